This design comes from an exercise in tuning for small area and a short achievable clock period on the open sky130 flow, not from production work.
RTL that was checked went through simulation tests only; none was proved equivalent to the original.
Order is by start time. A run may have started before the one above it ended, and the first run may already hold edits.
Not every run is shown, and edits may drop behaviour that the tests do not exercise.
For runs 2, 3, 12 and 21, only the layout was checked, not whether the RTL still works.
Power is estimated from default activity; no workload was simulated.

===== design/flow/config.mk =====
export PLATFORM = sky130hd
export DESIGN_NAME = muitiplier
export DESIGN_NICKNAME = muitiplier
export VERILOG_FILES = /design/flow/design.v
export SDC_FILE = /design/flow/constraint.sdc
export NUM_CORES = 4
export LEC_CHECK = 0
export CAP_MARGIN = 20
export CORE_MARGIN = 2
export CORE_UTILIZATION = 40
export SLEW_MARGIN = 20

===== design/flow/constraint.sdc =====
create_clock -name core_clock -period 12.0 [get_ports {clk}]
set_input_delay 2.4000 -clock core_clock [delete_from_list [all_inputs] [get_ports {clk}]]
set_output_delay 2.4000 -clock core_clock [all_outputs]
set_load 0.01 [all_outputs]

===== design/flow/design.v =====
module muitiplier(
    input clk,rstn,
    input pipeline_muitiplier_flush,
    input pipeline_muitiplier_stall,
    input [4:0] pipeline_muitiplier_subtype,
    input [31:0] pipeline_muitiplier_din1,
    input [31:0] pipeline_muitiplier_din2,
    output [31:0] muitiplier_pipeline_dout
);
    localparam MULW=0,MULHW=1,MULHWU=2;
    wire stall,flush;wire [4:0] mode;reg [4:0] mode_reg;wire [31:0] din1,din2;reg [31:0] dout;
    reg [63:0]result;reg [31:0] ac,ad,bc,bd,a_b,c_d,abs,cds;
    assign stall=pipeline_muitiplier_stall,flush=pipeline_muitiplier_flush;
    assign mode=pipeline_muitiplier_subtype,din1=pipeline_muitiplier_din1;
    assign din2=pipeline_muitiplier_din2,muitiplier_pipeline_dout=dout;
    always@(posedge(clk))
    begin
    if(!rstn || (flush&&!stall))
        begin
        ac<=0;ad<=0;bc<=0;bd<=0;a_b<=0;c_d<=0;mode_reg<=0;
        end
    else if(!stall)
        begin
        ac<=din1[31:16]*din2[31:16];
        bd<=din1[15:0]*din2[15:0];
        ad<=din1[31:16]*din2[15:0];
        bc<=din1[15:0]*din2[31:16];
        a_b<=din1;
        c_d<=din2;
        mode_reg<=mode;
        end
    end
    always@(*)
    begin
    dout=0;
    result={ac,bd}+{15'b0,{1'b0,ad}+{1'b0,bc},16'b0};
    if(c_d[31]&&mode_reg==MULHW)
        abs=a_b;
    else
        abs=0;
    if(a_b[31]&&mode_reg==MULHW)
        cds=c_d;
    else
        cds=0;
    if(mode_reg==MULW)
        dout=result[31:0];
    else
        dout=result[63:32]-abs-cds;
    end
endmodule

===== design/flow/run.sh =====
#!/bin/bash
# synth_recipe.tcl (not shown) runs the flow's synth.tcl, then flattens the netlist and writes it again
# the make line also repeats each setting of config.mk as NAME=value (left out here)
make -C /OpenROAD-flow-scripts/flow DESIGN_CONFIG=/design/flow/config.mk WORK_HOME=/design/flow/orfs CLKGATE_MAP_FILE= SYNTH_SCRIPT=/design/flow/synth_recipe.tcl finish

==> summary.md, run 1 <==
| Metric | Value |
|---|---|
| Hold Violations, Final | `0` |
| Synth area leaders | `fa_1, ha_1, dfxtp_1` |
| Drt pass-1 iters | `5` |
| CP max FO | `6` |
| RSZ-0062 raised after global routing | `false` |
| Asr flop ratio synth | `0` |
| Clk Latency, worst-skew pair | `0.49 ns` |
| Mean post-synth cell area | `8.452 um^2` |
| #FFs+latches synth | `197` |
| CP max stage delay | `0.56 ns` |
| Overall routing resource usage | `0.2386` |
| I/O Buffers | `104` |
| H-tree levels | `4` |
| Syn-to-layout area delta | `7.084%` |
| Root buffer cell | `clkbuf_16` |
| WL final | `136900 um` |
| Compound-Gate Fraction of Synth Area | `0.08745` |
| Worst Skew | `0 ns` |
| Mux share of post-synthesis cell area | `0.02095` |
| Total congestion overflow | `0` |
| Commonest non-fill, non-tap cell in the layout | `nand2_1` |
| Die area | `117400 um^2` |
| Adder-cell share of the synthesized area | `0.4935` |
| Max-Cap Viols | `0` |
| Total CTS buffers | `17` |
| Largest net degree at the start of global routing | `193` |
| Startpoint types | `register` |
| Worst setup margin | `0.6400 ns` |
| Clock Sinks | `197` |
| Pre-CTS WS | `1.147 ns` |
| Setup TNS | `0 ns` |
| Area leader, netlist | `fa_1` |
| Fin. max-slew vios | `0` |
| Final Wtd Congestion | `0.9217` |
| Fmax | `88.03 MHz` |
| Arrival @ worst endpoint | `8.96 ns` |
| Residual antenna-violating net count after detailed routing | `0` |
| Synthesized cell area | `45870 um^2` |
| Via density | `5.264` |
| Fin crit period | `11.36 ns` |
| Die height | `342.6 um` |
| Finish-stage setup viols | `0` |
| Core Rows | `124` |
| Post-synth cell types | `65` |
| Core ar. | `114000 um^2` |
| Final period utilization | `0.9467` |
| CP max stage cell | `clkdlybuf4s50_1` |
| Critical path type | `reg -> out` |
| Global-route wire length before repair | `215700 um` |
| Main flop type after synthesis | `dfxtp_1` |
| Filler instances | `11.39k` |
| Status | `timing/DRC/antenna clean` |
| Clock-pin slew on the worst setup and hold paths | `0.09 ns` |
| Layout cells sized above 1 | `0.03042` |
| CTS Buffer Depth | `2` |
| Avg WL per Cell | `19.81 um` |
| IO Count | `105` |
| Register area share after synthesis | `0.08598` |
| Post-Synthesis Cells | `5427` |
| Final net count | `6776` |
| Vias in the first global route | `36.80k` |
| Initial antenna violation count | `8` |
| Number of synthesized flops with an enable pin | `0` |
| Initial Utilization | `0.4022` |
| Combinational family with the most area after synthesis | `adder cells` |
| Most frequent cells in the layout | `nand2_1, inv_1, fa_1` |
| Drc violations | `0` |
| CP required | `9.60 ns` |
| Vias | `36.37k` |
| Worst setup EP type | `primary output` |
| Xor and xnor area share after synthesis | `0.03781` |
| Die width | `342.6 um` |
| CTS tree | `done` |
| DRT iter0 DRCs | `2536` |
| Worst-Margin Slew | `1.055 ns` |
| Dpl hpwl | `108200 um` |
| Hold WC Path Type | `reg -> reg` |
| Synthesis Warnings | `1` |
| Worst rel slew slack | `0.2944` |
| Top cell type's share of synthesized area | `0.3531` |
| Post-synthesis simple-gate area fraction | `0.1758` |
| Number of hold buffers added after CTS | `0` |
==> Yosys cell counts, types with 12 or more instances <==
library cell / n
nand2_1: 935
inv_1: 934
fa_1: 809
ha_1: 515
and2_1: 362
a21oi_1: 256
clkbuf_1: 256
nor2_1: 235
dfxtp_1: 197
xnor2_1: 139
o21ai_0: 119
a21o_1: 98
mux2i_1: 96
xor2_1: 59
nand3_1: 37
nor2b_1: 36
nand2b_1: 29
nor3_1: 27
and3_1: 26
o21bai_1: 25
o21a_1: 21
a31oi_1: 20
nand4_1: 19
a211oi_1: 17
or3_1: 16
buf_1: 12
o211ai_1: 12
==> cell families after synthesis <==
group,count (synthesis)
AND/OR/NAND/NOR,1761
AO/OA/AOI/OAI,648
buffers and inverters,1203
adder cells (fa/ha/maj),1324
multiplexers,96
XOR/XNOR,198
flip-flops,197
==> routing by layer <==
metal | vias to the layer above | wire, um | GRT usage
li1 | 16710 | - | -
met1 | 18410 | 61600 | 0.3377
met2 | 1091 | 63410 | 0.3878
met3 | 147 | 8607 | 0.02975
met4 | 8 | 3210 | 0.05729
met5 | - | 50 | 0
==> what timing repair did <==
action | CTS | global route
endpoints found under the setup margin | 0 | 5
gates resized for setup | 0 | 3
setup buffers | 0 | 1
==> path summary, 6_finish.rpt <==
path	start	end	slack, ns	cells past startpoint
setup / recovery	bc[0]	muitiplier_pipeline_dout[31]	0.64	37
hold reg to reg	ad[30]	ad[30]	0.47	2
setup reg to reg	ad[31]	ad[31]	10.75	5
hold / removal	ad[30]	ad[30]	0.47	2
==> cell type report <==
| cell class | instances | area [um^2] | share of cell area |
|---|---|---|---|
| antenna | 5 | 12.51 | 0.0002547 |
| multi-input combinational | 4027 | 37440 | 0.7621 |
| sequential | 197 | 3944 | 0.08029 |
| tap | 1512 | 1892 | 0.03851 |
| clock buffer | 17 | 425.4 | 0.008661 |
| clock inverter | 15 | 183.9 | 0.003744 |
| inverter | 935 | 3510 | 0.07145 |
| timing repair buffer | 201 | 1717 | 0.03495 |
==> stage by stage <==
| stage | util | cells | hold slack, ns | cell area [um^2] |
|---|---|---|---|---|
| after detailed placement | 0.4252 | 6871 | 0.4489 | 48480 |
| final | 0.4307 | 6909 | 0.4714 | 49120 |
| after global routing | 0.4306 | 6904 | 0.4911 | 49110 |
| after floorplan | - | 5427 | 0.4291 | 45870 |
| after global placement | 0.4252 | 6871 | 0.4457 | 48480 |
| after CTS | 0.4305 | 6903 | 0.4691 | 49090 |
==> worst max-delay path, delay by kind of cell (launching register included) <==
kind                     cells  cell delay, ns
AO/OA/AOI/OAI               17            3.48
multiplexers                 1            0.15
buffers and inverters        2            0.62
AND/OR/NAND/NOR              9            1.65
adder cells (fa/ha/maj)      5            1.72
flip-flops                   1            0.35
XOR/XNOR                     3            0.50
Power of run 1 is not shown: the default activity estimate is doubtful for this run.
==> run 2: too many edits to list; what changed since run 1 <==
design/flow/design.v: 50 -> 2245 lines; modules unchanged: 0
  muitiplier: edited, 50 -> 2237 lines, shown in part
  mul_fa: new, 4 lines
  mul_ha: new, 4 lines
==> module muitiplier, changes in run 2, first 43 of 2269 lines <==
@@ -7,44 +7,2231 @@
     input [31:0] pipeline_muitiplier_din2,
     output [31:0] muitiplier_pipeline_dout
 );
-    localparam MULW=0,MULHW=1,MULHWU=2;
-    wire stall,flush;wire [4:0] mode;reg [4:0] mode_reg;wire [31:0] din1,din2;reg [31:0] dout;
-    reg [63:0]result;reg [31:0] ac,ad,bc,bd,a_b,c_d,abs,cds;
-    assign stall=pipeline_muitiplier_stall,flush=pipeline_muitiplier_flush;
-    assign mode=pipeline_muitiplier_subtype,din1=pipeline_muitiplier_din1;
-    assign din2=pipeline_muitiplier_din2,muitiplier_pipeline_dout=dout;
-    always@(posedge(clk))
-    begin
-    if(!rstn || (flush&&!stall))
-        begin
-        ac<=0;ad<=0;bc<=0;bd<=0;a_b<=0;c_d<=0;mode_reg<=0;
-        end
-    else if(!stall)
-        begin
-        ac<=din1[31:16]*din2[31:16];
-        bd<=din1[15:0]*din2[15:0];
-        ad<=din1[31:16]*din2[15:0];
-        bc<=din1[15:0]*din2[31:16];
-        a_b<=din1;
-        c_d<=din2;
-        mode_reg<=mode;
+    wire stall = pipeline_muitiplier_stall;
+    wire flush = pipeline_muitiplier_flush;
+    wire [4:0] mode = pipeline_muitiplier_subtype;
+    wire [31:0] a = pipeline_muitiplier_din1;
+    wire [31:0] b = pipeline_muitiplier_din2;
+    wire sgn = (mode == 5'd1);
+    wire a32 = sgn & a[31];
+    wire b32 = sgn & b[31];
+    wire one0 = b[0] ^ 1'b0;
+    wire two0 = (b[1] & ~b[0] & ~1'b0) | (~b[1] & b[0] & 1'b0);
+    wire neg0 = b[1];
+    wire [33:0] pp0;
+    assign pp0[0] = ((one0 & a[0]) | (two0 & 1'b0)) ^ neg0;
+    assign pp0[1] = ((one0 & a[1]) | (two0 & a[0])) ^ neg0;
+    assign pp0[2] = ((one0 & a[2]) | (two0 & a[1])) ^ neg0;
+    assign pp0[3] = ((one0 & a[3]) | (two0 & a[2])) ^ neg0;
+    assign pp0[4] = ((one0 & a[4]) | (two0 & a[3])) ^ neg0;
+    assign pp0[5] = ((one0 & a[5]) | (two0 & a[4])) ^ neg0;
==> module mul_fa as of run 2 <==
module mul_fa(input a, input b, input c, output s, output co);
    assign s = a ^ b ^ c;
    assign co = (a & b) | (a & c) | (b & c);
endmodule
==> module mul_ha as of run 2 <==
module mul_ha(input a, input b, output s, output co);
    assign s = a ^ b;
    assign co = a & b;
endmodule
--- a/design/flow/config.mk
+++ b/design/flow/config.mk
@@ -5,7 +5,10 @@
 export SDC_FILE = /design/flow/constraint.sdc
 export NUM_CORES = 4
 export LEC_CHECK = 0
+export ABC_AREA = 1
 export CAP_MARGIN = 20
 export CORE_MARGIN = 2
-export CORE_UTILIZATION = 40
+export CORE_UTILIZATION = 60
+export SETUP_SLACK_MARGIN = 4
 export SLEW_MARGIN = 20
+export SYNTH_HIERARCHICAL = 1
==> run 2 against run 1 <==
Net effect:
- still clean on timing, DRC and antenna
- area after synthesis fell by 41%
- sequential share of layout area grew 5.3 points
- clock-buffer cell count is 2 higher
- fmax increased by 45%
- non-clock buffer count decreased by 15
- final area down 41%
- cell count is 54% lower
- critical path depth shrank 21
- flip-flop and latch count fell by 68
- global-route usage grew 19 points
- largest cell class unchanged
==> summary.md, run 2 <==
| Metric | Value |
|---|---|
| Status | `timing/DRC/antenna clean` |
| Startpoint types | `input pin` |
| Number of synthesized flops with an enable pin | `127 (+127)` |
| Leakage | `11.73 nW` |
| Vias | `23.05k (-37%)` |
| Synthesis Warnings | `7 (+6)` |
| Max reg flops | `64` |
| Filler instances | `3559 (-69%)` |
| CP required | `12.20 ns (+2.60 ns)` |
| Top cell type's share of synthesized area | `0.3569 (+0.003802)` |
| Main flop type after synthesis | `edfxtp_1` |
| DP Area | `28330 um^2 (-42%)` |
| Final net count | `3301 (-51%)` |
| Avg WL per Cell | `31.13 um (+57%)` |
| Top reg by flops | `r0` |
| Fin crit period | `7.818 ns (-3.542 ns)` |
| Synth top cells by count | `xor2_1, o22ai_1, fa_1` |
| CTS tree | `done` |
| Finish-stage setup viols | `0 (unchanged)` |
| Dpl hpwl | `65910 um (-39%)` |
| Die area | `46680 um^2 (-60%)` |
| Postcts setup bufs | `0 (unchanged)` |
| Total CTS buffers | `17 (unchanged)` |
| Most frequent cells in the layout | `xor2_1, o22ai_1, fa_1` |
| Commonest non-fill, non-tap cell in the layout | `xor2_1` |
| Asr flop ratio synth | `0 (unchanged)` |
| Post-Synthesis Cells | `2658 (-51%)` |
| Mean post-synth cell area | `10.15 um^2 (+20%)` |
| Area leader, netlist | `fa_1` |
| CP max FO | `34 (+28)` |
| Footprint of the multi-input gates | `21760 um^2 (-42%)` |
| H-tree levels | `4 (unchanged)` |
| RSZ-0062 raised after global routing | `false` |
| Root buffer cell | `clkbuf_16` |
| Fin. max-slew vios | `0 (unchanged)` |
| IO Count | `105 (unchanged)` |
| Final period utilization | `0.6515 (-0.2952)` |
| Die height | `216.1 um (-37%)` |
| Final Wtd Congestion | `0.9575 (+3.9%)` |
| Initial Utilization | `0.6088 (+0.2066)` |
| Number of hold buffers added after CTS | `0 (unchanged)` |
| Worst rel slew slack | `0.2603 (-0.03405)` |
| Hold Violations, Final | `0 (unchanged)` |
| Syn-to-layout area delta | `7.197%` |
| Critical path type | `in -> reg` |
| Synth area leaders | `fa_1, xor2_1, edfxtp_1` |
| Drc violations | `0 (unchanged)` |
| Worst setup EP type | `register` |
| Setup TNS | `0 ns (unchanged)` |
| Hold WC Path Type | `reg -> reg` |
| Fmax | `127.9 MHz (+45%)` |
| Pwr dens | `321.0 nW/um^2` |
| Largest registers | `r0: 64 flops, r1: 63 flops` |
| VDD IR-drop max | `0.3600 mV` |
| Drt pass-1 iters | `9 (+4)` |
| DRT iter0 DRCs | `3475 (+37%)` |
| Via density | `7.180 (+36%)` |
| Clock Sinks | `129 (-35%)` |
| Layout cells sized above 1 | `0.07260 (+0.04219)` |
| Count leader, synth | `xor2_1` |
| Residual antenna-violating net count after detailed routing | `0 (unchanged)` |
| Die width | `216.1 um (-37%)` |
| Core Rows | `77 (-38%)` |
| Global-route wire length before repair | `148600 um (-31%)` |
| Total congestion overflow | `0 (unchanged)` |
| Seq. cell area | `3854 um^2 (-2.3%)` |
| Worst Skew | `0 ns (unchanged)` |
| Post-route cell area | `28920 um^2 (-41%)` |
| Clk Latency, worst-skew pair | `0.46 ns (-0.03 ns)` |
| Register area share after synthesis | `0.1428 (+0.05685)` |
| Clock-pin slew on the worst setup and hold paths | `0.06 ns (-0.03 ns)` |
| Vias in the first global route | `23.77k (-35%)` |
| Arrival @ worst endpoint | `8.02 ns (-0.94 ns)` |
| I/O Buffers | `104 (unchanged)` |
| #FFs+latches synth | `129 (-35%)` |
| Core ar. | `44320 um^2 (-61%)` |
| Post-cts sizing count | `0 (unchanged)` |
| Worst-Margin Slew | `1.109 ns (+0.05423 ns)` |
| Overall routing resource usage | `0.4325 (+0.1939)` |
| CTS Buffer Depth | `2 (unchanged)` |
| Initial antenna violation count | `5 (-3)` |
| Post-synth cell types | `40 (-38%)` |
| Max-Cap Viols | `0 (unchanged)` |
| WL final | `99950 um (-27%)` |
| Synthesized cell area | `26980 um^2 (-41%)` |
| Largest net degree at the start of global routing | `67 (-65%)` |
## run 2: routing by layer
metal / GRT usage / routed length (um)
met5: 0 / 46
met4: 0.1947 / 4890
met3: 0.1780 / 15940
met2: 0.6167 / 42010
met1: 0.5792 / 37060
## run 2: power by group
part	switching (mW)	leakage (nW)	internal, mW
clock network	0.216	0.282	0.326
logic	4.18	10.2	3.14
registers	0.114	1.26	1.31
total	4.51	11.7	4.77
## run 2: through the flow
stage	setup WS, ns	power (mW)	std cells	utilization	hold slack [ns]
floorplan	5.279	6.097	2673	-	0.5738
global placement	3.912	8.168	3178	0.6392	0.8884
detailed placement	3.800	8.514	3178	0.6392	0.8931
CTS	4.287	9.089	3209	0.6525	0.9053
global route	4.047	10.07	3209	0.6525	1.065
finish	4.182	9.285	3211	0.6527	0.9439
## run 2: worst paths after layout
check	from	to	slack, ns	cells after the start
setup reg to reg	zero	zero	10.52	2
setup / recovery	pipeline_muitiplier_subtype[4]	r0[35]	4.18	16
hold reg to reg	hi	hi	0.94	2
hold / removal	hi	hi	0.94	2
## run 2: cells by family after synthesis
| family | Yosys count | synth area share |
|---|---|---|
| compound gates | 708 | 0.1629 |
| xor+xnor | 512 | 0.1662 |
| fa+ha+maj | 623 | 0.4227 |
| buf+inv | 377 | 0.05574 |
| flops | 129 | 0.1428 |
| other cells | 2 | 0.0002783 |
| simple gates | 307 | 0.04929 |
## run 2: cell type report
type,instances,share of cell area
clock inverter,12,0.005451
timing repair buffer,186,0.05468
tap,592,0.02561
clock buffer,19,0.01497
sequential,129,0.1332
antenna,2,0.0001730
multi-input combinational,2167,0.7523
inverter,104,0.01358
## run 2: per-module statistics from Yosys (local to each module, per instance)
module / times used / flops+latches
mul_fa: 481 / 0
muitiplier: 1 / 129
mul_ha: 110 / 0
## run 2: worst max-delay path, cell delays in order
cell and delay [ns]:
clkdlybuf4s50_1 0.41, nor2_1 0.11, nand2_1 0.09, nor2_1 0.14, inv_2 0.05, buf_4 0.28
nor2_4 0.45, inv_2 0.39, a21oi_1 0.25, xor2_1 0.40, fa_1 0.49, fa_1 0.50
fa_1 0.58, fa_1 0.44, fa_1 0.59, fa_1 0.43
==> inputs of run 3 (changes only) <==
--- a/design/flow/config.mk
+++ b/design/flow/config.mk
@@ -8,7 +8,6 @@
 export ABC_AREA = 1
 export CAP_MARGIN = 20
 export CORE_MARGIN = 2
-export CORE_UTILIZATION = 60
-export SETUP_SLACK_MARGIN = 4
+export CORE_UTILIZATION = 40
 export SLEW_MARGIN = 20
 export SYNTH_HIERARCHICAL = 1
==> run 3 against run 2 <==
Net effect:
- hold slack better by 0.038 ns
- still clean on timing, DRC and antenna
- largest cell class unchanged
- global-route usage down 14 points
- flip-flop and latch count unchanged
- utilization down 22 points
- largest power group unchanged
- register-to-register slack better by 0.06 ns
- critical path type unchanged
- worst setup slack better by 0.26 ns
==> summary.md, run 3 <==
| Metric | Value |
|---|---|
| Synthesis Warnings | `7 (unchanged)` |
| Drt pass-1 iters | `6 (-3)` |
| Hold WS | `0.9820 ns (+0.03807 ns)` |
| Core Rows | `95 (+23%)` |
| Top cell type's share of synthesized area | `0.3569 (unchanged)` |
| Arrival @ worst endpoint | `7.75 ns (-0.27 ns)` |
| I/O Buffers | `104 (unchanged)` |
| Residual antenna-violating net count after detailed routing | `0 (unchanged)` |
| Root buffer cell | `clkbuf_16` |
| Core ar. | `66920 um^2 (+51%)` |
| Synth top cells by count | `xor2_1, o22ai_1, fa_1` |
| Mean post-synth cell area | `10.15 um^2 (unchanged)` |
| Area leader, netlist | `fa_1` |
| Dpl hpwl | `67170 um (+1.9%)` |
| Register area share after synthesis | `0.1428 (unchanged)` |
| Syn-to-layout area delta | `8.365%` |
| Count leader, synth | `xor2_1` |
| Setup TNS | `0 ns (unchanged)` |
| Critical path type | `in -> reg` |
| Largest registers | `r0: 64 flops, r1: 63 flops` |
| Post-cts sizing count | `0 (unchanged)` |
| Leakage | `11.70 nW (-0.24%)` |
| Fmax | `132.3 MHz (+3.5%)` |
| Max-Cap Viols | `0 (unchanged)` |
| Postcts setup bufs | `0 (unchanged)` |
| Final period utilization | `0.6297 (-0.02179)` |
| Vias in the first global route | `23.96k (+0.81%)` |
| CP required | `12.19 ns (about the same)` |
| Synthesized cell area | `26980 um^2 (unchanged)` |
| CP max stage cell | `inv_2` |
| Avg WL per Cell | `29.22 um (-6.1%)` |
| Synth area leaders | `fa_1, xor2_1, edfxtp_1` |
| Placed Cells | `3458 (+8.8%)` |
| Final Wtd Congestion | `0.9670 (+0.99%)` |
| H-tree levels | `4 (unchanged)` |
| Cell family with most CP delay | `adder cells` |
| Most used cell, CP | `fa_1` |
| Worst rel slew slack | `0.3087 (+0.04840)` |
| Hold WC Path Type | `reg -> reg` |
| Total CTS buffers | `17 (unchanged)` |
| RSZ-0062 raised after global routing | `false` |
| Fin. max-slew vios | `0 (unchanged)` |
| Drc violations | `0 (unchanged)` |
| Clk Latency, worst-skew pair | `0.45 ns (about the same)` |
| Worst-Margin Slew | `1.033 ns (-0.07612 ns)` |
| Die area | `69550 um^2 (+49%)` |
| Crit. Startpoint | `pipeline_muitiplier_subtype[4]` |
| VDD IR-drop max | `0.2572 mV (-29%)` |
| WL final | `102100 um (+2.1%)` |
| CP max stage delay | `0.60 ns (about the same)` |
| Hold_sp | `hi` |
| Commonest non-fill, non-tap cell in the layout | `xor2_1` |
| Global-route wire length before repair | `152200 um (+2.4%)` |
| Initial antenna violation count | `5 (unchanged)` |
| Status | `timing/DRC/antenna clean` |
| Hold Violations, Final | `0 (unchanged)` |
| Number of hold buffers added after CTS | `0 (unchanged)` |
| Top reg by flops | `r0` |
| Post-synth cell types | `40 (unchanged)` |
| Largest net degree at the start of global routing | `72 (+7.5%)` |
| #FFs+latches synth | `129 (unchanged)` |
| Final net count | `3300 (-0.030%)` |
| Number of synthesized flops with an enable pin | `127 (unchanged)` |
| Asr flop ratio synth | `0 (unchanged)` |
| Worst Skew | `0 ns (unchanged)` |
| R2r startpoint | `zero` |
| Post-Synthesis Cells | `2658 (unchanged)` |
| DRT iter0 DRCs | `2971 (-15%)` |
| CP bufs+invs | `4 (unchanged)` |
| Overall routing resource usage | `0.2912 (-0.1413)` |
| Die height | `263.7 um (+22%)` |
| Clock-pin slew on the worst setup and hold paths | `0.07 ns (about the same)` |
| CP max FO | `34 (unchanged)` |
| Via density | `6.531 (-9.0%)` |
| Die width | `263.7 um (+22%)` |
| Crit-path cells | `clkdlybuf4s50_1 -> nor2_1 -> nand2_1 -> nor2_1 -> inv_2 -> nor2_4 -> inv_2 -> buf_4 -> o22ai_1 -> xor2_1 -> fa_1 -> fa_1 -> fa_1 -> fa_1 -> fa_1 -> fa_1` |
| Max reg flops | `64 (unchanged)` |
| Finish-stage setup viols | `0 (unchanged)` |
| Startpoint types | `input pin` |
| Initial Utilization | `0.4032 (-0.2056)` |
| CTS Buffer Depth | `2 (unchanged)` |
| Total congestion overflow | `0 (unchanged)` |
| Worst setup EP type | `register` |
| Layout Cells excl Fill | `3493 (+8.8%)` |
| Vias | `22.81k (-1.0%)` |
| Layout cells sized above 1 | `0.07337 (+0.0007642)` |
| Clock Sinks | `129 (unchanged)` |
| Main flop type after synthesis | `edfxtp_1` |
| Most frequent cells in the layout | `xor2_1, o22ai_1, fa_1` |
| Fin crit period | `7.556 ns (-0.2615 ns)` |
| CTS tree | `done` |
| IO Count | `105 (unchanged)` |
| Pwr dens | `318.3 nW/um^2 (-0.86%)` |
==> run 3: stage by stage <==
| step | worst slack (ns) | area (um^2) | util | total power, mW |
|---|---|---|---|---|
| after detailed placement | 4.042 | 28670 | 0.4284 | 8.650 |
| after CTS | 4.505 | 29230 | 0.4368 | 9.167 |
| after global placement | 4.047 | 28670 | 0.4284 | 8.360 |
| after floorplan | 5.279 | 27040 | - | 6.097 |
| after global routing | 4.209 | 29230 | 0.4368 | 10.22 |
| final | 4.444 | 29240 | 0.4369 | 9.306 |
==> run 3: final cells by class <==
| class | instances | area, um^2 |
|---|---|---|
| Fill cell | 6225 | 37680 |
| Timing Repair Buffer | 185 | 1574 |
| Antenna cell | 3 | 7.507 |
| Multi-Input combinational cell | 2167 | 21760 |
| Inverter | 104 | 392.9 |
| Tap cell | 873 | 1092 |
| Sequential cell | 129 | 3854 |
| Clock buffer | 17 | 425.4 |
| Clock inverter | 15 | 136.4 |
==> run 3: routing by layer <==
| layer | track usage | part of all wire | vias up |
|---|---|---|---|
| met4 | 0.1612 | 0.060 | 4 |
| met5 | 0 | 0.00046 | - |
| met1 | 0.3739 | 0.38 | 11410 |
| met2 | 0.4471 | 0.44 | 1831 |
| li1 | - | - | 9129 |
| met3 | 0.07793 | 0.12 | 438 |
==> run 3: final timing paths <==
check / endpoint / slack [ns] / cells past startpoint
worst max-delay path: r0[34] / 4.44 / 16
worst min-delay path: hi / 0.98 / 2
worst max register to register: zero / 10.58 / 2
worst min register to register: hi / 0.98 / 2
==> run 3: kinds of logic after synthesis <==
logic type / Yosys count / synth area share
AOI/OAI and AO/OA: 708 / 0.1629
xor gates and xnor gates: 512 / 0.1662
adders and majority gates: 623 / 0.4227
buffers and inverters: 377 / 0.05574
DFF: 129 / 0.1428
other: 2 / 0.0002783
and+or+nand+nor: 307 / 0.04929
==> run 3: power by group <==
part	switching, mW	internal (mW)
combinational	4.22	3.17
clock	0.232	0.273
sequential	0.107	1.31
total	4.56	4.75
==> run 3: tightest hold or removal path, cell delays in order (launching register included) <==
cell	delay, ns
dfxtp_1	0.58
o21ai_0	0.30
nor2_1	0.05
==> run 3: per-module statistics from Yosys, one instance, submodules excluded <==
module | flops+latches | times used | cell area, um^2
muitiplier | 129 | 1 | 15980
mul_fa | 0 | 481 | 20.02
mul_ha | 0 | 110 | 12.51
## Run 4: large edit since run 3, in outline
design/flow/design.v: 2245 -> 2206 lines; modules unchanged: 2
  muitiplier: edited, 2237 -> 2198 lines, shown in part
==> module muitiplier as of run 4, first 38 of 2198 lines <==
module muitiplier(
    input clk,rstn,
    input pipeline_muitiplier_flush,
    input pipeline_muitiplier_stall,
    input [4:0] pipeline_muitiplier_subtype,
    input [31:0] pipeline_muitiplier_din1,
    input [31:0] pipeline_muitiplier_din2,
    output [31:0] muitiplier_pipeline_dout
);
    wire stall = pipeline_muitiplier_stall;
    wire flush = pipeline_muitiplier_flush;
    wire [4:0] mode = pipeline_muitiplier_subtype;
    wire [31:0] a = pipeline_muitiplier_din1;
    wire [31:0] b = pipeline_muitiplier_din2;
    wire sgn = (mode == 5'd1);
    wire a32 = sgn & a[31];
    wire b32 = sgn & b[31];
    wire one0 = b[0] ^ 1'b0;
    wire two0 = (b[1] & ~b[0] & ~1'b0) | (~b[1] & b[0] & 1'b0);
    wire neg0 = b[1];
    wire [33:0] pp0;
    assign pp0[0] = ((one0 & a[0]) | (two0 & 1'b0)) ^ neg0;
    assign pp0[1] = ((one0 & a[1]) | (two0 & a[0])) ^ neg0;
    assign pp0[2] = ((one0 & a[2]) | (two0 & a[1])) ^ neg0;
    assign pp0[3] = ((one0 & a[3]) | (two0 & a[2])) ^ neg0;
    assign pp0[4] = ((one0 & a[4]) | (two0 & a[3])) ^ neg0;
    assign pp0[5] = ((one0 & a[5]) | (two0 & a[4])) ^ neg0;
    assign pp0[6] = ((one0 & a[6]) | (two0 & a[5])) ^ neg0;
    assign pp0[7] = ((one0 & a[7]) | (two0 & a[6])) ^ neg0;
    assign pp0[8] = ((one0 & a[8]) | (two0 & a[7])) ^ neg0;
    assign pp0[9] = ((one0 & a[9]) | (two0 & a[8])) ^ neg0;
    assign pp0[10] = ((one0 & a[10]) | (two0 & a[9])) ^ neg0;
    assign pp0[11] = ((one0 & a[11]) | (two0 & a[10])) ^ neg0;
    assign pp0[12] = ((one0 & a[12]) | (two0 & a[11])) ^ neg0;
    assign pp0[13] = ((one0 & a[13]) | (two0 & a[12])) ^ neg0;
    assign pp0[14] = ((one0 & a[14]) | (two0 & a[13])) ^ neg0;
    assign pp0[15] = ((one0 & a[15]) | (two0 & a[14])) ^ neg0;
    assign pp0[16] = ((one0 & a[16]) | (two0 & a[15])) ^ neg0;
--- a/design/flow/config.mk
+++ b/design/flow/config.mk
@@ -9,5 +9,6 @@
 export CAP_MARGIN = 20
 export CORE_MARGIN = 2
 export CORE_UTILIZATION = 40
+export SETUP_SLACK_MARGIN = 5
 export SLEW_MARGIN = 20
 export SYNTH_HIERARCHICAL = 1
==> run 4 against run 3 <==
Net effect:
- flip-flop and latch count unchanged
- area after synthesis decreased by 0.13%
- utilization increased by 0.64 points
- largest cell class unchanged
- largest power group unchanged
==> summary.md, run 4 <==
| Metric | Value |
|---|---|
| Seq. cell area | `3854 um^2 (unchanged)` |
| Clock-pin slew on the worst setup and hold paths | `0.07 ns (about the same)` |
| Psw | `4.300 mW (-5.6%)` |
| Pwr dens | `308.4 nW/um^2 (-3.1%)` |
| CP required | `12.25 ns (+0.06 ns)` |
| Status | `timing/DRC/antenna clean` |
| Finish-stage setup viols | `0 (unchanged)` |
| Root buffer cell | `clkbuf_16` |
| Asr flop ratio synth | `0 (unchanged)` |
| Clock Power Share | `0.066 (+0.012)` |
| IO Count | `105 (unchanged)` |
| Clock Sinks | `129 (unchanged)` |
| Dpl hpwl | `66750 um (-0.63%)` |
| Commonest non-fill, non-tap cell in the layout | `xor2_1` |
| Hold Violations, Final | `0 (unchanged)` |
| Number of hold buffers added after CTS | `0 (unchanged)` |
| GR Layer Usage met1 | `0.3655 (-0.008315)` |
| Drc violations | `0 (unchanged)` |
| Hold depth | `3 (+1)` |
| Layout cells sized above 1 | `0.08655 (+0.01318)` |
| Combinational share of power | `0.781 (-0.013)` |
| WL final | `99250 um (-2.7%)` |
| Worst-Margin Slew | `0.9884 ns (-0.04489 ns)` |
| Synthesized cell area | `26950 um^2 (-0.13%)` |
| Global-route wire length before repair | `149000 um (-2.1%)` |
| Die area | `69460 um^2 (-0.13%)` |
| Worst setup EP type | `register` |
| Largest registers | `r0: 64 flops, r1: 63 flops` |
| Int Pwr | `4.848 mW (+2.1%)` |
| Top cell type's share of synthesized area | `0.3484 (-0.008451)` |
| Mean post-synth cell area | `10.06 um^2 (-0.91%)` |
| Worst Skew | `0 ns (unchanged)` |
| RSZ-0062 raised after global routing | `true` |
| DRT iter0 DRCs | `2807 (-5.5%)` |
| Startpoint types | `input pin` |
| Residual antenna-violating net count after detailed routing | `0 (unchanged)` |
| Clk Latency, worst-skew pair | `0.49 ns (+0.04 ns)` |
| Synthesis Warnings | `7 (unchanged)` |
| Fmax | `143.7 MHz (+8.6%)` |
| Overall routing resource usage | `0.2866 (-0.004592)` |
| ANT cells | `0 (-3)` |
| H-tree levels | `4 (unchanged)` |
| Syn-to-layout area delta | `10.08%` |
| I/O Buffers | `104 (unchanged)` |
| Max reg flops | `64 (unchanged)` |
| GR peak layer | `met2` |
| Most frequent cells in the layout | `xor2_1, o22ai_1, fa_1` |
| Grt met3 use | `0.07820 (+0.0002697)` |
| Vias | `22.60k (-0.95%)` |
| Leakage | `12.01 nW (+2.6%)` |
| Register-to-Register Path Depth | `3 (+1)` |
| Largest net degree at the start of global routing | `69 (-4.2%)` |
| Arrival @ worst endpoint | `7.20 ns (-0.55 ns)` |
| CP max FO | `34 (unchanged)` |
| Post-synth cell types | `41 (+2.5%)` |
| Fin. max-slew vios | `0 (unchanged)` |
| Area leader, netlist | `fa_1` |
| Filler instances | `6348 (+2.0%)` |
| Final net count | `3323 (+0.70%)` |
| Initial antenna violation count | `0 (-5)` |
| R2r startpoint | `zero` |
| CTS tree | `done` |
| Hold WS | `0.8547 ns (-0.1272 ns)` |
| Max-Cap Viols | `0 (unchanged)` |
| #FFs+latches synth | `129 (unchanged)` |
| Worst rel slew slack | `0.3404 (+0.03164)` |
| Sequential Power Share | `0.153 (about the same)` |
| Number of synthesized flops with an enable pin | `127 (unchanged)` |
| Register area share after synthesis | `0.1430 (+0.0001857)` |
| Synth area leaders | `fa_1, xor2_1, edfxtp_1` |
| Footprint of the multi-input gates | `21650 um^2 (-0.51%)` |
| Synth top cells by count | `xor2_1, o22ai_1, fa_1` |
| Main flop type after synthesis | `edfxtp_1` |
| Drt pass-1 iters | `6 (unchanged)` |
| Met2 usage in global routing | `0.4389 (-0.008201)` |
| Core ar. | `66920 um^2 (unchanged)` |
| Total CTS buffers | `17 (unchanged)` |
| Die height | `263.6 um (about the same)` |
| Sw Ratio | `0.4700 (-0.01964)` |
| Fin crit period | `6.958 ns (-0.5979 ns)` |
| Crit. Startpoint | `pipeline_muitiplier_din2[7]` |
| VDD IR-drop max | `0.1500 mV (-42%)` |
| Post-Synthesis Cells | `2679 (+0.79%)` |
| Pwr Total | `9.148 mW (-1.7%)` |
| Hold_sp | `hi` |
| Final period utilization | `0.5799 (-0.04982)` |
| Top reg by flops | `r0` |
| Die width | `263.6 um (about the same)` |
| CTS Buffer Depth | `2 (unchanged)` |
| Initial Utilization | `0.4027 (-0.0005235)` |
| Final Wtd Congestion | `0.9133 (-5.6%)` |
| Vias in the first global route | `24.27k (+1.3%)` |
| Critical path type | `in -> reg` |
| Via density | `6.421 (-1.7%)` |
| Setup TNS | `0 ns (unchanged)` |
| Total congestion overflow | `0 (unchanged)` |
| Core Rows | `95 (unchanged)` |
| Hold WC Path Type | `reg -> reg` |
| Avg WL per Cell | `28.20 um (-3.5%)` |
| Count leader, synth | `xor2_1` |
run 4: cell types whose count changed after synthesis, moves of 23 or more:
cell      previous run  this run
a21oi_1            106        55
buf_1               29        77
buf_2               71        48
clkbuf_1           173       147
inv_1               99       131
o221ai_1            26         0
o22ai_1            486       512
xor2_1             512       545
run 4: power by group through the flow:
stage / Sequential, mW / Combinational [mW] / Clock, mW
after global routing: 1.42 / 8.11 / 0.627
final: 1.40 / 7.15 / 0.600
after global placement: 1.41 / 6.84 / 0
after CTS: 1.40 / 7.14 / 0.612
after floorplan: 1.38 / 4.87 / 0
after detailed placement: 1.41 / 7.04 / 0
run 4: worst paths after layout:
check	end	slack (ns)
max	r0[29]	5.04
min reg2reg	hi	0.85
min	hi	0.85
max reg2reg	zero	10.31
run 4: layer usage:
metal | vias up | share of wire
met5 | - | 0
met4 | 0 | 0.057
met3 | 391 | 0.11
met2 | 1688 | 0.45
met1 | 11380 | 0.38
li1 | 9138 | -
run 4: stage by stage:
stage               setup WS [ns]  utilization  cells  cell area, um^2
global route                4.964       0.4433   3519            29660
CTS                         5.006       0.4396   3507            29420
floorplan                   5.282            -   2679            26950
finish                      5.042       0.4433   3519            29660
detailed placement          4.144       0.4280   3472            28640
global placement            4.171       0.4280   3472            28640
run 4: critical path, stage by stage:
cell	delay (ns)
buf_2	0.08
clkbuf_8	0.41
inv_2	0.21
o21ai_2	0.19
buf_6	0.32
o22ai_1	0.16
xor2_1	0.21
fa_1	0.52
fa_1	0.60
fa_1	0.47
fa_1	0.57
fa_1	0.48
fa_1	0.50
run 4: repair_timing:
action	CTS	global route
gates resized for setup	27	40
cloned	1	0
endpoints found under the setup margin	43	46
pin swaps	0	4
buffers inserted	2	12
run 4: cell families after synthesis:
group,synth area share
buffers and inverters,0.06004
other,0.0001392
DFF,0.1430
xor gates and xnor gates,0.1775
AOI/OAI and AO/OA,0.1531
adders and majority gates,0.4171
and+or+nand+nor,0.04912
run 4: modules after synthesis, one instance, submodules excluded:
module / cells / times used / flops+latches / cell area, um^2
muitiplier: 2105 / 1 / 129 / 16240
mul_fa: 1 / 469 / 0 / 20.02
mul_ha: 1 / 105 / 0 / 12.51
run 4: layout make-up:
cell class / instances / area share
Timing Repair Buffer: 206 / 0.06306
Multi-Input combinational cell: 2135 / 0.7297
Inverter: 143 / 0.01864
Timing Repair inverter: 1 / 0.0001687
Clock inverter: 13 / 0.007128
Sequential cell: 129 / 0.1299
Tap cell: 873 / 0.03682
Clock buffer: 19 / 0.01459
==> inputs of run 5 (changes only) <==
--- a/design/flow/config.mk
+++ b/design/flow/config.mk
@@ -8,7 +8,7 @@
 export ABC_AREA = 1
 export CAP_MARGIN = 20
 export CORE_MARGIN = 2
-export CORE_UTILIZATION = 40
+export CORE_UTILIZATION = 55
 export SETUP_SLACK_MARGIN = 5
 export SLEW_MARGIN = 20
 export SYNTH_HIERARCHICAL = 1
==> run 5 against run 4 <==
Net effect:
- still clean
- utilization increased by 16 points
- hold slack improved by 0.0076 ns
- fmax about the same
==> summary.md, run 5 <==
| Metric | Value |
|---|---|
| Status | `timing/DRC/antenna clean` |
| #FFs+latches synth | `129 (unchanged)` |
| Worst setup EP type | `register` |
| Arrival @ worst endpoint | `7.18 ns (-0.02 ns)` |
| CP max stage cell | `fa_1` |
| Register-to-Register Path Depth | `3 (unchanged)` |
| Max reg flops | `64 (unchanged)` |
| Finish-stage setup viols | `0 (unchanged)` |
| Mux share of post-synthesis cell area | `0 (unchanged)` |
| DRT iter0 DRCs | `2683 (-4.4%)` |
| Layout cells sized above 1 | `0.08957 (+0.003023)` |
| Synthesized cell area | `26950 um^2 (unchanged)` |
| Core ar. | `48650 um^2 (-27%)` |
| Post-synthesis simple-gate area fraction | `0.04912 (unchanged)` |
| Largest net degree at the start of global routing | `69 (unchanged)` |
| CP max stage delay | `0.58 ns (-0.02 ns)` |
| Fmax | `143.8 MHz (about the same)` |
| Syn-to-layout area delta | `8.827%` |
| Initial Utilization | `0.5539 (+0.1513)` |
| Synthesis Warnings | `7 (unchanged)` |
| Xor and xnor area share after synthesis | `0.1775 (unchanged)` |
| Drt pass-1 iters | `6 (unchanged)` |
| Clock-pin slew on the worst setup and hold paths | `0.06 ns (about the same)` |
| Avg WL per Cell | `29.68 um (+5.2%)` |
| R2r endpoint | `zero` |
| CP required | `12.23 ns (-0.02 ns)` |
| H-tree levels | `4 (unchanged)` |
| Synth area leaders | `fa_1, xor2_1, edfxtp_1` |
| Footprint of the multi-input gates | `21660 um^2 (about the same)` |
| Initial antenna violation count | `0 (unchanged)` |
| Vias in the first global route | `23.54k (-3.0%)` |
| Most used cell, CP | `fa_1` |
| Vias | `22.22k (-1.7%)` |
| Mean post-synth cell area | `10.06 um^2 (unchanged)` |
| Via density | `6.800 (+5.9%)` |
| Hold Crit Endpoint | `hi` |
| Core Rows | `81 (-15%)` |
| Dpl hpwl | `65050 um (-2.6%)` |
| Overall routing resource usage | `0.3942 (+0.1076)` |
| Top reg by flops | `r0` |
| CTS Buffer Depth | `2 (unchanged)` |
| Global-route wire length before repair | `145200 um (-2.6%)` |
| WL final | `97010 um (-2.3%)` |
| CTS tree | `done` |
| Total congestion overflow | `0 (unchanged)` |
| Max-Cap Viols | `0 (unchanged)` |
| Count leader, synth | `xor2_1` |
| Drc violations | `0 (unchanged)` |
| Post-Synthesis Cells | `2679 (unchanged)` |
| I/O Buffers | `104 (unchanged)` |
| Top cell type's share of synthesized area | `0.3484 (unchanged)` |
| Crit-path cells | `buf_4 -> buf_4 -> inv_2 -> o21ai_2 -> buf_8 -> o22ai_1 -> xor2_1 -> fa_1 -> fa_1 -> fa_1 -> fa_1 -> fa_1 -> fa_1` |
| Register area share after synthesis | `0.1430 (unchanged)` |
| ANT cells | `0 (unchanged)` |
| Compound-Gate Fraction of Synth Area | `0.1531 (unchanged)` |
| Die height | `225.3 um (-14%)` |
| Area leader, netlist | `fa_1` |
| Setup TNS | `0 ns (unchanged)` |
| Clock Sinks | `129 (unchanged)` |
| Post-synth cell types | `41 (unchanged)` |
| Commonest non-fill, non-tap cell in the layout | `xor2_1` |
| Startpoint types | `input pin` |
| CP max FO | `33 (-2.9%)` |
| Synth top cells by count | `xor2_1, o22ai_1, fa_1` |
| Largest registers | `r0: 64 flops, r1: 63 flops` |
| Hold WC Path Type | `reg -> reg` |
| Clk Latency, worst-skew pair | `0.49 ns (about the same)` |
| Hold depth | `3 (unchanged)` |
| Final Wtd Congestion | `0.9474 (+3.7%)` |
| Fin crit period | `6.954 ns (-0.004290 ns)` |
| IO Count | `105 (unchanged)` |
| Worst rel slew slack | `0.2717 (-0.06867)` |
| Pwr dens | `310.5 nW/um^2 (+0.69%)` |
| Hold WS | `0.8623 ns (+0.007593 ns)` |
| Final net count | `3323 (unchanged)` |
| Total CTS buffers | `17 (unchanged)` |
| Most frequent cells in the layout | `xor2_1, o22ai_1, fa_1` |
| Worst Skew | `0 ns (unchanged)` |
| Hold Violations, Final | `0 (unchanged)` |
| Root buffer cell | `clkbuf_16` |
| Final period utilization | `0.5795 (about the same)` |
| Worst-Margin Slew | `1.091 ns (+0.1029 ns)` |
| Asr flop ratio synth | `0 (unchanged)` |
| Leakage | `11.99 nW (-0.14%)` |
| Hold_sp | `hi` |
| VDD IR-drop max | `0.2040 mV (+36%)` |
| Residual antenna-violating net count after detailed routing | `0 (unchanged)` |
| Die width | `225.3 um (-14%)` |
| Main flop type after synthesis | `edfxtp_1` |
| R2r startpoint | `zero` |
| Filler instances | `4122 (-35%)` |
| Number of synthesized flops with an enable pin | `127 (unchanged)` |
| RSZ-0062 raised after global routing | `true` |
| Combinational family with the most area after synthesis | `adder cells` |
| Fin. max-slew vios | `0 (unchanged)` |
| Critical path type | `in -> reg` |
| Die area | `50780 um^2 (-27%)` |
| Seq. cell area | `3854 um^2 (unchanged)` |
| Adder-cell share of the synthesized area | `0.4171 (unchanged)` |
| R2r setup slk | `10.24 ns (-0.07 ns)` |
run 5: layout make-up:
cell class                 count  area share
tap                          622     0.02654
inverter                     143     0.01903
clock buffer                  17     0.01451
sequential                   129      0.1314
clock inverter                15    0.005461
timing repair buffer         207     0.06460
multi-input combinational   2135      0.7385
run 5: critical path: cells and delay by family:
kind	cells	cell delay, ns
XOR/XNOR	1	0.32
AO/OA/AOI/OAI	2	0.33
adder cells (fa/ha/maj)	6	3.02
buffers and inverters	4	1.09
run 5: worst max-delay path by stage:
| stage | depth (start not counted) | end | startpoint | slack [ns] |
|---|---|---|---|---|
| 3_3_place_gp | 16 | r0[35] | pipeline_muitiplier_subtype[2] | 4.23 |
| 4_1_cts | 16 | r0[35] | pipeline_muitiplier_subtype[2] | 4.94 |
| 5_1_grt | 13 | r0[35] | pipeline_muitiplier_din2[20] | 4.95 |
| 2_1_floorplan | 12 | r0[34] | pipeline_muitiplier_din2[19] | 5.28 |
| 3_5_place_dp | 16 | r0[35] | pipeline_muitiplier_subtype[2] | 4.13 |
| 6_report | 13 | r0[36] | pipeline_muitiplier_din2[11] | 5.05 |
run 5: metal layers:
metal / track usage / part of all wire
met1: 0.4829 / 0.37
met2: 0.6154 / 0.46
met3: 0.1069 / 0.11
met4: 0.2574 / 0.068
met5: 0 / 0.00080
run 5: report_power, final:
group          leakage (nW)  internal (mW)  switching, mW
clock network         0.284          0.306          0.243
logic                  10.4           3.17           3.98
registers              1.26           1.32         0.0837
total                  12.0           4.80           4.31
run 5: cells by family (layout without fill, tap and decap cells):
kind of cell               Yosys count  in the layout
buffers and inverters              415            382
AOI/OAI and AO/OA                  668            668
and+or+nand+nor                    303            303
adders and majority gates          617            617
DFF                                129            129
other                                1              1
xor gates and xnor gates           546            546
run 5: metrics by stage:
stage	instances	power [mW]	instance area (um^2)	util	setup slack (ns)
after CTS	3258	9.109	29050	0.5971	4.944
final	3268	9.106	29330	0.6028	5.046
after floorplan	2679	6.241	26950	-	5.282
after detailed placement	3225	8.468	28360	0.5830	4.131
after global routing	3268	10.10	29330	0.6028	4.950
after global placement	3225	8.216	28360	0.5830	4.234
run 5: per-module statistics from Yosys, one instance, submodules excluded:
module      area [um^2]  cells  times used
mul_fa            20.02      1         469
muitiplier        16240   2105           1
mul_ha            12.51      1         105
run 5: what timing repair did:
item                       4_1_cts  5_1_grt
resized for setup               23       52
hold buffers                     0        0
setup buffers                    1       10
setup endpoints to repair       43       41
cloned                           0        0
pin swaps                        0        5
==> run 6: too many edits to list; what changed since run 5 <==
design/flow/design.v: 2206 -> 2232 lines; modules unchanged: 2
  muitiplier: edited, 2198 -> 2224 lines, shown in part
==> module muitiplier, changes in run 6, first 37 of 2522 lines <==
@@ -625,23 +625,23 @@
     assign pp15[33] = ((one15 & a32) | (two15 & a32)) ^ neg15;
     wire u31 = b[31] & ~sgn;
     wire s1, c2;
-    mul_ha us1 (.a(pp0[24]), .b(pp1[22]), .s(s1), .co(c2));
+    mul_ha us1 (.a(neg12), .b(pp0[24]), .s(s1), .co(c2));
     wire s3, c4;
     mul_ha us3 (.a(pp0[25]), .b(pp1[23]), .s(s3), .co(c4));
     wire s5, c6;
-    mul_fa us5 (.a(pp0[26]), .b(pp1[24]), .c(pp2[22]), .s(s5), .co(c6));
+    mul_fa us5 (.a(neg13), .b(pp0[26]), .c(pp1[24]), .s(s5), .co(c6));
     wire s7, c8;
-    mul_ha us7 (.a(pp3[20]), .b(pp4[18]), .s(s7), .co(c8));
+    mul_ha us7 (.a(pp2[22]), .b(pp3[20]), .s(s7), .co(c8));
     wire s9, c10;
     mul_fa us9 (.a(pp0[27]), .b(pp1[25]), .c(pp2[23]), .s(s9), .co(c10));
     wire s11, c12;
     mul_ha us11 (.a(pp3[21]), .b(pp4[19]), .s(s11), .co(c12));
     wire s13, c14;
-    mul_fa us13 (.a(pp0[28]), .b(pp1[26]), .c(pp2[24]), .s(s13), .co(c14));
+    mul_fa us13 (.a(neg14), .b(pp0[28]), .c(pp1[26]), .s(s13), .co(c14));
     wire s15, c16;
-    mul_fa us15 (.a(pp3[22]), .b(pp4[20]), .c(pp5[18]), .s(s15), .co(c16));
+    mul_fa us15 (.a(pp2[24]), .b(pp3[22]), .c(pp4[20]), .s(s15), .co(c16));
     wire s17, c18;
-    mul_ha us17 (.a(pp6[16]), .b(pp7[14]), .s(s17), .co(c18));
+    mul_ha us17 (.a(pp5[18]), .b(pp6[16]), .s(s17), .co(c18));
     wire s19, c20;
     mul_fa us19 (.a(pp0[29]), .b(pp1[27]), .c(pp2[25]), .s(s19), .co(c20));
     wire s21, c22;
@@ -649,13 +649,13 @@
     wire s23, c24;
     mul_ha us23 (.a(pp6[17]), .b(pp7[15]), .s(s23), .co(c24));
     wire s25, c26;
-    mul_fa us25 (.a(pp0[30]), .b(pp1[28]), .c(pp2[26]), .s(s25), .co(c26));
+    mul_fa us25 (.a(neg15), .b(pp0[30]), .c(pp1[28]), .s(s25), .co(c26));
     wire s27, c28;
==> run 6 against run 5 <==
Net effect:
- still clean
- first-iteration DRC count increased by 13%
- cell count decreased by 1.0%
- clock power increased by 3%
- clock skew unchanged
- via count increased by 1.6%
- sequential share of layout area decreased by 0.88 points
- worst setup slack got worse by 0.0011 ns
- utilization about the same
- non-clock buffer count decreased by 6
- sequential power decreased by 9%
- flip-flop and latch count decreased by 11
- critical path type unchanged
- largest cell class unchanged
- largest power group unchanged
==> summary.md, run 6 <==
| Metric | Value |
|---|---|
| Count leader, synth | `xor2_1` |
| Pwr dens | `293.2 nW/um^2 (-5.6%)` |
| Core ar. | `47650 um^2 (-2.1%)` |
| Largest net degree at the start of global routing | `67 (-2.9%)` |
| DRT iter0 DRCs | `3026 (+13%)` |
| Worst setup EP type | `register` |
| Synth top cells by count | `xor2_1, o22ai_1, fa_1` |
| H-tree levels | `4 (unchanged)` |
| DP Area | `27840 um^2 (-1.8%)` |
| Worst rel slew slack | `0.3270 (+0.05528)` |
| Post-route cell area | `28730 um^2 (-2.0%)` |
| Clock-pin slew on the worst setup and hold paths | `0.07 ns (about the same)` |
| Worst setup margin | `5.045 ns (-0.001130 ns)` |
| Finish-stage setup viols | `0 (unchanged)` |
| Leakage | `11.81 nW (-1.5%)` |
| Avg WL per Cell | `30.92 um (+4.2%)` |
| Pwr Total | `8.425 mW (-7.5%)` |
| Initial antenna violation count | `2 (+2)` |
| CTS tree | `done` |
| Synth area leaders | `fa_1, xor2_1, edfxtp_1` |
| Clock Sinks | `118 (-8.5%)` |
| Startpoint types | `input pin` |
| CTS Buffer Depth | `2 (unchanged)` |
| Synthesis Warnings | `7 (unchanged)` |
| Via density | `6.980 (+2.6%)` |
| Clk Latency, worst-skew pair | `0.49 ns (about the same)` |
| Max-Cap Viols | `0 (unchanged)` |
| Drt pass-1 iters | `8 (+2)` |
| Largest registers | `r0: 51 flops, r1: 51 flops, rl: 14 flops` |
| Mean post-synth cell area | `9.969 um^2 (-0.89%)` |
| Final net count | `3298 (-0.75%)` |
| Asr flop ratio synth | `0 (unchanged)` |
| Final period utilization | `0.5796 (about the same)` |
| Root buffer cell | `clkbuf_16` |
| IO Count | `105 (unchanged)` |
| Fin crit period | `6.955 ns (+0.001130 ns)` |
| Total congestion overflow | `0 (unchanged)` |
| Setup TNS | `0 ns (unchanged)` |
| Residual antenna-violating net count after detailed routing | `0 (unchanged)` |
| Main flop type after synthesis | `edfxtp_1` |
| Total CTS buffers | `17 (unchanged)` |
| Dpl hpwl | `67080 um (+3.1%)` |
| Seq. cell area | `3523 um^2 (-8.6%)` |
| Vias | `22.58k (+1.6%)` |
| Register area share after synthesis | `0.1330 (-0.01004)` |
| Area leader, netlist | `fa_1` |
| Die area | `49950 um^2 (-1.6%)` |
| Overall routing resource usage | `0.4075 (+0.01330)` |
| Status | `timing/DRC/antenna clean` |
| Number of synthesized flops with an enable pin | `116 (-8.7%)` |
| Share of the core filled with cells | `0.6030 (about the same)` |
| Fmax | `143.8 MHz (about the same)` |
| Arrival @ worst endpoint | `7.20 ns (+0.02 ns)` |
| Drc violations | `0 (unchanged)` |
| Die height | `223.5 um (-0.82%)` |
| Post-Synthesis Cells | `2658 (-0.78%)` |
| Post-synth cell types | `42 (+2.4%)` |
| Worst Skew | `0 ns (unchanged)` |
| Syn-to-layout area delta | `8.429%` |
| RSZ-0062 raised after global routing | `true` |
| Top cell type's share of synthesized area | `0.3543 (+0.005906)` |
| Global-route wire length before repair | `148100 um (+2.0%)` |
| Hold Violations, Final | `0 (unchanged)` |
| Die width | `223.5 um (-0.82%)` |
| #FFs+latches synth | `118 (-8.5%)` |
| Most frequent cells in the layout | `xor2_1, o22ai_1, fa_1` |
| Fin. max-slew vios | `0 (unchanged)` |
| Layout cells sized above 1 | `0.08130 (-0.008271)` |
| Filler instances | `4046 (-1.8%)` |
| CP max FO | `22 (-33%)` |
| Final Wtd Congestion | `0.9160 (-3.3%)` |
| Worst-Margin Slew | `1.008 ns (-0.08283 ns)` |
| CP required | `12.25 ns (+0.02 ns)` |
| Commonest non-fill, non-tap cell in the layout | `xor2_1` |
| Pre-CTS WS | `4.279 ns (+0.1478 ns)` |
| ANT cells | `0 (unchanged)` |
| WL final | `100000 um (+3.1%)` |
| Critical path type | `in -> reg` |
| Core Rows | `80 (-1.2%)` |
| Synthesized cell area | `26500 um^2 (-1.7%)` |
| Hold WC Path Type | `reg -> reg` |
| I/O Buffers | `104 (unchanged)` |
| Initial Utilization | `0.5561 (+0.002210)` |
| Vias in the first global route | `23.23k (-1.3%)` |
| Footprint of the multi-input gates | `21530 um^2 (-0.58%)` |
| VDD IR-drop max | `0.2762 mV (+35%)` |
-- run 6: cells by family (layout without fill, tap and decap cells) --
| family | after synthesis | after routing | share of synthesized area |
|---|---|---|---|
| adder cells (fa/ha/maj) | 618 | 618 | 0.4247 |
| flip-flops | 118 | 118 | 0.1330 |
| other | 1 | 1 | 0.0001415 |
| AO/OA/AOI/OAI | 653 | 653 | 0.1517 |
| buffers and inverters | 409 | 371 | 0.06134 |
| XOR/XNOR | 548 | 548 | 0.1811 |
| AND/OR/NAND/NOR | 311 | 311 | 0.04802 |
-- run 6: metal layers --
layer,global-route usage,up-vias,wire [um]
met5,0.01857,-,160
met2,0.6036,1858,43580
met3,0.1193,435,12760
met4,0.2234,6,5993
met1,0.5379,11260,37520
li1,-,9022,-
-- run 6: worst paths after layout --
path              slack (ns)                          from  cells after the start  endpoint
setup reg to reg        9.97                          zero                      2      zero
setup / recovery        5.04  pipeline_muitiplier_din1[14]                     11    r0[34]
hold reg to reg         0.85                            hi                      3        hi
hold / removal          0.85                            hi                      3        hi
-- run 6: report_power, final --
group / internal, mW / switching [mW] / total (mW)
Combinational: 2.86 / 3.72 / 6.57
Clock: 0.327 / 0.236 / 0.563
Sequential: 1.21 / 0.0736 / 1.29
-- run 6: critical path, stage by stage --
cell             delay (ns)
clkdlybuf4s50_1        0.67
inv_1                  0.47
buf_4                  0.44
o22ai_1                0.17
xor2_1                 0.19
fa_1                   0.50
fa_1                   0.58
fa_1                   0.44
fa_1                   0.39
fa_1                   0.50
fa_1                   0.42
-- run 6: what timing repair did --
item / in CTS / in global routing
setup buffers: 1 / 8
resized for setup: 15 / 38
hold buffers: 0 / 0
endpoints found under the setup margin: 21 / 37
pin swaps: 0 / 2
hold endpoints to repair: 0 / 0
-- run 6: cell type report --
type,count,share of cell area
Clock inverter,14,0.006097
Multi-Input combinational cell,2131,0.7494
Sequential cell,118,0.1226
Clock buffer,18,0.01494
Inverter,138,0.01899
Timing Repair Buffer,201,0.06119
Tap cell,615,0.02678
-- run 6: metrics by stage --
stage          instances  hold slack (ns)
4_1_cts             3227           0.8529
6_report            3235           0.8501
3_3_place_gp        3194           0.8294
2_1_floorplan       2658           0.7109
5_1_grt             3235           0.8758
3_5_place_dp        3194           0.8443
-- run 6: modules after synthesis, one instance, submodules excluded --
module | cells | flip-flops and latches | cell area [um^2]
muitiplier | 2084 | 118 | 15800
mul_fa | 1 | 0 | 20.02
mul_ha | 1 | 0 | 12.51
==> inputs of run 7 (changes only) <==
--- a/design/flow/config.mk
+++ b/design/flow/config.mk
@@ -12,3 +12,4 @@
 export SETUP_SLACK_MARGIN = 5
 export SLEW_MARGIN = 20
 export SYNTH_HIERARCHICAL = 1
+export TNS_END_PERCENT = 5
==> run 7 against run 6 <==
Net effect:
- critical path depth is the same
- largest power group unchanged
- largest cell class unchanged
- sequential power is essentially flat
- worst setup slack got worse by 0.22 ns
- critical path type unchanged
- sequential share of layout area about the same
==> summary.md, run 7 <==
| Metric | Value |
|---|---|
| CP max stage cell | `o22ai_1` |
| Met2 usage in global routing | `0.6015 (-0.002010)` |
| Synthesis Warnings | `7 (unchanged)` |
| Leakage | `11.77 nW (-0.40%)` |
| Max-Cap Viols | `0 (unchanged)` |
| Psw | `4.006 mW (-0.56%)` |
| Arrival @ worst endpoint | `7.40 ns (+0.20 ns)` |
| Status | `timing/DRC/antenna clean` |
| Sequential Power Share | `0.154 (about the same)` |
| I/O Buffers | `104 (unchanged)` |
| Total CTS buffers | `17 (unchanged)` |
| Largest registers | `r0: 51 flops, r1: 51 flops, rl: 14 flops` |
| #FFs+latches synth | `118 (unchanged)` |
| Worst Skew | `0 ns (unchanged)` |
| Clock-pin slew on the worst setup and hold paths | `0.06 ns (about the same)` |
| Hold Violations, Final | `0 (unchanged)` |
| H-tree levels | `4 (unchanged)` |
| VDD IR-drop max | `0.2751 mV (-0.37%)` |
| Final period utilization | `0.5978 (+0.01824)` |
| Overall routing resource usage | `0.4069 (-0.0005314)` |
| Fmax | `139.4 MHz (-3.1%)` |
| Hold WC Path Type | `reg -> reg` |
| Die area | `49950 um^2 (unchanged)` |
| Final Wtd Congestion | `0.9160 (unchanged)` |
| Worst setup EP type | `register` |
| Number of synthesized flops with an enable pin | `116 (unchanged)` |
| IO Count | `105 (unchanged)` |
| Avg WL per Cell | `30.85 um (-0.21%)` |
| RSZ-0062 raised after global routing | `true` |
| Number of hold buffers added after CTS | `0 (unchanged)` |
| Dpl hpwl | `67080 um (unchanged)` |
| Asr flop ratio synth | `0 (unchanged)` |
| Global-route wire length before repair | `148100 um (about the same)` |
| Die height | `223.5 um (unchanged)` |
| Vias in the first global route | `23.26k (+0.12%)` |
| Fin. max-slew vios | `0 (unchanged)` |
| Via density | `6.945 (-0.51%)` |
| Largest net degree at the start of global routing | `67 (unchanged)` |
| Setup TNS | `0 ns (unchanged)` |
| Root buffer cell | `clkbuf_16` |
| Finish-stage setup viols | `0 (unchanged)` |
| Worst-Margin Slew | `1.025 ns (+0.01640 ns)` |
| Drt pass-1 iters | `6 (-2)` |
| Clock Sinks | `118 (unchanged)` |
| Clk Latency, worst-skew pair | `0.49 ns (about the same)` |
| Crit-path cells | `buf_2 -> buf_4 -> nand2_1 -> buf_4 -> o22ai_1 -> fa_1 -> fa_1 -> fa_1 -> fa_1 -> fa_1 -> fa_1` |
| Most used cell, CP | `fa_1` |
| CTS tree | `done` |
| Main flop type after synthesis | `edfxtp_1` |
| Residual antenna-violating net count after detailed routing | `0 (unchanged)` |
| Worst rel slew slack | `0.3160 (-0.01095)` |
| CP max stage delay | `0.61 ns (-0.06 ns)` |
| Commonest non-fill, non-tap cell in the layout | `xor2_1` |
| DRT iter0 DRCs | `2968 (-1.9%)` |
| Layout cells sized above 1 | `0.07639 (-0.004904)` |
| Int Pwr | `4.365 mW (-0.72%)` |
| Startpoint types | `input pin` |
| GR peak layer | `met2` |
| Clock Power Share | `0.067 (about the same)` |
| Synthesized cell area | `26500 um^2 (unchanged)` |
| Pre-CTS WS | `4.279 ns (unchanged)` |
| Fin crit period | `7.174 ns (+0.2189 ns)` |
| Grt met3 use | `0.1197 (+0.0003951)` |
| Mean post-synth cell area | `9.969 um^2 (unchanged)` |
| Count leader, synth | `xor2_1` |
| CTS Buffer Depth | `2 (unchanged)` |
| Initial antenna violation count | `2 (unchanged)` |
| Area leader, netlist | `fa_1` |
| Post-synth cell types | `42 (unchanged)` |
| Synth area leaders | `fa_1, xor2_1, edfxtp_1` |
| Core ar. | `47650 um^2 (unchanged)` |
| Vias | `22.45k (-0.57%)` |
| Die width | `223.5 um (unchanged)` |
| Core Rows | `80 (unchanged)` |
| Register area share after synthesis | `0.1330 (unchanged)` |
| Pwr dens | `292.5 nW/um^2 (-0.25%)` |
| Total congestion overflow | `0 (unchanged)` |
| Sw Ratio | `0.4785 (about the same)` |
| Most frequent cells in the layout | `xor2_1, o22ai_1, fa_1` |
| WL final | `99740 um (-0.27%)` |
| Synth top cells by count | `xor2_1, o22ai_1, fa_1` |
| Post-Synthesis Cells | `2658 (unchanged)` |
| Worst setup margin | `4.826 ns (-0.2189 ns)` |
| Syn-to-layout area delta | `7.999%` |
| Final net count | `3296 (-0.061%)` |
| Combinational share of power | `0.779 (about the same)` |
| Initial Utilization | `0.5561 (unchanged)` |
| Drc violations | `0 (unchanged)` |
| ANT cells | `0 (unchanged)` |
| Critical path type | `in -> reg` |
| CP required | `12.23 ns (-0.02 ns)` |
| Top cell type's share of synthesized area | `0.3543 (unchanged)` |
| CP max FO | `32 (+45%)` |
| GR Layer Usage met1 | `0.5365 (-0.001360)` |
run 7: cell counts after synthesis:
No cell type changed its count.
run 7: kinds of logic after synthesis:
| family | count (synthesis) | share of synthesized area |
|---|---|---|
| other | 1 | 0.0001415 |
| AND/OR/NAND/NOR | 311 | 0.04802 |
| buffers and inverters | 409 | 0.06134 |
| flip-flops | 118 | 0.1330 |
| adder cells (fa/ha/maj) | 618 | 0.4247 |
| XOR/XNOR | 548 | 0.1811 |
| AO/OA/AOI/OAI | 653 | 0.1517 |
run 7: repair_timing:
| action | CTS | global route |
|---|---|---|
| pin swaps | 0 | 0 |
| resized for setup | 7 | 23 |
| cloned | 0 | 0 |
| setup buffers | 0 | 7 |
| hold endpoints to repair | 0 | 0 |
| endpoints found under the setup margin | 21 | 42 |
run 7: worst paths after layout:
kind | endpoint | cells after the start | startpoint | slack (ns)
hold reg to reg | hi | 3 | hi | 0.85
hold / removal | hi | 3 | hi | 0.85
setup / recovery | r0[31] | 11 | pipeline_muitiplier_din2[1] | 4.83
setup reg to reg | zero | 2 | zero | 9.98
run 7: stage by stage:
step | instances | instance area [um^2] | power (mW) | util | hold WS, ns
2_1_floorplan | 2658 | 26500 | 5.605 | - | 0.7109
3_3_place_gp | 3194 | 27840 | 7.475 | 0.5844 | 0.8294
3_5_place_dp | 3194 | 27840 | 7.698 | 0.5844 | 0.8443
4_1_cts | 3226 | 28490 | 8.308 | 0.5979 | 0.8529
5_1_grt | 3233 | 28620 | 9.167 | 0.6006 | 0.8731
6_report | 3233 | 28620 | 8.370 | 0.6006 | 0.8516
run 7: worst max-delay path, delay by kind of cell:
kind / cells / cell delay (ns)
AOI/OAI and AO/OA: 1 / 0.61
adders and majority gates: 6 / 2.92
buffers and inverters: 3 / 1.34
and+or+nand+nor: 1 / 0.10
run 7: per-module statistics from Yosys, one instance, submodules excluded:
module / flip-flops and latches / times used / cell area, um^2 / cells inside
muitiplier: 118 / 1 / 15800 / 2084
mul_ha: 0 / 105 / 12.51 / 1
mul_fa: 0 / 469 / 20.02 / 1
run 7: power groups by stage:
stage / clock [mW] / combinational, mW / sequential (mW)
6_report: 0.562 / 6.52 / 1.29
5_1_grt: 0.583 / 7.28 / 1.30
4_1_cts: 0.572 / 6.45 / 1.29
3_5_place_dp: 0 / 6.40 / 1.30
3_3_place_gp: 0 / 6.18 / 1.29
2_1_floorplan: 0 / 4.34 / 1.26
run 7: area by class of cell:
| class | count | area [um^2] |
|---|---|---|
| clock buffers | 18 | 429.2 |
| clock inverters | 14 | 175.2 |
| fillers | 4063 | 19030 |
| inverters | 138 | 534.3 |
| multi-input cells | 2131 | 21460 |
| flip-flops and latches | 118 | 3523 |
| well taps | 615 | 769.5 |
| repair buffers | 199 | 1728 |
run 7: metal layers:
| metal | wire, um | share of wire |
|---|---|---|
| met5 | 159 | 0.0016 |
| met2 | 43110 | 0.43 |
| met3 | 12630 | 0.13 |
| met4 | 6231 | 0.062 |
| met1 | 37610 | 0.38 |
==> inputs of run 8 (changes only) <==
==> design/flow/flow/run.sh (new file) <==
#!/bin/bash
# The standard ORFS layout (standard.sh) with three changes:
#  - every port still gets a buffer, but a buf_2 instead of the slow
#    clkdlybuf4s50_1 that buffer_ports picks by default;
#  - clock tree synthesis without dummy loads;
#  - timing repair aims for the setup slack in SETUP_SLACK_MARGIN below.
set -euo pipefail
export BUFFER_PORTS_ARGS="-buffer_cell sky130_fd_sc_hd__buf_2"
export CTS_ARGS="-sink_clustering_enable -repair_clock_nets -dont_use_dummy_load"
export SETUP_SLACK_MARGIN=5
bash standard.sh > standard_flow.log 2>&1
==> design/flow/standard.sh (new file) <==
#!/bin/bash
# synth_recipe.tcl (not shown) runs the flow's synth.tcl, then flattens the netlist and writes it again
# the make line also repeats each setting of config.mk as NAME=value (left out here)
make -C /OpenROAD-flow-scripts/flow DESIGN_CONFIG=/design/flow/config.mk WORK_HOME=/design/flow/orfs CLKGATE_MAP_FILE= SYNTH_SCRIPT=/design/flow/synth_recipe.tcl "${@:-finish}"
--- a/design/flow/config.mk
+++ b/design/flow/config.mk
@@ -9,7 +9,5 @@
 export CAP_MARGIN = 20
 export CORE_MARGIN = 2
 export CORE_UTILIZATION = 55
-export SETUP_SLACK_MARGIN = 5
 export SLEW_MARGIN = 20
 export SYNTH_HIERARCHICAL = 1
-export TNS_END_PERCENT = 5
removed: design/flow/run.sh
==> run 8 against run 7 <==
Net effect:
- still clean on timing, DRC and antenna
- final area fell by 2.3%
- wire length fell by 1.4%
- die area unchanged
- largest power group unchanged
==> summary.md, run 8 <==
| Metric | Value |
|---|---|
| Status | `timing/DRC/antenna clean` |
| Number of synthesized flops with an enable pin | `116 (unchanged)` |
| Drt pass-1 iters | `6 (unchanged)` |
| CP bufs+invs | `4 (+1)` |
| Total CTS buffers | `17 (unchanged)` |
| Residual antenna-violating net count after detailed routing | `0 (unchanged)` |
| Startpoint types | `input pin` |
| Sw Ratio | `0.4838 (+0.005292)` |
| CP max FO | `30 (-6.3%)` |
| Count leader, synth | `xor2_1` |
| Asr flop ratio synth | `0 (unchanged)` |
| Fmax | `142.9 MHz (+2.5%)` |
| Arrival @ worst endpoint | `7.22 ns (-0.18 ns)` |
| Via density | `7.011 (+0.95%)` |
| Global-route wire length before repair | `147100 um (-0.67%)` |
| Core ar. | `47650 um^2 (unchanged)` |
| Int Pwr | `4.259 mW (-2.4%)` |
| Clock Sinks | `118 (unchanged)` |
| Synth top cells by count | `xor2_1, o22ai_1, fa_1` |
| Psw | `3.992 mW (-0.34%)` |
| IO Count | `105 (unchanged)` |
| Worst setup EP type | `register` |
| Worst setup margin | `5.001 ns (+0.1747 ns)` |
| Vias in the first global route | `23.62k (+1.5%)` |
| Final Wtd Congestion | `0.9369 (+2.3%)` |
| Dpl hpwl | `65600 um (-2.2%)` |
| Critical path type | `in -> reg` |
| RSZ-0062 raised after global routing | `true` |
| Sequential Power Share | `0.155 (about the same)` |
| Total congestion overflow | `0 (unchanged)` |
| Post-Synthesis Cells | `2658 (unchanged)` |
| Final net count | `3290 (-0.18%)` |
| Syn-to-layout area delta | `5.487%` |
| Cell family with most CP delay | `adder cells` |
| Number of hold buffers added after CTS | `0 (unchanged)` |
| Finish-stage setup viols | `0 (unchanged)` |
| Pwr dens | `295.2 nW/um^2 (+0.92%)` |
| Max-Cap Viols | `0 (unchanged)` |
| ANT cells | `0 (unchanged)` |
| Worst-Margin Slew | `0.9895 ns (-0.03535 ns)` |
| Synth area leaders | `fa_1, xor2_1, edfxtp_1` |
| Die height | `223.5 um (unchanged)` |
| Synthesis Warnings | `7 (unchanged)` |
| Commonest non-fill, non-tap cell in the layout | `xor2_1` |
| Setup TNS | `0 ns (unchanged)` |
| Hold WC Path Type | `reg -> reg` |
| CTS tree | `done` |
| Most used cell, CP | `fa_1` |
| Clock-pin slew on the worst setup and hold paths | `0.05 ns (about the same)` |
| DP Area | `27370 um^2 (-1.7%)` |
| H-tree levels | `4 (unchanged)` |
| Pwr Total | `8.251 mW (-1.4%)` |
| Largest registers | `r0: 51 flops, r1: 51 flops, rl: 14 flops` |
| Post-synth cell types | `42 (unchanged)` |
| Post-route cell area | `27950 um^2 (-2.3%)` |
| Layout cells sized above 1 | `0.1028 (+0.02642)` |
| Register area share after synthesis | `0.1330 (unchanged)` |
| Area leader, netlist | `fa_1` |
| CP required | `12.22 ns (about the same)` |
| Worst Skew | `0 ns (unchanged)` |
| Top cell type's share of synthesized area | `0.3543 (unchanged)` |
| Crit-path cells | `buf_2 -> inv_1 -> buf_4 -> nand2_1 -> buf_4 -> o22ai_1 -> fa_1 -> fa_1 -> fa_1 -> fa_1 -> fa_1 -> fa_1` |
| Pre-CTS WS | `4.285 ns (+0.006610 ns)` |
| Hold Violations, Final | `0 (unchanged)` |
| Clk Latency, worst-skew pair | `0.48 ns (about the same)` |
| CP max stage delay | `0.53 ns (-0.08 ns)` |
| CP max stage cell | `fa_1` |
| Synthesized cell area | `26500 um^2 (unchanged)` |
| CTS Buffer Depth | `2 (unchanged)` |
| Die area | `49950 um^2 (unchanged)` |
| Most frequent cells in the layout | `xor2_1, o22ai_1, fa_1` |
| WL final | `98330 um (-1.4%)` |
| Root buffer cell | `clkbuf_16` |
| VDD IR-drop max | `0.2833 mV (+3.0%)` |
| Avg WL per Cell | `30.61 um (-0.77%)` |
| Fin. max-slew vios | `0 (unchanged)` |
| I/O Buffers | `104 (unchanged)` |
| Share of the core filled with cells | `0.5867 (-0.01397)` |
| Initial Utilization | `0.5561 (unchanged)` |
| Overall routing resource usage | `0.4014 (-0.005525)` |
| Final period utilization | `0.5833 (-0.01456)` |
| Worst rel slew slack | `0.3394 (+0.02336)` |
| Fin crit period | `6.999 ns (-0.1747 ns)` |
| Combinational share of power | `0.793 (+0.014)` |
| Mean post-synth cell area | `9.969 um^2 (unchanged)` |
| Clock Power Share | `0.052 (-0.015)` |
| Die width | `223.5 um (unchanged)` |
| Initial antenna violation count | `0 (-2)` |
| Main flop type after synthesis | `edfxtp_1` |
| Drc violations | `0 (unchanged)` |
| Leakage | `11.72 nW (-0.40%)` |
| #FFs+latches synth | `118 (unchanged)` |
| Core Rows | `80 (unchanged)` |
| Largest net degree at the start of global routing | `64 (-4.5%)` |
| Vias | `22.52k (+0.30%)` |
| DRT iter0 DRCs | `2797 (-5.8%)` |
==> run 8: kinds of logic (layout without fill, tap and decap cells) <==
| group | after synthesis | count (layout) | synth area share |
|---|---|---|---|
| and+or+nand+nor | 311 | 311 | 0.04802 |
| other | 1 | 1 | 0.0001415 |
| DFF | 118 | 118 | 0.1330 |
| buffers and inverters | 409 | 348 | 0.06134 |
| xor gates and xnor gates | 548 | 548 | 0.1811 |
| adders and majority gates | 618 | 618 | 0.4247 |
| AOI/OAI and AO/OA | 653 | 653 | 0.1517 |
==> run 8: per-stage QoR <==
stage	hold WS (ns)	cells
finish	0.8418	3212
global route	0.9131	3212
CTS	0.8397	3207
detailed placement	0.8318	3190
global placement	0.8201	3190
floorplan	0.7109	2658
==> run 8: timing repair <==
item	CTS	global route
resized for setup	9	18
setup buffers	0	5
pin swaps	0	3
gates cloned	0	0
endpoints found under the setup margin	35	39
==> run 8: final cells by class <==
| class | instances | area [um^2] |
|---|---|---|
| multi-input cells | 2131 | 21470 |
| clock buffers | 17 | 425.4 |
| inverters | 138 | 523.0 |
| repair buffers | 193 | 1237 |
| well taps | 615 | 769.5 |
| flip-flops and latches | 118 | 3523 |
| fillers | 4138 | 19690 |
==> run 8: per-layer routing <==
layer  share of wire  global-route usage  vias up
met5               0                   0        -
met4           0.057              0.2206        0
met3            0.13              0.1420      419
met2            0.44              0.5935     1757
met1            0.37              0.5162    11340
li1                -                   -     9000
==> run 8: path summary, 6_finish.rpt <==
path                               start     end  slack, ns  depth (start not counted)
min reg2reg                           hi      hi       0.84                          3
max reg2reg                         zero    zero      10.03                          2
min                                   hi      hi       0.84                          3
max          pipeline_muitiplier_din2[0]  r0[29]       5.00                         12
==> run 8: worst min-delay path, stage by stage (launching register included) <==
cell and delay [ns]:
dfxtp_1 0.29, buf_4 0.25, o21ai_0 0.20, nor2_1 0.05
==> run 8: power by group through the flow <==
| stage | sequential [mW] | clock [mW] | combinational [mW] |
|---|---|---|---|
| global route | 1.30 | 0.452 | 7.33 |
| global placement | 1.29 | 0 | 6.22 |
| detailed placement | 1.29 | 0 | 6.44 |
| floorplan | 1.26 | 0 | 4.34 |
| finish | 1.28 | 0.427 | 6.54 |
| CTS | 1.28 | 0.438 | 6.47 |
==> run 8: Yosys stat by module (local to each module, per instance) <==
module / cells inside / copies in the design / cell area (um^2) / flip-flops and latches
mul_fa: 1 / 469 / 20.02 / 0
mul_ha: 1 / 105 / 12.51 / 0
muitiplier: 2084 / 1 / 15800 / 118
==> inputs of run 9 (changes only) <==
--- a/design/flow/flow/run.sh
+++ b/design/flow/flow/run.sh
@@ -6,6 +6,6 @@
 #  - timing repair aims for the setup slack in SETUP_SLACK_MARGIN below.
 set -euo pipefail
 export BUFFER_PORTS_ARGS="-buffer_cell sky130_fd_sc_hd__buf_2"
-export CTS_ARGS="-sink_clustering_enable -repair_clock_nets -dont_use_dummy_load"
+export CTS_ARGS="-sink_clustering_enable -repair_clock_nets -dont_use_dummy_load -buf_list {sky130_fd_sc_hd__clkbuf_4 sky130_fd_sc_hd__clkbuf_8}"
 export SETUP_SLACK_MARGIN=5
 bash standard.sh > standard_flow.log 2>&1
==> run 9 against run 8 <==
Net effect:
- worst setup slack improved by 0.097 ns
- register-to-register slack got worse by 0.04 ns
- clock skew unchanged
- sequential share of layout area increased by 0.10 points
- combinational power about the same
- first-iteration DRC count increased by 0.79%
- area after synthesis unchanged
- highest routed layer unchanged
- largest cell class unchanged
- die area unchanged
- flip-flop and latch count unchanged
- global-route usage decreased by 0.094 points
- clock-buffer cell count unchanged
- synthesized cell count unchanged
==> summary.md, run 9 <==
| Metric | Value |
|---|---|
| CP required | `12.28 ns (+0.06 ns)` |
| Clock Sinks | `118 (unchanged)` |
| Core Rows | `80 (unchanged)` |
| CP max stage delay | `0.52 ns (about the same)` |
| Critical path type | `in -> reg` |
| Arrival @ worst endpoint | `7.19 ns (-0.03 ns)` |
| DP Area | `27370 um^2 (unchanged)` |
| Fin crit period | `6.902 ns (-0.09738 ns)` |
| R2r startpoint | `zero` |
| Most frequent cells in the layout | `xor2_1, o22ai_1, fa_1` |
| Global-route wire length before repair | `146700 um (-0.27%)` |
| Finish-stage setup viols | `0 (unchanged)` |
| CTS tree | `done` |
| Layout Cells excl Fill | `3207 (-0.16%)` |
| Drt pass-1 iters | `9 (+3)` |
| Die area | `49950 um^2 (unchanged)` |
| Count leader, synth | `xor2_1` |
| Worst setup EP type | `register` |
| Pwr Total | `8.126 mW (-1.5%)` |
| Hold depth | `3 (unchanged)` |
| Dpl hpwl | `65600 um (unchanged)` |
| Hold_sp | `hi` |
| Final period utilization | `0.5752 (-0.008115)` |
| Vias in the first global route | `23.63k (+0.017%)` |
| Hold Crit Endpoint | `hi` |
| Avg WL per Cell | `30.59 um (about the same)` |
| CP bufs+invs | `3 (-1)` |
| Hold WS | `0.8524 ns (+0.01058 ns)` |
| Asr flop ratio synth | `0 (unchanged)` |
| Hold WC Path Type | `reg -> reg` |
| Clock-pin slew on the worst setup and hold paths | `0.07 ns (+0.02 ns)` |
| Die height | `223.5 um (unchanged)` |
| Root buffer cell | `clkbuf_8` |
| Via density | `6.965 (-0.65%)` |
| Largest registers | `r0: 51 flops, r1: 51 flops, rl: 14 flops` |
| Fmax | `144.9 MHz (+1.4%)` |
| Final Wtd Congestion | `0.9369 (unchanged)` |
| CTS Buffer Depth | `2 (unchanged)` |
| Most used cell, CP | `fa_1` |
| Pwr dens | `293.1 nW/um^2 (-0.72%)` |
| R2r endpoint | `zero` |
| Post-Synthesis Cells | `2658 (unchanged)` |
| Placed Cells | `3190 (unchanged)` |
| Largest net degree at the start of global routing | `64 (unchanged)` |
| Main flop type after synthesis | `edfxtp_1` |
| Core ar. | `47650 um^2 (unchanged)` |
| Syn-to-layout area delta | `4.641%` |
| ANT cells | `0 (unchanged)` |
| Total CTS buffers | `17 (unchanged)` |
| Worst rel slew slack | `0.3514 (+0.01204)` |
| Startpoint types | `input pin` |
| Postcts setup bufs | `0 (unchanged)` |
| Worst setup margin | `5.098 ns (+0.09738 ns)` |
| Cell family with most CP delay | `adder cells` |
| CP max stage cell | `fa_1` |
| Clk Latency, worst-skew pair | `0.55 ns (+0.07 ns)` |
| Synth area leaders | `fa_1, xor2_1, edfxtp_1` |
| Worst-Margin Slew | `0.9715 ns (-0.01795 ns)` |
| Worst Skew | `0 ns (unchanged)` |
| Number of synthesized flops with an enable pin | `116 (unchanged)` |
| Post-synth cell types | `42 (unchanged)` |
| H-tree levels | `4 (unchanged)` |
| Pre-CTS WS | `4.285 ns (unchanged)` |
| Layout cells sized above 1 | `0.1015 (-0.001345)` |
| Synthesized cell area | `26500 um^2 (unchanged)` |
| WL final | `98110 um (-0.22%)` |
| CP max FO | `35 (+17%)` |
| Die width | `223.5 um (unchanged)` |
| Hold Violations, Final | `0 (unchanged)` |
| Commonest non-fill, non-tap cell in the layout | `xor2_1` |
| VDD IR-drop max | `0.2918 mV (+3.0%)` |
| Setup TNS | `0 ns (unchanged)` |
| Residual antenna-violating net count after detailed routing | `0 (unchanged)` |
| Total congestion overflow | `0 (unchanged)` |
| Max-Cap Viols | `0 (unchanged)` |
| Initial antenna violation count | `0 (unchanged)` |
| Synth top cells by count | `xor2_1, o22ai_1, fa_1` |
| Initial Utilization | `0.5561 (unchanged)` |
| Crit-path cells | `buf_2 -> buf_6 -> nor2_1 -> o21ai_4 -> buf_4 -> o22ai_1 -> xor2_1 -> fa_1 -> fa_1 -> fa_1 -> fa_1 -> fa_1 -> fa_1` |
| Fin. max-slew vios | `0 (unchanged)` |
| Top cell type's share of synthesized area | `0.3543 (unchanged)` |
| Mean post-synth cell area | `9.969 um^2 (unchanged)` |
| #FFs+latches synth | `118 (unchanged)` |
| Synthesis Warnings | `7 (unchanged)` |
| DRT iter0 DRCs | `2819 (+0.79%)` |
| Post-route cell area | `27730 um^2 (-0.80%)` |
| R2r setup slk | `9.99 ns (-0.04 ns)` |
| Leakage | `11.61 nW (-0.93%)` |
| Vias | `22.34k (-0.81%)` |
| RSZ-0062 raised after global routing | `true` |
| Share of the core filled with cells | `0.5820 (-0.004701)` |
| IO Count | `105 (unchanged)` |
| Filler instances | `4147 (+0.22%)` |
| Status | `timing/DRC/antenna clean` |
| Drc violations | `0 (unchanged)` |
| Register area share after synthesis | `0.1330 (unchanged)` |
| I/O Buffers | `104 (unchanged)` |
| Final net count | `3285 (-0.15%)` |
| Overall routing resource usage | `0.4005 (-0.0009414)` |
| Number of hold buffers added after CTS | `0 (unchanged)` |
| Area leader, netlist | `fa_1` |
| Register-to-Register Path Depth | `2 (unchanged)` |
## run 9: cell counts after synthesis
Identical to the previous run, type by type.
## run 9: power breakdown
group / total (mW) / internal, mW / leakage, nW / switching [mW]
combinational: 6.55 / 2.81 / 10.3 / 3.75
sequential: 1.28 / 1.21 / 1.15 / 0.0675
clock: 0.291 / 0.124 / 0.122 / 0.168
## run 9: worst max path at each step
stage                     slack (ns)                         start  endpoint  cells past startpoint
after floorplan                 5.52   pipeline_muitiplier_din2[9]    r0[38]                     13
after global placement          4.36   pipeline_muitiplier_din2[7]    r0[28]                     13
after detailed placement        4.29   pipeline_muitiplier_din2[9]    r0[32]                     13
after CTS                       5.00   pipeline_muitiplier_din2[9]    r0[36]                     13
after global routing            4.99  pipeline_muitiplier_din2[15]    r0[35]                     13
final                           5.10   pipeline_muitiplier_din2[7]    r0[40]                     13
## run 9: worst reg2reg max path, delay by kind of cell, from the launching register on
family | cells | cell delay, ns
DFF | 1 | 0.96
AOI/OAI and AO/OA | 1 | 0.29
buffers and inverters | 1 | 0.68
## run 9: what timing repair did
action | in CTS | in global routing
pin swaps | 0 | 1
gates resized for setup | 6 | 21
endpoints found under the setup margin | 20 | 31
## run 9: cell type report
cell class | count | area, um^2 | share of cell area
multi-input cells | 2131 | 21480 | 0.7747
flip-flops and latches | 118 | 3523 | 0.1271
repair buffers | 188 | 1197 | 0.04318
well taps | 615 | 769.5 | 0.02775
inverters | 138 | 523.0 | 0.01886
clock buffers | 17 | 234.0 | 0.008438
## run 9: kinds of logic (layout without fill, tap and decap cells)
logic type,count (synthesis),count (layout),share of synthesized area
AOI/OAI and AO/OA,653,653,0.1517
and+or+nand+nor,311,311,0.04802
xor gates and xnor gates,548,548,0.1811
buffers and inverters,409,343,0.06134
DFF,118,118,0.1330
other,1,1,0.0001415
adders and majority gates,618,618,0.4247
## run 9: per-layer routing
layer | global-route usage | part of all wire
met5 | 0 | 0
met4 | 0.2228 | 0.056
met3 | 0.1324 | 0.13
met2 | 0.5920 | 0.44
met1 | 0.5202 | 0.37
## run 9: per-module statistics from Yosys, one instance, submodules excluded
module,flip-flops and latches,cells
mul_ha,0,1
muitiplier,118,2084
mul_fa,0,1
==> inputs of run 10 (changes only) <==
--- a/design/flow/flow/run.sh
+++ b/design/flow/flow/run.sh
@@ -7,5 +7,5 @@
 set -euo pipefail
 export BUFFER_PORTS_ARGS="-buffer_cell sky130_fd_sc_hd__buf_2"
 export CTS_ARGS="-sink_clustering_enable -repair_clock_nets -dont_use_dummy_load -buf_list {sky130_fd_sc_hd__clkbuf_4 sky130_fd_sc_hd__clkbuf_8}"
-export SETUP_SLACK_MARGIN=5
+export SETUP_SLACK_MARGIN=5.6
 bash standard.sh > standard_flow.log 2>&1
==> run 10 against run 9 <==
Net effect:
- fmax rose by 6.6%
- sequential power barely moved
- power rose by 4.0%
- register-to-register slack improved by 0.07 ns
- largest power group unchanged
- largest cell class unchanged
- cell count rose by 2.9%
==> summary.md, run 10 <==
| Metric | Value |
|---|---|
| Post-Synthesis Cells | `2658 (unchanged)` |
| R2r startpoint | `zero` |
| Die height | `223.5 um (unchanged)` |
| VDD IR-drop max | `0.3373 mV (+16%)` |
| Synthesis Warnings | `7 (unchanged)` |
| Avg WL per Cell | `31.14 um (+1.8%)` |
| DRT iter0 DRCs | `3176 (+13%)` |
| Register area share after synthesis | `0.1330 (unchanged)` |
| Count leader, synth | `xor2_1` |
| Startpoint types | `input pin` |
| H-tree levels | `4 (unchanged)` |
| Register-to-Register Path Depth | `2 (unchanged)` |
| Root buffer cell | `clkbuf_8` |
| Met1 wire length | `37260 um (+1.4%)` |
| Setup TNS | `0 ns (unchanged)` |
| Fmax | `154.5 MHz (+6.6%)` |
| WL final | `102700 um (+4.7%)` |
| CTS tree | `done` |
| Asr flop ratio synth | `0 (unchanged)` |
| Share of the core filled with cells | `0.6166 (+0.03464)` |
| DP Area | `27390 um^2 (about the same)` |
| Clk Latency, worst-skew pair | `0.56 ns (about the same)` |
| Largest registers | `r0: 51 flops, r1: 51 flops, rl: 14 flops` |
| Die area | `49950 um^2 (unchanged)` |
| Synthesized cell area | `26500 um^2 (unchanged)` |
| Mean post-synth cell area | `9.969 um^2 (unchanged)` |
| Fin. max-slew vios | `0 (unchanged)` |
| Layout cells sized above 1 | `0.1513 (+0.04986)` |
| WL met2 | `45100 um (+4.3%)` |
| Final net count | `3376 (+2.8%)` |
| Clock-pin slew on the worst setup and hold paths | `0.08 ns (about the same)` |
| Initial antenna violation count | `2 (+2)` |
| Critical path type | `in -> reg` |
| Vias in the first global route | `23.18k (-1.9%)` |
| IO Count | `105 (unchanged)` |
| Largest net degree at the start of global routing | `61 (-4.7%)` |
| Status | `timing/DRC/antenna clean` |
| Worst-Margin Slew | `0.9923 ns (+0.02073 ns)` |
| Hold Violations, Final | `0 (unchanged)` |
| Area leader, netlist | `fa_1` |
| Synth area leaders | `fa_1, xor2_1, edfxtp_1` |
| Synth top cells by count | `xor2_1, o22ai_1, fa_1` |
| Worst rel slew slack | `0.3362 (-0.01528)` |
| Total CTS buffers | `17 (unchanged)` |
| R2r endpoint | `zero` |
| Post-route cell area | `29380 um^2 (+6.0%)` |
| Drt pass-1 iters | `9 (unchanged)` |
| Worst setup EP type | `register` |
| Number of hold buffers added after CTS | `0 (unchanged)` |
| Final Wtd Congestion | `0.9681 (+3.3%)` |
| Main flop type after synthesis | `edfxtp_1` |
| Metal3 WL | `14330 um (+13%)` |
| Fin crit period | `6.474 ns (-0.4280 ns)` |
| Pwr dens | `287.7 nW/um^2 (-1.8%)` |
| Hold depth | `3 (unchanged)` |
| Leakage | `12.33 nW (+6.2%)` |
| Die width | `223.5 um (unchanged)` |
| Post-synth cell types | `42 (unchanged)` |
| Initial Utilization | `0.5561 (unchanged)` |
| Hold_sp | `hi` |
| Overall routing resource usage | `0.4001 (-0.0004043)` |
| Syn-to-layout area delta | `10.87%` |
| Top cell type's share of synthesized area | `0.3543 (unchanged)` |
| CP required | `12.27 ns (about the same)` |
| Core Rows | `80 (unchanged)` |
| Most frequent cells in the layout | `xor2_1, o22ai_1, fa_1` |
| Finish-stage setup viols | `0 (unchanged)` |
| Via density | `6.948 (-0.24%)` |
| Arrival @ worst endpoint | `6.75 ns (-0.44 ns)` |
| Residual antenna-violating net count after detailed routing | `0 (unchanged)` |
| #FFs+latches synth | `118 (unchanged)` |
| Dpl hpwl | `67060 um (+2.2%)` |
| CTS Buffer Depth | `2 (unchanged)` |
| R2r setup slk | `10.06 ns (+0.07 ns)` |
| RSZ-0062 raised after global routing | `true` |
| CP max FO | `24 (-31%)` |
| Hold Crit Endpoint | `hi` |
| Top layer in use | `met4` |
| Commonest non-fill, non-tap cell in the layout | `xor2_1` |
| Vias | `22.92k (+2.6%)` |
| Core ar. | `47650 um^2 (unchanged)` |
| Max-Cap Viols | `0 (unchanged)` |
| Total congestion overflow | `0 (unchanged)` |
| Hold WC Path Type | `reg -> reg` |
| Drc violations | `0 (unchanged)` |
| I/O Buffers | `104 (unchanged)` |
| Number of synthesized flops with an enable pin | `116 (unchanged)` |
| Worst Skew | `0 ns (unchanged)` |
| Clock Sinks | `118 (unchanged)` |
| Global-route wire length before repair | `145300 um (-0.96%)` |
| Final period utilization | `0.5395 (-0.03567)` |
## run 10: per-layer routing
metal	global-route usage	vias up
met5	0	-
met4	0.2125	0
met3	0.1414	469
met2	0.5987	1844
met1	0.5112	11470
li1	-	9143
## run 10: final cells by class
type,instances,area (um^2)
fillers,3964,18270
inverters,138,565.5
flip-flops and latches,118,3523
clock buffers,17,234.0
multi-input cells,2131,21790
well taps,615,769.5
repair buffers,279,2491
diodes,1,2.502
## run 10: cells by family after synthesis
family                   after synthesis  share of synthesized area
AO/OA/AOI/OAI                        653                     0.1517
adder cells (fa/ha/maj)              618                     0.4247
XOR/XNOR                             548                     0.1811
buffers and inverters                409                    0.06134
AND/OR/NAND/NOR                      311                    0.04802
flip-flops                           118                     0.1330
other                                  1                  0.0001415
## run 10: through the flow
| step | hold WS [ns] | setup WS [ns] | std cells | total power, mW |
|---|---|---|---|---|
| 6_report | 0.8493 | 5.526 | 3299 | 8.452 |
| 5_1_grt | 0.9088 | 5.505 | 3299 | 9.216 |
| 4_1_cts | 0.8460 | 5.538 | 3217 | 8.242 |
| 3_5_place_dp | 0.8248 | 4.325 | 3191 | 7.825 |
| 3_3_place_gp | 0.8337 | 4.340 | 3191 | 7.548 |
| 2_1_floorplan | 0.7109 | 5.601 | 2658 | 5.608 |
## run 10: where the power goes
group	switching [mW]	internal, mW	leakage, nW
logic	3.92	2.97	11.1
registers	0.0719	1.21	1.15
clock network	0.161	0.124	0.122
## run 10: worst max-delay path by stage
| stage | startpoint | endpoint | cells after the start |
|---|---|---|---|
| 2_1_floorplan | pipeline_muitiplier_din2[17] | r0[38] | 13 |
| 3_3_place_gp | pipeline_muitiplier_din2[19] | r0[37] | 15 |
| 3_5_place_dp | pipeline_muitiplier_din2[19] | r0[36] | 15 |
| 4_1_cts | pipeline_muitiplier_din2[3] | r0[36] | 13 |
| 5_1_grt | r0[13] | muitiplier_pipeline_dout[20] | 21 |
| 6_report | pipeline_muitiplier_din2[17] | r0[36] | 14 |
## run 10: Yosys stat by module, one instance, submodules excluded
module,cell area [um^2],times used,cells,flip-flops and latches
mul_fa,20.02,469,1,0
mul_ha,12.51,105,1,0
muitiplier,15800,1,2084,118
## run 10: repair_timing
action / 4_1_cts / 5_1_grt
pin swaps: 8 / 32
gates cloned: 1 / 14
setup endpoints to repair: 74 / 52
setup buffers: 8 / 67
resized for setup: 99 / 87
## run 10: worst max-delay path: stages
cell	delay, ns
buf_2	0.20
buf_12	0.23
clkinvlp_4	0.20
nand2_1	0.15
o21ai_4	0.09
buf_12	0.17
o22ai_1	0.16
xor2_1	0.27
fa_1	0.48
fa_1	0.52
fa_1	0.45
fa_1	0.40
fa_1	0.53
fa_1	0.43
==> inputs of run 11 (changes only) <==
--- a/design/flow/config.mk
+++ b/design/flow/config.mk
@@ -8,6 +8,6 @@
 export ABC_AREA = 1
 export CAP_MARGIN = 20
 export CORE_MARGIN = 2
-export CORE_UTILIZATION = 55
+export CORE_UTILIZATION = 70
 export SLEW_MARGIN = 20
 export SYNTH_HIERARCHICAL = 1
==> run 11 against run 10 <==
Net effect:
- power fell by 0.37%
- fmax is 1.2% higher
- non-clock buffer count rose by 14
- via count increased by 4.8%
- sequential power hardly changed
- synthesized cell count unchanged
- wire length down 2.1%
- clock skew stayed put
- final area is 0.26% lower
- worst setup slack better by 0.077 ns
- critical endpoint unchanged
- largest cell class unchanged
==> summary.md, run 11 <==
| Metric | Value |
|---|---|
| Arrival @ worst endpoint | `6.69 ns (-0.06 ns)` |
| Placed Cells | `3088 (-3.2%)` |
| Max-Cap Viols | `0 (unchanged)` |
| Die height | `198.6 um (-11%)` |
| WL final | `100600 um (-2.1%)` |
| Most frequent cells in the layout | `xor2_1, o22ai_1, fa_1` |
| Leakage | `12.36 nW (+0.24%)` |
| Initial antenna violation count | `5 (+3)` |
| Footprint of the multi-input gates | `21760 um^2 (-0.16%)` |
| Fin crit period | `6.397 ns (-0.07703 ns)` |
| Hold WS | `0.8308 ns (-0.01849 ns)` |
| Die area | `39430 um^2 (-21%)` |
| Core ar. | `37490 um^2 (-21%)` |
| Residual antenna-violating net count after detailed routing | `0 (unchanged)` |
| Syn-to-layout area delta | `10.58%` |
| Pwr Total | `8.421 mW (-0.37%)` |
| Hold Violations, Final | `0 (unchanged)` |
| Clk Latency, worst-skew pair | `0.57 ns (about the same)` |
| Pwr dens | `287.4 nW/um^2 (-0.10%)` |
| Filler instances | `2575 (-35%)` |
| Sw Ratio | `0.4925 (+0.001613)` |
| Worst Skew | `0 ns (unchanged)` |
| Area leader, netlist | `fa_1` |
| Initial Utilization | `0.7068 (+0.1507)` |
| Setup TNS | `0 ns (unchanged)` |
| IO Count | `105 (unchanged)` |
| Main flop type after synthesis | `edfxtp_1` |
| Xor and xnor area share after synthesis | `0.1811 (unchanged)` |
| Synthesized cell area | `26500 um^2 (unchanged)` |
| Clock-pin slew on the worst setup and hold paths | `0.07 ns (about the same)` |
| Hold depth | `3 (unchanged)` |
| Avg WL per Cell | `31.33 um (+0.61%)` |
| Worst setup EP type | `register` |
| Final net count | `3390 (+0.41%)` |
| Vias in the first global route | `23.97k (+3.4%)` |
| R2r setup slk | `9.94 ns (-0.12 ns)` |
| Total CTS buffers | `17 (unchanged)` |
| Total congestion overflow | `0 (unchanged)` |
| Pre-CTS WS | `4.022 ns (-0.3024 ns)` |
| Register-to-Register Path Depth | `2 (unchanged)` |
| Count leader, synth | `xor2_1` |
| Mux share of post-synthesis cell area | `0 (unchanged)` |
| Drc violations | `0 (unchanged)` |
| Sequential Power Share | `0.153 (about the same)` |
| Post-route cell area | `29300 um^2 (-0.26%)` |
| Post-Synthesis Cells | `2658 (unchanged)` |
| Startpoint types | `input pin` |
| Seq. cell area | `3523 um^2 (unchanged)` |
| Commonest non-fill, non-tap cell in the layout | `xor2_1` |
| Mean post-synth cell area | `9.969 um^2 (unchanged)` |
| Final Wtd Congestion | `1.003 (+3.6%)` |
| Met1 wire length | `33300 um (-11%)` |
| Drt pass-1 iters | `9 (unchanged)` |
| #FFs+latches synth | `118 (unchanged)` |
| Status | `timing/DRC/antenna clean` |
| Largest registers | `r0: 51 flops, r1: 51 flops, rl: 14 flops` |
| RSZ-0062 raised after global routing | `true` |
| Dpl hpwl | `62770 um (-6.4%)` |
| Asr flop ratio synth | `0 (unchanged)` |
| WL met2 | `42040 um (-6.8%)` |
| Combinational share of power | `0.812 (-0.002)` |
| CP required | `12.30 ns (+0.03 ns)` |
| Root buffer cell | `clkbuf_8` |
| Worst rel slew slack | `0.3468 (+0.01069)` |
| Hold_sp | `hi` |
| Compound-Gate Fraction of Synth Area | `0.1517 (unchanged)` |
| Clock Power Share | `0.036 (+0.002)` |
| Adder-cell share of the synthesized area | `0.4247 (unchanged)` |
| Synthesis Warnings | `7 (unchanged)` |
| Combinational family with the most area after synthesis | `adder cells` |
| Layout cells sized above 1 | `0.1554 (+0.004035)` |
| DRT iter0 DRCs | `3923 (+24%)` |
| Fmax | `156.3 MHz (+1.2%)` |
| CP max FO | `33 (+38%)` |
| Synth top cells by count | `xor2_1, o22ai_1, fa_1` |
| Top layer in use | `met5` |
| I/O Buffers | `104 (unchanged)` |
| Share of the core filled with cells | `0.7816 (+0.1650)` |
| Global-route wire length before repair | `143300 um (-1.4%)` |
| Top cell type's share of synthesized area | `0.3543 (unchanged)` |
| Hold WC Path Type | `reg -> reg` |
| Post-synthesis simple-gate area fraction | `0.04802 (unchanged)` |
| Worst-Margin Slew | `0.9784 ns (-0.01386 ns)` |
| Post-synth cell types | `42 (unchanged)` |
| Int Pwr | `4.273 mW (-0.68%)` |
| Final period utilization | `0.5331 (-0.006419)` |
| Vias | `24.03k (+4.8%)` |
| Worst setup margin | `5.603 ns (+0.07703 ns)` |
| Layout Cells excl Fill | `3211 (-2.7%)` |
| Via density | `7.483 (+7.7%)` |
| Die width | `198.6 um (-11%)` |
| Core Rows | `71 (-11%)` |
| CTS tree | `done` |
| Hold Crit Endpoint | `hi` |
| Largest net degree at the start of global routing | `63 (+3.3%)` |
| Clock Sinks | `118 (unchanged)` |
| Synth area leaders | `fa_1, xor2_1, edfxtp_1` |
| Number of synthesized flops with an enable pin | `116 (unchanged)` |
| R2r startpoint | `zero` |
| Fin. max-slew vios | `0 (unchanged)` |
| Number of hold buffers added after CTS | `0 (unchanged)` |
| Psw | `4.147 mW (about the same)` |
| R2r endpoint | `zero` |
| Finish-stage setup viols | `0 (unchanged)` |
| CTS Buffer Depth | `2 (unchanged)` |
| Overall routing resource usage | `0.5059 (+0.1059)` |
| Register area share after synthesis | `0.1330 (unchanged)` |
| Critical path type | `in -> reg` |
| Metal3 WL | `16600 um (+16%)` |
| DP Area | `27260 um^2 (-0.47%)` |
| H-tree levels | `4 (unchanged)` |
| VDD IR-drop max | `0.4723 mV (+40%)` |
## run 11: cell counts after synthesis
Identical to the previous run, type by type.
## run 11: modules after synthesis (local to each module, per instance)
module	copies in the design	cell area (um^2)
muitiplier	1	15800
mul_fa	469	20.02
mul_ha	105	12.51
## run 11: per-layer routing
metal,GRT usage,vias to the layer above
met1,0.6213,11600
met3,0.2350,772
met4,0.3267,6
met2,0.7190,2473
met5,0,-
li1,-,9182
## run 11: cells by family (layout without fill, tap and decap cells)
group / Yosys count / after routing
simple gates: 311 / 311
fa+ha+maj: 618 / 618
compound gates: 653 / 653
buf+inv: 409 / 448
flops: 118 / 118
xor+xnor: 548 / 548
other cells: 1 / 4
## run 11: timing repair
item | 4_1_cts | 5_1_grt
endpoints found under the hold margin | 0 | 0
endpoints found under the setup margin | 87 | 44
resized for setup | 95 | 105
pin swaps | 18 | 20
gates cloned | 0 | 12
setup buffers | 23 | 68
## run 11: layout make-up
cell class | instances | area share
Multi-Input combinational cell | 2131 | 0.7426
Tap cell | 511 | 0.02182
Antenna cell | 3 | 0.0002562
Inverter | 138 | 0.02054
Timing Repair Buffer | 293 | 0.08656
Clock buffer | 17 | 0.007985
Sequential cell | 118 | 0.1202
## run 11: how the worst max path moves through the flow
| stage | startpoint | end | slack (ns) |
|---|---|---|---|
| 2_1_floorplan | pipeline_muitiplier_din2[17] | r0[38] | 5.60 |
| 3_3_place_gp | pipeline_muitiplier_din2[9] | r0[38] | 4.12 |
| 3_5_place_dp | pipeline_muitiplier_din2[9] | r0[38] | 4.02 |
| 4_1_cts | pipeline_muitiplier_din2[9] | r0[38] | 5.57 |
| 5_1_grt | pipeline_muitiplier_din2[7] | r0[38] | 5.55 |
| 6_report | pipeline_muitiplier_din2[1] | r0[36] | 5.60 |
## run 11: critical path: stages
cell and delay, ns:
buf_2 0.19, buf_12 0.23, nor2_1 0.10, nor2_1 0.19, inv_1 0.10, buf_12 0.19, a21oi_4 0.18, xor2_2 0.25
fa_1 0.51, fa_1 0.57, fa_1 0.44, fa_1 0.41, fa_1 0.52, fa_1 0.41
## run 11: power groups by stage
stage                     sequential, mW  clock (mW)  combinational (mW)
after floorplan                     1.26           0                4.35
after global placement              1.29           0                6.06
after detailed placement            1.29           0                6.33
after CTS                           1.28       0.305                6.49
after global routing                1.30       0.313                7.45
final                               1.29       0.301                6.83
--- run 12: outline of the changes from run 11 ---
design/flow/design.v: 2232 -> 2808 lines; modules unchanged: 2
  muitiplier: edited, 2224 -> 2800 lines, shown in part
==> module muitiplier as of run 12, first 50 of 2800 lines <==
module muitiplier(
    input clk,rstn,
    input pipeline_muitiplier_flush,
    input pipeline_muitiplier_stall,
    input [4:0] pipeline_muitiplier_subtype,
    input [31:0] pipeline_muitiplier_din1,
    input [31:0] pipeline_muitiplier_din2,
    output [31:0] muitiplier_pipeline_dout
);
    wire stall = pipeline_muitiplier_stall;
    wire flush = pipeline_muitiplier_flush;
    wire [4:0] mode = pipeline_muitiplier_subtype;
    wire [31:0] a = pipeline_muitiplier_din1;
    wire [31:0] b = pipeline_muitiplier_din2;
    wire sgn = (mode == 5'd1);
    wire a32 = sgn & a[31];
    wire b32 = sgn & b[31];
    wire one0 = b[0] ^ 1'b0;
    wire two0 = (b[1] & ~b[0] & ~1'b0) | (~b[1] & b[0] & 1'b0);
    wire neg0 = b[1] & ~(b[0] & 1'b0);
    wire [33:0] pp0;
    wire [33:0] y0;
    assign y0[0] = ~(a[0] ^ neg0);
    assign y0[1] = ~(a[1] ^ neg0);
    assign y0[2] = ~(a[2] ^ neg0);
    assign y0[3] = ~(a[3] ^ neg0);
    assign y0[4] = ~(a[4] ^ neg0);
    assign y0[5] = ~(a[5] ^ neg0);
    assign y0[6] = ~(a[6] ^ neg0);
    assign y0[7] = ~(a[7] ^ neg0);
    assign y0[8] = ~(a[8] ^ neg0);
    assign y0[9] = ~(a[9] ^ neg0);
    assign y0[10] = ~(a[10] ^ neg0);
    assign y0[11] = ~(a[11] ^ neg0);
    assign y0[12] = ~(a[12] ^ neg0);
    assign y0[13] = ~(a[13] ^ neg0);
    assign y0[14] = ~(a[14] ^ neg0);
    assign y0[15] = ~(a[15] ^ neg0);
    assign y0[16] = ~(a[16] ^ neg0);
    assign y0[17] = ~(a[17] ^ neg0);
    assign y0[18] = ~(a[18] ^ neg0);
    assign y0[19] = ~(a[19] ^ neg0);
    assign y0[20] = ~(a[20] ^ neg0);
    assign y0[21] = ~(a[21] ^ neg0);
    assign y0[22] = ~(a[22] ^ neg0);
    assign y0[23] = ~(a[23] ^ neg0);
    assign y0[24] = ~(a[24] ^ neg0);
    assign y0[25] = ~(a[25] ^ neg0);
    assign y0[26] = ~(a[26] ^ neg0);
    assign y0[27] = ~(a[27] ^ neg0);
--- a/design/flow/config.mk
+++ b/design/flow/config.mk
@@ -8,6 +8,6 @@
 export ABC_AREA = 1
 export CAP_MARGIN = 20
 export CORE_MARGIN = 2
-export CORE_UTILIZATION = 70
+export CORE_UTILIZATION = 55
 export SLEW_MARGIN = 20
 export SYNTH_HIERARCHICAL = 1
==> run 12 against run 11 <==
Net effect:
- area after synthesis rose by 8.7%
- clock skew did not move
- final area rose by 3.0%
- flip-flop and latch count did not move
- wire length fell by 3.5%
- critical path type unchanged
- critical endpoint is now r0[34]
==> summary.md, run 12 <==
| Metric | Value |
|---|---|
| Status | `timing/DRC/antenna clean` |
| Final Wtd Congestion | `0.9518 (-5.1%)` |
| CP required | `12.27 ns (-0.03 ns)` |
| Global-route wire length before repair | `146000 um (+1.9%)` |
| Hold WS | `0.8300 ns (-0.0007120 ns)` |
| Synthesized cell area | `28810 um^2 (+8.7%)` |
| Vias | `23.30k (-3.1%)` |
| Final period utilization | `0.5329 (about the same)` |
| Leakage | `13.57 nW (+9.8%)` |
| Overall routing resource usage | `0.3680 (-0.1379)` |
| Via density | `6.146 (-18%)` |
| Die width | `232.9 um (+17%)` |
| Layout cells sized above 1 | `0.09170 (-0.06366)` |
| Initial antenna violation count | `3 (-2)` |
| H-tree levels | `4 (unchanged)` |
| Worst rel slew slack | `0.2831 (-0.06371)` |
| Largest registers | `r0: 51 flops, r1: 51 flops, rl: 14 flops` |
| Synth area leaders | `fa_1, xor2_1, edfxtp_1` |
| DRT iter0 DRCs | `2592 (-34%)` |
| WL final | `97110 um (-3.5%)` |
| Fmax | `156.4 MHz (about the same)` |
| Pwr dens | `282.6 nW/um^2 (-1.7%)` |
| Arrival @ worst endpoint | `6.66 ns (-0.03 ns)` |
| Asr flop ratio synth | `0 (unchanged)` |
| Layout Cells excl Fill | `3790 (+18%)` |
| Area leader, netlist | `fa_1` |
| Int Pwr | `4.355 mW (+1.9%)` |
| Die height | `232.9 um (+17%)` |
| Number of synthesized flops with an enable pin | `116 (unchanged)` |
| Number of hold buffers added after CTS | `0 (unchanged)` |
| RSZ-0062 raised after global routing | `true` |
| Sequential Power Share | `0.155 (+0.002)` |
| Top cell type's share of synthesized area | `0.3259 (-0.02838)` |
| Final net count | `3831 (+13%)` |
| Clock Power Share | `0.034 (-0.002)` |
| Seq. cell area | `3523 um^2 (unchanged)` |
| Hold WC Path Type | `reg -> reg` |
| Count leader, synth | `inv_1` |
| Synth top cells by count | `inv_1, xor2_1, o22ai_1` |
| Metal3 WL | `10670 um (-36%)` |
| Worst setup margin | `5.605 ns (+0.002310 ns)` |
| Pre-CTS WS | `4.398 ns (+0.3763 ns)` |
| Fin. max-slew vios | `0 (unchanged)` |
| Largest net degree at the start of global routing | `78 (+24%)` |
| Synthesis Warnings | `7 (unchanged)` |
| IO Count | `105 (unchanged)` |
| Post-synth cell types | `40 (-4.8%)` |
| Setup TNS | `0 ns (unchanged)` |
| Footprint of the multi-input gates | `22070 um^2 (+1.4%)` |
| Total congestion overflow | `0 (unchanged)` |
| Dpl hpwl | `73230 um (+17%)` |
| Critical path type | `in -> reg` |
| Root buffer cell | `clkbuf_8` |
| I/O Buffers | `104 (unchanged)` |
| Main flop type after synthesis | `edfxtp_1` |
| Initial Utilization | `0.5592 (-0.1476)` |
| Syn-to-layout area delta | `4.756%` |
| Fin crit period | `6.395 ns (-0.002310 ns)` |
| Residual antenna-violating net count after detailed routing | `0 (unchanged)` |
| Top layer in use | `met4` |
| Clock Sinks | `118 (unchanged)` |
| Max-Cap Viols | `0 (unchanged)` |
| Hold Violations, Final | `0 (unchanged)` |
| Combinational share of power | `0.811 (about the same)` |
| WL met2 | `42810 um (+1.8%)` |
| Most frequent cells in the layout | `inv_1, xor2_1, o22ai_1` |
| VDD IR-drop max | `0.3494 mV (-26%)` |
| Vias in the first global route | `23.70k (-1.1%)` |
| Psw | `4.172 mW (+0.60%)` |
| Commonest non-fill, non-tap cell in the layout | `inv_1` |
| Worst Skew | `0 ns (unchanged)` |
| Register area share after synthesis | `0.1223 (-0.01065)` |
| CTS tree | `done` |
| Core ar. | `51510 um^2 (+37%)` |
| Sw Ratio | `0.4893 (-0.003194)` |
| Startpoint types | `input pin` |
| Die area | `54220 um^2 (+38%)` |
| Total CTS buffers | `17 (unchanged)` |
| Avg WL per Cell | `25.62 um (-18%)` |
| Met1 wire length | `38490 um (+16%)` |
| Filler instances | `4737 (+84%)` |
| Core Rows | `83 (+17%)` |
| Post-Synthesis Cells | `3149 (+18%)` |
| Placed Cells | `3765 (+22%)` |
| CP max FO | `34 (+3.0%)` |
| Mean post-synth cell area | `9.147 um^2 (-8.2%)` |
| Drc violations | `0 (unchanged)` |
| Clk Latency, worst-skew pair | `0.52 ns (-0.05 ns)` |
| Drt pass-1 iters | `7 (-2)` |
| Worst setup EP type | `register` |
| Worst-Margin Slew | `1.075 ns (+0.09690 ns)` |
| Finish-stage setup viols | `0 (unchanged)` |
| #FFs+latches synth | `118 (unchanged)` |
| Clock-pin slew on the worst setup and hold paths | `0.06 ns (about the same)` |
| CTS Buffer Depth | `2 (unchanged)` |
==> run 12: final cells by class <==
class,count,share of cell area
multi-input combinational,2183,0.7314
sequential,118,0.1168
inverter,624,0.07849
timing repair buffer,166,0.03719
tap,680,0.02820
clock buffer,17,0.007754
antenna,2,0.0001659
==> run 12: power groups by stage <==
stage | logic, mW | registers (mW) | clock network [mW]
final | 6.92 | 1.32 | 0.288
after global routing | 7.84 | 1.34 | 0.307
after CTS | 6.90 | 1.32 | 0.297
after detailed placement | 6.81 | 1.33 | 0
after global placement | 6.56 | 1.33 | 0
after floorplan | 4.65 | 1.28 | 0
==> run 12: worst max-delay path, cell delays in order <==
cell and delay [ns]:
buf_2 0.14, ha_1 0.23, nor2_4 0.11, buf_6 0.41, xor2_1 0.20, o22ai_1 0.20, inv_1 0.09, fa_1 0.47
fa_1 0.59, fa_1 0.46, fa_1 0.41, fa_1 0.51, fa_1 0.41
==> run 12: Yosys stat by module (local to each module, per instance) <==
module / times used / flip-flops and latches / cell area (um^2) / cells
mul_fa: 469 / 0 / 20.02 / 1
muitiplier: 1 / 118 / 18100 / 2575
mul_ha: 105 / 0 / 12.51 / 1
==> run 12: metrics by stage <==
stage / power [mW] / util / area (um^2)
floorplan: 5.934 / - / 28830
global placement: 7.894 / 0.5748 / 29610
detailed placement: 8.140 / 0.5748 / 29610
CTS: 8.521 / 0.5819 / 29970
global route: 9.490 / 0.5858 / 30170
finish: 8.527 / 0.5858 / 30180
==> run 12: worst paths after layout <==
kind	start	endpoint	slack (ns)	cells past startpoint
hold reg to reg	hi	hi	0.83	3
setup reg to reg	zero	zero	10.04	2
setup / recovery	pipeline_muitiplier_din2[17]	r0[34]	5.61	13
hold / removal	hi	hi	0.83	3
==> run 12: kinds of logic (layout without fill, tap and decap cells) <==
family                   after synthesis  count (layout)  synth area share
flip-flops                           118             118            0.1223
AO/OA/AOI/OAI                        688             688            0.1473
AND/OR/NAND/NOR                      331             332           0.05147
adder cells (fa/ha/maj)              648             648            0.4037
other                                  1               3         0.0001302
buffers and inverters                849             807            0.1188
XOR/XNOR                             514             514            0.1563
==> run 12: layer usage <==
| layer | GRT usage | up-vias |
|---|---|---|
| met1 | 0.4861 | 11500 |
| met4 | 0.1803 | 0 |
| met2 | 0.5578 | 1411 |
| li1 | - | 10160 |
| met5 | 0 | - |
| met3 | 0.1028 | 231 |
==> run 12: repair_timing <==
action | CTS | global route
endpoints found under the setup margin | 55 | 37
endpoints found under the hold margin | 0 | 0
gates cloned | 0 | 1
gates resized for setup | 26 | 49
pin swaps | 6 | 4
setup buffers | 3 | 2
## Run 13: large edit since run 12, in outline
design/flow/design.v: 2808 -> 2232 lines; modules unchanged: 2
  muitiplier: edited, 2800 -> 2224 lines, shown in part
==> module muitiplier as of run 13, first 37 of 2224 lines <==
module muitiplier(
    input clk,rstn,
    input pipeline_muitiplier_flush,
    input pipeline_muitiplier_stall,
    input [4:0] pipeline_muitiplier_subtype,
    input [31:0] pipeline_muitiplier_din1,
    input [31:0] pipeline_muitiplier_din2,
    output [31:0] muitiplier_pipeline_dout
);
    wire stall = pipeline_muitiplier_stall;
    wire flush = pipeline_muitiplier_flush;
    wire [4:0] mode = pipeline_muitiplier_subtype;
    wire [31:0] a = pipeline_muitiplier_din1;
    wire [31:0] b = pipeline_muitiplier_din2;
    wire sgn = (mode == 5'd1);
    wire a32 = sgn & a[31];
    wire b32 = sgn & b[31];
    wire one0 = b[0] ^ 1'b0;
    wire two0 = (b[1] & ~b[0] & ~1'b0) | (~b[1] & b[0] & 1'b0);
    wire neg0 = b[1] & ~(b[0] & 1'b0);
    wire [33:0] pp0;
    assign pp0[0] = ((one0 & a[0]) | (two0 & 1'b0)) ^ neg0;
    assign pp0[1] = ((one0 & a[1]) | (two0 & a[0])) ^ neg0;
    assign pp0[2] = ((one0 & a[2]) | (two0 & a[1])) ^ neg0;
    assign pp0[3] = ((one0 & a[3]) | (two0 & a[2])) ^ neg0;
    assign pp0[4] = ((one0 & a[4]) | (two0 & a[3])) ^ neg0;
    assign pp0[5] = ((one0 & a[5]) | (two0 & a[4])) ^ neg0;
    assign pp0[6] = ((one0 & a[6]) | (two0 & a[5])) ^ neg0;
    assign pp0[7] = ((one0 & a[7]) | (two0 & a[6])) ^ neg0;
    assign pp0[8] = ((one0 & a[8]) | (two0 & a[7])) ^ neg0;
    assign pp0[9] = ((one0 & a[9]) | (two0 & a[8])) ^ neg0;
    assign pp0[10] = ((one0 & a[10]) | (two0 & a[9])) ^ neg0;
    assign pp0[11] = ((one0 & a[11]) | (two0 & a[10])) ^ neg0;
    assign pp0[12] = ((one0 & a[12]) | (two0 & a[11])) ^ neg0;
    assign pp0[13] = ((one0 & a[13]) | (two0 & a[12])) ^ neg0;
    assign pp0[14] = ((one0 & a[14]) | (two0 & a[13])) ^ neg0;
    assign pp0[15] = ((one0 & a[15]) | (two0 & a[14])) ^ neg0;
--- a/design/flow/flow/run.sh
+++ b/design/flow/flow/run.sh
@@ -7,5 +7,5 @@
 set -euo pipefail
 export BUFFER_PORTS_ARGS="-buffer_cell sky130_fd_sc_hd__buf_2"
 export CTS_ARGS="-sink_clustering_enable -repair_clock_nets -dont_use_dummy_load -buf_list {sky130_fd_sc_hd__clkbuf_4 sky130_fd_sc_hd__clkbuf_8}"
-export SETUP_SLACK_MARGIN=5.6
+export SETUP_SLACK_MARGIN=5.8
 bash standard.sh > standard_flow.log 2>&1
==> run 13 against run 12 <==
Net effect:
- critical endpoint is now r0[36]
- power rose by 14%
- clock-buffer cell count is the same
- worst setup slack better by 0.15 ns
- clock skew stayed put
==> summary.md, run 13 <==
| Metric | Value |
|---|---|
| Status | `timing/DRC/antenna clean` |
| Synth area leaders | `fa_1, xor2_1, edfxtp_1` |
| Drt pass-1 iters | `10 (+3)` |
| Top cell type's share of synthesized area | `0.3522 (+0.02622)` |
| Via density | `7.201 (+17%)` |
| Main flop type after synthesis | `edfxtp_1` |
| R2r setup slk | `9.74 ns (-0.30 ns)` |
| Asr flop ratio synth | `0 (unchanged)` |
| Most frequent cells in the layout | `xor2_1, o22ai_1, fa_1` |
| Core ar. | `47750 um^2 (-7.3%)` |
| Layout Cells excl Fill | `3275 (-14%)` |
| WL final | `110700 um (+14%)` |
| Mean post-synth cell area | `10.05 um^2 (+9.9%)` |
| Overall routing resource usage | `0.4364 (+0.06839)` |
| Arrival @ worst endpoint | `6.51 ns (-0.15 ns)` |
| Largest registers | `r0: 51 flops, r1: 51 flops, rl: 14 flops` |
| Filler instances | `4040 (-15%)` |
| Clock Sinks | `118 (unchanged)` |
| Share of the core filled with cells | `0.6222 (+0.03638)` |
| Finish-stage setup viols | `0 (unchanged)` |
| Startpoint types | `input pin` |
| Post-Synthesis Cells | `2653 (-16%)` |
| Leakage | `12.43 nW (-8.4%)` |
| Commonest non-fill, non-tap cell in the layout | `xor2_1` |
| Setup TNS | `0 ns (unchanged)` |
| Layout cells sized above 1 | `0.1722 (+0.08055)` |
| Initial Utilization | `0.5584 (-0.0008350)` |
| Placed Cells | `3193 (-15%)` |
| Fmax | `160.3 MHz (+2.5%)` |
| Pwr Total | `9.737 mW (+14%)` |
| Synthesized cell area | `26660 um^2 (-7.4%)` |
| Root buffer cell | `clkbuf_8` |
| Drc violations | `0 (unchanged)` |
| Residual antenna-violating net count after detailed routing | `0 (unchanged)` |
| Footprint of the multi-input gates | `22390 um^2 (+1.4%)` |
| Synth top cells by count | `xor2_1, o22ai_1, fa_1` |
| Avg WL per Cell | `33.81 um (+32%)` |
| Total congestion overflow | `0 (unchanged)` |
| Die area | `50250 um^2 (-7.3%)` |
| Number of synthesized flops with an enable pin | `116 (unchanged)` |
| Hold Violations, Final | `0 (unchanged)` |
| Die height | `224.2 um (-3.7%)` |
| Hold WC Path Type | `reg -> reg` |
| Critical path type | `in -> reg` |
| Seq. cell area | `3523 um^2 (unchanged)` |
| Die width | `224.2 um (-3.7%)` |
| Worst rel slew slack | `0.2426 (-0.04054)` |
| VDD IR-drop max | `0.2947 mV (-16%)` |
| CP max FO | `32 (-5.9%)` |
| RSZ-0062 raised after global routing | `true` |
| Dpl hpwl | `70210 um (-4.1%)` |
| Syn-to-layout area delta | `11.43%` |
| Synthesis Warnings | `7 (unchanged)` |
| Vias | `23.58k (+1.2%)` |
| Pwr dens | `327.8 nW/um^2 (+16%)` |
| Register area share after synthesis | `0.1322 (+0.009839)` |
| Core Rows | `80 (-3.6%)` |
| Global-route wire length before repair | `157600 um (+7.9%)` |
| Worst Skew | `0 ns (unchanged)` |
| Total CTS buffers | `17 (unchanged)` |
| Area leader, netlist | `fa_1` |
| Worst-Margin Slew | `1.135 ns (+0.05926 ns)` |
| Clock-pin slew on the worst setup and hold paths | `0.08 ns (+0.02 ns)` |
| CP required | `12.27 ns (about the same)` |
| Final Wtd Congestion | `0.9501 (-0.18%)` |
| I/O Buffers | `104 (unchanged)` |
| Final period utilization | `0.5200 (-0.01288)` |
| Fin crit period | `6.240 ns (-0.1546 ns)` |
| Vias in the first global route | `24.26k (+2.4%)` |
| H-tree levels | `4 (unchanged)` |
| Max-Cap Viols | `0 (unchanged)` |
| Count leader, synth | `xor2_1` |
| Initial antenna violation count | `2 (-1)` |
| CTS tree | `done` |
| Worst setup EP type | `register` |
| Final net count | `3367 (-12%)` |
| CTS Buffer Depth | `2 (unchanged)` |
| IO Count | `105 (unchanged)` |
| Clk Latency, worst-skew pair | `0.56 ns (+0.04 ns)` |
| Largest net degree at the start of global routing | `79 (+1.3%)` |
| Fin. max-slew vios | `0 (unchanged)` |
| #FFs+latches synth | `118 (unchanged)` |
| Post-synth cell types | `44 (+10%)` |
| DRT iter0 DRCs | `3742 (+44%)` |
## run 13: changes by cell type in the layout (fill, tap and decap cells not counted), sizes merged, moves of 15 or more
cell,change
xnor2,+32
a21oi,-22
buf,+61
ha,-15
a32oi,-21
or2,-17
nand2,-17
inv,-498
## run 13: cell families (layout without fill, tap and decap cells)
group,after synthesis,after routing,share of synthesized area
AO/OA/AOI/OAI,650,650,0.1502
adder cells (fa/ha/maj),633,633,0.4291
XOR/XNOR,550,550,0.1807
buffers and inverters,390,396,0.05716
AND/OR/NAND/NOR,311,311,0.05054
flip-flops,118,118,0.1322
other,1,2,0.0001407
## run 13: modules after synthesis (local to each module, per instance)
| module | times used | flops+latches | area (um^2) |
|---|---|---|---|
| mul_fa | 469 | 0 | 20.02 |
| mul_ha | 105 | 0 | 12.51 |
| muitiplier | 1 | 118 | 15960 |
## run 13: worst max-delay path: stages
cell	delay [ns]
buf_2	0.16
inv_1	0.06
buf_4	0.52
o22ai_1	0.20
xor2_1	0.20
fa_1	0.53
fa_1	0.61
fa_2	0.48
fa_2	0.36
fa_1	0.56
fa_1	0.42
## run 13: layer usage
metal  vias up  GRT usage  routed length [um]
met5         -    0.01466                   0
li1       9135          -                   -
met2      2156     0.6244               46810
met4         0     0.2978                8275
met3       568     0.1658               15610
met1     11720     0.5466               40040
## run 13: area by class of cell
type                       instances  area share
antenna                            1  0.00008424
timing repair buffer             237     0.06684
multi-input combinational       2145      0.7535
sequential                       118      0.1186
timing repair inverter             6    0.001643
inverter                         136     0.02552
clock buffer                      17    0.007876
tap                              615     0.02590
## run 13: repair_timing
item                                   in CTS  in global routing
setup buffers                              23                 29
endpoints found under the hold margin       0                  0
hold buffers                                0                  0
setup endpoints to repair                  98                 54
cloned                                      2                 10
pin swaps                                  35                 56
gates resized for setup                   110                180
## run 13: stage by stage
stage | hold WS [ns] | instance area [um^2] | worst slack (ns)
2_1_floorplan | 0.7109 | 27040 | 5.771
3_3_place_gp | 0.8344 | 27680 | 4.101
3_5_place_dp | 0.8507 | 27680 | 4.001
4_1_cts | 0.8700 | 28590 | 5.716
5_1_grt | 0.9351 | 29700 | 5.684
6_report | 0.8723 | 29710 | 5.760
## run 13: path summary, 6_finish.rpt
| kind | start | to | cells past startpoint |
|---|---|---|---|
| worst max-delay path | pipeline_muitiplier_din1[24] | r0[36] | 11 |
| worst min-delay path | hi | hi | 3 |
| worst max register to register | zero | zero | 2 |
| worst min register to register | hi | hi | 3 |
## run 13: power by group
group          internal [mW]  total (mW)  switching, mW
Sequential              1.30        1.39         0.0914
Combinational           3.52        8.06           4.54
Clock                  0.123       0.287          0.164
Total                   4.94        9.74           4.79
==> inputs of run 14 (changes only) <==
--- a/design/flow/flow/run.sh
+++ b/design/flow/flow/run.sh
@@ -7,5 +7,5 @@
 set -euo pipefail
 export BUFFER_PORTS_ARGS="-buffer_cell sky130_fd_sc_hd__buf_2"
 export CTS_ARGS="-sink_clustering_enable -repair_clock_nets -dont_use_dummy_load -buf_list {sky130_fd_sc_hd__clkbuf_4 sky130_fd_sc_hd__clkbuf_8}"
-export SETUP_SLACK_MARGIN=5.8
+export SETUP_SLACK_MARGIN=5.6
 bash standard.sh > standard_flow.log 2>&1
==> run 14 against run 13 <==
Net effect:
- still clean on timing, DRC and antenna
- cell count down 1.4%
- fmax is 2.5% lower
- register-to-register slack better by 0.57 ns
- worst setup slack got worse by 0.16 ns
- utilization decreased by 2.7 points
- synthesized cell count is the same
- flip-flop and latch count did not move
- global-route usage rose by 0.56 points
- critical path depth down 1
- non-clock buffer count down 40
- largest cell class unchanged
==> summary.md, run 14 <==
| Metric | Value |
|---|---|
| Worst Skew | `0 ns (unchanged)` |
| Number of hold buffers added after CTS | `0 (unchanged)` |
| Final Wtd Congestion | `0.9788 (+3.0%)` |
| Fin. max-slew vios | `0 (unchanged)` |
| Vias | `23.22k (-1.5%)` |
| DP Area | `27640 um^2 (-0.13%)` |
| Die width | `224.2 um (unchanged)` |
| Total CTS buffers | `17 (unchanged)` |
| Finish-stage setup viols | `0 (unchanged)` |
| Largest net degree at the start of global routing | `64 (-19%)` |
| WL final | `110300 um (-0.43%)` |
| Footprint of the multi-input gates | `21920 um^2 (-2.1%)` |
| DRT iter0 DRCs | `3213 (-14%)` |
| Arrival @ worst endpoint | `6.65 ns (+0.14 ns)` |
| Core ar. | `47750 um^2 (unchanged)` |
| Dpl hpwl | `70750 um (+0.77%)` |
| Synthesis Warnings | `7 (unchanged)` |
| Area leader, netlist | `fa_1` |
| Post-synth cell types | `44 (unchanged)` |
| Die area | `50250 um^2 (unchanged)` |
| Fmax | `156.2 MHz (-2.5%)` |
| Max-Cap Viols | `0 (unchanged)` |
| Worst setup EP type | `register` |
| Synthesized cell area | `26660 um^2 (unchanged)` |
| I/O Buffers | `104 (unchanged)` |
| Register area share after synthesis | `0.1322 (unchanged)` |
| RSZ-0062 raised after global routing | `true` |
| Hold Violations, Final | `0 (unchanged)` |
| Syn-to-layout area delta | `6.570%` |
| Critical path type | `in -> reg` |
| Asr flop ratio synth | `0 (unchanged)` |
| CTS tree | `done` |
| Synth top cells by count | `xor2_1, o22ai_1, fa_1` |
| #FFs+latches synth | `118 (unchanged)` |
| Number of synthesized flops with an enable pin | `116 (unchanged)` |
| Count leader, synth | `xor2_1` |
| Overall routing resource usage | `0.4420 (+0.005620)` |
| Clock-pin slew on the worst setup and hold paths | `0.08 ns (about the same)` |
| Most frequent cells in the layout | `xor2_1, o22ai_1, fa_1` |
| Filler instances | `4049 (+0.22%)` |
| Die height | `224.2 um (unchanged)` |
| Hold WS | `0.8066 ns (-0.06568 ns)` |
| Largest registers | `r0: 51 flops, r1: 51 flops, rl: 14 flops` |
| Avg WL per Cell | `34.15 um (+0.99%)` |
| Vias in the first global route | `23.86k (-1.6%)` |
| Top cell type's share of synthesized area | `0.3522 (unchanged)` |
| Fin crit period | `6.402 ns (+0.1615 ns)` |
| Hold WC Path Type | `reg -> reg` |
| Mean post-synth cell area | `10.05 um^2 (unchanged)` |
| Setup TNS | `0 ns (unchanged)` |
| Layout cells sized above 1 | `0.1251 (-0.04710)` |
| CTS Buffer Depth | `2 (unchanged)` |
| Post-Synthesis Cells | `2653 (unchanged)` |
| Final period utilization | `0.5335 (+0.01346)` |
| Status | `timing/DRC/antenna clean` |
| Clk Latency, worst-skew pair | `0.51 ns (-0.05 ns)` |
| Seq. cell area | `3523 um^2 (unchanged)` |
| Main flop type after synthesis | `edfxtp_1` |
| Worst-Margin Slew | `1.107 ns (-0.02754 ns)` |
| Initial antenna violation count | `4 (+2)` |
| Clock Sinks | `118 (unchanged)` |
| Core Rows | `80 (unchanged)` |
| H-tree levels | `4 (unchanged)` |
| Total congestion overflow | `0 (unchanged)` |
| Synth area leaders | `fa_1, xor2_1, edfxtp_1` |
| Share of the core filled with cells | `0.5951 (-0.02712)` |
| IO Count | `105 (unchanged)` |
| Drc violations | `0 (unchanged)` |
| Residual antenna-violating net count after detailed routing | `0 (unchanged)` |
| Drt pass-1 iters | `6 (-4)` |
| CP required | `12.25 ns (-0.02 ns)` |
| Startpoint types | `input pin` |
| Post-route cell area | `28410 um^2 (-4.4%)` |
| Final net count | `3321 (-1.4%)` |
| Initial Utilization | `0.5584 (unchanged)` |
| Global-route wire length before repair | `159200 um (+0.99%)` |
| CP max FO | `32 (unchanged)` |
| Root buffer cell | `clkbuf_8` |
| Worst rel slew slack | `0.2609 (+0.01832)` |
| Via density | `7.192 (-0.13%)` |
==> run 14: logic make-up after synthesis <==
kind of cell / synth area share
and+or+nand+nor: 0.05054
xor gates and xnor gates: 0.1807
buffers and inverters: 0.05716
adders and majority gates: 0.4291
AOI/OAI and AO/OA: 0.1502
DFF: 0.1322
other: 0.0001407
==> run 14: final timing paths <==
kind                           startpoint  endpoint  slack [ns]  cells past startpoint
min                                    hi        hi        0.81                      3
min reg2reg                            hi        hi        0.81                      3
max          pipeline_muitiplier_din1[17]    r0[33]        5.60                     10
max reg2reg                          zero      zero       10.31                      2
==> run 14: critical path, cell delays in order <==
cell	delay, ns
buf_2	0.14
inv_2	0.80
o22ai_1	0.23
xor2_1	0.25
fa_1	0.47
fa_1	0.55
fa_1	0.47
fa_1	0.41
fa_1	0.51
fa_1	0.41
==> run 14: repair_timing <==
item                       4_1_cts  5_1_grt
hold endpoints to repair         0        0
cloned                           1        1
buffers inserted                 5       10
pin swaps                        6       18
resized for setup               25       75
setup endpoints to repair       46       41
==> run 14: through the flow <==
step | cells | setup slack, ns
finish | 3229 | 5.598
global route | 3228 | 5.579
CTS | 3217 | 5.606
detailed placement | 3194 | 4.738
global placement | 3194 | 4.774
floorplan | 2653 | 5.596
==> run 14: cell type report <==
| type | count | share of cell area |
|---|---|---|
| antenna | 1 | 0.00008807 |
| clock buffer | 17 | 0.008235 |
| inverter | 136 | 0.01920 |
| multi-input combinational | 2145 | 0.7715 |
| sequential | 118 | 0.1240 |
| tap | 615 | 0.02708 |
| timing repair buffer | 197 | 0.04985 |
==> run 14: per-module statistics from Yosys, one instance, submodules excluded <==
module,cells inside,area [um^2],times used
muitiplier,2079,15960,1
mul_fa,1,20.02,469
mul_ha,1,12.51,105
==> run 14: routing by layer <==
layer / routed length, um / GRT usage / vias to the layer above
met5: 0 / 0 / -
met4: 8041 / 0.2671 / 0
met3: 16380 / 0.1717 / 533
met2: 45750 / 0.6316 / 2171
met1: 40090 / 0.5672 / 11490
li1: - / - / 9031
Power of run 14 is not shown: the default activity estimate is doubtful for this run.
==> inputs of run 15 (changes only) <==
--- a/design/flow/config.mk
+++ b/design/flow/config.mk
@@ -8,6 +8,7 @@
 export ABC_AREA = 1
 export CAP_MARGIN = 20
 export CORE_MARGIN = 2
-export CORE_UTILIZATION = 55
+export CORE_UTILIZATION = 65
+export PLACE_DENSITY = 0.7
 export SLEW_MARGIN = 20
 export SYNTH_HIERARCHICAL = 1
==> run 15 against run 14 <==
Net effect:
- sequential share of layout area shrank 0.075 points
- flip-flop and latch count is the same
- cell count shrank 1.9%
- worst setup slack lost 0.014 ns
- critical path type unchanged
- critical endpoint is now r0[35]
==> summary.md, run 15 <==
| Metric | Value |
|---|---|
| Root buffer cell | `clkbuf_8` |
| DRT iter0 DRCs | `3830 (+19%)` |
| CTS tree | `done` |
| Post-Synthesis Cells | `2653 (unchanged)` |
| Synth area leaders | `fa_1, xor2_1, edfxtp_1` |
| Top cell type's share of synthesized area | `0.3522 (unchanged)` |
| Mean post-synth cell area | `10.05 um^2 (unchanged)` |
| Via density | `7.417 (+3.1%)` |
| Adder-cell share of the synthesized area | `0.4291 (unchanged)` |
| Clock-pin slew on the worst setup and hold paths | `0.06 ns (-0.02 ns)` |
| WL final | `104800 um (-4.9%)` |
| Largest registers | `r0: 51 flops, r1: 51 flops, rl: 14 flops` |
| Dpl hpwl | `67150 um (-5.1%)` |
| Post-synthesis simple-gate area fraction | `0.05054 (unchanged)` |
| Die height | `206.5 um (-7.9%)` |
| Placed Cells | `3119 (-2.3%)` |
| RSZ-0062 raised after global routing | `true` |
| End of the critical path | `r0[35]` |
| Core Rows | `74 (-7.5%)` |
| Setup TNS | `0 ns (unchanged)` |
| Crit-path cells | `buf_2 -> clkinvlp_4 -> buf_12 -> o21ai_2 -> o21ai_2 -> buf_8 -> o22ai_1 -> xor2_1 -> fa_1 -> fa_1 -> fa_1 -> fa_1 -> fa_1 -> fa_1` |
| Asr flop ratio synth | `0 (unchanged)` |
| Most used cell, CP | `fa_1` |
| Register area share after synthesis | `0.1322 (unchanged)` |
| Startpoint types | `input pin` |
| Finish-stage setup viols | `0 (unchanged)` |
| Avg WL per Cell | `33.09 um (-3.1%)` |
| Hold WC Path Type | `reg -> reg` |
| Status | `timing/DRC/antenna clean` |
| Initial antenna violation count | `4 (unchanged)` |
| H-tree levels | `4 (unchanged)` |
| Combinational family with the most area after synthesis | `adder cells` |
| Drc violations | `0 (unchanged)` |
| Fin crit period | `6.415 ns (+0.01375 ns)` |
| Vias | `23.50k (+1.2%)` |
| Final net count | `3340 (+0.57%)` |
| Count leader, synth | `xor2_1` |
| Global-route wire length before repair | `152200 um (-4.3%)` |
| CP max stage cell | `fa_1` |
| Main flop type after synthesis | `edfxtp_1` |
| Arrival @ worst endpoint | `6.65 ns (about the same)` |
| Synthesis Warnings | `7 (unchanged)` |
| Die width | `206.5 um (-7.9%)` |
| Area leader, netlist | `fa_1` |
| Hold Violations, Final | `0 (unchanged)` |
| Initial Utilization | `0.6559 (+0.09753)` |
| Final Wtd Congestion | `1.067 (+9.0%)` |
| Clock Sinks | `118 (unchanged)` |
| Register-to-Register Path Depth | `2 (unchanged)` |
| Drt pass-1 iters | `9 (+3)` |
| Worst-Margin Slew | `0.9727 ns (-0.1343 ns)` |
| R2r startpoint | `zero` |
| Overall routing resource usage | `0.4992 (+0.05714)` |
| Compound-Gate Fraction of Synth Area | `0.1502 (unchanged)` |
| Die area | `42650 um^2 (-15%)` |
| R2r setup slk | `10.40 ns (+0.09 ns)` |
| CTS Buffer Depth | `2 (unchanged)` |
| Largest net degree at the start of global routing | `71 (+11%)` |
| CP max stage delay | `0.59 ns (-0.21 ns)` |
| Xor and xnor area share after synthesis | `0.1807 (unchanged)` |
| Worst rel slew slack | `0.3515 (+0.09062)` |
| CP required | `12.24 ns (about the same)` |
| Number of synthesized flops with an enable pin | `116 (unchanged)` |
| Worst Skew | `0 ns (unchanged)` |
| R2r endpoint | `zero` |
| Fmax | `155.9 MHz (-0.21%)` |
| Synth top cells by count | `xor2_1, o22ai_1, fa_1` |
| Commonest non-fill, non-tap cell in the layout | `xor2_1` |
| Crit. Startpoint | `pipeline_muitiplier_din2[17]` |
| Post-synth cell types | `44 (unchanged)` |
| Core ar. | `40650 um^2 (-15%)` |
| Final period utilization | `0.5346 (+0.001146)` |
| Total CTS buffers | `17 (unchanged)` |
| Total congestion overflow | `0 (unchanged)` |
| Hold WS | `0.8338 ns (+0.02716 ns)` |
| Layout Cells excl Fill | `3168 (-1.9%)` |
| IO Count | `105 (unchanged)` |
| Fin. max-slew vios | `0 (unchanged)` |
| Layout cells sized above 1 | `0.1315 (+0.006315)` |
| Syn-to-layout area delta | `7.218%` |
| Synthesized cell area | `26660 um^2 (unchanged)` |
| Residual antenna-violating net count after detailed routing | `0 (unchanged)` |
| Filler instances | `3105 (-23%)` |
| #FFs+latches synth | `118 (unchanged)` |
| CP max FO | `31 (-3.1%)` |
| Vias in the first global route | `24.07k (+0.88%)` |
| Max-Cap Viols | `0 (unchanged)` |
| Mux share of post-synthesis cell area | `0 (unchanged)` |
| Critical path type | `in -> reg` |
| I/O Buffers | `104 (unchanged)` |
| Worst setup EP type | `register` |
| Most frequent cells in the layout | `xor2_1, o22ai_1, fa_1` |
| Clk Latency, worst-skew pair | `0.50 ns (about the same)` |
==> run 15: cell counts after synthesis <==
No cell type changed its count.
==> run 15: layer usage <==
metal  share of wire  global-route usage
met1            0.34              0.6058
met2            0.41              0.6957
met3            0.17              0.2471
met4           0.082              0.3413
met5         0.00028                   0
==> run 15: layout make-up <==
cell class / instances / area [um^2] / share of cell area
clock buffer: 17 / 234.0 / 0.008185
antenna: 4 / 10.01 / 0.0003502
timing repair inverter: 1 / 5.005 / 0.0001751
timing repair buffer: 215 / 1662 / 0.05813
inverter: 136 / 569.3 / 0.01992
sequential: 118 / 3523 / 0.1233
tap: 532 / 665.6 / 0.02329
multi-input combinational: 2145 / 21920 / 0.7667
==> run 15: critical path, delay by kind of cell <==
family,cells,cell delay (ns)
xor gates and xnor gates,1,0.12
buffers and inverters,4,0.75
AOI/OAI and AO/OA,3,0.59
adders and majority gates,6,2.78
==> run 15: logic make-up after synthesis <==
group,after synthesis
adder cells (fa/ha/maj),633
buffers and inverters,390
XOR/XNOR,550
AND/OR/NAND/NOR,311
flip-flops,118
other,1
AO/OA/AOI/OAI,650
==> run 15: metrics by stage <==
| step | setup slack [ns] | util | instance area, um^2 |
|---|---|---|---|
| after floorplan | 5.596 | - | 26670 |
| after global routing | 5.549 | 0.7030 | 28570 |
| after global placement | 4.761 | 0.6790 | 27600 |
| final | 5.585 | 0.7033 | 28580 |
| after detailed placement | 4.743 | 0.6790 | 27600 |
| after CTS | 5.603 | 0.6881 | 27970 |
==> run 15: timing repair <==
| item | 4_1_cts | 5_1_grt |
|---|---|---|
| gates cloned | 1 | 3 |
| setup buffers | 3 | 21 |
| resized for setup | 19 | 103 |
| setup endpoints to repair | 30 | 39 |
| hold buffers | 0 | 0 |
| pin swaps | 1 | 10 |
==> run 15: worst min path at each step <==
| stage | start | to | slack, ns | cells past startpoint |
|---|---|---|---|---|
| floorplan | zero | zero | 0.71 | 3 |
| global placement | hi | hi | 0.82 | 3 |
| detailed placement | hi | hi | 0.81 | 3 |
| CTS | hi | hi | 0.82 | 3 |
| global route | hi | hi | 0.87 | 3 |
| finish | hi | hi | 0.83 | 3 |
==> run 15: per-module statistics from Yosys (local to each module, per instance) <==
module      copies in the design  flip-flops and latches  area [um^2]
muitiplier                     1                     118        15960
mul_ha                       105                       0        12.51
mul_fa                       469                       0        20.02
Power of run 15 is not shown: the default activity estimate is doubtful for this run.
==> inputs of run 16 (changes only) <==
==> design/flow/config.mk (replaced) <==
export PLATFORM = sky130hd
export DESIGN_NAME = muitiplier
export DESIGN_NICKNAME = muitiplier
export VERILOG_FILES = /design/flow/design.v
export SDC_FILE = /design/flow/constraint.sdc
export NUM_CORES = 4
export LEC_CHECK = 0
export ABC_AREA = 1
export CAP_MARGIN = 5
export CORE_MARGIN = 2
export CORE_UTILIZATION = 55
export SLEW_MARGIN = 5
export SYNTH_HIERARCHICAL = 1
==> run 16 against run 15 <==
Net effect:
- worst setup slack better by 0.014 ns
- area after synthesis stayed put
- wire length is 5.2% higher
- via count is 1.2% lower
- largest cell class unchanged
- fmax is 0.21% higher
- clock-buffer cell count stayed put
- global-route usage is 5.7 points lower
==> summary.md, run 16 <==
| Metric | Value |
|---|---|
| Status | `timing/DRC/antenna clean` |
| H-tree levels | `4 (unchanged)` |
| Number of synthesized flops with an enable pin | `116 (unchanged)` |
| Worst setup EP type | `register` |
| Crit. Startpoint | `pipeline_muitiplier_din1[17]` |
| R2r startpoint | `zero` |
| Root buffer cell | `clkbuf_8` |
| Largest net degree at the start of global routing | `64 (-9.9%)` |
| WL final | `110300 um (+5.2%)` |
| R2r setup slk | `10.31 ns (-0.09 ns)` |
| Main flop type after synthesis | `edfxtp_1` |
| Total CTS buffers | `17 (unchanged)` |
| Register area share after synthesis | `0.1322 (unchanged)` |
| Drt pass-1 iters | `6 (-3)` |
| Worst rel slew slack | `0.2609 (-0.09062)` |
| Synth area leaders | `fa_1, xor2_1, edfxtp_1` |
| Area leader, netlist | `fa_1` |
| Worst-Margin Slew | `1.107 ns (+0.1343 ns)` |
| Avg WL per Cell | `34.15 um (+3.2%)` |
| Most frequent cells in the layout | `xor2_1, o22ai_1, fa_1` |
| Largest registers | `r0: 51 flops, r1: 51 flops, rl: 14 flops` |
| Vias in the first global route | `23.86k (-0.87%)` |
| Fin crit period | `6.402 ns (-0.01375 ns)` |
| Drc violations | `0 (unchanged)` |
| End of the critical path | `r0[33]` |
| DRT iter0 DRCs | `3213 (-16%)` |
| Overall routing resource usage | `0.4420 (-0.05714)` |
| Top cell type's share of synthesized area | `0.3522 (unchanged)` |
| Startpoint types | `input pin` |
| Residual antenna-violating net count after detailed routing | `0 (unchanged)` |
| Final Wtd Congestion | `0.9788 (-8.2%)` |
| Clk Latency, worst-skew pair | `0.51 ns (about the same)` |
| Layout cells sized above 1 | `0.1251 (-0.006315)` |
| Core ar. | `47750 um^2 (+17%)` |
| Finish-stage setup viols | `0 (unchanged)` |
| Vias | `23.22k (-1.2%)` |
| Critical path type | `in -> reg` |
| Synthesis Warnings | `7 (unchanged)` |
| Initial Utilization | `0.5584 (-0.09753)` |
| R2r endpoint | `zero` |
| CTS Buffer Depth | `2 (unchanged)` |
| Global-route wire length before repair | `159200 um (+4.5%)` |
| Post-Synthesis Cells | `2653 (unchanged)` |
| Hold WC Path Type | `reg -> reg` |
| Synthesized cell area | `26660 um^2 (unchanged)` |
| Clock Sinks | `118 (unchanged)` |
| Count leader, synth | `xor2_1` |
| Core Rows | `80 (+8.1%)` |
| Synth top cells by count | `xor2_1, o22ai_1, fa_1` |
| Max-Cap Viols | `0 (unchanged)` |
| Asr flop ratio synth | `0 (unchanged)` |
| IO Count | `105 (unchanged)` |
| Fmax | `156.2 MHz (+0.21%)` |
| #FFs+latches synth | `118 (unchanged)` |
| Clock-pin slew on the worst setup and hold paths | `0.08 ns (+0.02 ns)` |
| CP max FO | `32 (+3.2%)` |
| Die area | `50250 um^2 (+18%)` |
| Worst Skew | `0 ns (unchanged)` |
| I/O Buffers | `104 (unchanged)` |
| Total congestion overflow | `0 (unchanged)` |
| Filler instances | `4049 (+30%)` |
| Fin. max-slew vios | `0 (unchanged)` |
| Die width | `224.2 um (+8.5%)` |
| Initial antenna violation count | `4 (unchanged)` |
| Dpl hpwl | `70750 um (+5.4%)` |
| Arrival @ worst endpoint | `6.65 ns (about the same)` |
| Syn-to-layout area delta | `6.570%` |
| Final net count | `3321 (-0.57%)` |
| Setup TNS | `0 ns (unchanged)` |
| CP required | `12.25 ns (about the same)` |
| Mean post-synth cell area | `10.05 um^2 (unchanged)` |
| Via density | `7.192 (-3.0%)` |
| RSZ-0062 raised after global routing | `true` |
| Post-synth cell types | `44 (unchanged)` |
| Final period utilization | `0.5335 (-0.001146)` |
| CTS tree | `done` |
| Die height | `224.2 um (+8.5%)` |
| Hold Violations, Final | `0 (unchanged)` |
| Register-to-Register Path Depth | `2 (unchanged)` |
==> run 16: through the flow <==
| step | std cells | utilization | worst slack, ns | hold WS [ns] | cell area (um^2) |
|---|---|---|---|---|---|
| floorplan | 2653 | - | 5.596 | 0.7109 | 26670 |
| global placement | 3194 | 0.5789 | 4.774 | 0.7811 | 27640 |
| detailed placement | 3194 | 0.5789 | 4.738 | 0.7924 | 27640 |
| CTS | 3217 | 0.5871 | 5.606 | 0.8086 | 28030 |
| global route | 3228 | 0.5950 | 5.579 | 0.8453 | 28410 |
| finish | 3229 | 0.5951 | 5.598 | 0.8066 | 28410 |
==> run 16: timing repair <==
item                                    4_1_cts  5_1_grt
buffers inserted                              5       10
endpoints found under the setup margin       46       41
gates cloned                                  1        1
resized for setup                            25       75
hold buffers                                  0        0
pin swaps                                     6       18
==> run 16: final cells by class <==
class	count	area, um^2	area share
Multi-Input combinational cell	2145	21920	0.7715
Sequential cell	118	3523	0.1240
Timing Repair Buffer	197	1416	0.04985
Tap cell	615	769.5	0.02708
Inverter	136	545.5	0.01920
Clock buffer	17	234.0	0.008235
Antenna cell	1	2.502	0.00008807
==> run 16: modules after synthesis, one instance, submodules excluded <==
module / times used / cells
mul_fa: 469 / 1
muitiplier: 1 / 2079
mul_ha: 105 / 1
==> run 16: worst max-delay path, stage by stage <==
cell and delay (ns):
buf_2 0.14, inv_2 0.80, o22ai_1 0.23, xor2_1 0.25, fa_1 0.47, fa_1 0.55, fa_1 0.47, fa_1 0.41
fa_1 0.51, fa_1 0.41
==> run 16: worst min path at each step <==
stage | from | endpoint | cells past startpoint
finish | hi | hi | 3
global route | hi | hi | 3
CTS | hi | hi | 3
detailed placement | hi | hi | 3
global placement | hi | hi | 3
floorplan | zero | zero | 3
==> run 16: kinds of logic (layout without fill, tap and decap cells) <==
| kind of cell | Yosys count | after routing | synth area share |
|---|---|---|---|
| flops | 118 | 118 | 0.1322 |
| buf+inv | 390 | 350 | 0.05716 |
| xor+xnor | 550 | 550 | 0.1807 |
| simple gates | 311 | 311 | 0.05054 |
| other cells | 1 | 2 | 0.0001407 |
| compound gates | 650 | 650 | 0.1502 |
| fa+ha+maj | 633 | 633 | 0.4291 |
==> run 16: per-layer routing <==
layer  wire, um  global-route usage
met4       8041              0.2671
met1      40090              0.5672
met3      16380              0.1717
met5          0                   0
met2      45750              0.6316
Power of run 16 is not shown: the default activity estimate is doubtful for this run.
==> inputs of run 17 (changes only) <==
--- a/design/flow/flow/run.sh
+++ b/design/flow/flow/run.sh
@@ -7,5 +7,5 @@
 set -euo pipefail
 export BUFFER_PORTS_ARGS="-buffer_cell sky130_fd_sc_hd__buf_2"
 export CTS_ARGS="-sink_clustering_enable -repair_clock_nets -dont_use_dummy_load -buf_list {sky130_fd_sc_hd__clkbuf_4 sky130_fd_sc_hd__clkbuf_8}"
-export SETUP_SLACK_MARGIN=5.6
+export SETUP_SLACK_MARGIN=5.5
 bash standard.sh > standard_flow.log 2>&1
--- a/design/flow/config.mk
+++ b/design/flow/config.mk
@@ -6,8 +6,8 @@
 export NUM_CORES = 4
 export LEC_CHECK = 0
 export ABC_AREA = 1
-export CAP_MARGIN = 5
+export CAP_MARGIN = 20
 export CORE_MARGIN = 2
 export CORE_UTILIZATION = 55
-export SLEW_MARGIN = 5
+export SLEW_MARGIN = 20
 export SYNTH_HIERARCHICAL = 1
==> run 17 against run 16 <==
Net effect:
- still clean on timing, DRC and antenna
- register-to-register slack lost 0.03 ns
- via count up 0.33%
- die area did not move
- utilization is 0.53 points lower
- flip-flop and latch count did not move
- wire length down 0.20%
- fmax fell by 2.2%
- critical path type unchanged
- largest cell class unchanged
==> summary.md, run 17 <==
| Metric | Value |
|---|---|
| Status | `timing/DRC/antenna clean` |
| I/O Buffers | `104 (unchanged)` |
| Clock Sinks | `118 (unchanged)` |
| Synth area leaders | `fa_1, xor2_1, edfxtp_1` |
| Synthesized cell area | `26660 um^2 (unchanged)` |
| Root buffer cell | `clkbuf_8` |
| Core Rows | `80 (unchanged)` |
| Top cell type's share of synthesized area | `0.3522 (unchanged)` |
| Avg WL per Cell | `34.12 um (about the same)` |
| Synth top cells by count | `xor2_1, o22ai_1, fa_1` |
| Initial antenna violation count | `2 (-2)` |
| Final period utilization | `0.5454 (+0.01188)` |
| Initial Utilization | `0.5584 (unchanged)` |
| R2r endpoint | `zero` |
| Worst Skew | `0 ns (unchanged)` |
| H-tree levels | `4 (unchanged)` |
| Largest net degree at the start of global routing | `61 (-4.7%)` |
| Largest registers | `r0: 51 flops, r1: 51 flops, rl: 14 flops` |
| Finish-stage setup viols | `0 (unchanged)` |
| Max-Cap Viols | `0 (unchanged)` |
| Number of hold buffers added after CTS | `0 (unchanged)` |
| Core ar. | `47750 um^2 (unchanged)` |
| Layout Cells excl Fill | `3225 (-0.12%)` |
| R2r startpoint | `zero` |
| Crit. Startpoint | `pipeline_muitiplier_din2[17]` |
| Drc violations | `0 (unchanged)` |
| Footprint of the multi-input gates | `21850 um^2 (-0.32%)` |
| Hold Violations, Final | `0 (unchanged)` |
| Die area | `50250 um^2 (unchanged)` |
| CTS Buffer Depth | `2 (unchanged)` |
| End of the critical path | `r0[37]` |
| Post-Synthesis Cells | `2653 (unchanged)` |
| Worst-Margin Slew | `1.059 ns (-0.04777 ns)` |
| Hold WC Path Type | `reg -> reg` |
| Count leader, synth | `xor2_1` |
| Asr flop ratio synth | `0 (unchanged)` |
| Total congestion overflow | `0 (unchanged)` |
| Overall routing resource usage | `0.4436 (+0.001525)` |
| Main flop type after synthesis | `edfxtp_1` |
| Fin crit period | `6.544 ns (+0.1426 ns)` |
| CP max FO | `33 (+3.1%)` |
| Setup TNS | `0 ns (unchanged)` |
| Critical path type | `in -> reg` |
| Commonest non-fill, non-tap cell in the layout | `xor2_1` |
| #FFs+latches synth | `118 (unchanged)` |
| Vias in the first global route | `23.96k (+0.40%)` |
| Syn-to-layout area delta | `5.627%` |
| Arrival @ worst endpoint | `6.85 ns (+0.20 ns)` |
| Placed Cells | `3193 (-0.031%)` |
| Die width | `224.2 um (unchanged)` |
| Filler instances | `4130 (+2.0%)` |
| Synthesis Warnings | `7 (unchanged)` |
| Total CTS buffers | `17 (unchanged)` |
| Via density | `7.224 (+0.46%)` |
| RSZ-0062 raised after global routing | `false` |
| Clk Latency, worst-skew pair | `0.57 ns (+0.06 ns)` |
| Global-route wire length before repair | `158800 um (-0.20%)` |
| Fmax | `152.8 MHz (-2.2%)` |
| WL final | `110000 um (-0.20%)` |
| DRT iter0 DRCs | `3426 (+6.6%)` |
| Die height | `224.2 um (unchanged)` |
| Most frequent cells in the layout | `xor2_1, o22ai_1, fa_1` |
| CP required | `12.31 ns (+0.06 ns)` |
| Share of the core filled with cells | `0.5898 (-0.005267)` |
| Hold WS | `0.8186 ns (+0.01198 ns)` |
| Layout cells sized above 1 | `0.1196 (-0.005557)` |
| Post-synth cell types | `44 (unchanged)` |
| Register-to-Register Path Depth | `2 (unchanged)` |
| IO Count | `105 (unchanged)` |
| R2r setup slk | `10.28 ns (-0.03 ns)` |
| Vias | `23.30k (+0.33%)` |
| Register area share after synthesis | `0.1322 (unchanged)` |
| Dpl hpwl | `70920 um (+0.24%)` |
| Number of synthesized flops with an enable pin | `116 (unchanged)` |
| Final Wtd Congestion | `0.9665 (-1.3%)` |
| Fin. max-slew vios | `0 (unchanged)` |
| Drt pass-1 iters | `6 (unchanged)` |
| CTS tree | `done` |
| Final net count | `3317 (-0.12%)` |
| Mean post-synth cell area | `10.05 um^2 (unchanged)` |
| Seq. cell area | `3523 um^2 (unchanged)` |
| Worst rel slew slack | `0.2928 (+0.03189)` |
| Clock-pin slew on the worst setup and hold paths | `0.07 ns (about the same)` |
| Worst setup EP type | `register` |
| Area leader, netlist | `fa_1` |
| Startpoint types | `input pin` |
| Residual antenna-violating net count after detailed routing | `0 (unchanged)` |
run 17: cell counts after synthesis:
Identical to the previous run, type by type.
run 17: layer usage:
metal	wire length, um	vias to the layer above	GRT usage
met5	0	-	0.0009775
met4	7016	0	0.2398
met3	16740	480	0.1878
met2	46220	2226	0.6388
met1	40070	11570	0.5659
li1	-	9028	-
run 17: per-module statistics from Yosys (local to each module, per instance):
module / copies in the design / cells / flip-flops and latches
mul_fa: 469 / 1 / 0
mul_ha: 105 / 1 / 0
muitiplier: 1 / 2079 / 118
run 17: worst min-delay path by stage:
| stage | startpoint | endpoint | slack (ns) | depth (start not counted) |
|---|---|---|---|---|
| after CTS | hi | hi | 0.82 | 3 |
| after global routing | hi | hi | 0.96 | 3 |
| after floorplan | zero | zero | 0.71 | 3 |
| final | hi | hi | 0.82 | 3 |
| after detailed placement | hi | hi | 0.81 | 3 |
| after global placement | hi | hi | 0.80 | 3 |
run 17: what timing repair did:
action	in CTS	in global routing
setup buffers	1	10
gates resized for setup	11	41
pin swaps	5	21
cloned	2	1
endpoints found under the setup margin	46	36
run 17: final cells by class:
type                       count  share of cell area
multi-input combinational   2147              0.7759
sequential                   118              0.1251
timing repair buffer         191             0.04421
tap                          615             0.02732
inverter                     136             0.01902
clock buffer                  17            0.008308
antenna                        1          0.00008886
run 17: critical path: stages:
cell	delay [ns]
buf_2	0.14
ha_1	0.33
inv_2	0.05
buf_4	0.49
o22ai_1	0.22
xor2_1	0.20
fa_1	0.49
fa_1	0.50
fa_1	0.57
fa_1	0.41
fa_1	0.50
fa_1	0.49
run 17: per-stage QoR:
| stage | setup WS [ns] | instance area (um^2) |
|---|---|---|
| 5_1_grt | 5.486 | 28160 |
| 4_1_cts | 5.525 | 27910 |
| 2_1_floorplan | 5.557 | 26660 |
| 6_report | 5.456 | 28160 |
| 3_3_place_gp | 4.498 | 27630 |
| 3_5_place_dp | 4.287 | 27630 |
run 17: cell families after synthesis:
family                     share of synthesized area
other                                      0.0001407
xor gates and xnor gates                      0.1807
AOI/OAI and AO/OA                             0.1502
and+or+nand+nor                              0.05054
adders and majority gates                     0.4291
DFF                                           0.1322
buffers and inverters                        0.05716
Power of run 17 is not shown: the default activity estimate is doubtful for this run.
==> inputs of run 18 (changes only) <==
==> design/flow/flow/run.sh (replaced) <==
#!/bin/bash
# The standard ORFS layout (standard.sh) with three changes:
#  - every port still gets a buffer, but a buf_4 instead of the slow
#    clkdlybuf4s50_1 that buffer_ports picks by default;
#  - clock tree synthesis without dummy loads;
#  - timing repair aims for the setup slack in SETUP_SLACK_MARGIN below.
set -euo pipefail
export BUFFER_PORTS_ARGS="-buffer_cell sky130_fd_sc_hd__buf_4"
export CTS_ARGS="-sink_clustering_enable -repair_clock_nets -dont_use_dummy_load -buf_list {sky130_fd_sc_hd__clkbuf_4 sky130_fd_sc_hd__clkbuf_8}"
export SETUP_SLACK_MARGIN=5.6
bash standard.sh > standard_flow.log 2>&1
==> run 18 against run 17 <==
Net effect:
- register-to-register slack worse by 0.02 ns
- critical path type unchanged
- area after synthesis stayed put
- cell count is 0.31% lower
- wire length is 0.64% lower
- final area is 1.2% higher
- die area stayed put
- still clean on timing, DRC and antenna
==> summary.md, run 18 <==
| Metric | Value |
|---|---|
| Largest registers | `r0: 51 flops, r1: 51 flops, rl: 14 flops` |
| Register area share after synthesis | `0.1322 (unchanged)` |
| Commonest non-fill, non-tap cell in the layout | `xor2_1` |
| Layout cells sized above 1 | `0.1170 (-0.002573)` |
| Final net count | `3306 (-0.33%)` |
| Avg WL per Cell | `34.01 um (-0.33%)` |
| Total CTS buffers | `17 (unchanged)` |
| Drc violations | `0 (unchanged)` |
| Initial antenna violation count | `3 (+1)` |
| Worst setup EP type | `register` |
| Xor and xnor area share after synthesis | `0.1807 (unchanged)` |
| #FFs+latches synth | `118 (unchanged)` |
| Synthesis Warnings | `7 (unchanged)` |
| Vias in the first global route | `23.94k (-0.083%)` |
| Post-synthesis simple-gate area fraction | `0.05054 (unchanged)` |
| Finish-stage setup viols | `0 (unchanged)` |
| Post-synth cell types | `44 (unchanged)` |
| Critical path type | `in -> reg` |
| Adder-cell share of the synthesized area | `0.4291 (unchanged)` |
| Final Wtd Congestion | `0.9804 (+1.4%)` |
| Number of synthesized flops with an enable pin | `116 (unchanged)` |
| Worst Skew | `0 ns (unchanged)` |
| Worst setup margin | `5.561 ns (+0.1054 ns)` |
| Asr flop ratio synth | `0 (unchanged)` |
| Fin. max-slew vios | `0 (unchanged)` |
| CTS Buffer Depth | `2 (unchanged)` |
| Core ar. | `47750 um^2 (unchanged)` |
| Initial Utilization | `0.5584 (unchanged)` |
| Setup TNS | `0 ns (unchanged)` |
| Worst-Margin Slew | `1.096 ns (+0.03724 ns)` |
| Synthesized cell area | `26660 um^2 (unchanged)` |
| Die area | `50250 um^2 (unchanged)` |
| Most frequent cells in the layout | `xor2_1, o22ai_1, fa_1` |
| Total congestion overflow | `0 (unchanged)` |
| Synth area leaders | `fa_1, xor2_1, edfxtp_1` |
| Status | `timing/DRC/antenna clean` |
| Area leader, netlist | `fa_1` |
| Overall routing resource usage | `0.4407 (-0.002862)` |
| Startpoint types | `input pin` |
| CP required | `12.25 ns (-0.06 ns)` |
| Number of hold buffers added after CTS | `0 (unchanged)` |
| Arrival @ worst endpoint | `6.68 ns (-0.17 ns)` |
| I/O Buffers | `104 (unchanged)` |
| Clock Sinks | `118 (unchanged)` |
| Die height | `224.2 um (unchanged)` |
| Combinational family with the most area after synthesis | `adder cells` |
| Fin crit period | `6.439 ns (-0.1054 ns)` |
| Max-Cap Viols | `0 (unchanged)` |
| Dpl hpwl | `70650 um (-0.38%)` |
| Post-route cell area | `28490 um^2 (+1.2%)` |
| Pre-CTS WS | `4.632 ns (+0.3450 ns)` |
| Main flop type after synthesis | `edfxtp_1` |
| Syn-to-layout area delta | `6.875%` |
| Fmax | `155.3 MHz (+1.6%)` |
| DP Area | `27880 um^2 (+0.89%)` |
| Final period utilization | `0.5366 (-0.008782)` |
| CTS tree | `done` |
| Worst rel slew slack | `0.2680 (-0.02480)` |
| R2r setup slk | `10.26 ns (-0.02 ns)` |
| Synth top cells by count | `xor2_1, o22ai_1, fa_1` |
| RSZ-0062 raised after global routing | `true` |
| H-tree levels | `4 (unchanged)` |
| Drt pass-1 iters | `11 (+5)` |
| Compound-Gate Fraction of Synth Area | `0.1502 (unchanged)` |
| Top cell type's share of synthesized area | `0.3522 (unchanged)` |
| CP max FO | `25 (-24%)` |
| Vias | `23.12k (-0.75%)` |
| Mux share of post-synthesis cell area | `0 (unchanged)` |
| Hold WS | `1.087 ns (+0.2680 ns)` |
| Largest net degree at the start of global routing | `62 (+1.6%)` |
| Global-route wire length before repair | `158700 um (about the same)` |
| Die width | `224.2 um (unchanged)` |
| Most used cell, CP | `fa_1` |
| Crit-path cells | `buf_4 -> clkinv_1 -> buf_4 -> o22ai_1 -> xor2_1 -> fa_1 -> fa_1 -> fa_1 -> fa_1 -> fa_1 -> fa_1` |
| Mean post-synth cell area | `10.05 um^2 (unchanged)` |
| DRT iter0 DRCs | `3396 (-0.88%)` |
| CP max stage cell | `fa_1` |
| CP max stage delay | `0.57 ns (about the same)` |
| Clock-pin slew on the worst setup and hold paths | `0.09 ns (+0.02 ns)` |
| WL final | `109300 um (-0.64%)` |
| Hold Violations, Final | `0 (unchanged)` |
| IO Count | `105 (unchanged)` |
| Residual antenna-violating net count after detailed routing | `0 (unchanged)` |
| Count leader, synth | `xor2_1` |
| Clk Latency, worst-skew pair | `0.52 ns (-0.05 ns)` |
| Post-Synthesis Cells | `2653 (unchanged)` |
| Hold WC Path Type | `reg -> reg` |
| Via density | `7.193 (-0.44%)` |
| Root buffer cell | `clkbuf_8` |
| Core Rows | `80 (unchanged)` |
==> run 18: cell count changes in the layout (fill, tap and decap cells not counted), moves of 3 or more <==
cell / change
inv_2: -6
buf_8: +3
buf_6: +8
buf_2: -104
clkbuf_8: +6
inv_4: +4
clkinv_1: +4
buf_4: +76
==> run 18: critical path, delay by kind of cell <==
family                     cells  cell delay, ns
xor gates and xnor gates       1            0.19
adders and majority gates      6            3.04
AOI/OAI and AO/OA              1            0.19
buffers and inverters          3            0.83
==> run 18: through the flow <==
stage | instances | utilization
final | 3215 | 0.5968
after global routing | 3214 | 0.5967
after CTS | 3212 | 0.5912
after detailed placement | 3191 | 0.5839
after global placement | 3191 | 0.5839
after floorplan | 2653 | -
==> run 18: worst paths after layout <==
check,start,end,cells after the start
min,hi,hi,2
min reg2reg,hi,hi,2
max reg2reg,zero,zero,2
max,pipeline_muitiplier_din1[23],r0[37],11
==> run 18: final cells by class <==
cell class,count,area (um^2)
clock buffers,17,234.0
flip-flops and latches,118,3523
fillers,4081,19250
multi-input cells,2146,21890
well taps,615,769.5
diodes,2,5.005
repair buffers,181,1528
inverters,136,544.3
==> run 18: cells by family after synthesis <==
family	count (synthesis)
buffers and inverters	390
other	1
AND/OR/NAND/NOR	311
XOR/XNOR	550
adder cells (fa/ha/maj)	633
flip-flops	118
AO/OA/AOI/OAI	650
==> run 18: repair_timing <==
item / 4_1_cts / 5_1_grt
pin swaps: 2 / 7
resized for setup: 26 / 73
cloned: 1 / 0
setup buffers: 3 / 1
endpoints found under the setup margin: 49 / 35
==> run 18: per-module statistics from Yosys, one instance, submodules excluded <==
module | cell area [um^2] | flops+latches | times used | cells inside
muitiplier | 15960 | 118 | 1 | 2079
mul_fa | 20.02 | 0 | 469 | 1
mul_ha | 12.51 | 0 | 105 | 1
==> run 18: per-layer routing <==
layer  routed length, um  track usage  vias to the layer above
met3               16580       0.1764                      551
met5                  13            0                        -
met2               45430       0.6202                     2119
met1               39370       0.5682                    11460
met4                7940       0.2712                        2
li1                    -            -                     8995
Power of run 18 is not shown: the default activity estimate is doubtful for this run.
==> inputs of run 19 (changes only) <==
==> design/flow/flow/run.sh (replaced) <==
#!/bin/bash
# The standard ORFS layout (standard.sh) with three changes:
#  - every port still gets a buffer, but a buf_2 instead of the slow
#    clkdlybuf4s50_1 that buffer_ports picks by default;
#  - clock tree synthesis without dummy loads;
#  - timing repair aims for the setup slack in SETUP_SLACK_MARGIN below.
set -euo pipefail
export BUFFER_PORTS_ARGS="-buffer_cell sky130_fd_sc_hd__buf_2"
export CTS_ARGS="-sink_clustering_enable -repair_clock_nets -dont_use_dummy_load -buf_list {sky130_fd_sc_hd__clkbuf_4 sky130_fd_sc_hd__clkbuf_8}"
export SETUP_SLACK_MARGIN=5.6
bash standard.sh > standard_flow.log 2>&1
--- a/design/flow/config.mk
+++ b/design/flow/config.mk
@@ -9,5 +9,5 @@
 export CAP_MARGIN = 20
 export CORE_MARGIN = 2
 export CORE_UTILIZATION = 55
-export SLEW_MARGIN = 20
+export SLEW_MARGIN = 45
 export SYNTH_HIERARCHICAL = 1
==> run 19 against run 18 <==
Net effect:
- flip-flop and latch count unchanged
- hold slack worse by 0.28 ns
- utilization down 0.26 points
- worst setup slack better by 0.059 ns
- largest cell class unchanged
==> summary.md, run 19 <==
| Metric | Value |
|---|---|
| Startpoint types | `input pin` |
| Area leader, netlist | `fa_1` |
| Global-route wire length before repair | `159200 um (+0.30%)` |
| Overall routing resource usage | `0.4412 (+0.0005214)` |
| Layout cells sized above 1 | `0.1217 (+0.004733)` |
| Synthesis Warnings | `7 (unchanged)` |
| Worst Skew | `0 ns (unchanged)` |
| CP max stage cell | `fa_1` |
| Final net count | `3320 (+0.42%)` |
| Clock-pin slew on the worst setup and hold paths | `0.08 ns (about the same)` |
| Die area | `50250 um^2 (unchanged)` |
| CP max stage delay | `0.60 ns (+0.03 ns)` |
| Worst-Margin Slew | `0.8054 ns (-0.2911 ns)` |
| Register-to-Register Path Depth | `2 (unchanged)` |
| Fmax | `156.7 MHz (+0.93%)` |
| DP Area | `27680 um^2 (-0.70%)` |
| Adder-cell share of the synthesized area | `0.4291 (unchanged)` |
| RSZ-0062 raised after global routing | `false` |
| Hold WC Path Type | `reg -> reg` |
| Core Rows | `80 (unchanged)` |
| Vias in the first global route | `24.09k (+0.63%)` |
| Core ar. | `47750 um^2 (unchanged)` |
| DRT iter0 DRCs | `3073 (-9.5%)` |
| Final Wtd Congestion | `0.9788 (-0.16%)` |
| Dpl hpwl | `70910 um (+0.36%)` |
| Vias | `23.19k (+0.30%)` |
| Crit-path cells | `buf_2 -> ha_1 -> inv_1 -> buf_6 -> o22ai_1 -> xor2_1 -> fa_1 -> fa_1 -> fa_1 -> fa_1 -> fa_1 -> fa_1` |
| Total CTS buffers | `17 (unchanged)` |
| #FFs+latches synth | `118 (unchanged)` |
| Xor and xnor area share after synthesis | `0.1807 (unchanged)` |
| Most used cell, CP | `fa_1` |
| Status | `timing/DRC/antenna clean` |
| H-tree levels | `4 (unchanged)` |
| Main flop type after synthesis | `edfxtp_1` |
| Cell family with most CP delay | `adder cells` |
| Clk Latency, worst-skew pair | `0.52 ns (about the same)` |
| Worst rel slew slack | `0.4631 (+0.1950)` |
| Hold Violations, Final | `0 (unchanged)` |
| Commonest non-fill, non-tap cell in the layout | `xor2_1` |
| Synth area leaders | `fa_1, xor2_1, edfxtp_1` |
| Most frequent cells in the layout | `xor2_1, o22ai_1, fa_1` |
| WL final | `110200 um (+0.83%)` |
| CP bufs+invs | `3 (unchanged)` |
| IO Count | `105 (unchanged)` |
| Die width | `224.2 um (unchanged)` |
| Setup TNS | `0 ns (unchanged)` |
| Largest net degree at the start of global routing | `64 (+3.2%)` |
| CP max FO | `33 (+32%)` |
| Largest registers | `r0: 51 flops, r1: 51 flops, rl: 14 flops` |
| Arrival @ worst endpoint | `6.63 ns (-0.05 ns)` |
| Combinational family with the most area after synthesis | `adder cells` |
| I/O Buffers | `104 (unchanged)` |
| Fin crit period | `6.380 ns (-0.05913 ns)` |
| Synthesized cell area | `26660 um^2 (unchanged)` |
| Post-synthesis simple-gate area fraction | `0.05054 (unchanged)` |
| Drc violations | `0 (unchanged)` |
| Post-Synthesis Cells | `2653 (unchanged)` |
| Die height | `224.2 um (unchanged)` |
| Critical path type | `in -> reg` |
| Post-route cell area | `28370 um^2 (-0.43%)` |
| Hold depth | `3 (+1)` |
| Clock Sinks | `118 (unchanged)` |
| Asr flop ratio synth | `0 (unchanged)` |
| Number of synthesized flops with an enable pin | `116 (unchanged)` |
| Initial antenna violation count | `4 (+1)` |
| Avg WL per Cell | `34.15 um (+0.42%)` |
| Total congestion overflow | `0 (unchanged)` |
| Residual antenna-violating net count after detailed routing | `0 (unchanged)` |
| Max-Cap Viols | `0 (unchanged)` |
| CP required | `12.25 ns (about the same)` |
| Mean post-synth cell area | `10.05 um^2 (unchanged)` |
| CP Depth | `12 (+1)` |
| Syn-to-layout area delta | `6.411%` |
| Synth top cells by count | `xor2_1, o22ai_1, fa_1` |
| CTS Buffer Depth | `2 (unchanged)` |
| Top cell type's share of synthesized area | `0.3522 (unchanged)` |
| Mux share of post-synthesis cell area | `0 (unchanged)` |
| Compound-Gate Fraction of Synth Area | `0.1502 (unchanged)` |
| Count leader, synth | `xor2_1` |
| Finish-stage setup viols | `0 (unchanged)` |
| Drt pass-1 iters | `9 (-2)` |
| Via density | `7.185 (-0.10%)` |
| Root buffer cell | `clkbuf_8` |
| Register area share after synthesis | `0.1322 (unchanged)` |
| Initial Utilization | `0.5584 (unchanged)` |
| CTS tree | `done` |
| Worst setup EP type | `register` |
| Post-synth cell types | `44 (unchanged)` |
| Fin. max-slew vios | `0 (unchanged)` |
| Number of hold buffers added after CTS | `0 (unchanged)` |
| Final period utilization | `0.5316 (-0.004927)` |
run 19: metrics by stage:
stage / setup WS [ns] / hold slack (ns) / instances / util
3_5_place_dp: 4.762 / 0.8070 / 3195 / 0.5798
4_1_cts: 5.579 / 0.8165 / 3214 / 0.5865
6_report: 5.620 / 0.8092 / 3228 / 0.5942
3_3_place_gp: 4.774 / 0.7811 / 3194 / 0.5789
5_1_grt: 5.592 / 0.8714 / 3227 / 0.5941
2_1_floorplan: 5.596 / 0.7109 / 2653 / -
run 19: worst paths after layout:
check	startpoint	to	slack, ns
worst min-delay path	hi	hi	0.81
worst max-delay path	pipeline_muitiplier_din2[15]	r0[34]	5.62
worst min register to register	hi	hi	0.81
worst max register to register	zero	zero	10.34
run 19: Yosys stat by module, one instance, submodules excluded:
module,cells,times used
muitiplier,2079,1
mul_fa,1,469
mul_ha,1,105
run 19: area by class of cell:
| cell class | instances | area [um^2] |
|---|---|---|
| inverter | 136 | 551.8 |
| sequential | 118 | 3523 |
| clock buffer | 17 | 234.0 |
| multi-input combinational | 2145 | 21870 |
| timing repair buffer | 196 | 1419 |
| tap | 615 | 769.5 |
| fill | 4101 | 19380 |
| antenna | 1 | 2.502 |
run 19: cell families after synthesis:
group	Yosys count
AOI/OAI and AO/OA	650
xor gates and xnor gates	550
adders and majority gates	633
buffers and inverters	390
DFF	118
other	1
and+or+nand+nor	311
run 19: worst register-to-register path, delay by kind of cell, from the launching register on:
kind	cells	cell delay [ns]
flops	1	0.83
compound gates	1	0.26
buf+inv	1	0.49
run 19: timing repair:
item                       4_1_cts  5_1_grt
gates cloned                     0        2
pin swaps                        5       12
resized for setup               20       55
setup buffers                    2       11
setup endpoints to repair       35       40
run 19: metal layers:
layer / share of wire / up-vias / track usage
li1: - / 9040 / -
met1: 0.37 / 11480 / 0.5711
met2: 0.42 / 2126 / 0.6375
met3: 0.14 / 547 / 0.1598
met4: 0.070 / 4 / 0.2581
met5: 0.00027 / - / 0
Power of run 19 is not shown: the default activity estimate is doubtful for this run.
==> inputs of run 20 (changes only) <==
--- a/design/flow/config.mk
+++ b/design/flow/config.mk
@@ -5,7 +5,7 @@
 export SDC_FILE = /design/flow/constraint.sdc
 export NUM_CORES = 4
 export LEC_CHECK = 0
-export ABC_AREA = 1
+export ABC_AREA = 0
 export CAP_MARGIN = 20
 export CORE_MARGIN = 2
 export CORE_UTILIZATION = 55
==> run 20 against run 19 <==
Net effect:
- still clean on timing, DRC and antenna
- cell count decreased by 0.46%
- sequential share of layout area decreased by 0.65 points
- utilization increased by 1.5 points
- hold slack improved by 0.035 ns
- area after synthesis increased by 3.0%
- worst setup slack got worse by 0.29 ns
- via count decreased by 3.3%
- wire length decreased by 6.0%
- critical endpoint is now muitiplier_pipeline_dout[16]
==> summary.md, run 20 <==
| Metric | Value |
|---|---|
| R2r startpoint | `hi` |
| Register-to-Register Path Depth | `3 (+1)` |
| Post-synth cell types | `54 (+23%)` |
| WL final | `103600 um (-6.0%)` |
| Seq. cell area | `3525 um^2 (about the same)` |
| Setup TNS | `0 ns (unchanged)` |
| RSZ-0062 raised after global routing | `true` |
| Status | `timing/DRC/antenna clean` |
| Avg WL per Cell | `32.24 um (-5.6%)` |
| Root buffer cell | `clkbuf_8` |
| Main flop type after synthesis | `edfxtp_1` |
| Worst-Margin Slew | `0.7074 ns (-0.09799 ns)` |
| Syn-to-layout area delta | `8.992%` |
| DRT iter0 DRCs | `2880 (-6.3%)` |
| Worst setup EP type | `primary output` |
| H-tree levels | `4 (unchanged)` |
| Clk Latency, worst-skew pair | `0.51 ns (about the same)` |
| I/O Buffers | `104 (unchanged)` |
| Largest net degree at the start of global routing | `61 (-4.7%)` |
| Footprint of the multi-input gates | `23320 um^2 (+6.7%)` |
| Die height | `227.5 um (+1.5%)` |
| End of the critical path | `muitiplier_pipeline_dout[16]` |
| Arrival @ worst endpoint | `4.27 ns (-2.36 ns)` |
| Count leader, synth | `xnor2_1` |
| Synth top cells by count | `xnor2_1, fa_1, a22oi_1` |
| Commonest non-fill, non-tap cell in the layout | `xnor2_1` |
| Core ar. | `49150 um^2 (+2.9%)` |
| Hold Violations, Final | `0 (unchanged)` |
| CP required | `9.60 ns (-2.65 ns)` |
| Final net count | `3254 (-2.0%)` |
| Synthesis Warnings | `7 (unchanged)` |
| Pre-CTS WS | `4.331 ns (-0.4306 ns)` |
| Worst setup margin | `5.329 ns (-0.2916 ns)` |
| Clock Sinks | `118 (unchanged)` |
| Synth area leaders | `fa_1, xnor2_1, a22oi_1` |
| Residual antenna-violating net count after detailed routing | `0 (unchanged)` |
| Filler instances | `4103 (+0.049%)` |
| Total congestion overflow | `0 (unchanged)` |
| Startpoint types | `register` |
| Fmax | `149.9 MHz (-4.4%)` |
| R2r setup slk | `10.80 ns (+0.46 ns)` |
| Initial Utilization | `0.5588 (about the same)` |
| CTS tree | `done` |
| Area leader, netlist | `fa_1` |
| Number of hold buffers added after CTS | `0 (unchanged)` |
| Die width | `227.5 um (+1.5%)` |
| Die area | `51740 um^2 (+3.0%)` |
| Max-Cap Viols | `0 (unchanged)` |
| Drc violations | `0 (unchanged)` |
| CP max FO | `4 (-88%)` |
| Overall routing resource usage | `0.4027 (-0.03853)` |
| Largest registers | `r0: 51 flops, r1: 51 flops, rl: 14 flops` |
| Layout cells sized above 1 | `0.1469 (+0.02515)` |
| IO Count | `105 (unchanged)` |
| Vias in the first global route | `23.21k (-3.6%)` |
| Register area share after synthesis | `0.1283 (-0.003883)` |
| Fin. max-slew vios | `0 (unchanged)` |
| Fin crit period | `6.671 ns (+0.2916 ns)` |
| Critical path type | `reg -> out` |
| Synthesized cell area | `27470 um^2 (+3.0%)` |
| Post-Synthesis Cells | `2627 (-0.98%)` |
| Dpl hpwl | `65910 um (-7.1%)` |
| Final Wtd Congestion | `0.9452 (-3.4%)` |
| Vias | `22.44k (-3.3%)` |
| R2r endpoint | `hi` |
| Number of synthesized flops with an enable pin | `116 (unchanged)` |
| Asr flop ratio synth | `0 (unchanged)` |
| Mean post-synth cell area | `10.46 um^2 (+4.0%)` |
| Global-route wire length before repair | `149800 um (-5.9%)` |
| Worst rel slew slack | `0.5252 (+0.06216)` |
| Initial antenna violation count | `2 (-2)` |
| Top cell type's share of synthesized area | `0.3418 (-0.01035)` |
| #FFs+latches synth | `118 (unchanged)` |
| Finish-stage setup viols | `0 (unchanged)` |
| Crit. Startpoint | `r0[13]` |
| CTS Buffer Depth | `2 (unchanged)` |
| Most frequent cells in the layout | `xnor2_1, a22oi_1, fa_1` |
| Drt pass-1 iters | `6 (-3)` |
| Worst Skew | `0 ns (unchanged)` |
| Final period utilization | `0.5559 (+0.02430)` |
| Clock-pin slew on the worst setup and hold paths | `0.06 ns (-0.02 ns)` |
| Total CTS buffers | `17 (unchanged)` |
| Hold WC Path Type | `reg -> reg` |
| Via density | `6.983 (-2.8%)` |
| Core Rows | `81 (+1.3%)` |
==> run 20: cell types whose count changed after synthesis, sizes merged, moves of 44 or more <==
cell	before	now
o22ai	505	0
xnor2	44	517
a22oi	1	465
xor2	506	55
inv	131	51
clkbuf	194	273
nor2	142	77
nand2	136	92
==> run 20: modules after synthesis (local to each module, per instance) <==
module      times used  flip-flops and latches
muitiplier           1                     118
mul_fa             469                       0
mul_ha             105                       0
==> run 20: kinds of logic (layout without fill, tap and decap cells) <==
logic type / Yosys count / in the layout / share of synthesized area
AND/OR/NAND/NOR: 276 / 276 / 0.04819
adder cells (fa/ha/maj): 633 / 633 / 0.4165
XOR/XNOR: 572 / 572 / 0.1824
multiplexers: 24 / 24 / 0.008746
buffers and inverters: 370 / 289 / 0.05079
AO/OA/AOI/OAI: 633 / 633 / 0.1649
flip-flops: 118 / 118 / 0.1283
other: 1 / 4 / 0.0001365
==> run 20: worst min path at each step <==
stage | start | end | slack [ns] | cells past startpoint
floorplan | hi | hi | 0.62 | 3
global placement | zero | zero | 0.82 | 3
detailed placement | zero | zero | 0.84 | 3
CTS | zero | zero | 0.85 | 3
global route | zero | zero | 0.90 | 3
finish | zero | zero | 0.84 | 3
==> run 20: repair_timing <==
| item | 4_1_cts | 5_1_grt |
|---|---|---|
| setup buffers | 19 | 23 |
| setup endpoints to repair | 80 | 60 |
| pin swaps | 51 | 70 |
| resized for setup | 95 | 105 |
| gates cloned | 0 | 6 |
==> run 20: critical path: stages (launching register included) <==
cell and delay [ns]:
edfxtp_1 0.37, ha_1 0.30, ha_2 0.17, or2_4 0.26, ha_4 0.17, o211ai_1 0.26, a21oi_2 0.12, o211ai_4 0.24
a21boi_4 0.17, a31oi_4 0.19, buf_12 0.15, and2_4 0.18, inv_2 0.04, a21o_1 0.14, a21o_1 0.15, ha_2 0.18
nor2_4 0.13, xnor2_4 0.16, a21oi_2 0.11, nor2_1 0.12, buf_2 0.14
==> run 20: per-stage QoR <==
step                      hold slack (ns)  utilization  cell area, um^2  instances
after global routing               0.8983       0.6090            29930       3211
after CTS                          0.8454       0.5932            29160       3181
after detailed placement           0.8382       0.5759            28310       3145
final                              0.8439       0.6091            29940       3213
after global placement             0.8188       0.5742            28230       3145
after floorplan                    0.6207            -            27540       2627
==> run 20: final cells by class <==
type	count	share of cell area
tap	664	0.02775
timing repair buffer	220	0.05880
timing repair inverter	1	0.0002926
antenna	3	0.0002508
inverter	51	0.008233
clock buffer	17	0.007815
sequential	118	0.1177
multi-input combinational	2139	0.7791
==> run 20: metal layers <==
layer  global-route usage  vias up  wire (um)
li1                     -     8862          -
met5                    0        -          0
met3               0.1162      421      12730
met2               0.6121     1752      46050
met1               0.5188    11400      38420
met4               0.2229        0       6400
Power of run 20 is not shown: the default activity estimate is doubtful for this run.
==> inputs of run 21 (changes only) <==
--- a/design/flow/design.v
+++ b/design/flow/design.v
@@ -1676,10 +1676,7 @@
     mul_fa us1049 (.a(s927), .b(pp15[32]), .c(c926), .s(s1049), .co(c1050));
     wire s1051, c1052;
     mul_fa us1051 (.a((a[31] & u31)), .b(c928), .c(~pp15[33]), .s(s1051), .co(c1052));
-    wire [63:13] row0;
-    assign row0[13] = s951;
-    assign row0[14] = s953;
-    assign row0[15] = s955;
+    wire [63:16] row0;
     assign row0[16] = s957;
     assign row0[17] = s959;
     assign row0[18] = s961;
@@ -1728,10 +1725,7 @@
     assign row0[61] = s1047;
     assign row0[62] = s1049;
     assign row0[63] = s1051;
-    wire [63:13] row1;
-    assign row1[13] = c950;
-    assign row1[14] = c952;
-    assign row1[15] = c954;
+    wire [63:16] row1;
     assign row1[16] = c956;
     assign row1[17] = c958;
     assign row1[18] = c960;
@@ -1780,7 +1774,7 @@
     assign row1[61] = c1046;
     assign row1[62] = c1048;
     assign row1[63] = c1050;
-    wire [13:0] lowsum;
+    wire [16:0] lowsum;
     wire lag0, lap0;
     mul_ha ulah0 (.a(neg0), .b(pp0[0]), .s(lap0), .co(lag0));
     wire lag1, lap1;
@@ -1807,6 +1801,12 @@
     mul_ha ulah11 (.a(s947), .b(c946), .s(lap11), .co(lag11));
     wire lag12, lap12;
     mul_ha ulah12 (.a(s949), .b(c948), .s(lap12), .co(lag12));
+    wire lag13, lap13;
+    mul_ha ulah13 (.a(s951), .b(c950), .s(lap13), .co(lag13));
+    wire lag14, lap14;
+    mul_ha ulah14 (.a(s953), .b(c952), .s(lap14), .co(lag14));
+    wire lag15, lap15;
+    mul_ha ulah15 (.a(s955), .b(c954), .s(lap15), .co(lag15));
     wire laG1_0 = lag1 | (lap1 & lag0);
     wire laP1_0 = lap1 & lap0;
     wire laG3_2 = lag3 | (lap3 & lag2);
@@ -1819,20 +1819,32 @@
     wire laP9_8 = lap9 & lap8;
     wire laG11_10 = lag11 | (lap11 & lag10);
     wire laP11_10 = lap11 & lap10;
+    wire laG13_12 = lag13 | (lap13 & lag12);
+    wire laP13_12 = lap13 & lap12;
+    wire laG15_14 = lag15 | (lap15 & lag14);
+    wire laP15_14 = lap15 & lap14;
     wire laG3_1 = laG3_2 | (laP3_2 & laG1_0);
     wire laP3_1 = laP3_2 & laP1_0;
     wire laG7_5 = laG7_6 | (laP7_6 & laG5_4);
     wire laP7_5 = laP7_6 & laP5_4;
     wire laG11_9 = laG11_10 | (laP11_10 & laG9_8);
     wire laP11_9 = laP11_10 & laP9_8;
+    wire laG15_13 = laG15_14 | (laP15_14 & laG13_12);
+    wire laP15_13 = laP15_14 & laP13_12;
     wire laG7_3 = laG7_5 | (laP7_5 & laG3_1);
     wire laP7_3 = laP7_5 & laP3_1;
+    wire laG15_11 = laG15_13 | (laP15_13 & laG11_9);
+    wire laP15_11 = laP15_13 & laP11_9;
+    wire laG15_7 = laG15_11 | (laP15_11 & laG7_3);
+    wire laP15_7 = laP15_11 & laP7_3;
     wire laG11_7 = laG11_9 | (laP11_9 & laG7_3);
     wire laP11_7 = laP11_9 & laP7_3;
     wire laG5_3 = laG5_4 | (laP5_4 & laG3_1);
     wire laP5_3 = laP5_4 & laP3_1;
     wire laG9_7 = laG9_8 | (laP9_8 & laG7_3);
     wire laP9_7 = laP9_8 & laP7_3;
+    wire laG13_11 = laG13_12 | (laP13_12 & laG11_7);
+    wire laP13_11 = laP13_12 & laP11_7;
     wire laG2_1 = lag2 | (lap2 & laG1_0);
     wire laP2_1 = lap2 & laP1_0;
     wire laG4_3 = lag4 | (lap4 & laG3_1);
@@ -1845,6 +1857,8 @@
     wire laP10_9 = lap10 & laP9_7;
     wire laG12_11 = lag12 | (lap12 & laG11_7);
     wire laP12_11 = lap12 & laP11_7;
+    wire laG14_13 = lag14 | (lap14 & laG13_11);
+    wire laP14_13 = lap14 & laP13_11;
     assign lowsum[0] = lap0;
     assign lowsum[1] = lap1 ^ lag0;
     assign lowsum[2] = lap2 ^ laG1_0;
@@ -1858,10 +1872,13 @@
     assign lowsum[10] = lap10 ^ laG9_7;
     assign lowsum[11] = lap11 ^ laG10_9;
     assign lowsum[12] = lap12 ^ laG11_7;
-    assign lowsum[13] = laG12_11;
-    reg [63:13] r0;
-    reg [63:13] r1;
-    reg [13:0] rl;
+    assign lowsum[13] = lap13 ^ laG12_11;
+    assign lowsum[14] = lap14 ^ laG13_11;
+    assign lowsum[15] = lap15 ^ laG14_13;
+    assign lowsum[16] = laG15_7;
+    reg [63:16] r0;
+    reg [63:16] r1;
+    reg [16:0] rl;
     reg hi;     
     reg zero;   
     always @(posedge clk) begin
@@ -1881,110 +1898,104 @@
         end
     end
     wire [63:0] prod;
-    assign prod[12:0] = rl[12:0];
+    assign prod[15:0] = rl[15:0];
     wire fag0, fap0;
-    mul_ha ufah0 (.a(r0[13]), .b(r1[13]), .s(fap0), .co(fag0));
+    mul_ha ufah0 (.a(r0[16]), .b(r1[16]), .s(fap0), .co(fag0));
     wire fag1, fap1;
-    mul_ha ufah1 (.a(r0[14]), .b(r1[14]), .s(fap1), .co(fag1));
+    mul_ha ufah1 (.a(r0[17]), .b(r1[17]), .s(fap1), .co(fag1));
     wire fag2, fap2;
-    mul_ha ufah2 (.a(r0[15]), .b(r1[15]), .s(fap2), .co(fag2));
+    mul_ha ufah2 (.a(r0[18]), .b(r1[18]), .s(fap2), .co(fag2));
     wire fag3, fap3;
-    mul_ha ufah3 (.a(r0[16]), .b(r1[16]), .s(fap3), .co(fag3));
+    mul_ha ufah3 (.a(r0[19]), .b(r1[19]), .s(fap3), .co(fag3));
     wire fag4, fap4;
-    mul_ha ufah4 (.a(r0[17]), .b(r1[17]), .s(fap4), .co(fag4));
+    mul_ha ufah4 (.a(r0[20]), .b(r1[20]), .s(fap4), .co(fag4));
     wire fag5, fap5;
-    mul_ha ufah5 (.a(r0[18]), .b(r1[18]), .s(fap5), .co(fag5));
+    mul_ha ufah5 (.a(r0[21]), .b(r1[21]), .s(fap5), .co(fag5));
     wire fag6, fap6;
-    mul_ha ufah6 (.a(r0[19]), .b(r1[19]), .s(fap6), .co(fag6));
+    mul_ha ufah6 (.a(r0[22]), .b(r1[22]), .s(fap6), .co(fag6));
     wire fag7, fap7;
-    mul_ha ufah7 (.a(r0[20]), .b(r1[20]), .s(fap7), .co(fag7));
+    mul_ha ufah7 (.a(r0[23]), .b(r1[23]), .s(fap7), .co(fag7));
     wire fag8, fap8;
-    mul_ha ufah8 (.a(r0[21]), .b(r1[21]), .s(fap8), .co(fag8));
+    mul_ha ufah8 (.a(r0[24]), .b(r1[24]), .s(fap8), .co(fag8));
     wire fag9, fap9;
-    mul_ha ufah9 (.a(r0[22]), .b(r1[22]), .s(fap9), .co(fag9));
+    mul_ha ufah9 (.a(r0[25]), .b(r1[25]), .s(fap9), .co(fag9));
     wire fag10, fap10;
-    mul_ha ufah10 (.a(r0[23]), .b(r1[23]), .s(fap10), .co(fag10));
+    mul_ha ufah10 (.a(r0[26]), .b(r1[26]), .s(fap10), .co(fag10));
     wire fag11, fap11;
-    mul_ha ufah11 (.a(r0[24]), .b(r1[24]), .s(fap11), .co(fag11));
+    mul_ha ufah11 (.a(r0[27]), .b(r1[27]), .s(fap11), .co(fag11));
     wire fag12, fap12;
-    mul_ha ufah12 (.a(r0[25]), .b(r1[25]), .s(fap12), .co(fag12));
+    mul_ha ufah12 (.a(r0[28]), .b(r1[28]), .s(fap12), .co(fag12));
     wire fag13, fap13;
-    mul_ha ufah13 (.a(r0[26]), .b(r1[26]), .s(fap13), .co(fag13));
+    mul_ha ufah13 (.a(r0[29]), .b(r1[29]), .s(fap13), .co(fag13));
     wire fag14, fap14;
-    mul_ha ufah14 (.a(r0[27]), .b(r1[27]), .s(fap14), .co(fag14));
+    mul_ha ufah14 (.a(r0[30]), .b(r1[30]), .s(fap14), .co(fag14));
     wire fag15, fap15;
-    mul_ha ufah15 (.a(r0[28]), .b(r1[28]), .s(fap15), .co(fag15));
+    mul_ha ufah15 (.a(r0[31]), .b(r1[31]), .s(fap15), .co(fag15));
     wire fag16, fap16;
-    mul_ha ufah16 (.a(r0[29]), .b(r1[29]), .s(fap16), .co(fag16));
+    mul_ha ufah16 (.a(r0[32]), .b(r1[32]), .s(fap16), .co(fag16));
     wire fag17, fap17;
-    mul_ha ufah17 (.a(r0[30]), .b(r1[30]), .s(fap17), .co(fag17));
+    mul_ha ufah17 (.a(r0[33]), .b(r1[33]), .s(fap17), .co(fag17));
     wire fag18, fap18;
-    mul_ha ufah18 (.a(r0[31]), .b(r1[31]), .s(fap18), .co(fag18));
+    mul_ha ufah18 (.a(r0[34]), .b(r1[34]), .s(fap18), .co(fag18));
     wire fag19, fap19;
-    mul_ha ufah19 (.a(r0[32]), .b(r1[32]), .s(fap19), .co(fag19));
+    mul_ha ufah19 (.a(r0[35]), .b(r1[35]), .s(fap19), .co(fag19));
     wire fag20, fap20;
-    mul_ha ufah20 (.a(r0[33]), .b(r1[33]), .s(fap20), .co(fag20));
+    mul_ha ufah20 (.a(r0[36]), .b(r1[36]), .s(fap20), .co(fag20));
     wire fag21, fap21;
-    mul_ha ufah21 (.a(r0[34]), .b(r1[34]), .s(fap21), .co(fag21));
+    mul_ha ufah21 (.a(r0[37]), .b(r1[37]), .s(fap21), .co(fag21));
     wire fag22, fap22;
-    mul_ha ufah22 (.a(r0[35]), .b(r1[35]), .s(fap22), .co(fag22));
+    mul_ha ufah22 (.a(r0[38]), .b(r1[38]), .s(fap22), .co(fag22));
     wire fag23, fap23;
-    mul_ha ufah23 (.a(r0[36]), .b(r1[36]), .s(fap23), .co(fag23));
+    mul_ha ufah23 (.a(r0[39]), .b(r1[39]), .s(fap23), .co(fag23));
     wire fag24, fap24;
-    mul_ha ufah24 (.a(r0[37]), .b(r1[37]), .s(fap24), .co(fag24));
+    mul_ha ufah24 (.a(r0[40]), .b(r1[40]), .s(fap24), .co(fag24));
     wire fag25, fap25;
-    mul_ha ufah25 (.a(r0[38]), .b(r1[38]), .s(fap25), .co(fag25));
+    mul_ha ufah25 (.a(r0[41]), .b(r1[41]), .s(fap25), .co(fag25));
     wire fag26, fap26;
-    mul_ha ufah26 (.a(r0[39]), .b(r1[39]), .s(fap26), .co(fag26));
+    mul_ha ufah26 (.a(r0[42]), .b(r1[42]), .s(fap26), .co(fag26));
     wire fag27, fap27;
-    mul_ha ufah27 (.a(r0[40]), .b(r1[40]), .s(fap27), .co(fag27));
+    mul_ha ufah27 (.a(r0[43]), .b(r1[43]), .s(fap27), .co(fag27));
     wire fag28, fap28;
-    mul_ha ufah28 (.a(r0[41]), .b(r1[41]), .s(fap28), .co(fag28));
+    mul_ha ufah28 (.a(r0[44]), .b(r1[44]), .s(fap28), .co(fag28));
     wire fag29, fap29;
-    mul_ha ufah29 (.a(r0[42]), .b(r1[42]), .s(fap29), .co(fag29));
+    mul_ha ufah29 (.a(r0[45]), .b(r1[45]), .s(fap29), .co(fag29));
     wire fag30, fap30;
-    mul_ha ufah30 (.a(r0[43]), .b(r1[43]), .s(fap30), .co(fag30));
+    mul_ha ufah30 (.a(r0[46]), .b(r1[46]), .s(fap30), .co(fag30));
     wire fag31, fap31;
-    mul_ha ufah31 (.a(r0[44]), .b(r1[44]), .s(fap31), .co(fag31));
+    mul_ha ufah31 (.a(r0[47]), .b(r1[47]), .s(fap31), .co(fag31));
     wire fag32, fap32;
-    mul_ha ufah32 (.a(r0[45]), .b(r1[45]), .s(fap32), .co(fag32));
+    mul_ha ufah32 (.a(r0[48]), .b(r1[48]), .s(fap32), .co(fag32));
     wire fag33, fap33;
-    mul_ha ufah33 (.a(r0[46]), .b(r1[46]), .s(fap33), .co(fag33));
+    mul_ha ufah33 (.a(r0[49]), .b(r1[49]), .s(fap33), .co(fag33));
     wire fag34, fap34;
-    mul_ha ufah34 (.a(r0[47]), .b(r1[47]), .s(fap34), .co(fag34));
+    mul_ha ufah34 (.a(r0[50]), .b(r1[50]), .s(fap34), .co(fag34));
     wire fag35, fap35;
-    mul_ha ufah35 (.a(r0[48]), .b(r1[48]), .s(fap35), .co(fag35));
+    mul_ha ufah35 (.a(r0[51]), .b(r1[51]), .s(fap35), .co(fag35));
     wire fag36, fap36;
-    mul_ha ufah36 (.a(r0[49]), .b(r1[49]), .s(fap36), .co(fag36));
+    mul_ha ufah36 (.a(r0[52]), .b(r1[52]), .s(fap36), .co(fag36));
     wire fag37, fap37;
-    mul_ha ufah37 (.a(r0[50]), .b(r1[50]), .s(fap37), .co(fag37));
+    mul_ha ufah37 (.a(r0[53]), .b(r1[53]), .s(fap37), .co(fag37));
     wire fag38, fap38;
-    mul_ha ufah38 (.a(r0[51]), .b(r1[51]), .s(fap38), .co(fag38));
+    mul_ha ufah38 (.a(r0[54]), .b(r1[54]), .s(fap38), .co(fag38));
     wire fag39, fap39;
-    mul_ha ufah39 (.a(r0[52]), .b(r1[52]), .s(fap39), .co(fag39));
+    mul_ha ufah39 (.a(r0[55]), .b(r1[55]), .s(fap39), .co(fag39));
     wire fag40, fap40;
-    mul_ha ufah40 (.a(r0[53]), .b(r1[53]), .s(fap40), .co(fag40));
+    mul_ha ufah40 (.a(r0[56]), .b(r1[56]), .s(fap40), .co(fag40));
     wire fag41, fap41;
-    mul_ha ufah41 (.a(r0[54]), .b(r1[54]), .s(fap41), .co(fag41));
+    mul_ha ufah41 (.a(r0[57]), .b(r1[57]), .s(fap41), .co(fag41));
     wire fag42, fap42;
-    mul_ha ufah42 (.a(r0[55]), .b(r1[55]), .s(fap42), .co(fag42));
+    mul_ha ufah42 (.a(r0[58]), .b(r1[58]), .s(fap42), .co(fag42));
     wire fag43, fap43;
-    mul_ha ufah43 (.a(r0[56]), .b(r1[56]), .s(fap43), .co(fag43));
+    mul_ha ufah43 (.a(r0[59]), .b(r1[59]), .s(fap43), .co(fag43));
     wire fag44, fap44;
-    mul_ha ufah44 (.a(r0[57]), .b(r1[57]), .s(fap44), .co(fag44));
+    mul_ha ufah44 (.a(r0[60]), .b(r1[60]), .s(fap44), .co(fag44));
     wire fag45, fap45;
-    mul_ha ufah45 (.a(r0[58]), .b(r1[58]), .s(fap45), .co(fag45));
+    mul_ha ufah45 (.a(r0[61]), .b(r1[61]), .s(fap45), .co(fag45));
     wire fag46, fap46;
-    mul_ha ufah46 (.a(r0[59]), .b(r1[59]), .s(fap46), .co(fag46));
+    mul_ha ufah46 (.a(r0[62]), .b(r1[62]), .s(fap46), .co(fag46));
     wire fag47, fap47;
-    mul_ha ufah47 (.a(r0[60]), .b(r1[60]), .s(fap47), .co(fag47));
-    wire fag48, fap48;
-    mul_ha ufah48 (.a(r0[61]), .b(r1[61]), .s(fap48), .co(fag48));
-    wire fag49, fap49;
-    mul_ha ufah49 (.a(r0[62]), .b(r1[62]), .s(fap49), .co(fag49));
-    wire fag50, fap50;
-    mul_ha ufah50 (.a(r0[63]), .b(r1[63]), .s(fap50), .co(fag50));
-    wire fagc = fag0 | (fap0 & rl[13]);
+    mul_ha ufah47 (.a(r0[63]), .b(r1[63]), .s(fap47), .co(fag47));
+    wire fagc = fag0 | (fap0 & rl[16]);
     wire faG1_0 = fag1 | (fap1 & fagc);
     wire faP1_0 = fap1 & fap0;
     wire faG3_2 = fag3 | (fap3 & fag2);
@@ -2033,8 +2044,6 @@
     wire faP45_44 = fap45 & fap44;
     wire faG47_46 = fag47 | (fap47 & fag46);
     wire faP47_46 = fap47 & fap46;
-    wire faG49_48 = fag49 | (fap49 & fag48);
-    wire faP49_48 = fap49 & fap48;
     wire faG3_1 = faG3_2 | (faP3_2 & faG1_0);
     wire faP3_1 = faP3_2 & faP1_0;
     wire faG7_5 = faG7_6 | (faP7_6 & faG5_4);
@@ -2117,8 +2126,6 @@
     wire faP41_39 = faP41_40 & faP39_31;
     wire faG45_43 = faG45_44 | (faP45_44 & faG43_39);
     wire faP45_43 = faP45_44 & faP43_39;
-    wire faG49_47 = faG49_48 | (faP49_48 & faG47_31);
-    wire faP49_47 = faP49_48 & faP47_31;
     wire faG2_1 = fag2 | (fap2 & faG1_0);
     wire faP2_1 = fap2 & faP1_0;
     wire faG4_3 = fag4 | (fap4 & faG3_1);
@@ -2165,61 +2172,54 @@
     wire faP44_43 = fap44 & faP43_39;
     wire faG46_45 = fag46 | (fap46 & faG45_43);
     wire faP46_45 = fap46 & faP45_43;
-    wire faG48_47 = fag48 | (fap48 & faG47_31);
-    wire faP48_47 = fap48 & faP47_31;
-    wire faG50_49 = fag50 | (fap50 & faG49_47);
-    wire faP50_49 = fap50 & faP49_47;
-    assign prod[13] = fap0 ^ rl[13];
-    assign prod[14] = fap1 ^ fagc;
-    assign prod[15] = fap2 ^ faG1_0;
-    assign prod[16] = fap3 ^ faG2_1;
-    assign prod[17] = fap4 ^ faG3_1;
-    assign prod[18] = fap5 ^ faG4_3;
-    assign prod[19] = fap6 ^ faG5_3;
-    assign prod[20] = fap7 ^ faG6_5;
-    assign prod[21] = fap8 ^ faG7_3;
-    assign prod[22] = fap9 ^ faG8_7;
-    assign prod[23] = fap10 ^ faG9_7;
-    assign prod[24] = fap11 ^ faG10_9;
-    assign prod[25] = fap12 ^ faG11_7;
-    assign prod[26] = fap13 ^ faG12_11;
-    assign prod[27] = fap14 ^ faG13_11;
-    assign prod[28] = fap15 ^ faG14_13;
-    assign prod[29] = fap16 ^ faG15_7;
-    assign prod[30] = fap17 ^ faG16_15;
-    assign prod[31] = fap18 ^ faG17_15;
-    assign prod[32] = fap19 ^ faG18_17;
-    assign prod[33] = fap20 ^ faG19_15;
-    assign prod[34] = fap21 ^ faG20_19;
-    assign prod[35] = fap22 ^ faG21_19;
-    assign prod[36] = fap23 ^ faG22_21;
-    assign prod[37] = fap24 ^ faG23_15;
-    assign prod[38] = fap25 ^ faG24_23;
-    assign prod[39] = fap26 ^ faG25_23;
-    assign prod[40] = fap27 ^ faG26_25;
-    assign prod[41] = fap28 ^ faG27_23;
-    assign prod[42] = fap29 ^ faG28_27;
-    assign prod[43] = fap30 ^ faG29_27;
-    assign prod[44] = fap31 ^ faG30_29;
-    assign prod[45] = fap32 ^ faG31_15;
-    assign prod[46] = fap33 ^ faG32_31;
-    assign prod[47] = fap34 ^ faG33_31;
-    assign prod[48] = fap35 ^ faG34_33;
-    assign prod[49] = fap36 ^ faG35_31;
-    assign prod[50] = fap37 ^ faG36_35;
-    assign prod[51] = fap38 ^ faG37_35;
-    assign prod[52] = fap39 ^ faG38_37;
-    assign prod[53] = fap40 ^ faG39_31;
-    assign prod[54] = fap41 ^ faG40_39;
-    assign prod[55] = fap42 ^ faG41_39;
-    assign prod[56] = fap43 ^ faG42_41;
-    assign prod[57] = fap44 ^ faG43_39;
-    assign prod[58] = fap45 ^ faG44_43;
-    assign prod[59] = fap46 ^ faG45_43;
-    assign prod[60] = fap47 ^ faG46_45;
-    assign prod[61] = fap48 ^ faG47_31;
-    assign prod[62] = fap49 ^ faG48_47;
-    assign prod[63] = fap50 ^ faG49_47;
+    assign prod[16] = fap0 ^ rl[16];
+    assign prod[17] = fap1 ^ fagc;
+    assign prod[18] = fap2 ^ faG1_0;
+    assign prod[19] = fap3 ^ faG2_1;
+    assign prod[20] = fap4 ^ faG3_1;
+    assign prod[21] = fap5 ^ faG4_3;
+    assign prod[22] = fap6 ^ faG5_3;
+    assign prod[23] = fap7 ^ faG6_5;
+    assign prod[24] = fap8 ^ faG7_3;
+    assign prod[25] = fap9 ^ faG8_7;
+    assign prod[26] = fap10 ^ faG9_7;
+    assign prod[27] = fap11 ^ faG10_9;
+    assign prod[28] = fap12 ^ faG11_7;
+    assign prod[29] = fap13 ^ faG12_11;
+    assign prod[30] = fap14 ^ faG13_11;
+    assign prod[31] = fap15 ^ faG14_13;
+    assign prod[32] = fap16 ^ faG15_7;
+    assign prod[33] = fap17 ^ faG16_15;
+    assign prod[34] = fap18 ^ faG17_15;
+    assign prod[35] = fap19 ^ faG18_17;
+    assign prod[36] = fap20 ^ faG19_15;
+    assign prod[37] = fap21 ^ faG20_19;
+    assign prod[38] = fap22 ^ faG21_19;
+    assign prod[39] = fap23 ^ faG22_21;
+    assign prod[40] = fap24 ^ faG23_15;
+    assign prod[41] = fap25 ^ faG24_23;
+    assign prod[42] = fap26 ^ faG25_23;
+    assign prod[43] = fap27 ^ faG26_25;
+    assign prod[44] = fap28 ^ faG27_23;
+    assign prod[45] = fap29 ^ faG28_27;
+    assign prod[46] = fap30 ^ faG29_27;
+    assign prod[47] = fap31 ^ faG30_29;
+    assign prod[48] = fap32 ^ faG31_15;
+    assign prod[49] = fap33 ^ faG32_31;
+    assign prod[50] = fap34 ^ faG33_31;
+    assign prod[51] = fap35 ^ faG34_33;
+    assign prod[52] = fap36 ^ faG35_31;
+    assign prod[53] = fap37 ^ faG36_35;
+    assign prod[54] = fap38 ^ faG37_35;
+    assign prod[55] = fap39 ^ faG38_37;
+    assign prod[56] = fap40 ^ faG39_31;
+    assign prod[57] = fap41 ^ faG40_39;
+    assign prod[58] = fap42 ^ faG41_39;
+    assign prod[59] = fap43 ^ faG42_41;
+    assign prod[60] = fap44 ^ faG43_39;
+    assign prod[61] = fap45 ^ faG44_43;
+    assign prod[62] = fap46 ^ faG45_43;
+    assign prod[63] = fap47 ^ faG46_45;
     assign muitiplier_pipeline_dout = zero ? 32'd0 : (hi ? prod[63:32] : prod[31:0]);
 endmodule
 module mul_fa(input a, input b, input c, output s, output co);
--- a/design/flow/config.mk
+++ b/design/flow/config.mk
@@ -5,7 +5,7 @@
 export SDC_FILE = /design/flow/constraint.sdc
 export NUM_CORES = 4
 export LEC_CHECK = 0
-export ABC_AREA = 0
+export ABC_AREA = 1
 export CAP_MARGIN = 20
 export CORE_MARGIN = 2
 export CORE_UTILIZATION = 55
==> run 21 against run 20 <==
Net effect:
- area after synthesis decreased by 3.1%
- non-clock buffer count is 12 lower
- sequential share of layout area grew 0.26 points
- flip-flop and latch count down 3
- wire length is 2.2% lower
- clock skew is the same
- utilization fell by 1.1 points
- worst setup slack better by 0.27 ns
==> summary.md, run 21 <==
| Metric | Value |
|---|---|
| Status | `timing/DRC/antenna clean` |
| Largest registers | `r0: 48 flops, r1: 48 flops, rl: 17 flops` |
| Post-Synthesis Cells | `2657 (+1.1%)` |
| Total CTS buffers | `17 (unchanged)` |
| Register area share after synthesis | `0.1290 (+0.0007218)` |
| Crit. Startpoint | `pipeline_muitiplier_din2[15]` |
| Dpl hpwl | `66060 um (+0.23%)` |
| Global-route wire length before repair | `149100 um (-0.47%)` |
| Die height | `224.0 um (-1.5%)` |
| R2r startpoint | `zero` |
| Top cell type's share of synthesized area | `0.3528 (+0.01094)` |
| Worst rel slew slack | `0.4500 (-0.07524)` |
| Clock-pin slew on the worst setup and hold paths | `0.09 ns (+0.03 ns)` |
| Die area | `50170 um^2 (-3.0%)` |
| Vias in the first global route | `23.62k (+1.8%)` |
| R2r setup slk | `10.25 ns (-0.55 ns)` |
| Residual antenna-violating net count after detailed routing | `0 (unchanged)` |
| #FFs+latches synth | `115 (-2.5%)` |
| Max-Cap Viols | `0 (unchanged)` |
| Initial antenna violation count | `3 (+1)` |
| CP required | `12.31 ns (+2.71 ns)` |
| Commonest non-fill, non-tap cell in the layout | `xor2_1` |
| Total congestion overflow | `0 (unchanged)` |
| Root buffer cell | `clkbuf_8` |
| Drt pass-1 iters | `6 (unchanged)` |
| Finish-stage setup viols | `0 (unchanged)` |
| Worst-Margin Slew | `0.8250 ns (+0.1176 ns)` |
| Main flop type after synthesis | `edfxtp_1` |
| Hold WC Path Type | `reg -> reg` |
| Clock Sinks | `115 (-2.5%)` |
| RSZ-0062 raised after global routing | `true` |
| DRT iter0 DRCs | `3259 (+13%)` |
| Post-synth cell types | `38 (-30%)` |
| Final net count | `3333 (+2.4%)` |
| End of the critical path | `r0[38]` |
| Synth top cells by count | `xor2_1, o22ai_1, fa_1` |
| CTS Buffer Depth | `2 (unchanged)` |
| IO Count | `105 (unchanged)` |
| Area leader, netlist | `fa_1` |
| Final period utilization | `0.5335 (-0.02241)` |
| WL final | `101400 um (-2.2%)` |
| Vias | `22.59k (+0.68%)` |
| Hold Violations, Final | `0 (unchanged)` |
| Fin crit period | `6.402 ns (-0.2689 ns)` |
| Avg WL per Cell | `31.28 um (-3.0%)` |
| Critical path type | `in -> reg` |
| Clk Latency, worst-skew pair | `0.54 ns (+0.03 ns)` |
| CTS tree | `done` |
| Initial Utilization | `0.5574 (-0.001371)` |
| Largest net degree at the start of global routing | `72 (+18%)` |
| Asr flop ratio synth | `0 (unchanged)` |
| Arrival @ worst endpoint | `6.72 ns (+2.45 ns)` |
| Overall routing resource usage | `0.4092 (+0.006500)` |
| I/O Buffers | `104 (unchanged)` |
| Final Wtd Congestion | `0.9265 (-2.0%)` |
| Worst setup EP type | `register` |
| CP max FO | `35 (+31)` |
| Number of hold buffers added after CTS | `0 (unchanged)` |
| Core ar. | `47750 um^2 (-2.9%)` |
| Startpoint types | `input pin` |
| Register-to-Register Path Depth | `3 (unchanged)` |
| Drc violations | `0 (unchanged)` |
| Fin. max-slew vios | `0 (unchanged)` |
| ANT cells | `0 (-3)` |
| Fmax | `156.2 MHz (+4.2%)` |
| Synthesis Warnings | `7 (unchanged)` |
| Setup TNS | `0 ns (unchanged)` |
| Die width | `224.0 um (-1.5%)` |
| Count leader, synth | `xor2_1` |
| Number of synthesized flops with an enable pin | `113 (-2.6%)` |
| Mean post-synth cell area | `10.02 um^2 (-4.2%)` |
| Synthesized cell area | `26620 um^2 (-3.1%)` |
| Via density | `6.972 (-0.16%)` |
| Core Rows | `80 (-1.2%)` |
| Most frequent cells in the layout | `xor2_1, o22ai_1, fa_1` |
| H-tree levels | `4 (unchanged)` |
| Synth area leaders | `fa_1, xor2_1, edfxtp_1` |
| Worst Skew | `0 ns (unchanged)` |
| Syn-to-layout area delta | `7.221%` |
| R2r endpoint | `zero` |
| Layout cells sized above 1 | `0.1303 (-0.01661)` |
[run 21: changes by cell type in the layout (fill, tap and decap cells not counted), moves of 23 or more]
cell	change
nand2b_1	-23
o22ai_1	+504
a22oi_1	-464
nand2_1	+38
nor2_1	+58
inv_1	+83
xor2_1	+451
xnor2_1	-457
[run 21: cell families (layout without fill, tap and decap cells)]
| family | Yosys count | count (layout) | synth area share |
|---|---|---|---|
| buffers and inverters | 398 | 366 | 0.06078 |
| xor gates and xnor gates | 558 | 558 | 0.1836 |
| and+or+nand+nor | 316 | 316 | 0.04983 |
| AOI/OAI and AO/OA | 636 | 636 | 0.1468 |
| DFF | 115 | 115 | 0.1290 |
| adders and majority gates | 633 | 633 | 0.4299 |
| other | 1 | 1 | 0.0001409 |
[run 21: cell type report]
type | instances | area, um^2
clock buffer | 17 | 234.0
fill | 4070 | 19210
inverter | 141 | 580.6
multi-input combinational | 2144 | 22010
sequential | 115 | 3433
tap | 615 | 769.5
timing repair buffer | 208 | 1505
[run 21: stage by stage]
stage                     instance area, um^2  worst slack, ns  hold WS [ns]  utilization  instances
after global routing                    28540            5.575        0.9966       0.5977       3240
final                                   28540            5.598        0.9696       0.5977       3240
after CTS                               28010            5.524        0.9642       0.5866       3225
after detailed placement                27600            4.566        0.9542       0.5780       3204
after floorplan                         26620            5.596        0.7109            -       2657
after global placement                  27590            4.671        0.9296       0.5778       3204
[run 21: metal layers]
metal,global-route usage,vias up,wire length [um]
met2,0.6003,1900,44130
met5,0,-,27
met3,0.1192,442,12950
li1,-,9040,-
met1,0.5280,11200,37180
met4,0.2716,4,7061
[run 21: repair_timing]
item,CTS,global route
pin swaps,8,17
buffers inserted,4,11
cloned,0,4
gates resized for setup,36,86
endpoints found under the setup margin,48,49
hold endpoints to repair,0,0
[run 21: worst max-delay path: stages]
cell and delay [ns]:
buf_2 0.19, inv_1 0.20, nor2_4 0.11, buf_4 0.65, xor2_1 0.20, fa_1 0.50
fa_1 0.48, fa_1 0.56, fa_1 0.44, fa_1 0.54, fa_1 0.43
[run 21: worst min path at each step]
| stage | cells past startpoint | slack [ns] | startpoint | end |
|---|---|---|---|---|
| 2_1_floorplan | 3 | 0.71 | zero | zero |
| 3_3_place_gp | 3 | 0.93 | hi | hi |
| 3_5_place_dp | 3 | 0.95 | hi | hi |
| 4_1_cts | 3 | 0.96 | hi | hi |
| 5_1_grt | 3 | 1.0 | hi | hi |
| 6_report | 3 | 0.97 | hi | hi |
[run 21: per-module statistics from Yosys, one instance, submodules excluded]
module | flops+latches | cell area [um^2] | cells inside
mul_fa | 0 | 20.02 | 1
muitiplier | 115 | 15910 | 2083
mul_ha | 0 | 12.51 | 1
Power of run 21 is not shown: the default activity estimate is doubtful for this run.
==> inputs of run 22 (changes only) <==
==> design/flow/design.v: back to that of run 13 <==
--- a/design/flow/flow/run.sh
+++ b/design/flow/flow/run.sh
@@ -6,6 +6,6 @@
 #  - timing repair aims for the setup slack in SETUP_SLACK_MARGIN below.
 set -euo pipefail
 export BUFFER_PORTS_ARGS="-buffer_cell sky130_fd_sc_hd__buf_2"
-export CTS_ARGS="-sink_clustering_enable -repair_clock_nets -dont_use_dummy_load -buf_list {sky130_fd_sc_hd__clkbuf_4 sky130_fd_sc_hd__clkbuf_8}"
+export CTS_ARGS="-sink_clustering_enable -repair_clock_nets -dont_use_dummy_load -sink_clustering_size 30 -sink_clustering_max_diameter 120 -buf_list {sky130_fd_sc_hd__clkbuf_4 sky130_fd_sc_hd__clkbuf_8}"
 export SETUP_SLACK_MARGIN=5.6
 bash standard.sh > standard_flow.log 2>&1
==> run 22 against run 21 <==
Net effect:
- still clean on timing, DRC and antenna
- cell count down 0.37%
- final area down 0.59%
- area after synthesis up 0.17%
- largest cell class unchanged
==> summary.md, run 22 <==
| Metric | Value |
|---|---|
| Number of hold buffers added after CTS | `0 (unchanged)` |
| Count leader, synth | `xor2_1` |
| Total congestion overflow | `0 (unchanged)` |
| Clock Sinks | `118 (+2.6%)` |
| Crit. Startpoint | `pipeline_muitiplier_din2[15]` |
| Total CTS buffers | `17 (unchanged)` |
| CP max FO | `33 (-5.7%)` |
| Avg WL per Cell | `34.15 um (+9.2%)` |
| Clock-pin slew on the worst setup and hold paths | `0.08 ns (about the same)` |
| Commonest non-fill, non-tap cell in the layout | `xor2_1` |
| Final Wtd Congestion | `0.9788 (+5.6%)` |
| Synthesized cell area | `26660 um^2 (+0.17%)` |
| CTS Buffer Depth | `2 (unchanged)` |
| Critical path type | `in -> reg` |
| Die height | `224.2 um (about the same)` |
| Worst Skew | `0 ns (unchanged)` |
| R2r startpoint | `zero` |
| Synthesis Warnings | `7 (unchanged)` |
| Vias | `23.19k (+2.7%)` |
| Fin. max-slew vios | `0 (unchanged)` |
| Residual antenna-violating net count after detailed routing | `0 (unchanged)` |
| Main flop type after synthesis | `edfxtp_1` |
| Synth area leaders | `fa_1, xor2_1, edfxtp_1` |
| Asr flop ratio synth | `0 (unchanged)` |
| Fin crit period | `6.380 ns (-0.02272 ns)` |
| Vias in the first global route | `24.09k (+2.0%)` |
| Hold Violations, Final | `0 (unchanged)` |
| Die width | `224.2 um (about the same)` |
| Initial Utilization | `0.5584 (+0.0009434)` |
| Hold WC Path Type | `reg -> reg` |
| Clk Latency, worst-skew pair | `0.52 ns (-0.02 ns)` |
| #FFs+latches synth | `118 (+2.6%)` |
| Startpoint types | `input pin` |
| Cell family with most CP delay | `adder cells` |
| R2r endpoint | `zero` |
| Via density | `7.185 (+3.1%)` |
| I/O Buffers | `104 (unchanged)` |
| Register-to-Register Path Depth | `2 (-1)` |
| Global-route wire length before repair | `159200 um (+6.8%)` |
| CP Depth | `12 (+1)` |
| Arrival @ worst endpoint | `6.63 ns (-0.09 ns)` |
| Worst-Margin Slew | `0.8054 ns (-0.01962 ns)` |
| Worst setup EP type | `register` |
| Most used cell, CP | `fa_1` |
| Number of synthesized flops with an enable pin | `116 (+2.7%)` |
| Mean post-synth cell area | `10.05 um^2 (+0.32%)` |
| Synth top cells by count | `xor2_1, o22ai_1, fa_1` |
| Overall routing resource usage | `0.4412 (+0.03203)` |
| WL final | `110200 um (+8.8%)` |
| Drt pass-1 iters | `9 (+3)` |
| DRT iter0 DRCs | `3073 (-5.7%)` |
| Fmax | `156.7 MHz (+0.36%)` |
| Register area share after synthesis | `0.1322 (+0.003161)` |
| End of the critical path | `r0[34]` |
| Finish-stage setup viols | `0 (unchanged)` |
| Filler instances | `4101 (+0.76%)` |
| RSZ-0062 raised after global routing | `false` |
| Final period utilization | `0.5316 (-0.001893)` |
| Layout cells sized above 1 | `0.1217 (-0.008540)` |
| Area leader, netlist | `fa_1` |
| Root buffer cell | `clkbuf_8` |
| Drc violations | `0 (unchanged)` |
| H-tree levels | `4 (unchanged)` |
| Largest net degree at the start of global routing | `64 (-11%)` |
| Worst rel slew slack | `0.4631 (+0.01308)` |
| Max-Cap Viols | `0 (unchanged)` |
| R2r setup slk | `10.34 ns (+0.09 ns)` |
| Setup TNS | `0 ns (unchanged)` |
| CP bufs+invs | `3 (unchanged)` |
| Crit-path cells | `buf_2 -> ha_1 -> inv_1 -> buf_6 -> o22ai_1 -> xor2_1 -> fa_1 -> fa_1 -> fa_1 -> fa_1 -> fa_1 -> fa_1` |
| Die area | `50250 um^2 (+0.17%)` |
| Final net count | `3320 (-0.39%)` |
| Initial antenna violation count | `4 (+1)` |
| Layout Cells excl Fill | `3228 (-0.37%)` |
| Post-Synthesis Cells | `2653 (-0.15%)` |
| Core Rows | `80 (unchanged)` |
| CP max stage cell | `fa_1` |
| Placed Cells | `3195 (-0.28%)` |
| Most frequent cells in the layout | `xor2_1, o22ai_1, fa_1` |
| Top cell type's share of synthesized area | `0.3522 (-0.0005960)` |
| CP required | `12.25 ns (-0.06 ns)` |
| CTS tree | `done` |
| IO Count | `105 (unchanged)` |
| Core ar. | `47750 um^2 (unchanged)` |
| Dpl hpwl | `70910 um (+7.3%)` |
| Status | `timing/DRC/antenna clean` |
| Post-synth cell types | `44 (+16%)` |
| Largest registers | `r0: 51 flops, r1: 51 flops, rl: 14 flops` |
| CP max stage delay | `0.60 ns (-0.05 ns)` |
| Syn-to-layout area delta | `6.411%` |
[run 22: worst register-to-register path: stages, from the launching register on]
cell     delay (ns)
dfxtp_1        0.83
inv_1          0.49
o21ai_0        0.26
[run 22: per-module statistics from Yosys (local to each module, per instance)]
module / times used / flip-flops and latches / cells / cell area [um^2]
mul_ha: 105 / 0 / 1 / 12.51
muitiplier: 1 / 118 / 2079 / 15960
mul_fa: 469 / 0 / 1 / 20.02
[run 22: area by class of cell]
| type | instances | area, um^2 | share of cell area |
|---|---|---|---|
| multi-input cells | 2145 | 21870 | 0.7709 |
| flip-flops and latches | 118 | 3523 | 0.1242 |
| repair buffers | 196 | 1419 | 0.05001 |
| well taps | 615 | 769.5 | 0.02712 |
| inverters | 136 | 551.8 | 0.01945 |
| clock buffers | 17 | 234.0 | 0.008247 |
| diodes | 1 | 2.502 | 0.00008821 |
[run 22: cell families after synthesis]
family          Yosys count  synth area share
compound gates          650            0.1502
fa+ha+maj               633            0.4291
xor+xnor                550            0.1807
buf+inv                 390           0.05716
simple gates            311           0.05054
flops                   118            0.1322
other cells               1         0.0001407
[run 22: per-stage QoR]
step / hold WS, ns / instance area [um^2] / util / setup WS (ns)
2_1_floorplan: 0.7109 / 26670 / - / 5.596
3_3_place_gp: 0.7811 / 27640 / 0.5789 / 4.774
3_5_place_dp: 0.8070 / 27680 / 0.5798 / 4.762
4_1_cts: 0.8165 / 28000 / 0.5865 / 5.579
5_1_grt: 0.8714 / 28370 / 0.5941 / 5.592
6_report: 0.8092 / 28370 / 0.5942 / 5.620
[run 22: worst min path at each step]
stage,startpoint,to,slack [ns],depth (start not counted)
final,hi,hi,0.81,3
after global routing,hi,hi,0.87,3
after CTS,hi,hi,0.82,3
after detailed placement,hi,hi,0.81,3
after global placement,hi,hi,0.78,3
after floorplan,zero,zero,0.71,3
[run 22: what timing repair did]
| item | CTS | global route |
|---|---|---|
| setup endpoints to repair | 35 | 40 |
| gates cloned | 0 | 2 |
| buffers inserted | 2 | 11 |
| gates resized for setup | 20 | 55 |
| pin swaps | 5 | 12 |
[run 22: routing by layer]
metal | wire length, um | GRT usage | vias up
met1 | 40400 | 0.5711 | 11480
met5 | 30 | 0 | -
met4 | 7732 | 0.2581 | 4
li1 | - | - | 9040
met2 | 46190 | 0.6375 | 2126
met3 | 15890 | 0.1598 | 547
Power of run 22 is not shown: the default activity estimate is doubtful for this run.

## afterwards: timing with drivers on the ports
How much do the figures lean on ideal ports? The routed layouts below were timed once more, with nothing changed but the port constraints. Step 1, drivers: a clkbuf_16 drives clk and a buf_2 each remaining input, both assumed. Step 2 times the ports against the registers' clock, not the clock port: input delays grow and output delays shrink by t, the midpoint of the rising clock arrivals with the driver on. a / b / c = no drivers / after step 1 / after step 2; a / b = the first two.
| run | t, ns | setup slack, ns | worst setup path after step 2 |
|---|---|---|---|
| run 1 | 0.560 | 0.640 / 0.574 / 1.135 | register to output |
| run 2 | 0.528 | 4.182 / 4.224 / 3.697 | input to register |
| run 3 | 0.494 | 4.444 / 4.468 / 3.974 | input to register |
| run 4 | 0.549 | 5.042 / 5.073 / 4.523 | input to register |
| run 5 | 0.555 | 5.046 / 5.075 / 4.520 | input to register |
| run 6 | 0.561 | 5.045 / 5.085 / 4.524 | input to register |
| run 7 | 0.558 | 4.826 / 4.864 / 4.306 | input to register |
| run 8 | 0.538 | 5.001 / 5.036 / 4.498 | input to register |
| run 9 | 0.599 | 5.098 / 5.103 / 4.504 | input to register |
| run 10 | 0.605 | 5.526 / 5.562 / 4.957 | input to register |
| run 11 | 0.621 | 5.603 / 5.601 / 5.013 | input to register |
| run 12 | 0.583 | 5.605 / 5.638 / 5.056 | input to register |
| run 13 | 0.612 | 5.760 / 5.734 / 5.178 | input to register |
| run 14 | 0.557 | 5.598 / 5.628 / 5.071 | input to register |
| run 15 | 0.554 | 5.585 / 5.616 / 5.062 | input to register |
| run 16 | 0.557 | 5.598 / 5.628 / 5.071 | input to register |
| run 17 | 0.627 | 5.456 / 5.496 / 4.868 | input to register |
| run 18 | 0.567 | 5.561 / 5.598 / 5.032 | input to register |
| run 19 | 0.568 | 5.620 / 5.647 / 5.079 | input to register |
| run 20 | 0.575 | 5.329 / 5.273 / 5.099 | input to register |
| run 21 | 0.604 | 5.598 / 5.632 / 5.028 | input to register |
| run 22 | 0.568 | 5.620 / 5.647 / 5.079 | input to register |
After both steps setup and hold are still met in every run listed. For run 9, which loses most, drivers alone change the setup slack by +0.005 ns; drivers and shift together by -0.594 ns.
